This is an optimization exercise on Yosys and OpenROAD, whose aim is small area, not a production implementation. Function was checked by simulation only, so behaviour that the tests miss may differ from the original. The runs stand in the order in which they began. Some may have run side by side, so a run need not build on the results above it, and the first need not be the original design. Some runs may be left out. An edit can pass the tests and still lose a function that they never use. The clock cells of runs 9 to 21 come from the design's own scripts or RTL, not from TritonCTS. No driver is modelled on the clock port, so clock power and skew are understated where the tree is cut down; a real chip needs a root buffer or a tree. Power and IR drop assume default switching activity.

`flow/run.sh`:
```
#!/bin/bash
# synth_recipe.tcl (not shown) runs the flow's synth.tcl, then flattens the netlist and writes it again
# the make line also repeats each setting of config.mk as NAME=value (left out here)
make -C /OpenROAD-flow-scripts/flow DESIGN_CONFIG=/design/flow/config.mk WORK_HOME=/design/flow/orfs CLKGATE_MAP_FILE= SYNTH_SCRIPT=/design/flow/synth_recipe.tcl finish
```
`flow/design.v`:
```
`timescale 1ns/1ps
`default_nettype none
module top #(
  parameter integer CLK_FREQ_HZ            = 20_000,
  parameter         BUTTONS_ACTIVE_LOW      = 1,
  parameter         TESTMODE_ACTIVE_LOW     = 0,
  parameter         LED_ENABLE_ACTIVE_LOW    = 0,
  parameter integer DEBOUNCE_TIME_MS               = 5,
  parameter integer RUN_TIME_NORMAL_S         = 30,
  parameter integer RUN_TIME_TEST_S           = 3,
  parameter integer DIV_TIMER_TOGGLE       = CLK_FREQ_HZ/2,
  parameter integer DIV_LED_TOGGLE      = CLK_FREQ_HZ/2,
  parameter integer DIV_HEARTBEAT_TOGGLE       = CLK_FREQ_HZ/4
)(
  input  wire clk,
  input  wire rst,    
  input  wire I1, I2, I3, I4, I5,
  output reg  led,
  output reg  O1, O2, O3, O4, O5
);
  reg start_s0, start_s1_n, stop_s0, stop_s1_n, rst_s0, rst_s1_n;
  reg test_s0_n, test_s1, leden_s0_n, leden_s1;
  always @(posedge clk) begin
    start_s0   <= ~rst & ~I1;
    stop_s0    <= ~rst & ~I2;
    rst_s0     <= ~rst & ~I3;
    start_s1_n <= rst | ~start_s0;
    stop_s1_n  <= rst | ~stop_s0;
    rst_s1_n   <= rst | ~rst_s0;
    test_s0_n  <= rst | ~I4;
    leden_s0_n <= rst | ~I5;
    test_s1    <= ~rst & ~test_s0_n;
    leden_s1   <= ~rst & ~leden_s0_n;
  end
  reg [6:0] db_st, db_sp, db_rs;
  reg st_state, sp_state, rs_state;
  reg st_state_d, sp_state_d, rs_state_d;
  wire st_lvl = ~start_s1_n, sp_lvl = ~stop_s1_n, rs_lvl = ~rst_s1_n;
  wire st_term = (~db_st[0] & db_st[1] & ~db_st[2] & db_st[3] & db_st[5]);
  wire sp_term = (~db_sp[0] & db_sp[1] & ~db_sp[2] & db_sp[3] & db_sp[5]);
  wire rs_term = (~db_rs[0] & db_rs[1] & ~db_rs[2] & db_rs[3] & db_rs[5]);
  always @(posedge clk) begin
    db_st <= (rst | (st_lvl == st_state) | st_term) ? 7'h0 : {~db_st[5:0], db_st[6] ^ db_st[0]};
    db_sp <= (rst | (sp_lvl == sp_state) | sp_term) ? 7'h0 : {~db_sp[5:0], db_sp[6] ^ db_sp[0]};
    db_rs <= (rst | (rs_lvl == rs_state) | rs_term) ? 7'h0 : {~db_rs[5:0], db_rs[6] ^ db_rs[0]};
    st_state <= ~rst & (st_term ? st_lvl : st_state);
    sp_state <= ~rst & (sp_term ? sp_lvl : sp_state);
    rs_state <= ~rst & (rs_term ? rs_lvl : rs_state);
    st_state_d <= ~rst & st_state;
    sp_state_d <= ~rst & sp_state;
    rs_state_d <= ~rst & rs_state;
  end
  wire start_rise = st_state & ~st_state_d;
  wire stop_rise  = sp_state & ~sp_state_d;
  wire rst_rise   = rs_state & ~rs_state_d;
  reg m1, m2;
  reg timeup, past;    
  reg [19:0] tcnt;
  wire on = m1 | m2;
  wire kill = rst | rst_rise | (on & stop_rise);
  wire wrap = (~tcnt[1] & tcnt[2] & tcnt[3] & ~tcnt[4] & ~tcnt[5] & ~tcnt[6] & ~tcnt[7] & ~tcnt[9] & tcnt[10] & ~tcnt[11] & ~tcnt[13] & tcnt[14] & ~tcnt[15] & ~tcnt[16] & ~tcnt[17] & tcnt[18] & ~tcnt[19]) | (test_s1 & past);
  wire tclr = rst | ~on | wrap;
  always @(posedge clk) begin
    m1 <= ~kill & ((~on & start_rise) | (m1 & ~timeup) | (m2 & timeup));
    m2 <= ~kill & ((m2 & ~timeup) | (m1 & timeup));
    tcnt <= tclr ? 20'hb65da : {~tcnt[18:0], tcnt[19] ^ tcnt[16]};
    timeup <= ~rst & on & wrap;
    past <= ~tclr & (past | (tcnt[0] & ~tcnt[1] & ~tcnt[4] & tcnt[6] & tcnt[7] & ~tcnt[8] & tcnt[9] & tcnt[10] & ~tcnt[13] & ~tcnt[16] & tcnt[17] & tcnt[18]));
  end
  always @* begin
    O1 = m1;
    O2 = m2;
    O4 = on;
  end
  reg [13:0] div_o3, div_led;
  reg [12:0] div_o5;
  wire o3_term  = (div_o3[0] & div_o3[2] & div_o3[4] & div_o3[6] & div_o3[8] & ~div_o3[9] & div_o3[10] & ~div_o3[11] & div_o3[12] & ~div_o3[13]);
  wire led_term = (div_led[0] & div_led[2] & div_led[4] & div_led[6] & div_led[8] & ~div_led[9] & div_led[10] & ~div_led[11] & div_led[12] & ~div_led[13]);
  wire o5_term  = (div_o5[0] & ~div_o5[1] & div_o5[4] & ~div_o5[5] & div_o5[6] & div_o5[7] & div_o5[8] & ~div_o5[9] & div_o5[10]);
  always @(posedge clk) begin
    div_o3  <= (rst | ~on | o3_term) ? 14'hf50 : {~div_o3[12:0], div_o3[13] ^ div_o3[12]};
    O3      <= ~rst & on & (O3 ^ o3_term);
    div_led <= (rst | ~leden_s1 | led_term) ? 14'hf50 : {~div_led[12:0], div_led[13] ^ div_led[12]};
    led     <= ~rst & leden_s1 & (led ^ led_term);
    div_o5  <= (rst | o5_term) ? 13'h1848 : {~div_o5[11:0], div_o5[12] ^ div_o5[3]};
    O5      <= ~rst & (O5 ^ o5_term);
  end
endmodule
`default_nettype wire
```
`flow/constraint.sdc`:
```
create_clock -name core_clock -period 10.0 [get_ports {clk}]
set_input_delay 2.0000 -clock core_clock [delete_from_list [all_inputs] [get_ports {clk}]]
set_output_delay 2.0000 -clock core_clock [all_outputs]
set_load 0.01 [all_outputs]
```
`flow/config.mk`:
```
export PLATFORM = sky130hd
export DESIGN_NAME = top
export DESIGN_NICKNAME = top
export VERILOG_FILES = /design/flow/design.v
export SDC_FILE = /design/flow/constraint.sdc
export NUM_CORES = 4
export LEC_CHECK = 0
export CAP_MARGIN = 20
export CORE_MARGIN = 2
export CORE_UTILIZATION = 40
export SLEW_MARGIN = 20
```
==> results of run 1 <==
placed cells by master (no fill, tap or decap), types with 3 or more instances in the layout:
master | netlist | final
nor2_1 | 61 | 61
clkdlybuf4s50_1 | 0 | 12
xnor2_1 | 9 | 9
nor4bb_1 | 3 | 3
a311oi_1 | 3 | 3
nor2b_1 | 11 | 11
clkbuf_8 | 0 | 9
dfxtp_1 | 105 | 105
nand2_1 | 28 | 28
a21oi_1 | 5 | 5
xor2_1 | 4 | 4
a211o_1 | 3 | 3
nand2b_1 | 9 | 9
report_power, final:
part           total [mW]  internal, mW  switching, mW  leakage (nW)
logic              0.0119       0.00628        0.00559         0.346
registers           0.429         0.426        0.00359         0.855
clock network       0.270         0.140          0.130         0.107
total               0.711         0.572          0.139          1.31
worst paths after layout:
check                                      endpoint  cells past startpoint
worst max register to register  tcnt[12]$_SDFF_PP0_                      4
worst max-delay path            tcnt[11]$_SDFF_PP0_                      6
worst min-delay path            tcnt[13]$_SDFF_PP1_                      1
worst min register to register  tcnt[13]$_SDFF_PP1_                      1
metrics by stage:
step | std cells | util, %
floorplan | 277 | -
detailed placement | 383 | 44.7
global route | 398 | 47.6
finish | 398 | 47.6
CTS | 398 | 47.6
global placement | 383 | 44.7
cell usage after synthesis, drive strengths merged (3+ instances only):
master | n | share of area, %
a311oi | 3 | 0.86
nor2 | 61 | 7.5
nand2b | 9 | 1.8
nand2 | 28 | 3.4
clkbuf | 4 | 0.49
nor2b | 11 | 2.2
a211o | 3 | 0.86
nor4bb | 3 | 0.98
dfxtp | 105 | 69
a21oi | 6 | 1.1
xnor2 | 9 | 2.6
xor2 | 4 | 1.1
cell families (layout without fill, tap and decap cells):
kind of cell	Yosys count	after routing	share of synthesized area [%]
AOI/OAI and AO/OA	17	17	4.01
xor gates and xnor gates	13	13	3.72
buffers and inverters	8	30	1.27
DFF	105	105	68.7
muxes	2	2	0.654
and+or+nand+nor	132	132	21.6
layer usage:
layer | vias up | track usage [%]
met3 | 8 | 4.32
met5 | - | 0
li1 | 933 | -
met2 | 22 | 18.8
met4 | 0 | 6.06
met1 | 819 | 13.1
flip-flops by register name (all words and copies together), names as in the netlist, 7 cells and up:
register / cells
tcnt: 20
div_led: 14
div_o3: 14
div_o5: 13
db_rs: 7
db_sp: 7
db_st: 7
area by class of cell:
type	instances	area, um^2	area share [%]
inverter	2	7.51	0.215
clock inverter	5	78.8	2.26
sequential	105	2100	60.3
clock buffer	10	128	3.66
multi-input combinational	164	918	26.3
timing repair buffer	13	128	3.66
tap	99	124	3.55
==> flow_summary.rst, run 1 <==
.. list-table::
   :header-rows: 1

   * - Metric
     - Value
   * - Reg-to-reg startpoint
     - tcnt[18]$_SDFF_PP0_
   * - WP data arrival
     - between 3 and 4 ns
   * - Number of top-level pins
     - 13
   * - Cell with the largest stage delay on the worst path
     - a21oi_2
   * - Count of instances resized after the clock tree is built
     - 0
   * - Initial cell density of the core
     - roughly two fifths
   * - Dominant delay contributor by cell family on the critical path
     - compound AO/OA/AOI/OAI gates
   * - Placed Instance Area
     - 0.00328 mm^2
   * - Slowest cell delay on critical path
     - between 0.5 and 0.6 ns
   * - Detailed Route WL
     - around 4300 um
   * - Most used flip-flop cell after synthesis
     - dfxtp_1
   * - Layout cells sized above 1
     - 6.69%
   * - Maximum clock path buffer count
     - 2
   * - Status
     - no timing/DRC/antenna violations
   * - Net Count, Synth
     - between 200 and 300
   * - Overall routing resource usage
     - 11.5%
   * - Startpoint type of the worst setup path
     - input pin
   * - Layout Skew
     - between 0.009 and 0.01 ns
   * - Setup repair bufs after CTS
     - 0
   * - CP startpoint
     - rst
   * - Antenna violations before repair
     - 0
   * - Buffers & Inverters on Critical Path
     - 2
   * - Yosys Warn Count
     - 1
   * - Crit end category
     - flip-flop
   * - Die Footprint
     - 0.00836 mm^2
   * - Synthesized instance count
     - between 200 and 300
   * - Final critical-path required period
     - between 3 and 4 ns
   * - Met2 wire len
     - 1870 um
   * - FF+latch count, synth
     - approximately 110
   * - Violation count after the first detailed-route iteration
     - just under 80
   * - Vias per cell
     - 4.48
   * - Endpoints failing setup
     - 0
   * - Pin count of the biggest net entering global routing
     - 32
   * - Cell row count
     - 31
   * - Worst skew pair latency
     - 0.35 ns
   * - Cell area after synthesis
     - ~0.0031 mm^2
   * - # clock sinks
     - 105
   * - Clock tree from TritonCTS
     - yes
   * - Global placement routability congestion
     - ~0.74
   * - Final antenna diode count
     - 0
   * - CTS H-tree lvls
     - 3
   * - Number of buffers inserted by port buffering
     - 12
   * - Register-to-register setup slack
     - 8.21 ns
   * - Post-Synthesis Mean Instance Area
     - 11.0 um^2
   * - Width of the chip
     - 91.5 um
   * - Number of hold-slack violations in the final timing report
     - 0
   * - Worst-case vdd ir drop
     - around 140 uV
   * - Detailed route wirelength on metal3
     - approximately 150 um
   * - WL/cell
     - 10.7 um
   * - Number of buffers inserted for hold repair after clock tree synthesis
     - 0
   * - Hold slack
     - approximately 0.36 ns
   * - Clock buffers created by TritonCTS
     - 9
   * - Total number of nets in the final design
     - 302
   * - Leakage component of the power
     - 1.31 nW
   * - Number of remaining DRC errors
     - 0
   * - Via count of the routed design
     - ~1800
   * - Height of the die
     - 91.5 um
   * - Number of maximum-capacitance constraint violations
     - 0
   * - Post-synthesis to final-layout area growth
     - 13.9%
   * - Maximum fanout encountered on the critical timing path
     - 31
   * - Netlist cell types
     - 36
   * - Final Cycle Share
     - approximately 36%
   * - Antenna Violating Nets Remaining
     - 0
   * - Max Fclk
     - 0.276 GHz
   * - Worst setup timing slack at the placement stage
     - about 6.0 ns
   * - Worst-path cell chain
     - clkdlybuf4s50_1 -> buf_4 -> o21bai_1 -> a21o_1 -> a21oi_2 -> nor2b_1
   * - Hpwl dp
     - 2870 um
   * - Design Area, Final
     - 0.00349 mm^2
   * - Required time of the critical path
     - between 10 and 15 ns
   * - Sequential fraction of the synthesis area
     - between 60 and 70%
   * - CTS clock-pin slew for the worst setup and hold paths
     - approximately 0.08 ns
   * - Proportion of register bits with asynchronous set or reset after synthesis
     - 0%
   * - EDFF count, synth
     - 0
   * - Count of fill cells added during filler insertion
     - ~690
   * - RSZ-0062 raised after global routing
     - false
   * - Worst Hold Class
     - flip-flop to flip-flop
   * - Max-Slew Margin vs Limit
     - about half
   * - Core area
     - roughly 0.0073 mm^2
   * - Wire length of the first global-routing pass
     - 7590 um
   * - Setup TNS
     - 0 ns
   * - Worst-margin pin slew
     - approximately 0.74 ns
   * - Routed length on met1
     - 2170 um
   * - Via count of the first global-routing pass
     - ~1800
   * - Hold path startpoint
     - tcnt[12]$_SDFF_PP0_
   * - Highest metal layer used by the detailed router
     - met4
   * - Overall power after layout
     - 711 uW
   * - Areal power density over the cells
     - a little over 200 mW/mm^2
   * - Crit path setup slack, layout
     - roughly 6.4 ns
   * - Max Transition Viols Final
     - 0
   * - Worst Path Class, Setup
     - input pin to flip-flop
   * - Remaining global-route overflow
     - 0
   * - Number of detailed-route iterations in the first pass
     - 4
   * - Clock root buffer master
     - clkbuf_8
==> inputs of run 2 (changes only) <==
--- a/flow/config.mk
+++ b/flow/config.mk
@@ -10,2 +10,4 @@
 export CORE_UTILIZATION = 40
+export CTS_BUF_LIST = sky130_fd_sc_hd__clkbuf_8
+export CTS_CLUSTER_SIZE = 40
 export SLEW_MARGIN = 20
==> run 2 against run 1 <==
Compared with the run above: non-clock buffer count is the same; critical path depth unchanged; via count barely moved; clock power hardly changed; first-iteration DRC count is 2.6% lower; final area unchanged; register-to-register slack hardly changed; power down 0.15%; clock-buffer cell count decreased by 1; sequential power about the same; setup slack lost 0.0013 ns; die area is the same; highest routed layer unchanged.
==> flow_summary.rst, run 2 <==
.. list-table::
   :header-rows: 1

   * - Metric
     - Value
   * - Yosys Warn Count
     - 1
   * - Number of non-filler instances in the completed layout
     - 398
   * - Combinational family with the most area after synthesis
     - simple AND/OR/NAND/NOR gates
   * - Sequential fraction of the synthesis area
     - approximately 69%
   * - Clock buffers created by TritonCTS
     - 9
   * - Flip-flop count of the largest register after layout
     - 20
   * - Max-Slew Margin vs Limit
     - about half
   * - Share of the synthesized area in compound gates (AO/OA/AOI/OAI)
     - under 10%
   * - Worst setup timing slack at the placement stage
     - between 5 and 6 ns
   * - Number of buffers inserted for hold repair after clock tree synthesis
     - 0
   * - Post-synthesis adder-cell area fraction
     - 0%
   * - Areal power density over the cells
     - 204 mW/mm^2
   * - # placed instances
     - about 380
   * - Clock root buffer master
     - clkbuf_8
   * - Buffers & Inverters on Critical Path
     - 2
   * - Top library cells by usage in the layout, fill and taps aside
     - dfxtp_1, nor2_1, nand2_1
   * - FF+latch count, synth
     - approximately 110
   * - Wire length of the first global-routing pass
     - between 7000 and 8000 um
   * - Final Cycle Share
     - 36.2%
   * - Height of the die
     - between 90 and 100 um
   * - CTS clock-pin slew for the worst setup and hold paths
     - 0.08 ns
   * - Multi-input combinational cell area
     - roughly 920 um^2
   * - Register-to-register setup slack
     - roughly 8.2 ns
   * - Core area
     - about 0.0073 mm^2
   * - Number of maximum-capacitance constraint violations
     - 0
   * - Proportion of register bits with asynchronous set or reset after synthesis
     - 0%
   * - # clock sinks
     - around 110
   * - Top reg by flops
     - tcnt
   * - Layout Skew
     - 0.00956 ns
   * - Dominant delay contributor by cell family on the critical path
     - compound AO/OA/AOI/OAI gates
   * - Overall routing resource usage
     - a little under an eighth
   * - Setup repair bufs after CTS
     - 0
   * - Post-synthesis to final-layout area growth
     - 13.9%
   * - Hpwl dp
     - 2870 um
   * - Global placement routability congestion
     - 0.745
   * - Count of instances resized after the clock tree is built
     - 0
   * - Cell area after synthesis
     - between 0.003 and 0.004 mm^2
   * - Capture point of the worst reg-to-reg path
     - tcnt[12]$_SDFF_PP0_
   * - Worst-case vdd ir drop
     - roughly 140 uV
   * - Library cell with the highest instance count after synthesis
     - dfxtp_1
   * - Most used flip-flop cell after synthesis
     - dfxtp_1
   * - Synthesized instance count
     - approximately 280
   * - Biggest regs
     - tcnt x20, div_led x14, div_o3 x14
   * - Number of detailed-route iterations in the first pass
     - 4
   * - Worst Path Class, Setup
     - input pin to flip-flop
   * - Last element of the critical path
     - tcnt[11]$_SDFF_PP0_
   * - Final critical-path required period
     - 3.62 ns
   * - Required time of the critical path
     - 10.29 ns
   * - Xor and xnor area share after synthesis
     - roughly 3.7%
   * - Initial cell density of the core
     - 41.7%
   * - Maximum fanout encountered on the critical timing path
     - 31
   * - Width of the chip
     - between 90 and 100 um
   * - Leakage component of the power
     - ~1.3 nW
   * - Number of buffers inserted by port buffering
     - 12
   * - Post-Synthesis Mean Instance Area
     - about 11 um^2
   * - Netlist cell types
     - 36
   * - Worst Hold Class
     - flip-flop to flip-flop
   * - Antenna Violating Nets Remaining
     - 0
   * - Vias per cell
     - 4.48
   * - RSZ-0062 raised after global routing
     - false
   * - WL/cell
     - about 11 um
   * - Via count of the first global-routing pass
     - 1776
   * - Share of synthesized cell area in and, or, nand and nor gates
     - a little over a fifth
   * - Logic depth of the worst register-to-register path
     - 4
   * - Max Transition Viols Final
     - 0
   * - Number of cells on the critical path
     - 6
   * - Max Fclk
     - between 0.2 and 0.3 GHz
   * - Worst skew pair latency
     - 0.35 ns
   * - Crit path setup slack, layout
     - 6.38 ns
   * - Pin count of the biggest net entering global routing
     - 32
   * - Library cell with the largest summed area after synthesis
     - dfxtp_1
   * - Net Count, Synth
     - about 280
   * - Worst-margin pin slew
     - approximately 0.74 ns
   * - Final Core Density
     - between 40% and 50%
   * - Status
     - no timing/DRC/antenna violations
   * - Reg-to-reg startpoint
     - tcnt[18]$_SDFF_PP0_
   * - Final antenna diode count
     - 0
   * - Antenna violations before repair
     - 0
   * - Endpoints failing setup
     - 0
   * - Clock tree from TritonCTS
     - yes
   * - Count of fill cells added during filler insertion
     - 691
   * - CTS H-tree lvls
     - 3
   * - Via count of the routed design
     - around 1800
   * - Cell with the largest stage delay on the worst path
     - a21oi_2
   * - Startpoint type of the worst setup path
     - input pin
   * - Die Footprint
     - about 0.0084 mm^2
   * - Violation count after the first detailed-route iteration
     - 75
   * - Cell row count
     - 31
   * - Leading cell types by count after synthesis
     - dfxtp_1, nor2_1, nand2_1
   * - Remaining global-route overflow
     - 0
   * - Maximum clock path buffer count
     - 2
   * - Detailed Route WL
     - 4270 um
   * - Number of hold-slack violations in the final timing report
     - 0
   * - EDFF count, synth
     - 0
   * - Share of cell area taken by muxes after synthesis
     - less than 1%
   * - Layout cells sized above 1
     - between 6 and 7%
   * - Slowest cell delay on critical path
     - roughly 0.55 ns
   * - Cell types occupying the most area after synthesis
     - dfxtp_1, nor2_1, nand2_1, xnor2_1, nor2b_1
   * - Reg area
     - roughly 0.0021 mm^2
   * - Number of remaining DRC errors
     - 0
   * - Area share of the leading cell type in the synthesized netlist
     - between 60 and 70%
   * - CP startpoint
     - rst
   * - Setup TNS
     - 0 ns
   * - Crit end category
     - flip-flop
   * - WP data arrival
     - around 3.9 ns
   * - Total number of nets in the final design
     - between 300 and 400
   * - Number of top-level pins
     - 13
   * - Commonest non-fill, non-tap cell in the layout
     - dfxtp_1
   * - Hold slack
     - roughly 0.36 ns
   * - Worst-path cell chain
     - clkdlybuf4s50_1 -> buf_4 -> o21bai_1 -> a21o_1 -> a21oi_2 -> nor2b_1
run 2: report_power, final:
group,total [mW],switching (mW),internal [mW]
Combinational,0.0119,0.00559,0.00628
Clock,0.268,0.130,0.139
Sequential,0.429,0.00358,0.426
run 2: worst min-delay path by stage:
| stage | startpoint | to | slack, ns | depth (start not counted) |
|---|---|---|---|---|
| after floorplan | div_led[3]$_SDFF_PP0_ | div_led[4]$_SDFF_PP1_ | 0.34 | 1 |
| after global placement | div_led[7]$_SDFF_PP0_ | div_led[8]$_SDFF_PP1_ | 0.34 | 1 |
| after detailed placement | div_o5[2]$_SDFF_PP0_ | div_o5[3]$_SDFF_PP1_ | 0.35 | 1 |
| after CTS | tcnt[12]$_SDFF_PP0_ | tcnt[13]$_SDFF_PP1_ | 0.37 | 1 |
| after global routing | div_led[3]$_SDFF_PP0_ | div_led[4]$_SDFF_PP1_ | 0.38 | 1 |
| final | tcnt[12]$_SDFF_PP0_ | tcnt[13]$_SDFF_PP1_ | 0.36 | 1 |
run 2: metrics by stage:
step | power (mW) | instance area [um^2]
2_1_floorplan | 0.446 | 3060
3_3_place_gp | 0.451 | 3280
3_5_place_dp | 0.451 | 3280
4_1_cts | 0.722 | 3490
5_1_grt | 0.738 | 3490
6_report | 0.710 | 3490
run 2: cells by family (layout without fill, tap and decap cells):
kind of cell,count (synthesis),after routing
xor+xnor,13,13
compound gates,17,17
simple gates,132,132
mux,2,2
flops,105,105
buf+inv,8,30
run 2: cell type report:
cell class,instances,share of cell area [%]
well taps,99,3.55
multi-input cells,164,26.3
clock inverters,6,2.37
flip-flops and latches,105,60.3
inverters,2,0.215
clock buffers,9,3.55
repair buffers,13,3.66
run 2: routing by layer:
layer / global-route usage [%] / vias up / part of all wire, %
met5: 0 / - / 0
met4: 6.06 / 0 / 2.0
met3: 4.32 / 8 / 3.4
met2: 18.8 / 20 / 44
met1: 13.1 / 822 / 51
li1: - / 933 / -
==> inputs of run 3 (changes only) <==
==> flow/flow/run.sh (new file) <==
#!/bin/bash
# Standard layout, with small port buffers and a clock tree without dummy loads.
set -euo pipefail
bash standard.sh "BUFFER_PORTS_ARGS=-buffer_cell sky130_fd_sc_hd__buf_1" "CTS_ARGS=-sink_clustering_enable -repair_clock_nets -dont_use_dummy_load" finish > flow_make.log 2>&1
==> flow/standard.sh (new file) <==
#!/bin/bash
# synth_recipe.tcl (not shown) runs the flow's synth.tcl, then flattens the netlist and writes it again
# the make line also repeats each setting of config.mk as NAME=value (left out here)
make -C /OpenROAD-flow-scripts/flow DESIGN_CONFIG=/design/flow/config.mk WORK_HOME=/design/flow/orfs CLKGATE_MAP_FILE= SYNTH_SCRIPT=/design/flow/synth_recipe.tcl "${@:-finish}"
--- a/flow/config.mk
+++ b/flow/config.mk
@@ -10,4 +10,2 @@
 export CORE_UTILIZATION = 40
-export CTS_BUF_LIST = sky130_fd_sc_hd__clkbuf_8
-export CTS_CLUSTER_SIZE = 40
 export SLEW_MARGIN = 20
removed: flow/run.sh
==> run 3 against run 2 <==
Compared with the run above: still clean; sequential power about the same; register-to-register slack about the same; clock power down 27%; cell count down 1.5%; global-route usage down 0.052 points; setup slack better by 0.31 ns; power down 10%; via count down 1.0%; core utilization down 2.2 points; first-iteration DRC count down 23%; area after synthesis unchanged; clock-buffer cell count unchanged; critical endpoint is now tcnt[12]$_SDFF_PP0_; largest cell class unchanged.
==> flow_summary.rst, run 3 <==
.. list-table::
   :header-rows: 1

   * - Metric
     - Value
   * - Worst setup timing slack at the placement stage
     - ~6.3 ns
   * - Setup TNS
     - 0 ns
   * - Capture point of the worst reg-to-reg path
     - tcnt[12]$_SDFF_PP0_
   * - CTS H-tree lvls
     - 3
   * - Count of instances resized after the clock tree is built
     - 0
   * - Most used flip-flop cell after synthesis
     - dfxtp_1
   * - Synthesized instance count
     - 277
   * - Design Area, Final
     - around 0.0033 mm^2
   * - Max-Slew Margin vs Limit
     - a little over half
   * - Combinational family with the most area after synthesis
     - simple AND/OR/NAND/NOR gates
   * - Top reg by flops
     - tcnt
   * - Clock buffers created by TritonCTS
     - 9
   * - Dominant delay contributor by cell family on the critical path
     - compound AO/OA/AOI/OAI gates
   * - Clock tree from TritonCTS
     - yes
   * - Core area
     - 0.00733 mm^2
   * - Number of maximum-capacitance constraint violations
     - 0
   * - Setup repair bufs after CTS
     - 0
   * - Worst-path cell chain
     - buf_1 -> buf_4 -> o21bai_1 -> a21o_1 -> a21oi_2 -> nor2b_1
   * - Worst Hold Class
     - flip-flop to flip-flop
   * - Xor and xnor area share after synthesis
     - about 3.7%
   * - Library cell with the highest instance count after synthesis
     - dfxtp_1
   * - Violation count after the first detailed-route iteration
     - 58
   * - Post-synthesis to final-layout area growth
     - 8.79%
   * - # clock sinks
     - 105
   * - Count of fill cells added during filler insertion
     - approximately 720
   * - Net Count, Synth
     - 284
   * - Remaining global-route overflow
     - 0
   * - Post-Synthesis Mean Instance Area
     - 11.0 um^2
   * - Number of buffers inserted for hold repair after clock tree synthesis
     - 0
   * - Crit path setup slack, layout
     - roughly 6.7 ns
   * - Hpwl dp
     - around 2900 um
   * - Layout Skew
     - between 0.03 and 0.04 ns
   * - RSZ-0062 raised after global routing
     - false
   * - Cell area after synthesis
     - approximately 0.0031 mm^2
   * - Number of top-level pins
     - 13
   * - Placed Instance Area
     - approximately 0.0032 mm^2
   * - Post-synthesis adder-cell area fraction
     - 0%
   * - Leakage component of the power
     - around 1.2 nW
   * - Antenna Violating Nets Remaining
     - 0
   * - Cell count of the worst hold path
     - 1
   * - Slowest cell delay on critical path
     - between 0.5 and 0.6 ns
   * - Via count of the first global-routing pass
     - between 1500 and 2000
   * - Layout cells sized above 1
     - 5.12%
   * - Maximum clock path buffer count
     - 2
   * - Via count of the routed design
     - around 1800
   * - Maximum fanout encountered on the critical timing path
     - 31
   * - Hold path startpoint
     - tcnt[12]$_SDFF_PP0_
   * - Library cell with the largest summed area after synthesis
     - dfxtp_1
   * - Number of hold-slack violations in the final timing report
     - 0
   * - Share of synthesized cell area in and, or, nand and nor gates
     - a little over a fifth
   * - Crit end category
     - flip-flop
   * - Global placement routability congestion
     - 0.724
   * - Area share of the leading cell type in the synthesized netlist
     - slightly below 70%
   * - Worst skew pair latency
     - roughly 0.35 ns
   * - Netlist cell types
     - 36
   * - Flip-flop count of the largest register after layout
     - 20
   * - Worst-case vdd ir drop
     - 86.7 uV
   * - Yosys Warn Count
     - 1
   * - Endpoints failing setup
     - 0
   * - Number of detailed-route iterations in the first pass
     - 4
   * - Total number of nets in the final design
     - slightly above 300
   * - Die Footprint
     - between 0.008 and 0.009 mm^2
   * - FF+latch count, synth
     - 105
   * - CTS clock-pin slew for the worst setup and hold paths
     - about 0.070 ns
   * - Register-to-register setup slack
     - approximately 8.2 ns
   * - Vias per cell
     - 4.50
   * - Buffers & Inverters on Critical Path
     - 2
   * - Detailed Route WL
     - 4260 um
   * - Startpoint type of the worst setup path
     - input pin
   * - Final critical-path required period
     - roughly 3.3 ns
   * - Initial cell density of the core
     - a little over two fifths
   * - Worst Path Class, Setup
     - input pin to flip-flop
   * - Cell with the largest stage delay on the worst path
     - a21oi_2
   * - Number of cells on the critical path
     - 6
   * - EDFF count, synth
     - 0
   * - Status
     - no timing/DRC/antenna violations
   * - Reg-to-reg startpoint
     - tcnt[18]$_SDFF_PP0_
   * - Leading cell types by count after synthesis
     - dfxtp_1, nor2_1, nand2_1
   * - Top library cells by usage in the layout, fill and taps aside
     - dfxtp_1, nor2_1, nand2_1
   * - Overall routing resource usage
     - 11.5%
   * - Number of buffers inserted by port buffering
     - 12
   * - Share of the synthesized area in compound gates (AO/OA/AOI/OAI)
     - approximately 4%
   * - Required time of the critical path
     - between 10 and 15 ns
   * - Logic depth of the worst register-to-register path
     - 4
   * - Final Cycle Share
     - about a third
   * - Wire length of the first global-routing pass
     - between 7000 and 8000 um
   * - Width of the chip
     - 91.5 um
   * - WL/cell
     - approximately 11 um
   * - Worst-margin pin slew
     - between 0.7 and 0.8 ns
   * - Pin count of the biggest net entering global routing
     - 32
   * - Hold Path Sink
     - tcnt[13]$_SDFF_PP1_
   * - Proportion of register bits with asynchronous set or reset after synthesis
     - 0%
   * - WP data arrival
     - between 3 and 4 ns
   * - Antenna violations before repair
     - 0
   * - Final antenna diode count
     - 0
   * - Cell types occupying the most area after synthesis
     - dfxtp_1, nor2_1, nand2_1, xnor2_1, nor2b_1
   * - Max Transition Viols Final
     - 0
   * - Cell row count
     - 31
   * - Biggest regs
     - tcnt x20, div_led x14, div_o3 x14
   * - Max Fclk
     - between 0.3 and 0.4 GHz
   * - Share of cell area taken by muxes after synthesis
     - less than 1%
   * - Sequential fraction of the synthesis area
     - roughly 70%
   * - Areal power density over the cells
     - approximately 190 mW/mm^2
   * - Commonest non-fill, non-tap cell in the layout
     - dfxtp_1
   * - Number of remaining DRC errors
     - 0
   * - Clock root buffer master
     - clkbuf_8
   * - Height of the die
     - roughly 91 um
## run 3: cell counts after synthesis
No cell type changed its count.
## run 3: per-stage QoR
stage,cells,util (%),hold WS [ns],power [mW]
3_3_place_gp,383,43.7,0.345,0.450
3_5_place_dp,383,43.7,0.349,0.450
5_1_grt,392,45.4,0.367,0.665
2_1_floorplan,277,-,0.343,0.446
6_report,392,45.4,0.353,0.636
4_1_cts,392,45.4,0.361,0.647
## run 3: layout make-up
type	instances	area, um^2	share of cell area (%)
Sequential cell	105	2100	63.2
Multi-Input combinational cell	164	918	27.6
Clock buffer	9	124	3.72
Tap cell	99	124	3.72
Timing Repair Buffer	13	52.6	1.58
Inverter	2	7.51	0.226
## run 3: worst register-to-register path, stage by stage (launching register included)
cell and delay, ns:
dfxtp_1 0.34, or4bb_1 0.49, nor3_1 0.32, a21oi_2 0.28, nor2b_1 0.21
## run 3: worst max path at each step
stage / start / endpoint / slack [ns]
floorplan: rst / tcnt[17]$_SDFF_PP1_ / 7.08
global placement: rst / tcnt[0]$_SDFF_PP0_ / 6.35
detailed placement: rst / tcnt[2]$_SDFF_PP0_ / 6.32
CTS: rst / tcnt[12]$_SDFF_PP0_ / 6.68
global route: rst / tcnt[12]$_SDFF_PP0_ / 6.50
finish: rst / tcnt[12]$_SDFF_PP0_ / 6.69
## run 3: kinds of logic after synthesis
| logic type | count (synthesis) |
|---|---|
| AO/OA/AOI/OAI | 17 |
| XOR/XNOR | 13 |
| buffers and inverters | 8 |
| flip-flops | 105 |
| multiplexers | 2 |
| AND/OR/NAND/NOR | 132 |
## run 3: routing by layer
layer	share of wire [%]	vias up	global-route usage, %
met5	0	-	0
li1	-	930	-
met3	3.7	6	4.56
met1	52	813	14.8
met4	1.6	0	5.30
met2	42	16	16.8
## run 3: where the power goes
group	internal, mW	total (mW)	switching, mW
Combinational	0.00478	0.0105	0.00571
Sequential	0.426	0.430	0.00355
Clock	0.0810	0.196	0.115
Total	0.512	0.636	0.124
==> inputs of run 4 (changes only) <==
==> flow/flow/run.sh (replaced) <==
#!/bin/bash
# Standard layout, with small port buffers and a clock tree without dummy loads.
set -euo pipefail
bash standard.sh "BUFFER_PORTS_ARGS=-buffer_cell sky130_fd_sc_hd__buf_1" "CTS_ARGS=-sink_clustering_enable -repair_clock_nets -dont_use_dummy_load -sink_clustering_size 35 -sink_clustering_max_diameter 60 -buf_list sky130_fd_sc_hd__clkbuf_8" finish > flow_make.log 2>&1
==> run 4 against run 3 <==
Compared with the run above: sequential share of layout area unchanged; cell count unchanged; sequential power about the same; setup slack unchanged; fmax unchanged; clock skew unchanged; highest routed layer unchanged.
==> flow_summary.rst, run 4 <==
.. list-table::
   :header-rows: 1

   * - Metric
     - Value
   * - Status
     - no timing/DRC/antenna violations
   * - WP data arrival
     - 3.57 ns
   * - Endpoints failing setup
     - 0
   * - Leakage component of the power
     - between 1 and 1.5 nW
   * - Maximum clock path buffer count
     - 2
   * - Worst-path cell chain
     - buf_1 -> buf_4 -> o21bai_1 -> a21o_1 -> a21oi_2 -> nor2b_1
   * - Cell types occupying the most area after synthesis
     - dfxtp_1, nor2_1, nand2_1, xnor2_1, nor2b_1
   * - Required time of the critical path
     - 10.26 ns
   * - Via count of the first global-routing pass
     - between 1500 and 2000
   * - Post-synthesis to final-layout area growth
     - 8.79%
   * - Total net switching power
     - approximately 120 uW
   * - Layout Skew
     - ~0.034 ns
   * - Hpwl dp
     - 2850 um
   * - Number of buffers inserted for hold repair after clock tree synthesis
     - 0
   * - Setup TNS
     - 0 ns
   * - Area share of the leading cell type in the synthesized netlist
     - around 69%
   * - Buffers & Inverters on Critical Path
     - 2
   * - Cell row count
     - 31
   * - EDFF count, synth
     - 0
   * - Register-to-register setup slack
     - 8.21 ns
   * - Reg-to-reg startpoint
     - tcnt[18]$_SDFF_PP0_
   * - Cell area after synthesis
     - between 0.003 and 0.004 mm^2
   * - Cell with the largest stage delay on the worst path
     - a21oi_2
   * - Power share of the clock group
     - a little over 30%
   * - Remaining global-route overflow
     - 0
   * - # clock sinks
     - ~110
   * - Worst-margin pin slew
     - around 0.7 ns
   * - Top reg by flops
     - tcnt
   * - Leading cell types by count after synthesis
     - dfxtp_1, nor2_1, nand2_1
   * - Number of buffers inserted by port buffering
     - 12
   * - Initial cell density of the core
     - about two fifths
   * - Commonest non-fill, non-tap cell in the layout
     - dfxtp_1
   * - Top library cells by usage in the layout, fill and taps aside
     - dfxtp_1, nor2_1, nand2_1
   * - Slowest cell delay on critical path
     - about 0.53 ns
   * - Core area
     - around 0.0073 mm^2
   * - Dominant delay contributor by cell family on the critical path
     - compound AO/OA/AOI/OAI gates
   * - Sequential fraction of the synthesis area
     - slightly below 70%
   * - Antenna violations before repair
     - 0
   * - Pin count of the biggest net entering global routing
     - 32
   * - Height of the die
     - 91.5 um
   * - Fraction of power spent switching nets
     - between 10% and 20%
   * - Max Transition Viols Final
     - 0
   * - RSZ-0062 raised after global routing
     - false
   * - Number of top-level pins
     - 13
   * - Worst Path Class, Setup
     - input pin to flip-flop
   * - Clock tree from TritonCTS
     - yes
   * - Crit end category
     - flip-flop
   * - Netlist cell types
     - 36
   * - Overall routing resource usage
     - between 10% and 20%
   * - CP startpoint
     - rst
   * - Count of instances resized after the clock tree is built
     - 0
   * - Library cell with the largest summed area after synthesis
     - dfxtp_1
   * - Library cell with the highest instance count after synthesis
     - dfxtp_1
   * - Most used flip-flop cell after synthesis
     - dfxtp_1
   * - Setup repair bufs after CTS
     - 0
   * - Number of cells on the critical path
     - 6
   * - Vias per cell
     - 4.50
   * - Final Cycle Share
     - about a third
   * - Cell internal pwr
     - a little over 500 uW
   * - Startpoint type of the worst setup path
     - input pin
   * - Net Count, Synth
     - 284
   * - Clock root buffer master
     - clkbuf_8
   * - Final critical-path required period
     - 3.31 ns
   * - Proportion of power drawn by flip-flops and latches
     - roughly 68%
   * - Worst-case vdd ir drop
     - just under 90 uV
   * - Width of the chip
     - 91.5 um
   * - Total number of nets in the final design
     - between 300 and 400
   * - Capture point of the worst reg-to-reg path
     - tcnt[12]$_SDFF_PP0_
   * - FF+latch count, synth
     - roughly 110
   * - Violation count after the first detailed-route iteration
     - 58
   * - Number of detailed-route iterations in the first pass
     - 4
   * - Detailed Route WL
     - ~4300 um
   * - Biggest regs
     - tcnt x20, div_led x14, div_o3 x14
   * - Number of remaining DRC errors
     - 0
   * - Max Fclk
     - slightly above 0.3 GHz
   * - Combinational share of power
     - ~1.6%
   * - Number of maximum-capacitance constraint violations
     - 0
   * - Overall power after layout
     - about 640 uW
   * - WL/cell
     - ~11 um
   * - Maximum fanout encountered on the critical timing path
     - 31
   * - Number of hold-slack violations in the final timing report
     - 0
   * - Post-Synthesis Mean Instance Area
     - between 10 and 15 um^2
   * - Areal power density over the cells
     - ~190 mW/mm^2
   * - Max-Slew Margin vs Limit
     - 52.0%
   * - Worst Hold Class
     - flip-flop to flip-flop
   * - Synthesized instance count
     - 277
   * - Wire length of the first global-routing pass
     - 7650 um
   * - Flip-flop count of the largest register after layout
     - 20
   * - Clock buffers created by TritonCTS
     - 9
   * - Global placement routability congestion
     - about 0.72
   * - Worst skew pair latency
     - ~0.35 ns
   * - CTS H-tree lvls
     - 3
   * - Proportion of register bits with asynchronous set or reset after synthesis
     - 0%
   * - CTS clock-pin slew for the worst setup and hold paths
     - 0.07 ns
   * - Via count of the routed design
     - ~1800
   * - Die Footprint
     - about 0.0084 mm^2
   * - Yosys Warn Count
     - 1
   * - Last element of the critical path
     - tcnt[12]$_SDFF_PP0_
   * - Antenna Violating Nets Remaining
     - 0
   * - Final antenna diode count
     - 0
   * - Logic depth of the worst register-to-register path
     - 4
   * - Layout cells sized above 1
     - under 10%
run 4: cell counts after synthesis:
Identical to the previous run, type by type.
run 4: logic make-up after synthesis:
| logic type | synth area share, % |
|---|---|
| AND/OR/NAND/NOR | 21.6 |
| multiplexers | 0.654 |
| AO/OA/AOI/OAI | 4.01 |
| flip-flops | 68.7 |
| XOR/XNOR | 3.72 |
| buffers and inverters | 1.27 |
run 4: metrics by stage:
step	std cells	area (um^2)	util, %	setup slack, ns	hold WS [ns]
5_1_grt	392	3330	45.4	6.50	0.367
6_report	392	3330	45.4	6.69	0.353
4_1_cts	392	3330	45.4	6.68	0.361
2_1_floorplan	277	3060	-	7.08	0.343
3_5_place_dp	383	3200	43.7	6.32	0.349
3_3_place_gp	383	3200	43.7	6.35	0.345
run 4: power by group through the flow:
stage	sequential, mW	combinational [mW]	clock [mW]
after floorplan	0.438	0.00807	0
after global placement	0.439	0.0106	0
after detailed placement	0.439	0.0109	0
after CTS	0.429	0.0108	0.207
after global routing	0.430	0.0123	0.222
final	0.430	0.0105	0.196
run 4: worst min-delay path by stage:
stage / startpoint / endpoint / slack [ns] / cells past startpoint
after floorplan: div_led[3]$_SDFF_PP0_ / div_led[4]$_SDFF_PP1_ / 0.34 / 1
after global placement: div_o3[3]$_SDFF_PP0_ / div_o3[4]$_SDFF_PP1_ / 0.35 / 1
after detailed placement: div_o3[5]$_SDFF_PP0_ / div_o3[6]$_SDFF_PP1_ / 0.35 / 1
after CTS: tcnt[12]$_SDFF_PP0_ / tcnt[13]$_SDFF_PP1_ / 0.36 / 1
after global routing: tcnt[12]$_SDFF_PP0_ / tcnt[13]$_SDFF_PP1_ / 0.37 / 1
final: tcnt[12]$_SDFF_PP0_ / tcnt[13]$_SDFF_PP1_ / 0.35 / 1
run 4: worst reg2reg max path: stages, from the launching register on:
cell and delay [ns]:
dfxtp_1 0.34, or4bb_1 0.49, nor3_1 0.32, a21oi_2 0.28
nor2b_1 0.21
run 4: metal layers:
layer,vias up,track usage [%],part of all wire [%]
li1,930,-,-
met1,813,14.8,52
met2,16,16.8,42
met3,6,4.56,3.7
met4,0,5.30,1.6
met5,-,0,0
run 4: final cells by class:
type                            instances  area [um^2]
Fill cell                             719         4000
Multi-Input combinational cell        164          918
Tap cell                               99          124
Timing Repair Buffer                   13         52.6
Inverter                                2         7.51
Clock buffer                            9          124
Sequential cell                       105         2100
==> inputs of run 5 (changes only) <==
==> flow/flow/run.sh (replaced) <==
#!/bin/bash
# Standard layout, with small port buffers and a clock tree without dummy loads.
set -euo pipefail
bash standard.sh "BUFFER_PORTS_ARGS=-buffer_cell sky130_fd_sc_hd__buf_1" "CTS_ARGS=-sink_clustering_enable -repair_clock_nets -dont_use_dummy_load" finish > flow_make.log 2>&1
--- a/flow/config.mk
+++ b/flow/config.mk
@@ -9,3 +9,3 @@
 export CORE_MARGIN = 2
-export CORE_UTILIZATION = 40
+export CORE_UTILIZATION = 60
 export SLEW_MARGIN = 20
==> run 5 against run 4 <==
Compared with the run above: still clean; critical path depth stayed put; flip-flop and latch count stayed put; area after synthesis stayed put; routed wire length is 1.3% lower; synthesized cell count stayed put; setup slack better by 0.0088 ns; combinational power hardly changed; cell count is 8.2% lower; critical path type unchanged; critical endpoint is now tcnt[15]$_SDFF_PP0_; largest power group unchanged; highest routed layer unchanged.
==> flow_summary.rst, run 5 <==
.. list-table::
   :header-rows: 1

   * - Metric
     - Value
   * - Status
     - no timing/DRC/antenna violations
   * - Top library cells by usage in the layout, fill and taps aside
     - dfxtp_1, nor2_1, nand2_1
   * - Initial cell density of the core
     - ~64%
   * - Number of detailed-route iterations in the first pass
     - 4
   * - Worst-margin pin slew
     - approximately 0.73 ns
   * - Cell count of the worst hold path
     - 1
   * - Via count of the first global-routing pass
     - around 1500
   * - Maximum fanout encountered on the critical timing path
     - 31
   * - CTS H-tree lvls
     - 3
   * - Most used flip-flop cell after synthesis
     - dfxtp_1
   * - Hold slack
     - about 0.35 ns
   * - Final Cycle Share
     - between 30% and 40%
   * - Yosys Warn Count
     - 1
   * - Library cell with the highest instance count after synthesis
     - dfxtp_1
   * - Max Transition Viols Final
     - 0
   * - Logic depth of the worst register-to-register path
     - 4
   * - Reg-to-reg startpoint
     - tcnt[4]$_SDFF_PP1_
   * - Worst setup timing slack at the placement stage
     - 6.30 ns
   * - Commonest non-fill, non-tap cell in the layout
     - dfxtp_1
   * - Clock buffers created by TritonCTS
     - 9
   * - Number of remaining DRC errors
     - 0
   * - Number of hold-slack violations in the final timing report
     - 0
   * - Vias per cell
     - 4.86
   * - Flip-flop count of the largest register after layout
     - 20
   * - Antenna violations before repair
     - 0
   * - Area share of the leading cell type in the synthesized netlist
     - ~69%
   * - Count of instances resized after the clock tree is built
     - 0
   * - Endpoints failing setup
     - 0
   * - Pin count of the biggest net entering global routing
     - 32
   * - Wire length of the first global-routing pass
     - roughly 6800 um
   * - Worst skew pair latency
     - 0.35 ns
   * - Post-synthesis to final-layout area growth
     - 7.48%
   * - Layout cells sized above 1
     - under 10%
   * - Max Fclk
     - approximately 0.30 GHz
   * - Clock tree from TritonCTS
     - yes
   * - Top reg by flops
     - tcnt
   * - Cell types occupying the most area after synthesis
     - dfxtp_1, nor2_1, nand2_1, xnor2_1, nor2b_1
   * - Synthesized instance count
     - ~280
   * - Layout Skew
     - 0.0161 ns
   * - Netlist cell types
     - 36
   * - Overall routing resource usage
     - between 15 and 20%
   * - Library cell with the largest summed area after synthesis
     - dfxtp_1
   * - Setup repair bufs after CTS
     - 0
   * - Proportion of register bits with asynchronous set or reset after synthesis
     - 0%
   * - Maximum clock path buffer count
     - 2
   * - Total number of nets in the final design
     - 302
   * - Count of fill cells added during filler insertion
     - 405
   * - Hpwl dp
     - between 2000 and 3000 um
   * - Die Footprint
     - between 0.005 and 0.006 mm^2
   * - Combinational family with the most area after synthesis
     - simple AND/OR/NAND/NOR gates
   * - Final critical-path required period
     - between 3 and 4 ns
   * - Crit end category
     - flip-flop
   * - Areal power density over the cells
     - 194 mW/mm^2
   * - CTS clock-pin slew for the worst setup and hold paths
     - around 0.08 ns
   * - CP startpoint
     - rst
   * - Required time of the critical path
     - ~10 ns
   * - Height of the die
     - 75.4 um
   * - Share of the synthesized area in compound gates (AO/OA/AOI/OAI)
     - about 4.0%
   * - # clock sinks
     - ~110
   * - Worst Path Class, Setup
     - input pin to flip-flop
   * - WP data arrival
     - around 3.6 ns
   * - Clock root buffer master
     - clkbuf_8
   * - Setup TNS
     - 0 ns
   * - Width of the chip
     - ~75 um
   * - Remaining global-route overflow
     - 0
   * - Leakage component of the power
     - 1.24 nW
   * - EDFF count, synth
     - 0
   * - Worst Hold Class
     - flip-flop to flip-flop
   * - Final Core Density
     - ~68%
   * - Cell row count
     - 25
   * - Violation count after the first detailed-route iteration
     - 54
   * - WL/cell
     - ~12 um
   * - Worst-case vdd ir drop
     - 118 uV
   * - Number of buffers inserted by port buffering
     - 12
   * - Share of synthesized cell area in and, or, nand and nor gates
     - between 20% and 30%
   * - RSZ-0062 raised after global routing
     - false
   * - Post-Synthesis Mean Instance Area
     - between 10 and 15 um^2
   * - Global placement routability congestion
     - between 0.7 and 0.8
   * - Share of cell area taken by muxes after synthesis
     - less than 1%
   * - Max-Slew Margin vs Limit
     - 51.3%
   * - FF+latch count, synth
     - roughly 110
   * - Crit path setup slack, layout
     - around 6.7 ns
   * - Hold path startpoint
     - div_led[3]$_SDFF_PP0_
   * - Biggest regs
     - tcnt x20, div_led x14, div_o3 x14
   * - Antenna Violating Nets Remaining
     - 0
   * - Via count of the routed design
     - approximately 1700
   * - Number of maximum-capacitance constraint violations
     - 0
   * - Leading cell types by count after synthesis
     - dfxtp_1, nor2_1, nand2_1
   * - Sequential fraction of the synthesis area
     - roughly 69%
   * - Detailed Route WL
     - 4200 um
   * - Number of buffers inserted for hold repair after clock tree synthesis
     - 0
   * - Core area
     - 0.00482 mm^2
   * - Post-synthesis adder-cell area fraction
     - 0%
   * - Number of top-level pins
     - 13
   * - Cell area after synthesis
     - around 0.0031 mm^2
   * - Final antenna diode count
     - 0
   * - Net Count, Synth
     - 284
   * - Startpoint type of the worst setup path
     - input pin
   * - Xor and xnor area share after synthesis
     - 3.72%
run 5: worst max-delay path, cell delays in order:
cell and delay, ns:
buf_1 0.08, buf_4 0.22, o21bai_1 0.30, a21o_1 0.22, a21oi_2 0.54, nor2b_1 0.23
run 5: area by class of cell:
| type | instances | area (um^2) | share of cell area, % |
|---|---|---|---|
| multi-input cells | 164 | 918 | 27.9 |
| repair buffers | 13 | 52.6 | 1.60 |
| flip-flops and latches | 105 | 2100 | 63.9 |
| well taps | 67 | 83.8 | 2.55 |
| inverters | 2 | 7.51 | 0.228 |
| clock buffers | 9 | 124 | 3.77 |
run 5: report_power, final:
group          switching, mW  total [mW]  leakage, nW  internal [mW]
Clock                  0.116       0.197       0.0647         0.0809
Sequential           0.00368       0.430        0.855          0.426
Combinational        0.00580      0.0106        0.316        0.00478
run 5: cell families (layout without fill, tap and decap cells):
group,after synthesis,in the layout
and+or+nand+nor,132,132
muxes,2,2
xor gates and xnor gates,13,13
AOI/OAI and AO/OA,17,17
DFF,105,105
buffers and inverters,8,24
run 5: routing by layer:
metal  track usage, %  vias to the layer above  wire (um)
li1                 -                      929          -
met1             21.7                      794       2180
met5                0                        -          0
met3             8.99                        6        164
met2             23.1                       20       1800
met4             6.43                        0         60
run 5: per-stage QoR:
step	total power, mW	area (um^2)	cells
final	0.637	3290	360
after global routing	0.663	3290	360
after CTS	0.646	3290	360
after detailed placement	0.450	3160	351
after global placement	0.450	3160	351
after floorplan	0.446	3060	277
run 5: path summary, 6_finish.rpt:
path	slack (ns)	endpoint
worst max-delay path	6.69	tcnt[15]$_SDFF_PP0_
worst min-delay path	0.35	div_led[4]$_SDFF_PP1_
worst max register to register	8.23	tcnt[18]$_SDFF_PP0_
worst min register to register	0.35	div_led[4]$_SDFF_PP1_
==> inputs of run 6 (changes only) <==
--- a/flow/config.mk
+++ b/flow/config.mk
@@ -9,3 +9,4 @@
 export CORE_MARGIN = 2
-export CORE_UTILIZATION = 60
+export CORE_UTILIZATION = 75
+export PLACE_DENSITY = 0.85
 export SLEW_MARGIN = 20
==> run 6 against run 5 <==
Compared with the run above: register-to-register slack got worse by 0.06 ns; synthesized cell count unchanged; critical path depth unchanged; setup slack better by 0.020 ns; critical path type unchanged.
==> flow_summary.rst, run 6 <==
.. list-table::
   :header-rows: 1

   * - Metric
     - Value
   * - Die Footprint
     - 0.00461 mm^2
   * - Overall routing resource usage
     - between 20% and 30%
   * - Clock root buffer master
     - clkbuf_8
   * - Worst-margin pin slew
     - ~0.7 ns
   * - Netlist cell types
     - 36
   * - Number of remaining DRC errors
     - 0
   * - Status
     - no timing/DRC/antenna violations
   * - Top library cells by usage in the layout, fill and taps aside
     - dfxtp_1, nor2_1, nand2_1
   * - Setup TNS
     - 0 ns
   * - Worst skew pair latency
     - between 0.3 and 0.4 ns
   * - Flip-flop count of the largest register after layout
     - 20
   * - Biggest regs
     - tcnt x20, div_led x14, div_o3 x14
   * - Top reg by flops
     - tcnt
   * - Layout Skew
     - about 0.025 ns
   * - Net Count, Synth
     - between 200 and 300
   * - WL/cell
     - around 13 um
   * - Worst Path Class, Setup
     - input pin to flip-flop
   * - Wire length of the first global-routing pass
     - about 7100 um
   * - Hold path startpoint
     - div_led[7]$_SDFF_PP0_
   * - Number of buffers inserted for hold repair after clock tree synthesis
     - 0
   * - Capture point of the worst reg-to-reg path
     - past$_DFF_P_
   * - Yosys Warn Count
     - 1
   * - Via count of the routed design
     - approximately 1800
   * - Height of the die
     - just under 70 um
   * - Clock buffers created by TritonCTS
     - 9
   * - Startpoint type of the worst setup path
     - input pin
   * - Core area
     - 0.00397 mm^2
   * - WP data arrival
     - between 3 and 4 ns
   * - Cell row count
     - 23
   * - Post-synthesis to final-layout area growth
     - 6.79%
   * - Number of buffers inserted by port buffering
     - 12
   * - Initial cell density of the core
     - approximately 77%
   * - Register-to-register setup slack
     - approximately 8 ns
   * - Width of the chip
     - 67.9 um
   * - Total number of nets in the final design
     - ~300
   * - Library cell with the largest summed area after synthesis
     - dfxtp_1
   * - Setup repair bufs after CTS
     - 0
   * - Max-Slew Margin vs Limit
     - a little over half
   * - Layout cells sized above 1
     - around 5.1%
   * - Area share of the leading cell type in the synthesized netlist
     - between 60 and 70%
   * - Hold Path Sink
     - div_led[8]$_SDFF_PP1_
   * - Leakage component of the power
     - approximately 1.2 nW
   * - Number of top-level pins
     - 13
   * - Leading cell types by count after synthesis
     - dfxtp_1, nor2_1, nand2_1
   * - Antenna violations before repair
     - 0
   * - Most used flip-flop cell after synthesis
     - dfxtp_1
   * - RSZ-0062 raised after global routing
     - false
   * - Detailed Route WL
     - around 4300 um
   * - Via count of the first global-routing pass
     - about 1700
   * - Count of instances resized after the clock tree is built
     - 0
   * - Final Cycle Share
     - between 30% and 40%
   * - Dominant delay contributor by cell family on the critical path
     - compound AO/OA/AOI/OAI gates
   * - Pin count of the biggest net entering global routing
     - 32
   * - Buffers & Inverters on Critical Path
     - 2
   * - Vias per cell
     - 5.16
   * - Logic depth of the worst register-to-register path
     - 4
   * - Number of maximum-capacitance constraint violations
     - 0
   * - Synthesized instance count
     - between 200 and 300
   * - Max Transition Viols Final
     - 0
   * - Crit end category
     - flip-flop
   * - CTS H-tree lvls
     - 3
   * - Remaining global-route overflow
     - 0
   * - # clock sinks
     - roughly 110
   * - Slowest cell delay on critical path
     - around 0.53 ns
   * - Areal power density over the cells
     - roughly 200 mW/mm^2
   * - Sequential fraction of the synthesis area
     - 68.7%
   * - Reg-to-reg startpoint
     - tcnt[4]$_SDFF_PP1_
   * - Global placement routability congestion
     - ~0.77
   * - Cell area after synthesis
     - between 0.003 and 0.004 mm^2
   * - EDFF count, synth
     - 0
   * - FF+latch count, synth
     - between 100 and 150
   * - Commonest non-fill, non-tap cell in the layout
     - dfxtp_1
   * - Cell with the largest stage delay on the worst path
     - a21oi_2
   * - Clock tree from TritonCTS
     - yes
   * - Cell count of the worst hold path
     - 1
   * - Violation count after the first detailed-route iteration
     - 53
   * - Hold slack
     - 0.365 ns
   * - Hpwl dp
     - between 2000 and 3000 um
   * - Required time of the critical path
     - a little over 10 ns
   * - Number of detailed-route iterations in the first pass
     - 4
   * - Proportion of register bits with asynchronous set or reset after synthesis
     - 0%
   * - Cell types occupying the most area after synthesis
     - dfxtp_1, nor2_1, nand2_1, xnor2_1, nor2b_1
   * - Maximum fanout encountered on the critical timing path
     - 31
   * - Endpoints failing setup
     - 0
   * - Worst-path cell chain
     - buf_1 -> buf_4 -> o21bai_1 -> a21o_1 -> a21oi_2 -> nor2b_1
   * - Maximum clock path buffer count
     - 2
   * - Final antenna diode count
     - 0
   * - Worst-case vdd ir drop
     - between 150 and 200 uV
   * - Max Fclk
     - 0.304 GHz
   * - Library cell with the highest instance count after synthesis
     - dfxtp_1
   * - CTS clock-pin slew for the worst setup and hold paths
     - about 0.060 ns
   * - Post-Synthesis Mean Instance Area
     - 11.0 um^2
   * - Antenna Violating Nets Remaining
     - 0
   * - Number of hold-slack violations in the final timing report
     - 0
   * - Worst Hold Class
     - flip-flop to flip-flop
   * - Final critical-path required period
     - 3.29 ns
run 6: logic make-up after synthesis:
| group | share of synthesized area [%] |
|---|---|
| AOI/OAI and AO/OA | 4.01 |
| xor gates and xnor gates | 3.72 |
| buffers and inverters | 1.27 |
| DFF | 68.7 |
| muxes | 0.654 |
| and+or+nand+nor | 21.6 |
run 6: layer usage:
layer | part of all wire, % | wire length [um] | vias to the layer above | track usage [%]
met1 | 51 | 2190 | 804 | 27.4
met3 | 4.0 | 174 | 5 | 10.0
li1 | - | - | 937 | -
met5 | 0 | 0 | - | 0
met4 | 1.1 | 46 | 0 | 7.50
met2 | 44 | 1890 | 23 | 32.7
run 6: layout make-up:
| class | instances | area (um^2) |
|---|---|---|
| flip-flops and latches | 105 | 2100 |
| multi-input cells | 164 | 918 |
| fillers | 256 | 704 |
| clock buffers | 9 | 124 |
| well taps | 50 | 62.6 |
| repair buffers | 13 | 52.6 |
| inverters | 2 | 7.51 |
run 6: power by group:
group / total [mW] / switching, mW / internal (mW)
sequential: 0.430 / 0.00406 / 0.426
combinational: 0.0106 / 0.00585 / 0.00478
clock: 0.195 / 0.114 / 0.0808
total: 0.635 / 0.124 / 0.512
run 6: worst max path at each step:
stage | start | to | slack, ns | cells after the start
after CTS | rst | past$_DFF_P_ | 6.69 | 6
after global routing | rst | past$_DFF_P_ | 6.56 | 6
after floorplan | rst | tcnt[17]$_SDFF_PP1_ | 7.08 | 5
after global placement | rst | tcnt[0]$_SDFF_PP0_ | 6.39 | 6
after detailed placement | rst | past$_DFF_P_ | 6.33 | 6
final | rst | past$_DFF_P_ | 6.71 | 6
run 6: worst reg2reg max path, stage by stage (launching register included):
cell	delay [ns]
dfxtp_1	0.32
or4bb_1	0.49
nor3_1	0.37
a21oi_2	0.30
nor2b_1	0.22
run 6: per-stage QoR:
step | setup slack, ns | utilization, % | instance area, um^2 | instances | power, mW
finish | 6.71 | 82.3 | 3270 | 343 | 0.635
global route | 6.56 | 82.3 | 3270 | 343 | 0.658
CTS | 6.69 | 82.3 | 3270 | 343 | 0.641
detailed placement | 6.33 | 79.1 | 3140 | 334 | 0.450
global placement | 6.39 | 79.1 | 3140 | 334 | 0.449
floorplan | 7.08 | - | 3060 | 277 | 0.446
==> inputs of run 7 (changes only) <==
--- a/flow/design.v
+++ b/flow/design.v
@@ -20,4 +20,4 @@
 );
-  reg start_s0, start_s1_n, stop_s0, stop_s1_n, rst_s0, rst_s1_n;
-  reg test_s0_n, test_s1, leden_s0_n, leden_s1;
+  reg start_s0, start_s1, stop_s0, stop_s1, rst_s0, rst_s1;
+  reg test_s0_n, test_s1_n, leden_s0_n, leden_s1_n;
   always @(posedge clk) begin
@@ -26,10 +26,11 @@
     rst_s0     <= ~rst & ~I3;
-    start_s1_n <= rst | ~start_s0;
-    stop_s1_n  <= rst | ~stop_s0;
-    rst_s1_n   <= rst | ~rst_s0;
     test_s0_n  <= rst | ~I4;
     leden_s0_n <= rst | ~I5;
-    test_s1    <= ~rst & ~test_s0_n;
-    leden_s1   <= ~rst & ~leden_s0_n;
+    start_s1   <= start_s0;
+    stop_s1    <= stop_s0;
+    rst_s1     <= rst_s0;
+    test_s1_n  <= test_s0_n;
+    leden_s1_n <= leden_s0_n;
   end
+  wire test_lvl = ~test_s1_n, leden_lvl = ~leden_s1_n;
   reg [6:0] db_st, db_sp, db_rs;
@@ -37,3 +38,3 @@
   reg st_state_d, sp_state_d, rs_state_d;
-  wire st_lvl = ~start_s1_n, sp_lvl = ~stop_s1_n, rs_lvl = ~rst_s1_n;
+  wire st_lvl = start_s1, sp_lvl = stop_s1, rs_lvl = rst_s1;
   wire st_term = (~db_st[0] & db_st[1] & ~db_st[2] & db_st[3] & db_st[5]);
@@ -48,5 +49,5 @@
     rs_state <= ~rst & (rs_term ? rs_lvl : rs_state);
-    st_state_d <= ~rst & st_state;
-    sp_state_d <= ~rst & sp_state;
-    rs_state_d <= ~rst & rs_state;
+    st_state_d <= st_state;
+    sp_state_d <= sp_state;
+    rs_state_d <= rs_state;
   end
@@ -60,4 +61,4 @@
   wire kill = rst | rst_rise | (on & stop_rise);
-  wire wrap = (~tcnt[1] & tcnt[2] & tcnt[3] & ~tcnt[4] & ~tcnt[5] & ~tcnt[6] & ~tcnt[7] & ~tcnt[9] & tcnt[10] & ~tcnt[11] & ~tcnt[13] & tcnt[14] & ~tcnt[15] & ~tcnt[16] & ~tcnt[17] & tcnt[18] & ~tcnt[19]) | (test_s1 & past);
-  wire tclr = rst | ~on | wrap;
+  wire wrap = (~tcnt[1] & tcnt[2] & tcnt[3] & ~tcnt[4] & ~tcnt[5] & ~tcnt[6] & ~tcnt[7] & ~tcnt[9] & tcnt[10] & ~tcnt[11] & ~tcnt[13] & tcnt[14] & ~tcnt[15] & ~tcnt[16] & ~tcnt[17] & tcnt[18] & ~tcnt[19]) | (test_lvl & past);
+  wire tclr = ~on | wrap;    
   always @(posedge clk) begin
@@ -66,3 +67,3 @@
     tcnt <= tclr ? 20'hb65da : {~tcnt[18:0], tcnt[19] ^ tcnt[16]};
-    timeup <= ~rst & on & wrap;
+    timeup <= on & wrap;
     past <= ~tclr & (past | (tcnt[0] & ~tcnt[1] & ~tcnt[4] & tcnt[6] & tcnt[7] & ~tcnt[8] & tcnt[9] & tcnt[10] & ~tcnt[13] & ~tcnt[16] & tcnt[17] & tcnt[18]));
@@ -80,6 +81,6 @@
   always @(posedge clk) begin
-    div_o3  <= (rst | ~on | o3_term) ? 14'hf50 : {~div_o3[12:0], div_o3[13] ^ div_o3[12]};
+    div_o3  <= (~on | o3_term) ? 14'hf50 : {~div_o3[12:0], div_o3[13] ^ div_o3[12]};
     O3      <= ~rst & on & (O3 ^ o3_term);
-    div_led <= (rst | ~leden_s1 | led_term) ? 14'hf50 : {~div_led[12:0], div_led[13] ^ div_led[12]};
-    led     <= ~rst & leden_s1 & (led ^ led_term);
+    div_led <= (rst | ~leden_lvl | led_term) ? 14'hf50 : {~div_led[12:0], div_led[13] ^ div_led[12]};
+    led     <= ~rst & leden_lvl & (led ^ led_term);
     div_o5  <= (rst | o5_term) ? 13'h1848 : {~div_o5[11:0], div_o5[12] ^ div_o5[3]};
==> flow/flow/run.sh (replaced) <==
#!/bin/bash
# The standard layout (standard.sh) with three changes:
#  - ABC's final mapping pass skips its delay-driven buffering and upsizing
#    (synthesis is otherwise the standard one, so the registers are the same);
#  - the port buffers are buf_1 cells;
#  - clock tree synthesis inserts no dummy loads.
# Each tool's output is in ORFS's logs under orfs/logs; make's output is in flow_make.log.
set -euo pipefail
here=$(pwd)
extra=()
if [[ "${ABC_NOUP:-0}" == 1 ]]; then
  cp -r "$FLOW_HOME/scripts" "$here/scripts"
  python3 - "$here/scripts/abc_speed.script" <<'P'
import sys
p = sys.argv[1]
s = open(p).read()
tail = "buffer -c\ntopo\nstime -c\nupsize -c\ndnsize -c\n"
assert s.endswith(tail), "unexpected abc script"
open(p, "w").write(s[: -len(tail)] + "topo\nstime -c\n")
P
  extra+=("SCRIPTS_DIR=$here/scripts")
fi
bash standard.sh "${extra[@]}" \
  "BUFFER_PORTS_ARGS=-buffer_cell sky130_fd_sc_hd__buf_1" \
  "CTS_ARGS=-sink_clustering_enable -repair_clock_nets -dont_use_dummy_load" \
  finish > flow_make.log 2>&1
--- a/flow/config.mk
+++ b/flow/config.mk
@@ -9,4 +9,3 @@
 export CORE_MARGIN = 2
-export CORE_UTILIZATION = 75
-export PLACE_DENSITY = 0.85
+export CORE_UTILIZATION = 60
 export SLEW_MARGIN = 20
==> run 7 against run 6 <==
Compared with the run above: still clean on timing, DRC and antenna; synthesized cell count fell by 0.36%; core utilization fell by 15 points; register-to-register slack improved by 0.09 ns; critical path depth down 3; die area is 21% higher; cell count rose by 4.7%; sequential share of layout area is 0.67 points higher; final area is 1.0% lower; sequential power about the same; global-route usage down 5.2 points; fmax decreased by 7.7%; critical path type is now flip-flop to output pin; highest routed layer unchanged.
==> flow_summary.rst, run 7 <==
.. list-table::
   :header-rows: 1

   * - Metric
     - Value
   * - Via count of the first global-routing pass
     - 1525
   * - WP data arrival
     - around 1.6 ns
   * - Number of detailed-route iterations in the first pass
     - 4
   * - Final antenna diode count
     - 0
   * - Maximum clock path buffer count
     - 2
   * - Area share of the leading cell type in the synthesized netlist
     - 70.1%
   * - CTS H-tree lvls
     - 3
   * - Final critical-path required period
     - roughly 3.6 ns
   * - Register-to-register setup slack
     - 8.26 ns
   * - Flip-flop count of the largest register after layout
     - 20
   * - Post-Synthesis Mean Instance Area
     - around 11 um^2
   * - Clock root buffer master
     - clkbuf_8
   * - Clock tree from TritonCTS
     - yes
   * - Detailed Route WL
     - about 4000 um
   * - Worst-margin pin slew
     - 0.940 ns
   * - Worst Path Class, Setup
     - flip-flop to output pin
   * - Hpwl dp
     - between 2000 and 3000 um
   * - Initial cell density of the core
     - around 63%
   * - Final Cycle Share
     - a little over a third
   * - Final Core Density
     - 67.6%
   * - Setup TNS
     - 0 ns
   * - Via count of the routed design
     - about 1700
   * - Global placement routability congestion
     - around 0.75
   * - Maximum fanout encountered on the critical timing path
     - 12
   * - Wire length of the first global-routing pass
     - roughly 6700 um
   * - Commonest non-fill, non-tap cell in the layout
     - dfxtp_1
   * - FF+latch count, synth
     - between 100 and 150
   * - Cell types occupying the most area after synthesis
     - dfxtp_1, nor2_1, nand2_1, xnor2_1, nor2b_1
   * - Layout Skew
     - 0.0184 ns
   * - Core area
     - 0.00479 mm^2
   * - Placed Instance Area
     - about 0.0031 mm^2
   * - Leakage component of the power
     - 1.20 nW
   * - Max Transition Viols Final
     - 0
   * - Remaining global-route overflow
     - 0
   * - Violation count after the first detailed-route iteration
     - between 60 and 70
   * - Proportion of register bits with asynchronous set or reset after synthesis
     - 0%
   * - WL/cell
     - 11.1 um
   * - Clock buffers created by TritonCTS
     - 9
   * - Worst skew pair latency
     - 0.35 ns
   * - Layout cells sized above 1
     - under 10%
   * - Library cell with the largest summed area after synthesis
     - dfxtp_1
   * - Startpoint type of the worst setup path
     - flip-flop
   * - Width of the chip
     - around 75 um
   * - Pin count of the biggest net entering global routing
     - 25
   * - Cell row count
     - 25
   * - Yosys Warn Count
     - 1
   * - Total number of nets in the final design
     - 301
   * - Max Fclk
     - 0.281 GHz
   * - Top library cells by usage in the layout, fill and taps aside
     - dfxtp_1, nor2_1, nand2_1
   * - Crit path setup slack, layout
     - roughly 6.4 ns
   * - Synthesized instance count
     - about 280
   * - Worst-case vdd ir drop
     - around 130 uV
   * - Design Area, Final
     - around 0.0032 mm^2
   * - # clock sinks
     - roughly 110
   * - Number of hold-slack violations in the final timing report
     - 0
   * - Number of buffers inserted for hold repair after clock tree synthesis
     - 0
   * - Endpoints failing setup
     - 0
   * - CTS clock-pin slew for the worst setup and hold paths
     - 0.08 ns
   * - Post-synthesis to final-layout area growth
     - 7.85%
   * - Overall routing resource usage
     - 16.4%
   * - Number of remaining DRC errors
     - 0
   * - Hold slack
     - about 0.32 ns
   * - Setup repair bufs after CTS
     - 0
   * - Status
     - no timing/DRC/antenna violations
   * - Max-Slew Margin vs Limit
     - 37.3%
   * - Number of top-level pins
     - 13
   * - Sequential fraction of the synthesis area
     - about 70%
   * - Crit end category
     - output pin
   * - Count of instances resized after the clock tree is built
     - 0
   * - Count of fill cells added during filler insertion
     - between 300 and 400
   * - Height of the die
     - roughly 75 um
   * - Biggest regs
     - tcnt x20, div_led x14, div_o3 x14
   * - Worst setup timing slack at the placement stage
     - about 6.7 ns
   * - Areal power density over the cells
     - between 150 and 200 mW/mm^2
   * - Leading cell types by count after synthesis
     - dfxtp_1, nor2_1, nand2_1
   * - Number of maximum-capacitance constraint violations
     - 0
   * - Cell area after synthesis
     - roughly 0.0030 mm^2
   * - Vias per cell
     - between 4 and 5
   * - Required time of the critical path
     - approximately 8 ns
   * - Net Count, Synth
     - 283
   * - Die Footprint
     - about 0.0056 mm^2
   * - Antenna Violating Nets Remaining
     - 0
   * - Most used flip-flop cell after synthesis
     - dfxtp_1
   * - Antenna violations before repair
     - 0
   * - RSZ-0062 raised after global routing
     - false
   * - Library cell with the highest instance count after synthesis
     - dfxtp_1
   * - Number of buffers inserted by port buffering
     - 12
   * - Netlist cell types
     - 32
   * - Top reg by flops
     - tcnt
   * - EDFF count, synth
     - 0
   * - Worst Hold Class
     - flip-flop to flip-flop
[run 7: layer usage]
layer  share of wire [%]  GRT usage (%)  up-vias
li1                    -              -      912
met1                  52           21.4      778
met2                  43           23.6       25
met3                 4.4           7.63        5
met4                 1.2           7.14        0
met5                   0              0        -
[run 7: logic make-up after synthesis]
group,after synthesis,synth area share [%]
and+or+nand+nor,139,22.6
DFF,105,70.1
xor gates and xnor gates,13,3.80
AOI/OAI and AO/OA,9,1.71
buffers and inverters,8,1.09
muxes,2,0.668
[run 7: stage by stage]
step	instances	power, mW
final	359	0.638
after global routing	359	0.665
after CTS	359	0.648
after detailed placement	350	0.454
after global placement	350	0.453
after floorplan	276	0.450
[run 7: path summary, 6_finish.rpt]
kind                                           from                  to  cells past startpoint
worst max-delay path                     m2$_DFF_P_                  O4                      3
worst min-delay path                 rst_s0$_DFF_P_      rst_s1$_DFF_P_                      0
worst min register to register       rst_s0$_DFF_P_      rst_s1$_DFF_P_                      0
worst max register to register  tcnt[18]$_SDFF_PP0_  tcnt[0]$_SDFF_PP0_                      5
[run 7: cell type report]
class                      instances  area [um^2]  share of cell area [%]
timing repair buffer              13         52.6                    1.63
multi-input combinational        163          863                    26.7
sequential                       105         2100                    65.0
clock buffer                       9          124                    3.83
tap                               67         83.8                    2.59
inverter                           2         7.51                   0.232
[run 7: worst max-delay path, stage by stage (launching register included)]
cell,delay [ns]
dfxtp_1,0.33
nor2_1,0.60
inv_1,0.13
buf_1,0.16
[run 7: power breakdown]
part | internal, mW | switching (mW)
clock network | 0.0809 | 0.113
registers | 0.428 | 0.00454
logic | 0.00494 | 0.00627
==> inputs of run 8 (changes only) <==
--- a/flow/flow/run.sh
+++ b/flow/flow/run.sh
@@ -10,3 +10,3 @@
 extra=()
-if [[ "${ABC_NOUP:-0}" == 1 ]]; then
+if [[ "${ABC_NOUP:-1}" == 1 ]]; then
   cp -r "$FLOW_HOME/scripts" "$here/scripts"
==> run 8 against run 7 <==
Compared with the run above: worst hold slack better by 0.010 ns; power increased by 0.15%; clock skew increased by 0.0068 ns; global-route usage grew 0.59 points; clock-buffer cell count did not move; flip-flop and latch count is the same; sequential power hardly changed; critical endpoint unchanged; highest routed layer unchanged.
==> flow_summary.rst, run 8 <==
.. list-table::
   :header-rows: 1

   * - Metric
     - Value
   * - Status
     - no timing/DRC/antenna violations
   * - Areal power density over the cells
     - 199 mW/mm^2
   * - Max-Slew Margin vs Limit
     - between 30% and 40%
   * - Initial cell density of the core
     - 62.5%
   * - Worst Hold Class
     - flip-flop to flip-flop
   * - Worst Path Class, Setup
     - flip-flop to output pin
   * - Number of maximum-capacitance constraint violations
     - 0
   * - Sequential fraction of the synthesis area
     - 71.2%
   * - Flip-flop count of the largest register after layout
     - 20
   * - Proportion of power drawn by flip-flops and latches
     - between 60% and 70%
   * - Number of top-level pins
     - 13
   * - CTS H-tree lvls
     - 3
   * - Clock tree from TritonCTS
     - yes
   * - Last element of the critical path
     - O4
   * - WL/cell
     - 11.2 um
   * - Post-synthesis to final-layout area growth
     - 8.81%
   * - Reg-to-reg startpoint
     - tcnt[15]$_SDFF_PP0_
   * - Global placement routability congestion
     - approximately 0.73
   * - Max Transition Viols Final
     - 0
   * - Die Footprint
     - roughly 0.0055 mm^2
   * - Leading cell types by count after synthesis
     - dfxtp_1, nor2_1, nand2_1
   * - Number of cells on the critical path
     - 3
   * - Dominant delay contributor by cell family on the critical path
     - simple AND/OR/NAND/NOR gates
   * - Count of instances resized after the clock tree is built
     - 0
   * - Number of non-filler instances in the completed layout
     - approximately 360
   * - Net Count, Synth
     - ~280
   * - Number of detailed-route iterations in the first pass
     - 4
   * - Final Cycle Share
     - ~36%
   * - Detailed Route WL
     - 4020 um
   * - Fraction of power spent switching nets
     - 19.6%
   * - Layout Skew
     - approximately 0.025 ns
   * - Biggest regs
     - tcnt x20, div_led x14, div_o3 x14
   * - Total number of nets in the final design
     - between 300 and 400
   * - Maximum fanout encountered on the critical timing path
     - 12
   * - Cell types occupying the most area after synthesis
     - dfxtp_1, nor2_1, nand2_1, xnor2_1, nor2b_1
   * - Antenna violations before repair
     - 0
   * - Overall power after layout
     - 639 uW
   * - Area share of the leading cell type in the synthesized netlist
     - 71.2%
   * - Remaining global-route overflow
     - 0
   * - Proportion of register bits with asynchronous set or reset after synthesis
     - 0%
   * - FF+latch count, synth
     - 105
   * - Yosys Warn Count
     - 1
   * - Final antenna diode count
     - 0
   * - Setup repair bufs after CTS
     - 0
   * - Via count of the routed design
     - 1729
   * - Crit end category
     - output pin
   * - Worst skew pair latency
     - between 0.3 and 0.4 ns
   * - Width of the chip
     - 74.2 um
   * - Vias per cell
     - a little under 5
   * - Worst-path cell chain
     - nor2_1 -> clkinv_1 -> buf_1
   * - Startpoint type of the worst setup path
     - flip-flop
   * - Number of remaining DRC errors
     - 0
   * - Number of hold-slack violations in the final timing report
     - 0
   * - Capture point of the worst reg-to-reg path
     - tcnt[0]$_SDFF_PP0_
   * - Antenna Violating Nets Remaining
     - 0
   * - Logic depth of the worst register-to-register path
     - 5
   * - Clock root buffer master
     - clkbuf_8
   * - Cell area after synthesis
     - ~0.0030 mm^2
   * - # placed instances
     - 350
   * - Height of the die
     - 74.2 um
   * - Top reg by flops
     - tcnt
   * - Pin count of the biggest net entering global routing
     - 25
   * - Required time of the critical path
     - 8.00 ns
   * - CP startpoint
     - m2$_DFF_P_
   * - Total net switching power
     - 125 uW
   * - Number of buffers inserted by port buffering
     - 12
   * - Top library cells by usage in the layout, fill and taps aside
     - dfxtp_1, nor2_1, nand2_1
   * - Hpwl dp
     - around 2800 um
   * - Layout cells sized above 1
     - approximately 3.4%
   * - Register-to-register setup slack
     - 8.17 ns
   * - Clock buffers created by TritonCTS
     - 9
   * - Library cell with the highest instance count after synthesis
     - dfxtp_1
   * - Core area
     - between 0.004 and 0.005 mm^2
   * - Cell with the largest stage delay on the worst path
     - nor2_1
   * - Violation count after the first detailed-route iteration
     - a little under 70
   * - Combinational share of power
     - approximately 1.7%
   * - Cell internal pwr
     - roughly 500 uW
   * - EDFF count, synth
     - 0
   * - Maximum clock path buffer count
     - 2
   * - Buffers & Inverters on Critical Path
     - 2
   * - # clock sinks
     - 105
   * - Number of buffers inserted for hold repair after clock tree synthesis
     - 0
   * - Leakage component of the power
     - 1.17 nW
   * - Library cell with the largest summed area after synthesis
     - dfxtp_1
   * - WP data arrival
     - approximately 1.6 ns
   * - Power share of the clock group
     - 30.6%
   * - Final critical-path required period
     - between 3 and 4 ns
   * - RSZ-0062 raised after global routing
     - false
   * - Worst-margin pin slew
     - roughly 0.94 ns
   * - CTS clock-pin slew for the worst setup and hold paths
     - around 0.08 ns
   * - Post-Synthesis Mean Instance Area
     - around 11 um^2
   * - Endpoints failing setup
     - 0
   * - Netlist cell types
     - 28
   * - Overall routing resource usage
     - 17.0%
   * - Worst-case vdd ir drop
     - between 100 and 150 uV
   * - Via count of the first global-routing pass
     - between 1500 and 2000
   * - Commonest non-fill, non-tap cell in the layout
     - dfxtp_1
   * - Wire length of the first global-routing pass
     - approximately 6900 um
   * - Most used flip-flop cell after synthesis
     - dfxtp_1
   * - Max Fclk
     - roughly 0.28 GHz
   * - Synthesized instance count
     - 270
   * - Slowest cell delay on critical path
     - 0.55 ns
   * - Cell row count
     - 25
   * - Setup TNS
     - 0 ns
run 8: worst min path at each step:
stage                       startpoint  depth (start not counted)                 end
floorplan           leden_s0_n$_DFF_P_                          0  leden_s1_n$_DFF_P_
global placement     test_s0_n$_DFF_P_                          0   test_s1_n$_DFF_P_
detailed placement     stop_s0$_DFF_P_                          0     stop_s1$_DFF_P_
CTS                  test_s0_n$_DFF_P_                          0   test_s1_n$_DFF_P_
global route         test_s0_n$_DFF_P_                          0   test_s1_n$_DFF_P_
finish               test_s0_n$_DFF_P_                          0   test_s1_n$_DFF_P_
run 8: routing by layer:
layer  track usage [%]  share of wire (%)  vias to the layer above
met5                 0                  0                        -
met4              7.68                1.1                        0
li1                  -                  -                      916
met2              26.7                 46                       25
met3              8.13                5.0                        7
met1              19.9                 48                      781
run 8: final cells by class:
cell class,instances,area (um^2)
clock buffer,9,124
sequential,105,2100
timing repair buffer,13,52.6
multi-input combinational,163,845
tap,67,83.8
inverter,2,7.51
fill,378,1510
run 8: kinds of logic (layout without fill, tap and decap cells):
logic type	Yosys count	count (layout)	share of synthesized area [%]
xor gates and xnor gates	13	13	3.85
AOI/OAI and AO/OA	9	9	1.74
muxes	2	2	0.678
DFF	105	105	71.2
and+or+nand+nor	139	139	22.3
buffers and inverters	2	24	0.254
run 8: power by group through the flow:
stage / clock network, mW / logic [mW] / registers, mW
finish: 0.195 / 0.0110 / 0.432
CTS: 0.203 / 0.0113 / 0.433
global placement: 0 / 0.0109 / 0.442
floorplan: 0 / 0.00772 / 0.441
detailed placement: 0 / 0.0114 / 0.442
global route: 0.218 / 0.0131 / 0.434
run 8: stage by stage:
| step | instance area [um^2] | hold slack, ns | util [%] | setup WS (ns) |
|---|---|---|---|---|
| after detailed placement | 3090 | 0.312 | 65.4 | 6.69 |
| final | 3210 | 0.327 | 68.1 | 6.42 |
| after global placement | 3090 | 0.310 | 65.4 | 6.73 |
| after CTS | 3210 | 0.328 | 68.1 | 6.37 |
| after floorplan | 2950 | 0.310 | - | 7.00 |
| after global routing | 3210 | 0.334 | 68.1 | 6.24 |
==> inputs of run 9 (changes only) <==
--- a/flow/flow/run.sh
+++ b/flow/flow/run.sh
@@ -5,3 +5,4 @@
 #  - the port buffers are buf_1 cells;
-#  - clock tree synthesis inserts no dummy loads.
+#  - the clock tree is built by flow/pre_cts.tcl: the clock port drives 4
+#    clkbuf_16 cells, each driving one cluster of registers.
 # Each tool's output is in ORFS's logs under orfs/logs; make's output is in flow_make.log.
@@ -22,5 +23,5 @@
 fi
+export PRE_CTS_TCL="$here/flow/pre_cts.tcl" CTS_M_K=4 CTS_M_CELL=sky130_fd_sc_hd__clkbuf_16 CTS_M_ROOT=
 bash standard.sh "${extra[@]}" \
   "BUFFER_PORTS_ARGS=-buffer_cell sky130_fd_sc_hd__buf_1" \
-  "CTS_ARGS=-sink_clustering_enable -repair_clock_nets -dont_use_dummy_load" \
   finish > flow_make.log 2>&1
==> flow/flow/manual_cts.tcl (new file) <==
# Manual one-level clock tree: the clock port drives K clock buffers, each drives
# the clock pins of one cluster of registers (k-means on register locations).
proc my_manual_cts {K master_name {root_name ""}} {
  set db [ord::get_db]
  set block [ord::get_db_block]
  set master [$db findMaster $master_name]
  set clknet [$block findNet clk]
  set sinks {}
  foreach it [$clknet getITerms] {
    set inst [$it getInst]
    lassign [$inst getLocation] x y
    set w [[$inst getMaster] getWidth]; set h [[$inst getMaster] getHeight]
    lappend sinks [list $it [expr {$x + $w/2.0}] [expr {$y + $h/2.0}]]
  }
  set n [llength $sinks]
  # k-means init: spread by sorted x then y
  set srt [lsort -real -index 1 $sinks]
  set cents {}
  for {set k 0} {$k < $K} {incr k} {
    set s [lindex $srt [expr {int(($k + 0.5) * $n / $K)}]]
    lappend cents [list [lindex $s 1] [lindex $s 2]]
  }
  for {set iter 0} {$iter < 50} {incr iter} {
    set assign {}
    foreach s $sinks {
      set best 0; set bd 1e30
      for {set k 0} {$k < $K} {incr k} {
        lassign [lindex $cents $k] cx cy
        set d [expr {abs([lindex $s 1]-$cx) + abs([lindex $s 2]-$cy)}]
        if {$d < $bd} {set bd $d; set best $k}
      }
      lappend assign $best
    }
    set nc {}
    for {set k 0} {$k < $K} {incr k} {
      set sx 0; set sy 0; set c 0
      foreach s $sinks a $assign { if {$a == $k} { set sx [expr {$sx + [lindex $s 1]}]; set sy [expr {$sy + [lindex $s 2]}]; incr c } }
      if {$c > 0} { lappend nc [list [expr {$sx/$c}] [expr {$sy/$c}]] } else { lappend nc [lindex $cents $k] }
    }
    set cents $nc
  }
  set drvnet $clknet
  if {$root_name != ""} {
    set rmaster [$db findMaster $root_name]
    set rinst [odb::dbInst_create $block $rmaster "clkbuf_m_root"]
    set rnet [odb::dbNet_create $block "clk_m_root"]
    $rnet setSigType CLOCK
    set sx 0; set sy 0
    foreach c $cents { set sx [expr {$sx + [lindex $c 0]}]; set sy [expr {$sy + [lindex $c 1]}] }
    $rinst setLocation [expr {int($sx/$K)}] [expr {int($sy/$K)}]
    $rinst setPlacementStatus PLACED
    foreach mt [$rinst getITerms] {
      set nm [[$mt getMTerm] getName]
      if {$nm == "A"} { $mt connect $clknet } elseif {$nm == "X"} { $mt connect $rnet }
    }
    set drvnet $rnet
  }
  for {set k 0} {$k < $K} {incr k} {
    set inst [odb::dbInst_create $block $master "clkbuf_m_$k"]
    set net [odb::dbNet_create $block "clk_m_$k"]
    $net setSigType CLOCK
    lassign [lindex $cents $k] cx cy
    $inst setLocation [expr {int($cx) - [$master getWidth]/2}] [expr {int($cy)}]
    $inst setPlacementStatus PLACED
    foreach mt [$inst getITerms] {
      set nm [[$mt getMTerm] getName]
      if {$nm == "A"} { $mt connect $drvnet } elseif {$nm == "X"} { $mt connect $net }
    }
    set cnt 0
    foreach s $sinks a $assign { if {$a == $k} { set it [lindex $s 0]; $it disconnect; $it connect $net; incr cnt } }
    puts "manual cts: buffer $k at [lindex $cents $k] drives $cnt sinks"
  }
}
==> flow/flow/pre_cts.tcl (new file) <==
# Sourced by ORFS's cts.tcl just before clock_tree_synthesis (PRE_CTS_TCL).
# Builds a one-level clock tree by hand (the clock port drives CTS_M_K clock
# buffers, each driving one cluster of registers) and turns the following
# clock_tree_synthesis call into setting the clock as propagated.
source [file join [file dirname [info script]] manual_cts.tcl]
my_manual_cts $::env(CTS_M_K) $::env(CTS_M_CELL) $::env(CTS_M_ROOT)
rename clock_tree_synthesis my_orig_clock_tree_synthesis
proc clock_tree_synthesis {args} {
  puts "clock_tree_synthesis replaced by the manual clock tree"
  set_propagated_clock [all_clocks]
}
==> run 9 against run 8 <==
Compared with the run above: still clean; via count decreased by 2.0%; combinational power about the same; final area decreased by 0.74%; clock power fell by 14%; area after synthesis unchanged; worst hold slack lost 0.0034 ns; sequential power hardly changed; critical path type unchanged.
==> flow_summary.rst, run 9 <==
.. list-table::
   :header-rows: 1

   * - Metric
     - Value
   * - Max Fclk
     - slightly below 0.3 GHz
   * - Number of hold-slack violations in the final timing report
     - 0
   * - Endpoints failing setup
     - 0
   * - Buffers & Inverters on Critical Path
     - 2
   * - Cell area after synthesis
     - around 0.0030 mm^2
   * - Max Transition Viols Final
     - 0
   * - Cell with the largest stage delay on the worst path
     - nor2_1
   * - Commonest non-fill, non-tap cell in the layout
     - dfxtp_1
   * - Layout cells sized above 1
     - 1.74%
   * - Setup TNS
     - 0 ns
   * - Antenna Violating Nets Remaining
     - 0
   * - Max-Slew Margin vs Limit
     - 38.3%
   * - Layout Skew
     - approximately 0.012 ns
   * - Top reg by flops
     - tcnt
   * - Library cell with the largest summed area after synthesis
     - dfxtp_1
   * - Final critical-path required period
     - between 3 and 4 ns
   * - Reg area
     - between 0.002 and 0.0025 mm^2
   * - Vias per cell
     - around 4.8
   * - Worst-path cell chain
     - nor2_1 -> clkinv_1 -> buf_1
   * - Post-Synthesis Mean Instance Area
     - between 10 and 15 um^2
   * - Number of detailed-route iterations in the first pass
     - 4
   * - Total number of nets in the final design
     - just under 300
   * - WP data arrival
     - 1.39 ns
   * - Cell internal pwr
     - about 500 uW
   * - Worst-case vdd ir drop
     - around 180 uV
   * - WL/cell
     - 11.2 um
   * - Multi-input combinational cell area
     - 845 um^2
   * - Pin count of the biggest net entering global routing
     - 30
   * - Most used flip-flop cell after synthesis
     - dfxtp_1
   * - Maximum fanout encountered on the critical timing path
     - 12
   * - Sequential fraction of the synthesis area
     - between 70% and 80%
   * - Post-synthesis to final-layout area growth
     - 8.01%
   * - Cell types occupying the most area after synthesis
     - dfxtp_1, nor2_1, nand2_1, xnor2_1, nor2b_1
   * - Worst-margin pin slew
     - between 0.9 and 1 ns
   * - CTS clock-pin slew for the worst setup and hold paths
     - 0.09 ns
   * - Global placement routability congestion
     - between 0.7 and 0.8
   * - Slowest cell delay on critical path
     - roughly 0.54 ns
   * - Count of instances resized after the clock tree is built
     - 0
   * - Total net switching power
     - 105 uW
   * - Hpwl dp
     - between 2000 and 3000 um
   * - Worst Hold Class
     - flip-flop to flip-flop
   * - Proportion of register bits with asynchronous set or reset after synthesis
     - 0%
   * - Worst skew pair latency
     - approximately 0.16 ns
   * - Cell row count
     - 25
   * - Status
     - no timing/DRC/antenna violations
   * - Net Count, Synth
     - 277
   * - Leakage component of the power
     - 1.16 nW
   * - Hold path startpoint
     - leden_s0_n$_DFF_P_
   * - Width of the chip
     - roughly 74 um
   * - Leading cell types by count after synthesis
     - dfxtp_1, nor2_1, nand2_1
   * - Crit end category
     - output pin
   * - Core area
     - about 0.0047 mm^2
   * - Count of fill cells added during filler insertion
     - ~380
   * - CP startpoint
     - m1$_DFF_P_
   * - Height of the die
     - roughly 74 um
   * - Fraction of power spent switching nets
     - between 10% and 20%
   * - Yosys Warn Count
     - 1
   * - Areal power density over the cells
     - ~190 mW/mm^2
   * - Top library cells by usage in the layout, fill and taps aside
     - dfxtp_1, nor2_1, nand2_1
   * - EDFF count, synth
     - 0
   * - RSZ-0062 raised after global routing
     - false
   * - Required time of the critical path
     - ~8.0 ns
   * - Number of remaining DRC errors
     - 0
   * - Netlist cell types
     - 28
   * - Number of buffers inserted for hold repair after clock tree synthesis
     - 0
   * - Detailed Route WL
     - 3950 um
   * - Startpoint type of the worst setup path
     - flip-flop
   * - Combinational share of power
     - 1.8%
   * - Wire length of the first global-routing pass
     - between 6000 and 7000 um
   * - Biggest regs
     - tcnt x20, div_led x14, div_o3 x14
   * - Final Cycle Share
     - 33.9%
   * - Reg-to-reg startpoint
     - tcnt[15]$_SDFF_PP0_
   * - Antenna violations before repair
     - 0
   * - Worst Path Class, Setup
     - flip-flop to output pin
   * - Via count of the first global-routing pass
     - approximately 1600
   * - Number of maximum-capacitance constraint violations
     - 0
   * - Setup repair bufs after CTS
     - 0
   * - Remaining global-route overflow
     - 0
   * - Library cell with the highest instance count after synthesis
     - dfxtp_1
   * - Flip-flop count of the largest register after layout
     - 20
   * - Via count of the routed design
     - 1694
   * - Hold slack
     - between 0.3 and 0.4 ns
   * - Power share of the clock group
     - around 27%
   * - Synthesized instance count
     - 270
   * - Violation count after the first detailed-route iteration
     - 66
   * - Final antenna diode count
     - 0
   * - Initial cell density of the core
     - a little over three fifths
   * - FF+latch count, synth
     - between 100 and 150
   * - Dominant delay contributor by cell family on the critical path
     - simple AND/OR/NAND/NOR gates
   * - Area share of the leading cell type in the synthesized netlist
     - between 70% and 80%
   * - Number of buffers inserted by port buffering
     - 12
   * - Overall routing resource usage
     - roughly 15%
   * - Proportion of power drawn by flip-flops and latches
     - a little over two thirds
   * - Number of top-level pins
     - 13
   * - Die Footprint
     - 0.00550 mm^2
## run 9: changes by cell type in the layout (fill, tap and decap cells not counted)
cell / delta
clkbuf_16: +4
clkbuf_8: -9
## run 9: cell families (layout without fill, tap and decap cells)
group | Yosys count | in the layout | share of synthesized area, %
muxes | 2 | 2 | 0.678
buffers and inverters | 2 | 19 | 0.254
and+or+nand+nor | 139 | 139 | 22.3
xor gates and xnor gates | 13 | 13 | 3.85
AOI/OAI and AO/OA | 9 | 9 | 1.74
DFF | 105 | 105 | 71.2
## run 9: stage by stage
step	util, %	std cells	total power [mW]	setup slack (ns)	instance area (um^2)
global route	67.5	354	0.634	6.42	3190
CTS	67.5	354	0.617	6.57	3190
detailed placement	65.4	350	0.454	6.69	3090
global placement	65.4	350	0.453	6.73	3090
finish	67.5	354	0.611	6.61	3190
floorplan	-	270	0.449	7.00	2950
## run 9: path summary, 6_finish.rpt
kind | slack (ns) | cells after the start | to
worst max register to register | 8.18 | 5 | tcnt[11]$_SDFF_PP0_
worst min-delay path | 0.32 | 0 | leden_s1_n$_DFF_P_
worst max-delay path | 6.61 | 3 | O4
worst min register to register | 0.32 | 0 | leden_s1_n$_DFF_P_
## run 9: cell type report
type                       instances  share of cell area [%]
sequential                       105                    65.9
multi-input combinational        163                    26.5
buffer                             4                    3.14
tap                               67                    2.63
timing repair buffer              13                    1.65
inverter                           2                   0.235
## run 9: power by group through the flow
stage | combinational, mW | sequential, mW | clock, mW
finish | 0.0111 | 0.432 | 0.168
global route | 0.0132 | 0.434 | 0.187
CTS | 0.0114 | 0.433 | 0.173
detailed placement | 0.0114 | 0.442 | 0
global placement | 0.0109 | 0.442 | 0
floorplan | 0.00772 | 0.441 | 0
## run 9: per-layer routing
metal	up-vias	share of wire (%)	global-route usage, %
li1	906	-	-
met1	769	49	20.5
met2	14	46	26.9
met3	5	3.4	1.63
met4	0	1.3	1.82
met5	-	0	0
==> inputs of run 10 (changes only) <==
--- a/flow/flow/run.sh
+++ b/flow/flow/run.sh
@@ -5,3 +5,3 @@
 #  - the port buffers are buf_1 cells;
-#  - the clock tree is built by flow/pre_cts.tcl: the clock port drives 4
+#  - the clock tree is built by flow/pre_cts.tcl: the clock port drives 3
 #    clkbuf_16 cells, each driving one cluster of registers.
@@ -23,3 +23,3 @@
 fi
-export PRE_CTS_TCL="$here/flow/pre_cts.tcl" CTS_M_K=4 CTS_M_CELL=sky130_fd_sc_hd__clkbuf_16 CTS_M_ROOT=
+export PRE_CTS_TCL="$here/flow/pre_cts.tcl" CTS_M_K=3 CTS_M_CELL=sky130_fd_sc_hd__clkbuf_16 CTS_M_ROOT=
 bash standard.sh "${extra[@]}" \
==> run 10 against run 9 <==
Compared with the run above: die area is the same; largest cell class unchanged; clock power shrank about 10%; highest routed layer unchanged; clock skew shrank 0.0032 ns; sequential share of layout area grew 0.52 points.
==> flow_summary.rst, run 10 <==
.. list-table::
   :header-rows: 1

   * - Metric
     - Value
   * - Setup repair bufs after CTS
     - 0
   * - Hold slack
     - 0.338 ns
   * - Number of detailed-route iterations in the first pass
     - 4
   * - Reg area
     - between 0.002 and 0.0025 mm^2
   * - Leading cell types by count after synthesis
     - dfxtp_1, nor2_1, nand2_1
   * - Areal power density over the cells
     - between 150 and 200 mW/mm^2
   * - Hpwl dp
     - 2760 um
   * - Number of maximum-capacitance constraint violations
     - 0
   * - Netlist cell types
     - 28
   * - Vias per cell
     - about 4.8
   * - Cell row count
     - 25
   * - FF+latch count, synth
     - between 100 and 150
   * - Maximum fanout encountered on the critical timing path
     - 12
   * - Post-Synthesis Mean Instance Area
     - about 11 um^2
   * - Total number of nets in the final design
     - around 300
   * - Detailed Route WL
     - 3880 um
   * - Crit end category
     - output pin
   * - Worst Hold Class
     - flip-flop to flip-flop
   * - Post-synthesis to final-layout area growth
     - 7.16%
   * - Synthesized instance count
     - 270
   * - Pin count of the biggest net entering global routing
     - 38
   * - Die Footprint
     - between 0.005 and 0.006 mm^2
   * - Endpoints failing setup
     - 0
   * - Final Cycle Share
     - roughly 34%
   * - Overall power after layout
     - 595 uW
   * - Global placement routability congestion
     - 0.731
   * - Max Transition Viols Final
     - 0
   * - Placed Instance Area
     - 0.00309 mm^2
   * - Most used flip-flop cell after synthesis
     - dfxtp_1
   * - Yosys Warn Count
     - 1
   * - Count of instances resized after the clock tree is built
     - 0
   * - Wire length of the first global-routing pass
     - between 6000 and 7000 um
   * - Max-Slew Margin vs Limit
     - 38.3%
   * - Height of the die
     - roughly 74 um
   * - Flip-flop count of the largest register after layout
     - 20
   * - Design Area, Final
     - roughly 0.0032 mm^2
   * - Status
     - no timing/DRC/antenna violations
   * - Library cell with the highest instance count after synthesis
     - dfxtp_1
   * - Worst-case vdd ir drop
     - 235 uV
   * - Remaining global-route overflow
     - 0
   * - Count of fill cells added during filler insertion
     - roughly 380
   * - Number of buffers inserted for hold repair after clock tree synthesis
     - 0
   * - Top reg by flops
     - tcnt
   * - Worst Path Class, Setup
     - flip-flop to output pin
   * - Cell area after synthesis
     - a little under 0.003 mm^2
   * - Area share of the leading cell type in the synthesized netlist
     - 71.2%
   * - Required time of the critical path
     - around 8.0 ns
   * - Proportion of register bits with asynchronous set or reset after synthesis
     - 0%
   * - Number of remaining DRC errors
     - 0
   * - Violation count after the first detailed-route iteration
     - 61
   * - Leakage component of the power
     - about 1.1 nW
   * - Via count of the first global-routing pass
     - 1550
   * - Core area
     - between 0.004 and 0.005 mm^2
   * - WP data arrival
     - approximately 1.4 ns
   * - Antenna violations before repair
     - 0
   * - Cell types occupying the most area after synthesis
     - dfxtp_1, nor2_1, nand2_1, xnor2_1, nor2b_1
   * - Overall routing resource usage
     - between 10% and 20%
   * - Worst-margin pin slew
     - slightly above 0.9 ns
   * - Via count of the routed design
     - 1686
   * - EDFF count, synth
     - 0
   * - Commonest non-fill, non-tap cell in the layout
     - dfxtp_1
   * - Number of top-level pins
     - 13
   * - Library cell with the largest summed area after synthesis
     - dfxtp_1
   * - Top library cells by usage in the layout, fill and taps aside
     - dfxtp_1, nor2_1, nand2_1
   * - Multi-input combinational cell area
     - about 840 um^2
   * - Antenna Violating Nets Remaining
     - 0
   * - Number of hold-slack violations in the final timing report
     - 0
   * - Net Count, Synth
     - 277
   * - Initial cell density of the core
     - 62.5%
   * - Startpoint type of the worst setup path
     - flip-flop
   * - Number of buffers inserted by port buffering
     - 12
   * - Final critical-path required period
     - between 3 and 4 ns
   * - Layout cells sized above 1
     - under 10%
   * - Layout Skew
     - roughly 0.0084 ns
   * - Setup TNS
     - 0 ns
   * - Worst skew pair latency
     - about 0.18 ns
   * - Sequential fraction of the synthesis area
     - slightly above 70%
   * - WL/cell
     - between 10 and 15 um
   * - Width of the chip
     - between 70 and 80 um
   * - RSZ-0062 raised after global routing
     - false
   * - Biggest regs
     - tcnt x20, div_led x14, div_o3 x14
   * - Max Fclk
     - ~0.29 GHz
   * - CTS clock-pin slew for the worst setup and hold paths
     - ~0.12 ns
   * - Final antenna diode count
     - 0
## run 10: cell types whose count changed in the layout (fill, tap and decap cells not counted), sizes merged
cell / delta
clkbuf: -1
## run 10: through the flow
step / utilization, % / cells / worst slack [ns]
global placement: 65.4 / 350 / 6.73
finish: 67.0 / 353 / 6.57
global route: 67.0 / 353 / 6.40
CTS: 67.0 / 353 / 6.54
detailed placement: 65.4 / 350 / 6.69
floorplan: - / 270 / 7.00
## run 10: power breakdown
part | total [mW] | internal [mW] | switching (mW)
Sequential | 0.433 | 0.428 | 0.00461
Clock | 0.151 | 0.0561 | 0.0949
Combinational | 0.0111 | 0.00487 | 0.00619
## run 10: final cells by class
type                            instances  share of cell area, %
Sequential cell                       105                   66.4
Inverter                                2                  0.237
Multi-Input combinational cell        163                   26.7
Buffer                                  3                   2.37
Timing Repair Buffer                   13                   1.66
Tap cell                               67                   2.65
## run 10: cells by family after synthesis
group	synth area share [%]
AO/OA/AOI/OAI	1.74
XOR/XNOR	3.85
buffers and inverters	0.254
flip-flops	71.2
multiplexers	0.678
AND/OR/NAND/NOR	22.3
## run 10: routing by layer
metal	wire length, um	vias to the layer above	part of all wire, %	track usage [%]
met2	1840	15	48	26.5
met5	0	-	0	0
met3	95	2	2.5	0.949
met1	1910	765	49	20.2
li1	-	904	-	-
met4	26	0	0.67	1.01
## run 10: final timing paths
path                             from  slack [ns]  cells after the start             endpoint
hold reg to reg       stop_s0$_DFF_P_        0.34                      0      stop_s1$_DFF_P_
setup / recovery           m2$_DFF_P_        6.57                      3                   O4
setup reg to reg  tcnt[15]$_SDFF_PP0_        8.17                      5  tcnt[11]$_SDFF_PP0_
hold / removal        stop_s0$_DFF_P_        0.34                      0      stop_s1$_DFF_P_
## run 10: worst max-delay path, cell delays in order, from the launching register on
cell	delay (ns)
dfxtp_1	0.35
nor2_1	0.55
clkinv_1	0.19
buf_1	0.17
==> inputs of run 11 (changes only) <==
--- a/flow/flow/run.sh
+++ b/flow/flow/run.sh
@@ -6,3 +6,3 @@
 #  - the clock tree is built by flow/pre_cts.tcl: the clock port drives 3
-#    clkbuf_16 cells, each driving one cluster of registers.
+#    buf_12 cells, each driving one cluster of registers.
 # Each tool's output is in ORFS's logs under orfs/logs; make's output is in flow_make.log.
@@ -23,3 +23,3 @@
 fi
-export PRE_CTS_TCL="$here/flow/pre_cts.tcl" CTS_M_K=3 CTS_M_CELL=sky130_fd_sc_hd__clkbuf_16 CTS_M_ROOT=
+export PRE_CTS_TCL="$here/flow/pre_cts.tcl" CTS_M_K=3 CTS_M_CELL=sky130_fd_sc_hd__buf_12 CTS_M_ROOT=
 bash standard.sh "${extra[@]}" \
--- a/flow/config.mk
+++ b/flow/config.mk
@@ -9,3 +9,4 @@
 export CORE_MARGIN = 2
-export CORE_UTILIZATION = 60
+export CORE_UTILIZATION = 80
+export PLACE_DENSITY = 0.9
 export SLEW_MARGIN = 20
==> run 11 against run 10 <==
Compared with the run above: critical path depth did not move; sequential share of layout area grew 0.82 points; clock skew about the same; cell count down 5.4%; via count grew 6.0%; clock power down 7%; die area fell by 24%; fmax fell by 2.9%; setup slack got worse by 0.10 ns; combinational power increased by 6%; core utilization up 20 points.
==> flow_summary.rst, run 11 <==
.. list-table::
   :header-rows: 1

   * - Metric
     - Value
   * - Width of the chip
     - 64.8 um
   * - Max Fclk
     - 0.283 GHz
   * - Wire length of the first global-routing pass
     - roughly 8000 um
   * - Number of buffers inserted for hold repair after clock tree synthesis
     - 0
   * - Worst-case vdd ir drop
     - 217 uV
   * - Post-synthesis to final-layout area growth
     - 5.85%
   * - Worst-margin pin slew
     - about 1 ns
   * - Hold path startpoint
     - start_s0$_DFF_P_
   * - Detailed Route WL
     - ~4500 um
   * - Library cell with the highest instance count after synthesis
     - dfxtp_1
   * - Final Cycle Share
     - about 35%
   * - Leakage component of the power
     - about 1.1 nW
   * - Via count of the first global-routing pass
     - about 1800
   * - Count of instances resized after the clock tree is built
     - 0
   * - Final antenna diode count
     - 0
   * - Cell area after synthesis
     - 0.00295 mm^2
   * - Xor and xnor area share after synthesis
     - approximately 3.9%
   * - Layout Skew
     - between 0.008 and 0.009 ns
   * - Required time of the critical path
     - around 8.0 ns
   * - Die Footprint
     - roughly 0.0042 mm^2
   * - RSZ-0062 raised after global routing
     - false
   * - Core area
     - around 0.0036 mm^2
   * - Net Count, Synth
     - roughly 280
   * - Antenna violations before repair
     - 0
   * - WL/cell
     - roughly 14 um
   * - FF+latch count, synth
     - roughly 110
   * - Worst-path cell chain
     - nor2_1 -> clkinv_1 -> buf_1
   * - Top reg by flops
     - tcnt
   * - Area share of the leading cell type in the synthesized netlist
     - between 70 and 80%
   * - Flip-flop count of the largest register after layout
     - 20
   * - Netlist cell types
     - 28
   * - Count of fill cells added during filler insertion
     - about 190
   * - Worst Path Class, Setup
     - flip-flop to output pin
   * - Final critical-path required period
     - between 3 and 4 ns
   * - Antenna Violating Nets Remaining
     - 0
   * - Share of the synthesized area in compound gates (AO/OA/AOI/OAI)
     - under 10%
   * - Max-Slew Margin vs Limit
     - approximately 34%
   * - Proportion of register bits with asynchronous set or reset after synthesis
     - 0%
   * - Number of non-filler instances in the completed layout
     - 334
   * - Design Area, Final
     - ~0.0031 mm^2
   * - Sequential fraction of the synthesis area
     - ~71%
   * - Startpoint type of the worst setup path
     - flip-flop
   * - Yosys Warn Count
     - 1
   * - CTS clock-pin slew for the worst setup and hold paths
     - about 0.12 ns
   * - Number of buffers inserted by port buffering
     - 12
   * - Number of top-level pins
     - 13
   * - Initial cell density of the core
     - 81.9%
   * - WP data arrival
     - approximately 1.5 ns
   * - Placed Instance Area
     - roughly 0.003 mm^2
   * - Violation count after the first detailed-route iteration
     - 94
   * - Crit path setup slack, layout
     - between 6 and 7 ns
   * - Combinational family with the most area after synthesis
     - simple AND/OR/NAND/NOR gates
   * - Cell with the largest stage delay on the worst path
     - nor2_1
   * - EDFF count, synth
     - 0
   * - Library cell with the largest summed area after synthesis
     - dfxtp_1
   * - Height of the die
     - 64.8 um
   * - Vias per cell
     - 5.35
   * - Setup repair bufs after CTS
     - 0
   * - CP startpoint
     - m1$_DFF_P_
   * - Overall routing resource usage
     - ~23%
   * - Crit end category
     - output pin
   * - Worst Hold Class
     - flip-flop to flip-flop
   * - Worst skew pair latency
     - roughly 0.15 ns
   * - # placed instances
     - about 330
   * - Hpwl dp
     - just over 3000 um
   * - Setup TNS
     - 0 ns
   * - Number of remaining DRC errors
     - 0
   * - Cell types occupying the most area after synthesis
     - dfxtp_1, nor2_1, nand2_1, xnor2_1, nor2b_1
   * - Global placement routability congestion
     - between 0.7 and 0.8
   * - Top library cells by usage in the layout, fill and taps aside
     - dfxtp_1, nor2_1, nand2_1
   * - Post-Synthesis Mean Instance Area
     - between 10 and 15 um^2
   * - Via count of the routed design
     - about 1800
   * - Total number of nets in the final design
     - slightly below 300
   * - Endpoints failing setup
     - 0
   * - Worst setup timing slack at the placement stage
     - ~6.7 ns
   * - Cell row count
     - 22
   * - Share of synthesized cell area in and, or, nand and nor gates
     - between 20 and 25%
   * - Status
     - no timing/DRC/antenna violations
   * - Biggest regs
     - tcnt x20, div_led x14, div_o3 x14
   * - Reg-to-reg startpoint
     - tcnt[15]$_SDFF_PP0_
   * - Layout cells sized above 1
     - between 1 and 1.5%
   * - Pin count of the biggest net entering global routing
     - 37
   * - Max Transition Viols Final
     - 0
   * - Number of detailed-route iterations in the first pass
     - 4
   * - Most used flip-flop cell after synthesis
     - dfxtp_1
   * - Synthesized instance count
     - between 200 and 300
   * - Share of cell area taken by muxes after synthesis
     - less than 1%
   * - Remaining global-route overflow
     - 0
   * - Overall power after layout
     - approximately 600 uW
   * - Number of hold-slack violations in the final timing report
     - 0
   * - Maximum fanout encountered on the critical timing path
     - 12
   * - Number of maximum-capacitance constraint violations
     - 0
   * - Commonest non-fill, non-tap cell in the layout
     - dfxtp_1
   * - Areal power density over the cells
     - 188 mW/mm^2
   * - Post-synthesis adder-cell area fraction
     - 0%
   * - Slowest cell delay on critical path
     - about 0.62 ns
   * - Leading cell types by count after synthesis
     - dfxtp_1, nor2_1, nand2_1
run 11: layer usage:
metal  vias to the layer above  track usage, %  part of all wire (%)
met2                        19            43.3                    53
met3                         5            1.56                   2.3
li1                        913               -                     -
met1                       850            30.0                    44
met4                         0            3.46                   1.1
met5                         -               0                     0
run 11: final cells by class:
cell class,count,area [um^2],share of cell area (%)
inverters,2,7.51,0.240
flip-flops and latches,105,2100,67.2
well taps,48,60.1,1.92
multi-input cells,163,845,27.0
repair buffers,13,52.6,1.68
plain buffers,3,60.1,1.92
run 11: worst max-delay path: cells and delay by family, from the launching register on:
| family | cells | cell delay [ns] |
|---|---|---|
| buffers and inverters | 2 | 0.41 |
| flip-flops | 1 | 0.36 |
| AND/OR/NAND/NOR | 1 | 0.62 |
run 11: worst paths after layout:
path                    endpoint  slack, ns  cells past startpoint
min             start_s1$_DFF_P_       0.34                      0
max reg2reg  tcnt[18]$_SDFF_PP0_       8.15                      5
min reg2reg     start_s1$_DFF_P_       0.34                      0
max                           O4       6.46                      3
run 11: cell families (layout without fill, tap and decap cells):
group                     Yosys count  count (layout)
buffers and inverters               2              18
and+or+nand+nor                   139             139
xor gates and xnor gates           13              13
AOI/OAI and AO/OA                   9               9
DFF                               105             105
muxes                               2               2
run 11: metrics by stage:
| stage | hold slack [ns] | util, % |
|---|---|---|
| detailed placement | 0.312 | 85.0 |
| finish | 0.338 | 86.7 |
| global route | 0.346 | 86.7 |
| global placement | 0.310 | 85.0 |
| floorplan | 0.310 | - |
| CTS | 0.341 | 86.7 |
run 11: power breakdown:
group | switching (mW) | leakage, nW | internal [mW]
registers | 0.00509 | 0.857 | 0.428
clock network | 0.0924 | 0.0282 | 0.0491
logic | 0.00695 | 0.252 | 0.00488
total | 0.104 | 1.14 | 0.482
==> inputs of run 12 (changes only) <==
--- a/flow/flow/run.sh
+++ b/flow/flow/run.sh
@@ -5,3 +5,3 @@
 #  - the port buffers are buf_1 cells;
-#  - the clock tree is built by flow/pre_cts.tcl: the clock port drives 3
+#  - the clock tree is built by flow/pre_cts.tcl: the clock port drives 4
 #    buf_12 cells, each driving one cluster of registers.
@@ -23,3 +23,3 @@
 fi
-export PRE_CTS_TCL="$here/flow/pre_cts.tcl" CTS_M_K=3 CTS_M_CELL=sky130_fd_sc_hd__buf_12 CTS_M_ROOT=
+export PRE_CTS_TCL="$here/flow/pre_cts.tcl" CTS_M_K=4 CTS_M_CELL=sky130_fd_sc_hd__buf_12 CTS_M_ROOT=
 bash standard.sh "${extra[@]}" \
--- a/flow/config.mk
+++ b/flow/config.mk
@@ -9,4 +9,3 @@
 export CORE_MARGIN = 2
-export CORE_UTILIZATION = 80
-export PLACE_DENSITY = 0.9
+export CORE_UTILIZATION = 60
 export SLEW_MARGIN = 20
==> run 12 against run 11 <==
Compared with the run above: fmax rose by 4.9%; combinational power decreased by 6%; sequential share of layout area shrank 0.93 points.
==> flow_summary.rst, run 12 <==
.. list-table::
   :header-rows: 1

   * - Metric
     - Value
   * - CTS clock-pin slew for the worst setup and hold paths
     - 0.10 ns
   * - Leading cell types by count after synthesis
     - dfxtp_1, nor2_1, nand2_1
   * - Endpoints failing setup
     - 0
   * - Setup repair bufs after CTS
     - 0
   * - Worst-case vdd ir drop
     - 147 uV
   * - Via count of the routed design
     - about 1700
   * - Post-Synthesis Mean Instance Area
     - 10.9 um^2
   * - Antenna violations before repair
     - 0
   * - Final Core Density
     - between 60% and 70%
   * - Design Area, Final
     - between 0.003 and 0.004 mm^2
   * - Most used flip-flop cell after synthesis
     - dfxtp_1
   * - Worst Hold Class
     - flip-flop to flip-flop
   * - Cell with the largest stage delay on the worst path
     - nor2_1
   * - Overall routing resource usage
     - around 15%
   * - Hold slack
     - roughly 0.32 ns
   * - Top library cells by usage in the layout, fill and taps aside
     - dfxtp_1, nor2_1, nand2_1
   * - Yosys Warn Count
     - 1
   * - Fraction of power spent switching nets
     - between 10% and 20%
   * - Max Fclk
     - between 0.2 and 0.3 GHz
   * - Setup TNS
     - 0 ns
   * - Total number of nets in the final design
     - approximately 300
   * - Library cell with the highest instance count after synthesis
     - dfxtp_1
   * - Biggest regs
     - tcnt x20, div_led x14, div_o3 x14
   * - Hpwl dp
     - roughly 2800 um
   * - Via count of the first global-routing pass
     - 1610
   * - Post-synthesis to final-layout area growth
     - 7.33%
   * - Max-Slew Margin vs Limit
     - between 30% and 40%
   * - Number of detailed-route iterations in the first pass
     - 4
   * - Cell row count
     - 25
   * - Worst setup timing slack at the placement stage
     - roughly 6.7 ns
   * - Flip-flop count of the largest register after layout
     - 20
   * - Layout cells sized above 1
     - around 1.7%
   * - Count of fill cells added during filler insertion
     - about 380
   * - Cell types occupying the most area after synthesis
     - dfxtp_1, nor2_1, nand2_1, xnor2_1, nor2b_1
   * - Worst-path cell chain
     - nor2_1 -> clkinv_1 -> buf_1
   * - Total net switching power
     - about 110 uW
   * - WL/cell
     - roughly 11 um
   * - FF+latch count, synth
     - between 100 and 150
   * - Final Cycle Share
     - between 30% and 40%
   * - Number of remaining DRC errors
     - 0
   * - Count of instances resized after the clock tree is built
     - 0
   * - Antenna Violating Nets Remaining
     - 0
   * - Library cell with the largest summed area after synthesis
     - dfxtp_1
   * - Number of buffers inserted for hold repair after clock tree synthesis
     - 0
   * - Number of hold-slack violations in the final timing report
     - 0
   * - Required time of the critical path
     - ~8 ns
   * - Number of maximum-capacitance constraint violations
     - 0
   * - Worst skew pair latency
     - around 0.13 ns
   * - Net Count, Synth
     - 277
   * - EDFF count, synth
     - 0
   * - Commonest non-fill, non-tap cell in the layout
     - dfxtp_1
   * - Pin count of the biggest net entering global routing
     - 30
   * - Violation count after the first detailed-route iteration
     - between 60 and 70
   * - Crit path setup slack, layout
     - roughly 6.6 ns
   * - Status
     - no timing/DRC/antenna violations
   * - Power share of the clock group
     - roughly a quarter
   * - Slowest cell delay on critical path
     - roughly 0.55 ns
   * - Proportion of register bits with asynchronous set or reset after synthesis
     - 0%
   * - Combinational share of power
     - under 10%
   * - Leakage component of the power
     - about 1.1 nW
   * - # placed instances
     - 350
   * - Netlist cell types
     - 28
   * - Sequential fraction of the synthesis area
     - 71.2%
   * - RSZ-0062 raised after global routing
     - false
   * - Areal power density over the cells
     - roughly 190 mW/mm^2
   * - Global placement routability congestion
     - 0.731
   * - Number of top-level pins
     - 13
   * - WP data arrival
     - approximately 1.4 ns
   * - Final critical-path required period
     - roughly 3.4 ns
   * - Proportion of power drawn by flip-flops and latches
     - approximately 70%
   * - Core area
     - 0.00472 mm^2
   * - Width of the chip
     - between 70 and 80 um
   * - Placed Instance Area
     - slightly above 0.003 mm^2
   * - Die Footprint
     - between 0.005 and 0.006 mm^2
   * - Height of the die
     - roughly 74 um
   * - Detailed Route WL
     - between 3000 and 4000 um
   * - Max Transition Viols Final
     - 0
   * - Worst Path Class, Setup
     - flip-flop to output pin
   * - Crit end category
     - output pin
   * - Initial cell density of the core
     - a little over three fifths
   * - Maximum fanout encountered on the critical timing path
     - 12
   * - Vias per cell
     - approximately 4.8
   * - Wire length of the first global-routing pass
     - 6820 um
   * - Synthesized instance count
     - 270
   * - Worst-margin pin slew
     - around 0.93 ns
   * - Top reg by flops
     - tcnt
   * - Number of buffers inserted by port buffering
     - 12
   * - Number of non-filler instances in the completed layout
     - between 300 and 400
   * - Overall power after layout
     - 603 uW
   * - Area share of the leading cell type in the synthesized netlist
     - a little over 70%
   * - Layout Skew
     - between 0.01 and 0.015 ns
   * - Startpoint type of the worst setup path
     - flip-flop
   * - Cell area after synthesis
     - 0.00295 mm^2
   * - Remaining global-route overflow
     - 0
   * - Final antenna diode count
     - 0
   * - Cell internal pwr
     - about 500 uW
==> run 12: cells by family after synthesis <==
group / Yosys count / synth area share [%]
DFF: 105 / 71.2
and+or+nand+nor: 139 / 22.3
xor gates and xnor gates: 13 / 3.85
AOI/OAI and AO/OA: 9 / 1.74
muxes: 2 / 0.678
buffers and inverters: 2 / 0.254
==> run 12: path summary, 6_finish.rpt <==
check | startpoint | to | slack (ns) | cells after the start
worst max-delay path | m2$_DFF_P_ | O4 | 6.63 | 3
worst min-delay path | leden_s0_n$_DFF_P_ | leden_s1_n$_DFF_P_ | 0.32 | 0
worst max register to register | tcnt[15]$_SDFF_PP0_ | tcnt[11]$_SDFF_PP0_ | 8.18 | 5
worst min register to register | leden_s0_n$_DFF_P_ | leden_s1_n$_DFF_P_ | 0.32 | 0
==> run 12: cell type report <==
class,count,area (um^2),share of cell area [%]
buffer,4,80.1,2.53
inverter,2,7.51,0.237
multi-input combinational,163,845,26.6
sequential,105,2100,66.3
tap,67,83.8,2.64
timing repair buffer,13,52.6,1.66
==> run 12: per-layer routing <==
layer	GRT usage (%)	up-vias	part of all wire, %
met5	0	-	0
met1	20.3	776	49
met4	2.83	0	2.2
met3	0.949	6	2.4
li1	-	905	-
met2	27.1	16	47
==> run 12: power groups by stage <==
stage | clock network, mW | registers (mW) | logic, mW
finish | 0.160 | 0.433 | 0.0111
global route | 0.178 | 0.434 | 0.0132
CTS | 0.165 | 0.433 | 0.0114
detailed placement | 0 | 0.442 | 0.0114
global placement | 0 | 0.442 | 0.0109
floorplan | 0 | 0.441 | 0.00772
==> run 12: critical path, delay by kind of cell, from the launching register on <==
| kind | cells | cell delay (ns) |
|---|---|---|
| buf+inv | 2 | 0.36 |
| flops | 1 | 0.34 |
| simple gates | 1 | 0.55 |
==> inputs of run 13 (changes only) <==
--- a/flow/design.v
+++ b/flow/design.v
@@ -37,3 +37,2 @@
   reg st_state, sp_state, rs_state;
-  reg st_state_d, sp_state_d, rs_state_d;
   wire st_lvl = start_s1, sp_lvl = stop_s1, rs_lvl = rst_s1;
@@ -49,14 +48,10 @@
     rs_state <= ~rst & (rs_term ? rs_lvl : rs_state);
-    st_state_d <= st_state;
-    sp_state_d <= sp_state;
-    rs_state_d <= rs_state;
   end
-  wire start_rise = st_state & ~st_state_d;
-  wire stop_rise  = sp_state & ~sp_state_d;
-  wire rst_rise   = rs_state & ~rs_state_d;
-  reg m1, m2;
+  wire st_press = st_term & st_lvl & ~st_state;
+  wire sp_press = sp_term & sp_lvl & ~sp_state;
+  wire rs_press = rs_term & rs_lvl & ~rs_state;
+  reg on, go, sel;
   reg timeup, past;    
   reg [19:0] tcnt;
-  wire on = m1 | m2;
-  wire kill = rst | rst_rise | (on & stop_rise);
+  wire on_nxt = ~rst & go;
   wire wrap = (~tcnt[1] & tcnt[2] & tcnt[3] & ~tcnt[4] & ~tcnt[5] & ~tcnt[6] & ~tcnt[7] & ~tcnt[9] & tcnt[10] & ~tcnt[11] & ~tcnt[13] & tcnt[14] & ~tcnt[15] & ~tcnt[16] & ~tcnt[17] & tcnt[18] & ~tcnt[19]) | (test_lvl & past);
@@ -64,4 +59,5 @@
   always @(posedge clk) begin
-    m1 <= ~kill & ((~on & start_rise) | (m1 & ~timeup) | (m2 & timeup));
-    m2 <= ~kill & ((m2 & ~timeup) | (m1 & timeup));
+    on  <= on_nxt;
+    go  <= ~rst & ~rs_press & ~(sp_press & on_nxt) & (on_nxt | st_press);
+    sel <= on & (sel ^ timeup);    
     tcnt <= tclr ? 20'hb65da : {~tcnt[18:0], tcnt[19] ^ tcnt[16]};
@@ -71,4 +67,4 @@
   always @* begin
-    O1 = m1;
-    O2 = m2;
+    O1 = on & ~sel;
+    O2 = on & sel;
     O4 = on;
==> run 13 against run 12 <==
Compared with the run above: final area down 0.87%; worst hold slack better by 0.0073 ns; combinational power is essentially flat; sequential power shrank 2%; flip-flop and latch count down 2; area after synthesis shrank 0.68%; first-iteration DRC count grew 19%; power down 1.6%; synthesized cell count grew 0.37%.
==> flow_summary.rst, run 13 <==
.. list-table::
   :header-rows: 1

   * - Metric
     - Value
   * - Status
     - no timing/DRC/antenna violations
   * - Cell with the largest stage delay on the worst path
     - buf_1
   * - WL/cell
     - between 10 and 15 um
   * - Setup repair bufs after CTS
     - 0
   * - Hold Path Sink
     - rst_s1$_DFF_P_
   * - Share of synthesized cell area in and, or, nand and nor gates
     - between 20% and 30%
   * - Design Area, Final
     - 0.00314 mm^2
   * - Core area
     - 0.00472 mm^2
   * - Power share of the clock group
     - approximately a quarter
   * - Final Cycle Share
     - about a third
   * - Vias per cell
     - 4.77
   * - Total number of nets in the final design
     - around 300
   * - # placed instances
     - 350
   * - Yosys Warn Count
     - 1
   * - Cell area after synthesis
     - slightly below 0.003 mm^2
   * - Leading cell types by count after synthesis
     - dfxtp_1, nor2_1, nand2_1
   * - Crit path setup slack, layout
     - between 6 and 7 ns
   * - WP data arrival
     - approximately 3.2 ns
   * - Most used flip-flop cell after synthesis
     - dfxtp_1
   * - Flip-flop count of the largest register after layout
     - 20
   * - Reg area
     - roughly 0.0021 mm^2
   * - Final antenna diode count
     - 0
   * - Cell types occupying the most area after synthesis
     - dfxtp_1, nor2_1, nand2_1, xnor2_1, nor2b_1
   * - Number of top-level pins
     - 13
   * - Post-synthesis to final-layout area growth
     - 7.12%
   * - Netlist cell types
     - 28
   * - Wire length of the first global-routing pass
     - 6710 um
   * - Worst-path cell chain
     - buf_1 -> nor2_1 -> nand2b_1 -> nor2_1
   * - Hpwl dp
     - 2740 um
   * - Antenna violations before repair
     - 0
   * - EDFF count, synth
     - 0
   * - Detailed Route WL
     - 3780 um
   * - Required time of the critical path
     - 10.02 ns
   * - Violation count after the first detailed-route iteration
     - between 70 and 80
   * - Top library cells by usage in the layout, fill and taps aside
     - dfxtp_1, nor2_1, nand2_1
   * - Worst setup timing slack at the placement stage
     - ~6.7 ns
   * - Commonest non-fill, non-tap cell in the layout
     - dfxtp_1
   * - Worst skew pair latency
     - roughly 0.14 ns
   * - Post-synthesis adder-cell area fraction
     - 0%
   * - Remaining global-route overflow
     - 0
   * - Synthesized instance count
     - between 200 and 300
   * - Combinational family with the most area after synthesis
     - simple AND/OR/NAND/NOR gates
   * - Slowest cell delay on critical path
     - slightly below 0.7 ns
   * - Areal power density over the cells
     - around 190 mW/mm^2
   * - Worst-case vdd ir drop
     - about 150 uV
   * - Hold slack
     - around 0.33 ns
   * - Overall routing resource usage
     - between 10 and 15%
   * - Multi-input combinational cell area
     - ~870 um^2
   * - Cell count of the worst hold path
     - 0
   * - RSZ-0062 raised after global routing
     - false
   * - Cell internal pwr
     - 490 uW
   * - FF+latch count, synth
     - 103
   * - Maximum fanout encountered on the critical timing path
     - 25
   * - Hold path startpoint
     - rst_s0$_DFF_P_
   * - Total net switching power
     - 103 uW
   * - Combinational share of power
     - roughly 1.9%
   * - Setup TNS
     - 0 ns
   * - Share of cell area taken by muxes after synthesis
     - less than 1%
   * - Antenna Violating Nets Remaining
     - 0
   * - Worst Path Class, Setup
     - input pin to flip-flop
   * - Worst-margin pin slew
     - 0.944 ns
   * - Xor and xnor area share after synthesis
     - approximately 4.2%
   * - Via count of the first global-routing pass
     - 1591
   * - Count of instances resized after the clock tree is built
     - 0
   * - CTS clock-pin slew for the worst setup and hold paths
     - around 0.090 ns
   * - Logic depth of the worst register-to-register path
     - 4
   * - Share of the synthesized area in compound gates (AO/OA/AOI/OAI)
     - under 10%
   * - Height of the die
     - 73.9 um
   * - Biggest regs
     - tcnt x20, div_led x14, div_o3 x14
   * - Cell type with the highest occurrence count on the critical path
     - nor2_1
   * - Reg-to-reg startpoint
     - tcnt[17]$_SDFF_PP1_
   * - Number of remaining DRC errors
     - 0
   * - Global placement routability congestion
     - between 0.7 and 0.8
   * - Die Footprint
     - between 0.005 and 0.006 mm^2
   * - Final critical-path required period
     - about 3.1 ns
   * - Overall power after layout
     - 594 uW
   * - Capture point of the worst reg-to-reg path
     - tcnt[0]$_SDFF_PP0_
   * - Via count of the routed design
     - approximately 1700
   * - Cell row count
     - 25
   * - Number of hold-slack violations in the final timing report
     - 0
   * - Area share of the leading cell type in the synthesized netlist
     - a little over two thirds
   * - Proportion of power drawn by flip-flops and latches
     - 71.6%
   * - Count of fill cells added during filler insertion
     - around 380
   * - Number of buffers inserted for hold repair after clock tree synthesis
     - 0
   * - Register-to-register setup slack
     - around 8.4 ns
   * - Initial cell density of the core
     - between 60 and 70%
   * - Crit end category
     - flip-flop
   * - Fraction of power spent switching nets
     - around 17%
   * - Number of maximum-capacitance constraint violations
     - 0
   * - Final Core Density
     - between 60% and 70%
   * - Max-Slew Margin vs Limit
     - a little under two fifths
   * - Leakage component of the power
     - between 1 and 1.5 nW
   * - Startpoint type of the worst setup path
     - input pin
   * - Max Transition Viols Final
     - 0
   * - Library cell with the largest summed area after synthesis
     - dfxtp_1
   * - Layout Skew
     - 0.0262 ns
   * - Library cell with the highest instance count after synthesis
     - dfxtp_1
   * - Post-Synthesis Mean Instance Area
     - approximately 11 um^2
   * - Pin count of the biggest net entering global routing
     - 31
   * - Sequential fraction of the synthesis area
     - 70.3%
   * - Placed Instance Area
     - 0.00306 mm^2
   * - Width of the chip
     - around 74 um
   * - Worst Hold Class
     - flip-flop to flip-flop
   * - Proportion of register bits with asynchronous set or reset after synthesis
     - 0%
   * - Number of non-filler instances in the completed layout
     - about 350
   * - Top reg by flops
     - tcnt
   * - Net Count, Synth
     - ~280
   * - Number of buffers inserted by port buffering
     - 12
   * - Max Fclk
     - 0.318 GHz
   * - Endpoints failing setup
     - 0
   * - Number of detailed-route iterations in the first pass
     - 6
   * - Layout cells sized above 1
     - 1.39%
run 13: cell types whose count changed in the layout (fill, tap and decap cells not counted), sizes merged, moves of 2 or more:
cell | before | now
a21oi | 6 | 2
and2 | 1 | 3
dfxtp | 105 | 103
nand2 | 38 | 36
nor2 | 58 | 61
nor3b | 0 | 2
nor4 | 1 | 3
run 13: layout make-up:
type | count | share of cell area [%]
Timing Repair Buffer | 12 | 1.43
Multi-Input combinational cell | 167 | 27.6
Sequential cell | 103 | 65.6
Tap cell | 67 | 2.67
Inverter | 1 | 0.119
Buffer | 4 | 2.55
run 13: cells by family after synthesis:
group,Yosys count
AOI/OAI and AO/OA,7
muxes,1
and+or+nand+nor,145
DFF,103
xor gates and xnor gates,14
buffers and inverters,1
run 13: worst max-delay path by stage:
stage / start / end / slack [ns] / depth (start not counted)
global route: rst / div_led[0]$_SDFF_PP0_ / 6.65 / 4
finish: rst / div_led[0]$_SDFF_PP0_ / 6.85 / 4
global placement: rst / div_led[0]$_SDFF_PP0_ / 6.71 / 4
CTS: rst / div_led[0]$_SDFF_PP0_ / 6.81 / 4
floorplan: on$_DFF_P_ / O1 / 7.25 / 1
detailed placement: rst / div_led[0]$_SDFF_PP0_ / 6.67 / 4
run 13: worst max-delay path: cells and delay by family:
kind                   cells  cell delay [ns]
buffers and inverters      1             0.69
and+or+nand+nor            3             0.48
run 13: power groups by stage:
| stage | clock network (mW) | registers [mW] | logic (mW) |
|---|---|---|---|
| 3_5_place_dp | 0 | 0.434 | 0.0115 |
| 3_3_place_gp | 0 | 0.434 | 0.0110 |
| 4_1_cts | 0.163 | 0.425 | 0.0115 |
| 5_1_grt | 0.176 | 0.426 | 0.0132 |
| 6_report | 0.158 | 0.425 | 0.0111 |
| 2_1_floorplan | 0 | 0.433 | 0.00792 |
run 13: routing by layer:
metal  global-route usage [%]  vias to the layer above  share of wire (%)
met2                     24.8                       14                 42
met1                     21.8                      762                 53
met5                        0                        -                  0
li1                         -                      905                  -
met3                    0.949                        7                3.1
met4                     1.62                        0                1.5
==> inputs of run 14 (changes only) <==
--- a/flow/design.v
+++ b/flow/design.v
@@ -21,3 +21,3 @@
   reg start_s0, start_s1, stop_s0, stop_s1, rst_s0, rst_s1;
-  reg test_s0_n, test_s1_n, leden_s0_n, leden_s1_n;
+  reg test_s0, test_s1, leden_s0_n, leden_s1_n;
   always @(posedge clk) begin
@@ -26,3 +26,3 @@
     rst_s0     <= ~rst & ~I3;
-    test_s0_n  <= rst | ~I4;
+    test_s0    <= I4;
     leden_s0_n <= rst | ~I5;
@@ -31,6 +31,6 @@
     rst_s1     <= rst_s0;
-    test_s1_n  <= test_s0_n;
+    test_s1    <= test_s0;
     leden_s1_n <= leden_s0_n;
   end
-  wire test_lvl = ~test_s1_n, leden_lvl = ~leden_s1_n;
+  wire test_lvl = test_s1, leden_lvl = ~leden_s1_n;
   reg [6:0] db_st, db_sp, db_rs;
==> run 14 against run 13 <==
Compared with the run above: still clean on timing, DRC and antenna; routed wire length down 0.24%; fmax up 4.5%; global-route usage shrank 0.75 points; cell count decreased by 0.28%; largest cell class unchanged; largest power group unchanged.
==> flow_summary.rst, run 14 <==
.. list-table::
   :header-rows: 1

   * - Metric
     - Value
   * - Status
     - no timing/DRC/antenna violations
   * - Share of synthesized cell area in and, or, nand and nor gates
     - 23.3%
   * - Proportion of register bits with asynchronous set or reset after synthesis
     - 0%
   * - Leading cell types by count after synthesis
     - dfxtp_1, nor2_1, nand2_1
   * - WP data arrival
     - about 1.0 ns
   * - Initial cell density of the core
     - slightly above 60%
   * - Combinational family with the most area after synthesis
     - simple AND/OR/NAND/NOR gates
   * - Width of the chip
     - between 70 and 80 um
   * - Layout cells sized above 1
     - 1.75%
   * - Setup TNS
     - 0 ns
   * - Height of the die
     - approximately 74 um
   * - FF+latch count, synth
     - roughly 100
   * - Startpoint type of the worst setup path
     - flip-flop
   * - Number of top-level pins
     - 13
   * - Share of cell area taken by muxes after synthesis
     - less than 1%
   * - Wire length of the first global-routing pass
     - 6290 um
   * - Top reg by flops
     - tcnt
   * - Cell with the largest stage delay on the worst path
     - dfxtp_1
   * - Overall routing resource usage
     - 13.9%
   * - Worst-case vdd ir drop
     - between 150 and 200 uV
   * - Most used flip-flop cell after synthesis
     - dfxtp_1
   * - Number of buffers inserted for hold repair after clock tree synthesis
     - 0
   * - Cell types occupying the most area after synthesis
     - dfxtp_1, nor2_1, nand2_1, xnor2_1, nor2b_1
   * - RSZ-0062 raised after global routing
     - false
   * - Worst-margin pin slew
     - between 0.6 and 0.7 ns
   * - Layout Skew
     - around 0.024 ns
   * - Biggest regs
     - tcnt x20, div_led x14, div_o3 x14
   * - Max-Slew Margin vs Limit
     - a little under three fifths
   * - Net Count, Synth
     - about 280
   * - Worst skew pair latency
     - 0.14 ns
   * - Final antenna diode count
     - 0
   * - Yosys Warn Count
     - 1
   * - Remaining global-route overflow
     - 0
   * - Post-Synthesis Mean Instance Area
     - ~11 um^2
   * - Count of instances resized after the clock tree is built
     - 0
   * - Netlist cell types
     - 27
   * - Number of buffers inserted by port buffering
     - 12
   * - Sequential fraction of the synthesis area
     - between 70% and 80%
   * - Crit path setup slack, layout
     - roughly 7 ns
   * - Required time of the critical path
     - around 8.0 ns
   * - Max Fclk
     - 0.332 GHz
   * - Commonest non-fill, non-tap cell in the layout
     - dfxtp_1
   * - Max Transition Viols Final
     - 0
   * - Endpoints failing setup
     - 0
   * - Antenna violations before repair
     - 0
   * - Slowest cell delay on critical path
     - 0.55 ns
   * - Cell row count
     - 25
   * - Number of remaining DRC errors
     - 0
   * - Hpwl dp
     - roughly 2700 um
   * - Via count of the first global-routing pass
     - 1556
   * - Worst Hold Class
     - flip-flop to flip-flop
   * - Global placement routability congestion
     - slightly above 0.7
   * - Areal power density over the cells
     - 189 mW/mm^2
   * - Worst Path Class, Setup
     - flip-flop to output pin
   * - Xor and xnor area share after synthesis
     - between 4 and 5%
   * - Number of maximum-capacitance constraint violations
     - 0
   * - Die Footprint
     - around 0.0054 mm^2
   * - Leakage component of the power
     - between 1 and 1.5 nW
   * - Number of detailed-route iterations in the first pass
     - 4
   * - Detailed Route WL
     - between 3000 and 4000 um
   * - Post-synthesis adder-cell area fraction
     - 0%
   * - Cell area after synthesis
     - 0.00292 mm^2
   * - Core area
     - approximately 0.0047 mm^2
   * - Number of hold-slack violations in the final timing report
     - 0
   * - EDFF count, synth
     - 0
   * - Area share of the leading cell type in the synthesized netlist
     - 70.5%
   * - Final Cycle Share
     - a little under a third
   * - Final critical-path required period
     - 3.01 ns
   * - Setup repair bufs after CTS
     - 0
   * - Synthesized instance count
     - 269
   * - Post-synthesis to final-layout area growth
     - 7.40%
   * - CTS clock-pin slew for the worst setup and hold paths
     - ~0.10 ns
   * - Pin count of the biggest net entering global routing
     - 31
   * - Maximum fanout encountered on the critical timing path
     - 14
   * - Total number of nets in the final design
     - 295
   * - Vias per cell
     - around 4.9
   * - Top library cells by usage in the layout, fill and taps aside
     - dfxtp_1, nor2_1, nand2_1
   * - Share of the synthesized area in compound gates (AO/OA/AOI/OAI)
     - between 1.5 and 2%
   * - WL/cell
     - between 10 and 15 um
   * - Crit end category
     - output pin
   * - Via count of the routed design
     - 1713
   * - Library cell with the largest summed area after synthesis
     - dfxtp_1
   * - Violation count after the first detailed-route iteration
     - 56
   * - Library cell with the highest instance count after synthesis
     - dfxtp_1
   * - Flip-flop count of the largest register after layout
     - 20
   * - Worst setup timing slack at the placement stage
     - around 7.0 ns
   * - Worst-path cell chain
     - nor2b_1 -> buf_1
   * - Hold slack
     - around 0.33 ns
   * - Antenna Violating Nets Remaining
     - 0
[run 14: final timing paths]
kind	startpoint	cells past startpoint	slack, ns	endpoint
min reg2reg	start_s0$_DFF_P_	0	0.33	start_s1$_DFF_P_
max	on$_DFF_P_	2	6.99	O1
max reg2reg	tcnt[16]$_SDFF_PP1_	4	8.35	tcnt[0]$_SDFF_PP0_
min	start_s0$_DFF_P_	0	0.33	start_s1$_DFF_P_
[run 14: through the flow]
stage	cells	utilization (%)	area (um^2)	power, mW
6_report	353	66.5	3140	0.593
3_3_place_gp	349	64.8	3060	0.445
2_1_floorplan	269	-	2920	0.441
3_5_place_dp	349	64.8	3060	0.446
5_1_grt	353	66.5	3140	0.615
4_1_cts	353	66.5	3140	0.598
[run 14: kinds of logic (layout without fill, tap and decap cells)]
logic type	after synthesis	in the layout
compound gates	7	7
buf+inv	0	17
xor+xnor	14	14
flops	103	103
simple gates	144	144
mux	1	1
[run 14: layout make-up]
class | count | area (um^2)
Tap cell | 67 | 83.8
Fill cell | 386 | 1580
Buffer | 4 | 80.1
Timing Repair Buffer | 13 | 52.6
Sequential cell | 103 | 2060
Multi-Input combinational cell | 166 | 862
[run 14: metal layers]
metal  routed length (um)  global-route usage [%]
met4                    8                    2.02
met1                 1970                    19.3
met3                  112                    1.65
met5                    0                       0
met2                 1680                    24.1
[run 14: worst max-delay path: cells and delay by family (launching register included)]
| family | cells | cell delay (ns) |
|---|---|---|
| DFF | 1 | 0.55 |
| and+or+nand+nor | 1 | 0.17 |
| buffers and inverters | 1 | 0.15 |
[run 14: power breakdown]
group          internal [mW]  switching, mW  total (mW)
Sequential             0.420        0.00474       0.425
Combinational        0.00513        0.00613      0.0113
Clock                 0.0651         0.0919       0.157
==> inputs of run 15 (changes only) <==
==> flow/flow/run.sh (replaced) <==
#!/bin/bash
# The standard layout (standard.sh) with three changes:
#  - ABC's final mapping pass uses flow/abc.script, an area-oriented script
#    (synthesis is otherwise the standard one, so the registers are the same);
#  - the port buffers are buf_1 cells;
#  - the clock tree is built by flow/pre_cts.tcl: the clock port drives 4
#    buf_12 cells, each driving one cluster of registers.
# Each tool's output is in ORFS's logs under orfs/logs; make's output is in flow_make.log.
set -euo pipefail
here=$(pwd)
extra=()
cp -r "$FLOW_HOME/scripts" "$here/scripts"
cp "$here/flow/abc.script" "$here/scripts/abc_speed.script"
extra+=("SCRIPTS_DIR=$here/scripts")
export PRE_CTS_TCL="$here/flow/pre_cts.tcl" CTS_M_K=4 CTS_M_CELL=sky130_fd_sc_hd__buf_12 CTS_M_ROOT=
bash standard.sh "${extra[@]}" \
  "BUFFER_PORTS_ARGS=-buffer_cell sky130_fd_sc_hd__buf_1" \
  finish > flow_make.log 2>&1
==> flow/flow/abc.script (new file) <==
strash
&get -n
&st
&syn2
&dch -f
&nf -a
&st
&dch -f
&nf -a
&put
topo
stime -c
==> run 15 against run 14 <==
Compared with the run above: clock skew shrank 0.0032 ns; die area shrank 1.1%; sequential power is essentially flat; highest routed layer unchanged; combinational power is 9% lower; still clean; register-to-register slack got worse by 0.02 ns; fmax is 2.1% lower.
==> flow_summary.rst, run 15 <==
.. list-table::
   :header-rows: 1

   * - Metric
     - Value
   * - Remaining global-route overflow
     - 0
   * - Post-synthesis to final-layout area growth
     - 6.67%
   * - Antenna Violating Nets Remaining
     - 0
   * - Layout Skew
     - between 0.02 and 0.025 ns
   * - Number of buffers inserted for hold repair after clock tree synthesis
     - 0
   * - Post-Synthesis Mean Instance Area
     - approximately 11 um^2
   * - Share of cell area taken by muxes after synthesis
     - 1.43%
   * - Width of the chip
     - around 73 um
   * - Synthesized instance count
     - approximately 260
   * - Count of instances resized after the clock tree is built
     - 0
   * - Reg-to-reg startpoint
     - tcnt[17]$_SDFF_PP1_
   * - Biggest regs
     - tcnt x20, div_led x14, div_o3 x14
   * - Vias per cell
     - roughly 5
   * - Share of the synthesized area in compound gates (AO/OA/AOI/OAI)
     - 2.38%
   * - Layout cells sized above 1
     - roughly 1.4%
   * - Violation count after the first detailed-route iteration
     - 57
   * - Status
     - no timing/DRC/antenna violations
   * - RSZ-0062 raised after global routing
     - false
   * - Sequential fraction of the synthesis area
     - 71.3%
   * - Netlist cell types
     - 28
   * - Library cell with the highest instance count after synthesis
     - dfxtp_1
   * - Final antenna diode count
     - 0
   * - Cell type with the highest occurrence count on the critical path
     - nor2_1
   * - Proportion of register bits with asynchronous set or reset after synthesis
     - 0%
   * - Initial cell density of the core
     - between 60% and 70%
   * - Wire length of the first global-routing pass
     - between 6000 and 7000 um
   * - Buffers & Inverters on Critical Path
     - 1
   * - Endpoints failing setup
     - 0
   * - Number of cells on the critical path
     - 4
   * - Maximum fanout encountered on the critical timing path
     - 21
   * - Most used flip-flop cell after synthesis
     - dfxtp_1
   * - WL/cell
     - 11.4 um
   * - Cell row count
     - 25
   * - Yosys Warn Count
     - 1
   * - Net Count, Synth
     - about 270
   * - Number of detailed-route iterations in the first pass
     - 4
   * - Setup TNS
     - 0 ns
   * - Worst Hold Class
     - flip-flop to flip-flop
   * - Overall routing resource usage
     - ~14%
   * - Count of fill cells added during filler insertion
     - around 380
   * - Number of top-level pins
     - 13
   * - Xor and xnor area share after synthesis
     - between 3 and 4%
   * - FF+latch count, synth
     - just over 100
   * - Area share of the leading cell type in the synthesized netlist
     - between 70 and 80%
   * - Combinational family with the most area after synthesis
     - simple AND/OR/NAND/NOR gates
   * - Max Transition Viols Final
     - 0
   * - Library cell with the largest summed area after synthesis
     - dfxtp_1
   * - Cell area after synthesis
     - 0.00289 mm^2
   * - Reg area
     - 0.00206 mm^2
   * - Hold path startpoint
     - rst_s0$_DFF_P_
   * - Worst-path cell chain
     - buf_1 -> nor2_1 -> nand2b_1 -> nor2_1
   * - Top library cells by usage in the layout, fill and taps aside
     - dfxtp_1, nor2_1, nand2_1
   * - Logic depth of the worst register-to-register path
     - 4
   * - Dominant delay contributor by cell family on the critical path
     - buffers and inverters
   * - Via count of the first global-routing pass
     - roughly 1500
   * - Core area
     - approximately 0.0047 mm^2
   * - Number of hold-slack violations in the final timing report
     - 0
   * - Final Cycle Share
     - between 30% and 40%
   * - Final critical-path required period
     - about 3.1 ns
   * - Via count of the routed design
     - approximately 1700
   * - EDFF count, synth
     - 0
   * - Startpoint type of the worst setup path
     - input pin
   * - Post-synthesis adder-cell area fraction
     - 0%
   * - Share of synthesized cell area in and, or, nand and nor gates
     - 21.7%
   * - Cell types occupying the most area after synthesis
     - dfxtp_1, nor2_1, nand2_1, xnor2_1, nor4b_1
   * - Setup repair bufs after CTS
     - 0
   * - Die Footprint
     - between 0.005 and 0.006 mm^2
   * - Flip-flop count of the largest register after layout
     - 20
   * - Leakage component of the power
     - about 1.2 nW
   * - Pin count of the biggest net entering global routing
     - 33
   * - Total number of nets in the final design
     - approximately 290
   * - Slowest cell delay on critical path
     - a little under 0.6 ns
   * - Multi-input combinational cell area
     - 825 um^2
   * - Top reg by flops
     - tcnt
   * - Hold Path Sink
     - rst_s1$_DFF_P_
   * - Worst-case vdd ir drop
     - 145 uV
   * - Number of maximum-capacitance constraint violations
     - 0
   * - Areal power density over the cells
     - between 150 and 200 mW/mm^2
   * - Max-Slew Margin vs Limit
     - roughly 47%
   * - Number of remaining DRC errors
     - 0
   * - Worst skew pair latency
     - approximately 0.14 ns
   * - Cell with the largest stage delay on the worst path
     - buf_1
   * - Antenna violations before repair
     - 0
   * - Cell count of the worst hold path
     - 0
   * - Number of buffers inserted by port buffering
     - 12
   * - CTS clock-pin slew for the worst setup and hold paths
     - around 0.08 ns
   * - Capture point of the worst reg-to-reg path
     - tcnt[0]$_SDFF_PP0_
   * - WP data arrival
     - between 3 and 4 ns
   * - Hpwl dp
     - ~2700 um
   * - Height of the die
     - approximately 73 um
   * - Register-to-register setup slack
     - 8.33 ns
   * - Crit end category
     - flip-flop
   * - Worst Path Class, Setup
     - input pin to flip-flop
   * - Overall power after layout
     - about 600 uW
   * - Worst-margin pin slew
     - around 0.79 ns
   * - Max Fclk
     - between 0.3 and 0.4 GHz
   * - Leading cell types by count after synthesis
     - dfxtp_1, nor2_1, nand2_1
   * - Required time of the critical path
     - 10.01 ns
   * - Detailed Route WL
     - ~3800 um
   * - Commonest non-fill, non-tap cell in the layout
     - dfxtp_1
   * - Global placement routability congestion
     - between 0.7 and 0.8
[run 15: cell count changes in the layout (fill, tap and decap cells not counted), sizes merged, moves of 2 or more]
| cell | change |
|---|---|
| nor3b | -2 |
| nor4b | +2 |
| nand3 | -2 |
| mux2i | +2 |
| nor3 | -3 |
| or3 | +2 |
| xnor2 | -3 |
| nor2 | +3 |
| o21ai | +2 |
| nand2 | -4 |
| nand3b | -2 |
| nor2b | -5 |
[run 15: how the worst max path moves through the flow]
| stage | start | end | slack (ns) |
|---|---|---|---|
| after floorplan | on$_DFF_P_ | O1 | 7.27 |
| after global placement | rst | div_led[0]$_SDFF_PP0_ | 6.77 |
| after detailed placement | rst | div_led[0]$_SDFF_PP0_ | 6.75 |
| after CTS | rst | div_led[0]$_SDFF_PP0_ | 6.89 |
| after global routing | rst | div_led[0]$_SDFF_PP0_ | 6.71 |
| final | rst | div_led[0]$_SDFF_PP0_ | 6.92 |
[run 15: layout make-up]
cell class / count / area share (%)
Inverter: 1 / 0.122
Buffer: 4 / 2.60
Tap cell: 54 / 2.19
Multi-Input combinational cell: 158 / 26.7
Sequential cell: 103 / 66.9
Timing Repair Buffer: 12 / 1.46
[run 15: per-layer routing]
metal,global-route usage (%),vias up,part of all wire (%)
met4,2.02,0,1.6
met2,25.5,18,45
met1,19.1,750,50
met5,0,-,0
met3,0.960,5,2.8
li1,-,893,-
[run 15: cell families (layout without fill, tap and decap cells)]
group	count (synthesis)	in the layout
simple gates	133	133
flops	103	103
compound gates	11	11
xor+xnor	10	10
mux	4	4
buf+inv	1	17
[run 15: report_power, final]
part | leakage (nW) | total [mW] | internal (mW) | switching (mW)
logic | 0.273 | 0.0103 | 0.00467 | 0.00562
registers | 0.841 | 0.425 | 0.420 | 0.00456
clock network | 0.0376 | 0.158 | 0.0652 | 0.0930
total | 1.15 | 0.593 | 0.490 | 0.103
[run 15: through the flow]
stage               hold WS [ns]  cell area [um^2]  instances  util (%)  worst slack [ns]
floorplan                  0.310              2890        262         -              7.27
global placement           0.310              3000        328      64.0              6.77
detailed placement         0.313              3000        328      64.0              6.75
CTS                        0.333              3080        332      65.7              6.89
global route               0.339              3080        332      65.7              6.71
finish                     0.330              3080        332      65.7              6.92
==> inputs of run 16 (changes only) <==
==> flow/flow/abc.script (replaced) <==
strash
&get -n
&st
&syn2
&dch
&nf -a
&st
&dch
&nf -a
&put
topo
stime -c
==> run 16 against run 15 <==
Compared with the run above: still clean on timing, DRC and antenna; fmax down 3.4%; routed wire length increased by 1.0%; sequential power barely moved; final area down 0.16%; core utilization is 0.11 points lower; synthesized cell count is 0.76% higher; worst hold slack improved by 0.0025 ns; area after synthesis shrank 0.17%; largest cell class unchanged; largest power group unchanged.
==> flow_summary.rst, run 16 <==
.. list-table::
   :header-rows: 1

   * - Metric
     - Value
   * - Core area
     - roughly 0.0047 mm^2
   * - Most used flip-flop cell after synthesis
     - dfxtp_1
   * - Reg-to-reg startpoint
     - tcnt[17]$_SDFF_PP1_
   * - Share of cell area taken by muxes after synthesis
     - less than 1%
   * - Layout cells sized above 1
     - 1.43%
   * - Area share of the leading cell type in the synthesized netlist
     - between 70% and 80%
   * - Post-synthesis adder-cell area fraction
     - 0%
   * - Count of fill cells added during filler insertion
     - 388
   * - Library cell with the highest instance count after synthesis
     - dfxtp_1
   * - Antenna violations before repair
     - 0
   * - Detailed Route WL
     - between 3000 and 4000 um
   * - Setup TNS
     - 0 ns
   * - Count of instances resized after the clock tree is built
     - 0
   * - Worst-case vdd ir drop
     - 173 uV
   * - Multi-input combinational cell area
     - between 800 and 900 um^2
   * - Register-to-register setup slack
     - 8.39 ns
   * - Areal power density over the cells
     - 192 mW/mm^2
   * - Worst Hold Class
     - flip-flop to flip-flop
   * - Required time of the critical path
     - 8.00 ns
   * - Sequential fraction of the synthesis area
     - about 71%
   * - Leading cell types by count after synthesis
     - dfxtp_1, nor2_1, nand2_1
   * - Global placement routability congestion
     - 0.763
   * - Yosys Warn Count
     - 1
   * - Number of top-level pins
     - 13
   * - Hold path startpoint
     - stop_s0$_DFF_P_
   * - Die Footprint
     - 0.00538 mm^2
   * - Wire length of the first global-routing pass
     - about 6700 um
   * - Commonest non-fill, non-tap cell in the layout
     - dfxtp_1
   * - Cell types occupying the most area after synthesis
     - dfxtp_1, nor2_1, nand2_1, xnor2_1, nor4b_1
   * - Pin count of the biggest net entering global routing
     - 29
   * - Placed Instance Area
     - about 0.0030 mm^2
   * - EDFF count, synth
     - 0
   * - Setup repair bufs after CTS
     - 0
   * - Layout Skew
     - about 0.014 ns
   * - Proportion of register bits with asynchronous set or reset after synthesis
     - 0%
   * - Overall routing resource usage
     - around 15%
   * - Number of detailed-route iterations in the first pass
     - 4
   * - RSZ-0062 raised after global routing
     - false
   * - Hpwl dp
     - about 2700 um
   * - Combinational family with the most area after synthesis
     - simple AND/OR/NAND/NOR gates
   * - Antenna Violating Nets Remaining
     - 0
   * - WL/cell
     - roughly 11 um
   * - Synthesized instance count
     - roughly 260
   * - Maximum fanout encountered on the critical timing path
     - 8
   * - Via count of the first global-routing pass
     - approximately 1600
   * - Worst-margin pin slew
     - 0.842 ns
   * - Worst skew pair latency
     - between 0.1 and 0.15 ns
   * - Initial cell density of the core
     - between 60% and 70%
   * - Total number of nets in the final design
     - between 200 and 300
   * - Logic depth of the worst register-to-register path
     - 4
   * - Max Fclk
     - about 0.31 GHz
   * - Netlist cell types
     - 29
   * - Xor and xnor area share after synthesis
     - 3.04%
   * - Vias per cell
     - between 5 and 6
   * - Cell area after synthesis
     - just under 0.003 mm^2
   * - Top reg by flops
     - tcnt
   * - Post-Synthesis Mean Instance Area
     - roughly 11 um^2
   * - Post-synthesis to final-layout area growth
     - 6.68%
   * - FF+latch count, synth
     - approximately 100
   * - Status
     - no timing/DRC/antenna violations
   * - Final antenna diode count
     - 0
   * - Number of maximum-capacitance constraint violations
     - 0
   * - Startpoint type of the worst setup path
     - flip-flop
   * - Capture point of the worst reg-to-reg path
     - tcnt[12]$_SDFF_PP0_
   * - Net Count, Synth
     - 271
   * - WP data arrival
     - ~1.2 ns
   * - Library cell with the largest summed area after synthesis
     - dfxtp_1
   * - Top library cells by usage in the layout, fill and taps aside
     - dfxtp_1, nor2_1, nand2_1
   * - Via count of the routed design
     - roughly 1700
   * - Share of the synthesized area in compound gates (AO/OA/AOI/OAI)
     - between 2 and 3%
   * - Overall power after layout
     - 592 uW
   * - Leakage component of the power
     - 1.15 nW
   * - Worst Path Class, Setup
     - flip-flop to output pin
   * - Final critical-path required period
     - 3.18 ns
   * - Number of hold-slack violations in the final timing report
     - 0
   * - Crit end category
     - output pin
   * - Hold Path Sink
     - stop_s1$_DFF_P_
   * - Share of synthesized cell area in and, or, nand and nor gates
     - 22.3%
   * - Height of the die
     - 73.3 um
   * - Remaining global-route overflow
     - 0
   * - Cell count of the worst hold path
     - 0
   * - Cell row count
     - 25
   * - Violation count after the first detailed-route iteration
     - 57
   * - Max-Slew Margin vs Limit
     - between 40% and 50%
   * - Max Transition Viols Final
     - 0
   * - Width of the chip
     - ~73 um
   * - Number of buffers inserted by port buffering
     - 12
   * - Reg area
     - 0.00206 mm^2
   * - Biggest regs
     - tcnt x20, div_led x14, div_o3 x14
   * - CTS clock-pin slew for the worst setup and hold paths
     - around 0.090 ns
   * - Number of buffers inserted for hold repair after clock tree synthesis
     - 0
   * - Final Cycle Share
     - between 30% and 40%
   * - Endpoints failing setup
     - 0
   * - Flip-flop count of the largest register after layout
     - 20
   * - Design Area, Final
     - just over 0.003 mm^2
   * - Number of remaining DRC errors
     - 0
[run 16: metrics by stage]
stage,worst slack (ns),std cells,utilization [%],hold slack [ns]
floorplan,7.15,264,-,0.310
global placement,6.77,330,63.9,0.310
finish,6.82,334,65.6,0.333
detailed placement,6.75,330,63.9,0.312
global route,6.71,334,65.6,0.338
CTS,6.77,334,65.6,0.335
[run 16: where the power goes]
part | total [mW] | switching, mW | internal, mW | leakage (nW)
clock | 0.157 | 0.0919 | 0.0651 | 0.0376
combinational | 0.0101 | 0.00557 | 0.00456 | 0.273
sequential | 0.425 | 0.00465 | 0.420 | 0.841
total | 0.592 | 0.102 | 0.490 | 1.15
[run 16: kinds of logic after synthesis]
| group | Yosys count |
|---|---|
| simple gates | 138 |
| flops | 103 |
| buf+inv | 2 |
| mux | 1 |
| compound gates | 10 |
| xor+xnor | 10 |
[run 16: worst max-delay path by stage]
stage	slack (ns)	startpoint	cells after the start	end
after floorplan	7.15	on$_DFF_P_	2	O1
final	6.82	on$_DFF_P_	3	O1
after global routing	6.71	on$_DFF_P_	3	O1
after global placement	6.77	rst	3	div_o5[0]$_SDFF_PP0_
after CTS	6.77	on$_DFF_P_	3	O1
after detailed placement	6.75	rst	3	div_led[6]$_SDFF_PP1_
[run 16: layout make-up]
type / count / share of cell area [%]
buffer: 4 / 2.60
inverter: 2 / 0.244
multi-input combinational: 159 / 26.5
sequential: 103 / 67.0
tap: 54 / 2.20
timing repair buffer: 12 / 1.46
[run 16: metal layers]
layer	GRT usage [%]	vias up	part of all wire, %
li1	-	897	-
met1	20.8	783	52
met2	26.0	20	43
met3	1.10	6	2.8
met4	2.22	0	1.9
met5	0	-	0
[run 16: worst max-delay path: stages, from the launching register on]
cell and delay, ns:
dfxtp_1 0.48, clkinv_1 0.24, nor2_1 0.16, buf_1 0.17
==> inputs of run 17 (changes only) <==
==> flow/flow/abc.script (replaced) <==
strash
&get -n
&st
&syn2
&dch
&nf -a -R 1000
&st
&dch
&nf -a -R 1000
&put
topo
stime -c
==> run 17 against run 16 <==
Compared with the run above: register-to-register slack got worse by 0.34 ns; fmax barely moved; cell count did not move; die area fell by 0.45%; worst hold slack got worse by 0.0035 ns; combinational power barely moved; via count fell by 0.94%; setup slack barely moved; final area fell by 0.45%; synthesized cell count did not move; global-route usage fell by 0.61 points; still clean; critical endpoint unchanged; sequential power barely moved.
==> flow_summary.rst, run 17 <==
.. list-table::
   :header-rows: 1

   * - Metric
     - Value
   * - Number of remaining DRC errors
     - 0
   * - Proportion of register bits with asynchronous set or reset after synthesis
     - 0%
   * - Via count of the first global-routing pass
     - ~1500
   * - Overall routing resource usage
     - 14.3%
   * - Setup TNS
     - 0 ns
   * - Antenna Violating Nets Remaining
     - 0
   * - Remaining global-route overflow
     - 0
   * - Cell types occupying the most area after synthesis
     - dfxtp_1, nor2_1, nand2_1, xnor2_1, nor4b_1
   * - Area share of the leading cell type in the synthesized netlist
     - between 70% and 80%
   * - Hpwl dp
     - ~2600 um
   * - Layout cells sized above 1
     - under 10%
   * - Number of buffers inserted by port buffering
     - 12
   * - Leading cell types by count after synthesis
     - dfxtp_1, nor2_1, nand2_1
   * - Status
     - no timing/DRC/antenna violations
   * - EDFF count, synth
     - 0
   * - Leakage component of the power
     - around 1.1 nW
   * - Power share of the clock group
     - between 20% and 30%
   * - Height of the die
     - between 70 and 80 um
   * - Total number of nets in the final design
     - approximately 290
   * - Wire length of the first global-routing pass
     - roughly 6400 um
   * - Worst-case vdd ir drop
     - between 100 and 150 uV
   * - Register-to-register setup slack
     - roughly 8 ns
   * - Setup repair bufs after CTS
     - 0
   * - Initial cell density of the core
     - about three fifths
   * - Number of detailed-route iterations in the first pass
     - 6
   * - Library cell with the largest summed area after synthesis
     - dfxtp_1
   * - Layout Skew
     - roughly 0.018 ns
   * - Violation count after the first detailed-route iteration
     - between 60 and 70
   * - Global placement routability congestion
     - 0.740
   * - Startpoint type of the worst setup path
     - flip-flop
   * - Number of top-level pins
     - 13
   * - Flip-flop count of the largest register after layout
     - 20
   * - Top reg by flops
     - tcnt
   * - Final Cycle Share
     - a little under a third
   * - Number of buffers inserted for hold repair after clock tree synthesis
     - 0
   * - Max-Slew Margin vs Limit
     - 43.8%
   * - Cell area after synthesis
     - about 0.0029 mm^2
   * - Netlist cell types
     - 28
   * - Worst skew pair latency
     - between 0.1 and 0.15 ns
   * - Worst Path Class, Setup
     - flip-flop to output pin
   * - Hold Path Sink
     - rst_s1$_DFF_P_
   * - Detailed Route WL
     - about 3800 um
   * - Core area
     - between 0.004 and 0.005 mm^2
   * - Required time of the critical path
     - about 8.0 ns
   * - FF+latch count, synth
     - between 100 and 150
   * - Commonest non-fill, non-tap cell in the layout
     - dfxtp_1
   * - Max Transition Viols Final
     - 0
   * - Number of maximum-capacitance constraint violations
     - 0
   * - WP data arrival
     - 1.19 ns
   * - CTS clock-pin slew for the worst setup and hold paths
     - ~0.09 ns
   * - Final critical-path required period
     - 3.19 ns
   * - Worst Hold Class
     - flip-flop to flip-flop
   * - Total net switching power
     - approximately 100 uW
   * - Width of the chip
     - 73.2 um
   * - Cell count of the worst hold path
     - 0
   * - Reg-to-reg startpoint
     - tcnt[17]$_SDFF_PP1_
   * - Overall power after layout
     - 593 uW
   * - Pin count of the biggest net entering global routing
     - 32
   * - Count of instances resized after the clock tree is built
     - 0
   * - Via count of the routed design
     - roughly 1700
   * - Library cell with the highest instance count after synthesis
     - dfxtp_1
   * - Hold path startpoint
     - rst_s0$_DFF_P_
   * - Antenna violations before repair
     - 0
   * - Final antenna diode count
     - 0
   * - Cell internal pwr
     - about 490 uW
   * - Worst-margin pin slew
     - ~0.84 ns
   * - Sequential fraction of the synthesis area
     - 71.8%
   * - Number of hold-slack violations in the final timing report
     - 0
   * - Crit end category
     - output pin
   * - Die Footprint
     - 0.00536 mm^2
   * - Yosys Warn Count
     - 1
   * - Endpoints failing setup
     - 0
   * - RSZ-0062 raised after global routing
     - false
   * - Most used flip-flop cell after synthesis
     - dfxtp_1
   * - Post-Synthesis Mean Instance Area
     - ~11 um^2
   * - WL/cell
     - roughly 11 um
   * - Biggest regs
     - tcnt x20, div_led x14, div_o3 x14
   * - Combinational share of power
     - 1.7%
   * - Logic depth of the worst register-to-register path
     - 5
   * - Cell row count
     - 25
   * - Fraction of power spent switching nets
     - 17.4%
   * - Proportion of power drawn by flip-flops and latches
     - between 70% and 80%
   * - Vias per cell
     - 5.06
   * - Areal power density over the cells
     - just under 200 mW/mm^2
   * - Synthesized instance count
     - between 200 and 300
   * - Net Count, Synth
     - about 270
   * - Capture point of the worst reg-to-reg path
     - tcnt[9]$_SDFF_PP0_
   * - Max Fclk
     - between 0.3 and 0.4 GHz
   * - Post-synthesis to final-layout area growth
     - 6.71%
   * - Top library cells by usage in the layout, fill and taps aside
     - dfxtp_1, nor2_1, nand2_1
   * - Final Core Density
     - between 60% and 70%
   * - Maximum fanout encountered on the critical timing path
     - 8
run 17: cell families after synthesis:
group	synth area share, %
simple gates	22.2
flops	71.8
xor+xnor	2.75
compound gates	2.61
mux	0.392
buf+inv	0.262
run 17: metrics by stage:
stage	hold slack [ns]	setup WS [ns]	instance area (um^2)	std cells
after floorplan	0.310	7.17	2870	264
after global placement	0.310	6.72	2980	330
after detailed placement	0.312	6.69	2980	330
after CTS	0.332	6.79	3060	334
after global routing	0.339	6.66	3060	334
final	0.329	6.81	3060	334
run 17: final cells by class:
class	count	area [um^2]
fill	386	1600
sequential	103	2060
buffer	4	80.1
inverter	2	7.51
timing repair buffer	12	45.0
tap	54	67.6
multi-input combinational	159	802
run 17: critical path, stage by stage, from the launching register on:
cell and delay (ns):
dfxtp_1 0.45, clkinv_1 0.26, nor2_1 0.18, buf_1 0.16
run 17: per-layer routing:
layer	vias to the layer above	global-route usage [%]	share of wire (%)
li1	893	-	-
met1	773	21.6	54
met2	19	22.7	41
met3	5	1.66	3.4
met4	0	1.65	1.4
met5	-	0	0
run 17: worst max path at each step:
stage                    start                      to  slack [ns]  cells past startpoint
floorplan           on$_DFF_P_                      O1        7.17                      2
finish              on$_DFF_P_                      O1        6.81                      3
global placement           rst     db_rs[0]$_SDFF_PP0_        6.72                      4
global route        on$_DFF_P_                      O1        6.66                      3
detailed placement         rst  div_led[11]$_SDFF_PP1_        6.69                      3
CTS                 on$_DFF_P_                      O1        6.79                      3
run 17: power groups by stage:
stage / registers (mW) / clock network (mW) / logic (mW)
5_1_grt: 0.426 / 0.178 / 0.0117
6_report: 0.425 / 0.158 / 0.0101
3_3_place_gp: 0.434 / 0 / 0.00999
4_1_cts: 0.425 / 0.162 / 0.0103
3_5_place_dp: 0.434 / 0 / 0.0104
2_1_floorplan: 0.433 / 0 / 0.00711
==> inputs of run 18 (changes only) <==
==> flow/flow/abc.script (replaced) <==
strash
&get -n
&st
&dch
&nf -a -R 1000
&put
topo
stime -c
==> run 18 against run 17 <==
Compared with the run above: still clean; register-to-register slack worse by 0.61 ns; worst hold slack worse by 0.014 ns; clock power barely moved; sequential power barely moved; global-route usage up 0.25 points; die area rose by 0.33%; flip-flop and latch count did not move; final area grew 0.33%; fmax increased by 2.9%; routed wire length about the same; largest power group unchanged.
==> flow_summary.rst, run 18 <==
.. list-table::
   :header-rows: 1

   * - Metric
     - Value
   * - Commonest non-fill, non-tap cell in the layout
     - dfxtp_1
   * - Post-synthesis to final-layout area growth
     - 6.69%
   * - Crit end category
     - flip-flop
   * - Total net switching power
     - roughly 100 uW
   * - Max Fclk
     - around 0.32 GHz
   * - Netlist cell types
     - 28
   * - Cell types occupying the most area after synthesis
     - dfxtp_1, nor2_1, nand2_1, xnor2_1, nor3_1
   * - Width of the chip
     - between 70 and 80 um
   * - Leading cell types by count after synthesis
     - dfxtp_1, nor2_1, nand2_1
   * - Top library cells by usage in the layout, fill and taps aside
     - dfxtp_1, nor2_1, nand2_1
   * - Detailed Route WL
     - 3810 um
   * - Violation count after the first detailed-route iteration
     - between 80 and 90
   * - Remaining global-route overflow
     - 0
   * - Worst-margin pin slew
     - 0.863 ns
   * - Count of instances resized after the clock tree is built
     - 0
   * - Max-Slew Margin vs Limit
     - 42.5%
   * - Buffers & Inverters on Critical Path
     - 1
   * - Synthesized instance count
     - ~270
   * - CTS clock-pin slew for the worst setup and hold paths
     - approximately 0.10 ns
   * - Hpwl dp
     - around 2700 um
   * - Worst-path cell chain
     - buf_1 -> nor3_1 -> nand2_1
   * - Overall routing resource usage
     - between 10 and 15%
   * - Sequential fraction of the synthesis area
     - a little under three quarters
   * - Post-Synthesis Mean Instance Area
     - between 10 and 15 um^2
   * - Combinational share of power
     - between 1.5 and 2%
   * - Total number of nets in the final design
     - slightly below 300
   * - Number of hold-slack violations in the final timing report
     - 0
   * - Number of detailed-route iterations in the first pass
     - 4
   * - Areal power density over the cells
     - between 150 and 200 mW/mm^2
   * - Maximum fanout encountered on the critical timing path
     - 22
   * - Worst skew pair latency
     - between 0.1 and 0.15 ns
   * - Global placement routability congestion
     - around 0.73
   * - Antenna violations before repair
     - 0
   * - Number of top-level pins
     - 13
   * - Initial cell density of the core
     - about three fifths
   * - Final Cycle Share
     - between 30% and 40%
   * - Via count of the routed design
     - about 1700
   * - EDFF count, synth
     - 0
   * - FF+latch count, synth
     - 103
   * - Number of buffers inserted for hold repair after clock tree synthesis
     - 0
   * - Cell area after synthesis
     - between 0.002 and 0.003 mm^2
   * - Required time of the critical path
     - 10.00 ns
   * - Register-to-register setup slack
     - 7.44 ns
   * - Flip-flop count of the largest register after layout
     - 20
   * - Library cell with the highest instance count after synthesis
     - dfxtp_1
   * - Layout Skew
     - around 0.016 ns
   * - Final antenna diode count
     - 0
   * - Antenna Violating Nets Remaining
     - 0
   * - Max Transition Viols Final
     - 0
   * - Fraction of power spent switching nets
     - between 10% and 20%
   * - Dominant delay contributor by cell family on the critical path
     - simple AND/OR/NAND/NOR gates
   * - WL/cell
     - between 10 and 15 um
   * - WP data arrival
     - between 3 and 4 ns
   * - Net Count, Synth
     - 279
   * - Startpoint type of the worst setup path
     - input pin
   * - Layout cells sized above 1
     - approximately 1.4%
   * - Number of maximum-capacitance constraint violations
     - 0
   * - Count of fill cells added during filler insertion
     - approximately 380
   * - Proportion of register bits with asynchronous set or reset after synthesis
     - 0%
   * - Leakage component of the power
     - between 1 and 1.5 nW
   * - Yosys Warn Count
     - 1
   * - Worst Path Class, Setup
     - input pin to flip-flop
   * - Endpoints failing setup
     - 0
   * - Number of buffers inserted by port buffering
     - 12
   * - Via count of the first global-routing pass
     - around 1600
   * - Wire length of the first global-routing pass
     - around 6500 um
   * - Power share of the clock group
     - 26.8%
   * - Worst-case vdd ir drop
     - approximately 140 uV
   * - Placed Instance Area
     - 0.00299 mm^2
   * - Cell internal pwr
     - about 490 uW
   * - Final critical-path required period
     - between 3 and 4 ns
   * - Proportion of power drawn by flip-flops and latches
     - between 70% and 80%
   * - Height of the die
     - 73.3 um
   * - Area share of the leading cell type in the synthesized netlist
     - a little under three quarters
   * - Core area
     - 0.00469 mm^2
   * - Setup TNS
     - 0 ns
   * - Pin count of the biggest net entering global routing
     - 29
   * - Vias per cell
     - between 5 and 6
   * - Number of remaining DRC errors
     - 0
   * - Final Core Density
     - between 60% and 70%
   * - Library cell with the largest summed area after synthesis
     - dfxtp_1
   * - Worst Hold Class
     - flip-flop to flip-flop
   * - Status
     - no timing/DRC/antenna violations
   * - Most used flip-flop cell after synthesis
     - dfxtp_1
   * - Die Footprint
     - approximately 0.0054 mm^2
   * - Design Area, Final
     - a little over 0.003 mm^2
   * - Slowest cell delay on critical path
     - 0.63 ns
   * - Cell row count
     - 25
   * - Cell with the largest stage delay on the worst path
     - nor3_1
   * - Biggest regs
     - tcnt x20, div_led x14, div_o3 x14
   * - Top reg by flops
     - tcnt
   * - Setup repair bufs after CTS
     - 0
   * - RSZ-0062 raised after global routing
     - false
-- run 18: cell count changes in the layout (fill, tap and decap cells not counted), sizes merged, moves of 2 or more --
cell,change
o21ai,+2
nand2,+10
nor2,-4
and4b,-2
nor2b,-5
a2111oi,-2
a21oi,+4
-- run 18: metrics by stage --
step / std cells / worst slack, ns / hold slack, ns / total power [mW]
2_1_floorplan: 272 / 7.23 / 0.310 / 0.440
3_3_place_gp: 338 / 6.77 / 0.310 / 0.444
3_5_place_dp: 338 / 6.72 / 0.315 / 0.444
4_1_cts: 342 / 6.88 / 0.321 / 0.599
5_1_grt: 342 / 6.76 / 0.323 / 0.617
6_report: 342 / 6.91 / 0.315 / 0.594
-- run 18: path summary, 6_finish.rpt --
path	endpoint	start	depth (start not counted)
hold reg to reg	start_s1$_DFF_P_	start_s0$_DFF_P_	0
setup reg to reg	tcnt[0]$_SDFF_PP0_	tcnt[1]$_SDFF_PP1_	11
hold / removal	start_s1$_DFF_P_	start_s0$_DFF_P_	0
setup / recovery	div_led[10]$_SDFF_PP1_	rst	3
-- run 18: logic make-up after synthesis --
kind of cell	Yosys count	synth area share (%)
compound gates	11	2.17
xor+xnor	11	3.34
buf+inv	3	0.391
flops	103	71.6
mux	1	0.391
simple gates	143	22.1
-- run 18: cell type report --
cell class | instances | area [um^2] | share of cell area [%]
Inverter | 3 | 11.3 | 0.366
Tap cell | 54 | 67.6 | 2.20
Timing Repair Buffer | 12 | 45.0 | 1.47
Sequential cell | 103 | 2060 | 67.1
Buffer | 4 | 80.1 | 2.60
Multi-Input combinational cell | 166 | 808 | 26.3
-- run 18: metal layers --
layer | GRT usage, % | share of wire, % | wire (um)
met5 | 0 | 0 | 0
met4 | 2.02 | 1.9 | 73
met3 | 0.960 | 2.0 | 77
met2 | 25.4 | 43 | 1660
met1 | 20.4 | 53 | 2000
-- run 18: power groups by stage --
stage	combinational [mW]	clock, mW	sequential (mW)
6_report	0.00996	0.159	0.425
3_3_place_gp	0.00988	0	0.434
5_1_grt	0.0117	0.180	0.426
3_5_place_dp	0.0103	0	0.434
4_1_cts	0.0103	0.165	0.425
2_1_floorplan	0.00700	0	0.433
==> inputs of run 19 (changes only) <==
--- a/flow/flow/run.sh
+++ b/flow/flow/run.sh
@@ -2,3 +2,3 @@
 # The standard layout (standard.sh) with three changes:
-#  - ABC's final mapping pass uses flow/abc.script, an area-oriented script
+#  - ABC's final mapping pass uses flow/abc.script, an area-oriented script with the delay target relaxed
 #    (synthesis is otherwise the standard one, so the registers are the same);
==> flow/flow/abc.script (replaced) <==
strash
&get -n
&st
&syn2
&dch
&nf -a -R 1000
&st
&dch
&nf -a -R 1000
&put
topo
stime -c
==> run 19 against run 18 <==
Compared with the run above: via count decreased by 1.5%; flip-flop and latch count unchanged; largest cell class unchanged; sequential share of layout area increased by 0.22 points.
==> flow_summary.rst, run 19 <==
.. list-table::
   :header-rows: 1

   * - Metric
     - Value
   * - Max Fclk
     - approximately 0.31 GHz
   * - Core area
     - ~0.0047 mm^2
   * - Leading cell types by count after synthesis
     - dfxtp_1, nor2_1, nand2_1
   * - Cell types occupying the most area after synthesis
     - dfxtp_1, nor2_1, nand2_1, xnor2_1, nor4b_1
   * - Number of remaining DRC errors
     - 0
   * - Number of hold-slack violations in the final timing report
     - 0
   * - Antenna violations before repair
     - 0
   * - Top reg by flops
     - tcnt
   * - Vias per cell
     - 5.06
   * - Number of top-level pins
     - 13
   * - Synthesized instance count
     - 264
   * - Crit end category
     - output pin
   * - Number of buffers inserted by port buffering
     - 12
   * - WP data arrival
     - 1.19 ns
   * - Worst Hold Class
     - flip-flop to flip-flop
   * - Height of the die
     - 73.2 um
   * - RSZ-0062 raised after global routing
     - false
   * - Biggest regs
     - tcnt x20, div_led x14, div_o3 x14
   * - Post-Synthesis Mean Instance Area
     - ~11 um^2
   * - Worst skew pair latency
     - ~0.14 ns
   * - Width of the chip
     - around 73 um
   * - Multi-input combinational cell area
     - about 800 um^2
   * - Final critical-path required period
     - 3.19 ns
   * - Number of buffers inserted for hold repair after clock tree synthesis
     - 0
   * - Yosys Warn Count
     - 1
   * - Areal power density over the cells
     - between 150 and 200 mW/mm^2
   * - Count of instances resized after the clock tree is built
     - 0
   * - Startpoint type of the worst setup path
     - flip-flop
   * - Placed Instance Area
     - around 0.0030 mm^2
   * - Antenna Violating Nets Remaining
     - 0
   * - Worst Path Class, Setup
     - flip-flop to output pin
   * - Top library cells by usage in the layout, fill and taps aside
     - dfxtp_1, nor2_1, nand2_1
   * - Cell with the largest stage delay on the worst path
     - dfxtp_1
   * - Worst-path cell chain
     - clkinv_1 -> nor2_1 -> buf_1
   * - Overall routing resource usage
     - 14.3%
   * - Flip-flop count of the largest register after layout
     - 20
   * - FF+latch count, synth
     - between 100 and 150
   * - Setup repair bufs after CTS
     - 0
   * - Final antenna diode count
     - 0
   * - Detailed Route WL
     - between 3000 and 4000 um
   * - Die Footprint
     - approximately 0.0054 mm^2
   * - Post-synthesis to final-layout area growth
     - 6.71%
   * - Most used flip-flop cell after synthesis
     - dfxtp_1
   * - Count of fill cells added during filler insertion
     - just under 400
   * - Wire length of the first global-routing pass
     - around 6400 um
   * - Sequential fraction of the synthesis area
     - a little over 70%
   * - Global placement routability congestion
     - approximately 0.74
   * - Layout cells sized above 1
     - under 10%
   * - Setup TNS
     - 0 ns
   * - Library cell with the highest instance count after synthesis
     - dfxtp_1
   * - WL/cell
     - around 11 um
   * - Remaining global-route overflow
     - 0
   * - Number of maximum-capacitance constraint violations
     - 0
   * - Max Transition Viols Final
     - 0
   * - Number of detailed-route iterations in the first pass
     - 6
   * - Reg area
     - 0.00206 mm^2
   * - Netlist cell types
     - 28
   * - EDFF count, synth
     - 0
   * - Area share of the leading cell type in the synthesized netlist
     - 71.8%
   * - Net Count, Synth
     - ~270
   * - CTS clock-pin slew for the worst setup and hold paths
     - ~0.090 ns
   * - Via count of the routed design
     - between 1500 and 2000
   * - Pin count of the biggest net entering global routing
     - 32
   * - Final Cycle Share
     - a little under a third
   * - Worst-case vdd ir drop
     - ~150 uV
   * - Slowest cell delay on critical path
     - between 0.4 and 0.5 ns
   * - Worst-margin pin slew
     - 0.844 ns
   * - Design Area, Final
     - roughly 0.003 mm^2
   * - Layout Skew
     - roughly 0.018 ns
   * - Status
     - no timing/DRC/antenna violations
   * - Initial cell density of the core
     - between 60% and 70%
   * - Proportion of register bits with asynchronous set or reset after synthesis
     - 0%
   * - Hpwl dp
     - between 2000 and 3000 um
   * - Violation count after the first detailed-route iteration
     - 65
   * - Cell row count
     - 25
   * - Endpoints failing setup
     - 0
   * - Max-Slew Margin vs Limit
     - a little over two fifths
   * - Total number of nets in the final design
     - 289
   * - Overall power after layout
     - about 590 uW
   * - Via count of the first global-routing pass
     - between 1000 and 1500
   * - Maximum fanout encountered on the critical timing path
     - 8
   * - Cell area after synthesis
     - between 0.002 and 0.003 mm^2
   * - Commonest non-fill, non-tap cell in the layout
     - dfxtp_1
   * - Leakage component of the power
     - 1.14 nW
   * - Library cell with the largest summed area after synthesis
     - dfxtp_1
   * - Required time of the critical path
     - 8.00 ns
==> run 19: cell types whose count changed in the layout (fill, tap and decap cells not counted), moves of 2 or more <==
cell,change
nand2_1,-10
nor2b_1,+5
a21oi_1,-4
nor2_1,+4
a2111oi_0,+2
and4b_1,+2
o21ai_0,-2
==> run 19: path summary, 6_finish.rpt <==
path | startpoint | to | slack (ns) | cells past startpoint
worst max-delay path | on$_DFF_P_ | O1 | 6.81 | 3
worst min-delay path | rst_s0$_DFF_P_ | rst_s1$_DFF_P_ | 0.33 | 0
worst max register to register | tcnt[17]$_SDFF_PP1_ | tcnt[9]$_SDFF_PP0_ | 8.05 | 5
worst min register to register | rst_s0$_DFF_P_ | rst_s1$_DFF_P_ | 0.33 | 0
==> run 19: worst max-delay path: cells and delay by family, from the launching register on <==
family	cells	cell delay, ns
DFF	1	0.45
and+or+nand+nor	1	0.18
buffers and inverters	2	0.42
==> run 19: metrics by stage <==
| stage | hold slack [ns] | setup slack, ns | util [%] | instances |
|---|---|---|---|---|
| final | 0.329 | 6.81 | 65.7 | 334 |
| after global routing | 0.339 | 6.66 | 65.7 | 334 |
| after CTS | 0.332 | 6.79 | 65.7 | 334 |
| after detailed placement | 0.312 | 6.69 | 64.0 | 330 |
| after global placement | 0.310 | 6.72 | 64.0 | 330 |
| after floorplan | 0.310 | 7.17 | - | 264 |
==> run 19: per-layer routing <==
metal  wire length [um]  track usage [%]  up-vias
met3                128             1.66        5
li1                   -                -      893
met5                  0                0        -
met1               2070             21.6      773
met2               1550             22.7       19
met4                 54             1.65        0
==> run 19: final cells by class <==
cell class	count	area share, %
inverters	2	0.245
plain buffers	4	2.61
repair buffers	12	1.47
well taps	54	2.20
flip-flops and latches	103	67.3
multi-input cells	159	26.2
==> run 19: kinds of logic (layout without fill, tap and decap cells) <==
kind of cell	count (synthesis)	count (layout)	share of synthesized area (%)
and+or+nand+nor	139	139	22.2
DFF	103	103	71.8
AOI/OAI and AO/OA	10	10	2.61
xor gates and xnor gates	9	9	2.75
buffers and inverters	2	18	0.262
muxes	1	1	0.392
==> run 19: power breakdown <==
part           leakage (nW)  internal (mW)  total (mW)  switching [mW]
Combinational         0.266        0.00448      0.0101         0.00566
Sequential            0.841          0.420       0.425         0.00472
Clock                0.0376         0.0652       0.158          0.0931
Total                  1.14          0.490       0.593           0.103
==> inputs of run 20 (changes only) <==
--- a/flow/design.v
+++ b/flow/design.v
@@ -61,3 +61,3 @@
     go  <= ~rst & ~rs_press & ~(sp_press & on_nxt) & (on_nxt | st_press);
-    sel <= on & (sel ^ timeup);    
+    sel <= on_nxt & on & (sel ^ timeup);    
     tcnt <= tclr ? 20'hb65da : {~tcnt[18:0], tcnt[19] ^ tcnt[16]};
@@ -68,3 +68,3 @@
     O1 = on & ~sel;
-    O2 = on & sel;
+    O2 = sel;
     O4 = on;
==> run 20 against run 19 <==
Compared with the run above: synthesized cell count rose by 0.38%; highest routed layer unchanged; still clean; critical path depth is 1 higher; sequential power about the same; worst hold slack gained 0.0017 ns; critical endpoint is now db_rs[0]$_SDFF_PP0_.
==> flow_summary.rst, run 20 <==
.. list-table::
   :header-rows: 1

   * - Metric
     - Value
   * - Status
     - no timing/DRC/antenna violations
   * - Top reg by flops
     - tcnt
   * - Post-Synthesis Mean Instance Area
     - ~11 um^2
   * - Proportion of power drawn by flip-flops and latches
     - approximately 72%
   * - Layout cells sized above 1
     - 1.42%
   * - Cell with the largest stage delay on the worst path
     - buf_1
   * - Worst-case vdd ir drop
     - between 100 and 150 uV
   * - Pin count of the biggest net entering global routing
     - 31
   * - Endpoints failing setup
     - 0
   * - Cell type with the highest occurrence count on the critical path
     - nor2_1
   * - Buffers & Inverters on Critical Path
     - 1
   * - Dominant delay contributor by cell family on the critical path
     - buffers and inverters
   * - Flip-flop count of the largest register after layout
     - 20
   * - Number of hold-slack violations in the final timing report
     - 0
   * - Number of buffers inserted for hold repair after clock tree synthesis
     - 0
   * - Cell internal pwr
     - 490 uW
   * - Wire length of the first global-routing pass
     - approximately 6600 um
   * - Crit end category
     - flip-flop
   * - Die Footprint
     - roughly 0.0054 mm^2
   * - Post-synthesis to final-layout area growth
     - 6.71%
   * - Max-Slew Margin vs Limit
     - a little over two fifths
   * - Top library cells by usage in the layout, fill and taps aside
     - dfxtp_1, nor2_1, nand2_1
   * - Design Area, Final
     - 0.00306 mm^2
   * - Library cell with the highest instance count after synthesis
     - dfxtp_1
   * - Netlist cell types
     - 29
   * - Final Core Density
     - ~66%
   * - CTS clock-pin slew for the worst setup and hold paths
     - about 0.090 ns
   * - Worst Hold Class
     - flip-flop to flip-flop
   * - Max Transition Viols Final
     - 0
   * - Leakage component of the power
     - between 1 and 1.5 nW
   * - Final critical-path required period
     - around 3.1 ns
   * - Remaining global-route overflow
     - 0
   * - Cell row count
     - 25
   * - Number of maximum-capacitance constraint violations
     - 0
   * - Yosys Warn Count
     - 1
   * - Library cell with the largest summed area after synthesis
     - dfxtp_1
   * - FF+latch count, synth
     - 103
   * - Power share of the clock group
     - between 20% and 30%
   * - Number of top-level pins
     - 13
   * - Share of synthesized cell area in and, or, nand and nor gates
     - 22.2%
   * - Area share of the leading cell type in the synthesized netlist
     - between 70% and 80%
   * - Leading cell types by count after synthesis
     - dfxtp_1, nor2_1, nand2_1
   * - Hold path startpoint
     - rst_s0$_DFF_P_
   * - Overall routing resource usage
     - between 10% and 20%
   * - Antenna violations before repair
     - 0
   * - Commonest non-fill, non-tap cell in the layout
     - dfxtp_1
   * - Number of detailed-route iterations in the first pass
     - 4
   * - Via count of the first global-routing pass
     - approximately 1600
   * - RSZ-0062 raised after global routing
     - false
   * - Maximum fanout encountered on the critical timing path
     - 22
   * - Vias per cell
     - roughly 5.0
   * - WP data arrival
     - 3.14 ns
   * - Number of buffers inserted by port buffering
     - 12
   * - Post-synthesis adder-cell area fraction
     - 0%
   * - Slowest cell delay on critical path
     - ~0.63 ns
   * - Synthesized instance count
     - around 270
   * - Layout Skew
     - around 0.013 ns
   * - Reg-to-reg startpoint
     - tcnt[17]$_SDFF_PP1_
   * - Violation count after the first detailed-route iteration
     - 61
   * - Number of remaining DRC errors
     - 0
   * - Required time of the critical path
     - 10.00 ns
   * - Global placement routability congestion
     - 0.769
   * - Number of non-filler instances in the completed layout
     - about 340
   * - Setup repair bufs after CTS
     - 0
   * - Share of the synthesized area in compound gates (AO/OA/AOI/OAI)
     - around 2.7%
   * - Count of instances resized after the clock tree is built
     - 0
   * - Proportion of register bits with asynchronous set or reset after synthesis
     - 0%
   * - Count of fill cells added during filler insertion
     - roughly 380
   * - Via count of the routed design
     - around 1700
   * - Sequential fraction of the synthesis area
     - a little under three quarters
   * - Initial cell density of the core
     - roughly 62%
   * - Final antenna diode count
     - 0
   * - Areal power density over the cells
     - ~190 mW/mm^2
   * - Height of the die
     - between 70 and 80 um
   * - Width of the chip
     - 73.2 um
   * - Combinational share of power
     - 1.7%
   * - Setup TNS
     - 0 ns
   * - Total number of nets in the final design
     - 290
   * - Placed Instance Area
     - just under 0.003 mm^2
   * - Fraction of power spent switching nets
     - about 17%
   * - EDFF count, synth
     - 0
   * - CP startpoint
     - rst
   * - Worst-path cell chain
     - buf_1 -> nor2_1 -> o21ai_0 -> nor2_1
   * - # placed instances
     - about 330
   * - Startpoint type of the worst setup path
     - input pin
   * - Total net switching power
     - around 100 uW
   * - Most used flip-flop cell after synthesis
     - dfxtp_1
   * - WL/cell
     - 11.4 um
   * - Cell area after synthesis
     - between 0.002 and 0.003 mm^2
   * - Share of cell area taken by muxes after synthesis
     - 0%
   * - Xor and xnor area share after synthesis
     - under 10%
   * - Combinational family with the most area after synthesis
     - simple AND/OR/NAND/NOR gates
   * - Hpwl dp
     - 2640 um
   * - Worst-margin pin slew
     - ~0.86 ns
   * - Worst skew pair latency
     - approximately 0.13 ns
   * - Core area
     - approximately 0.0047 mm^2
   * - Cell types occupying the most area after synthesis
     - dfxtp_1, nor2_1, nand2_1, xnor2_1, nor4b_1
   * - Net Count, Synth
     - 272
   * - Worst Path Class, Setup
     - input pin to flip-flop
   * - Max Fclk
     - 0.318 GHz
   * - Antenna Violating Nets Remaining
     - 0
   * - Biggest regs
     - tcnt x20, div_led x14, div_o3 x14
   * - Final Cycle Share
     - 31.4%
   * - Detailed Route WL
     - 3820 um
==> run 20: changes by cell type after synthesis, sizes merged <==
cell     previous run  this run
o21ai               1         2
mux2                1         0
and2                2         1
and3                0         1
xor2                0         1
a21oi               1         2
a2111oi             2         1
==> run 20: cell families after synthesis <==
logic type | after synthesis
AND/OR/NAND/NOR | 139
AO/OA/AOI/OAI | 11
buffers and inverters | 2
flip-flops | 103
XOR/XNOR | 10
==> run 20: power groups by stage <==
stage / registers, mW / logic (mW) / clock network [mW]
2_1_floorplan: 0.433 / 0.00711 / 0
3_3_place_gp: 0.434 / 0.0101 / 0
3_5_place_dp: 0.434 / 0.0104 / 0
4_1_cts: 0.425 / 0.0105 / 0.162
5_1_grt: 0.426 / 0.0121 / 0.176
6_report: 0.425 / 0.0102 / 0.157
==> run 20: path summary, 6_finish.rpt <==
path | to | slack [ns] | cells after the start
worst max-delay path | db_rs[0]$_SDFF_PP0_ | 6.86 | 4
worst min-delay path | rst_s1$_DFF_P_ | 0.33 | 0
worst max register to register | past$_DFF_P_ | 8.04 | 5
worst min register to register | rst_s1$_DFF_P_ | 0.33 | 0
==> run 20: area by class of cell <==
class | instances | area, um^2 | area share, %
buffer | 4 | 80.1 | 2.61
inverter | 2 | 7.51 | 0.245
multi-input combinational | 160 | 801 | 26.1
sequential | 103 | 2060 | 67.3
tap | 54 | 67.6 | 2.21
timing repair buffer | 12 | 45.0 | 1.47
==> run 20: per-layer routing <==
layer	wire length [um]	global-route usage, %
met1	2040	21.4
met2	1610	23.9
met3	119	1.66
met4	53	3.29
met5	0	0
==> run 20: stage by stage <==
stage / total power [mW] / worst slack (ns) / hold WS (ns)
finish: 0.592 / 6.86 / 0.331
global route: 0.614 / 6.61 / 0.341
CTS: 0.597 / 6.82 / 0.334
detailed placement: 0.444 / 6.70 / 0.313
global placement: 0.444 / 6.73 / 0.310
floorplan: 0.440 / 7.18 / 0.310
==> inputs of run 21 (changes only) <==
--- a/flow/design.v
+++ b/flow/design.v
@@ -56,3 +56,3 @@
   wire on_nxt = ~rst & go;
-  wire wrap = (~tcnt[1] & tcnt[2] & tcnt[3] & ~tcnt[4] & ~tcnt[5] & ~tcnt[6] & ~tcnt[7] & ~tcnt[9] & tcnt[10] & ~tcnt[11] & ~tcnt[13] & tcnt[14] & ~tcnt[15] & ~tcnt[16] & ~tcnt[17] & tcnt[18] & ~tcnt[19]) | (test_lvl & past);
+  wire wrap = (~tcnt[0] & tcnt[1] & ~tcnt[3] & tcnt[4] & tcnt[5] & tcnt[6] & tcnt[7] & ~tcnt[8] & tcnt[9] & ~tcnt[10] & ~tcnt[12] & ~tcnt[13] & tcnt[14] & ~tcnt[15] & ~tcnt[16] & ~tcnt[17] & ~tcnt[18] & ~tcnt[19]) | (test_lvl & past);
   wire tclr = ~on | wrap;    
@@ -62,5 +62,5 @@
     sel <= on_nxt & on & (sel ^ timeup);    
-    tcnt <= tclr ? 20'hb65da : {~tcnt[18:0], tcnt[19] ^ tcnt[16]};
+    tcnt <= tclr ? 20'h0 : {~tcnt[18:0], tcnt[19] ^ tcnt[16]};
     timeup <= on & wrap;
-    past <= ~tclr & (past | (tcnt[0] & ~tcnt[1] & ~tcnt[4] & tcnt[6] & tcnt[7] & ~tcnt[8] & tcnt[9] & tcnt[10] & ~tcnt[13] & ~tcnt[16] & tcnt[17] & tcnt[18]));
+    past <= ~tclr & (past | (~tcnt[0] & tcnt[2] & ~tcnt[4] & ~tcnt[6] & tcnt[9] & ~tcnt[12] & tcnt[13] & ~tcnt[14] & ~tcnt[15] & ~tcnt[16] & tcnt[17] & ~tcnt[18] & ~tcnt[19]));
   end
@@ -73,11 +73,11 @@
   reg [12:0] div_o5;
-  wire o3_term  = (div_o3[0] & div_o3[2] & div_o3[4] & div_o3[6] & div_o3[8] & ~div_o3[9] & div_o3[10] & ~div_o3[11] & div_o3[12] & ~div_o3[13]);
-  wire led_term = (div_led[0] & div_led[2] & div_led[4] & div_led[6] & div_led[8] & ~div_led[9] & div_led[10] & ~div_led[11] & div_led[12] & ~div_led[13]);
-  wire o5_term  = (div_o5[0] & ~div_o5[1] & div_o5[4] & ~div_o5[5] & div_o5[6] & div_o5[7] & div_o5[8] & ~div_o5[9] & div_o5[10]);
+  wire o3_term  = (div_o3[1] & div_o3[2] & ~div_o3[3] & ~div_o3[4] & ~div_o3[5] & div_o3[7] & div_o3[8] & div_o3[9] & div_o3[10] & ~div_o3[11] & div_o3[12] & div_o3[13]);
+  wire led_term = (div_led[1] & div_led[2] & ~div_led[3] & ~div_led[4] & ~div_led[5] & div_led[7] & div_led[8] & div_led[9] & div_led[10] & ~div_led[11] & div_led[12] & div_led[13]);
+  wire o5_term  = (div_o5[1] & div_o5[2] & div_o5[3] & div_o5[4] & div_o5[5] & div_o5[7] & ~div_o5[8] & div_o5[9] & div_o5[10] & ~div_o5[11]);
   always @(posedge clk) begin
-    div_o3  <= (~on | o3_term) ? 14'hf50 : {~div_o3[12:0], div_o3[13] ^ div_o3[12]};
+    div_o3  <= (~on | o3_term) ? 14'h0 : {~div_o3[12:0], div_o3[13] ^ div_o3[12]};
     O3      <= ~rst & on & (O3 ^ o3_term);
-    div_led <= (rst | ~leden_lvl | led_term) ? 14'hf50 : {~div_led[12:0], div_led[13] ^ div_led[12]};
+    div_led <= (rst | ~leden_lvl | led_term) ? 14'h0 : {~div_led[12:0], div_led[13] ^ div_led[12]};
     led     <= ~rst & leden_lvl & (led ^ led_term);
-    div_o5  <= (rst | o5_term) ? 13'h1848 : {~div_o5[11:0], div_o5[12] ^ div_o5[3]};
+    div_o5  <= (rst | o5_term) ? 13'h0 : {~div_o5[11:0], div_o5[12] ^ div_o5[2]};
     O5      <= ~rst & (O5 ^ o5_term);
==> run 21 against run 20 <==
Compared with the run above: clock power about the same; global-route usage about the same; fmax decreased by 3.6%; flip-flop and latch count unchanged; register-to-register slack got worse by 0.23 ns; routed wire length decreased by 2.2%; via count decreased by 2.9%; sequential share of layout area increased by 0.083 points; first-iteration DRC count decreased by 36%; core utilization decreased by 0.081 points; largest power group unchanged; highest routed layer unchanged.
==> flow_summary.rst, run 21 <==
.. list-table::
   :header-rows: 1

   * - Metric
     - Value
   * - Total number of nets in the final design
     - roughly 290
   * - Synthesized instance count
     - 264
   * - Final Cycle Share
     - about a third
   * - Flip-flop count of the largest register after layout
     - 20
   * - Areal power density over the cells
     - 195 mW/mm^2
   * - WL/cell
     - 11.2 um
   * - Yosys Warn Count
     - 1
   * - Pin count of the biggest net entering global routing
     - 28
   * - Via count of the routed design
     - 1633
   * - Remaining global-route overflow
     - 0
   * - Post-Synthesis Mean Instance Area
     - 10.9 um^2
   * - Sequential fraction of the synthesis area
     - between 70% and 80%
   * - Endpoints failing setup
     - 0
   * - Number of non-filler instances in the completed layout
     - between 300 and 400
   * - Status
     - no timing/DRC/antenna violations
   * - Count of fill cells added during filler insertion
     - 372
   * - Number of detailed-route iterations in the first pass
     - 4
   * - Worst-margin pin slew
     - ~0.85 ns
   * - Top reg by flops
     - tcnt
   * - Cell types occupying the most area after synthesis
     - dfxtp_1, nor2_1, xnor2_1, nor2b_1, nand2_1
   * - Vias per cell
     - about 4.9
   * - Initial cell density of the core
     - between 60% and 70%
   * - Library cell with the highest instance count after synthesis
     - dfxtp_1
   * - Commonest non-fill, non-tap cell in the layout
     - dfxtp_1
   * - Crit end category
     - flip-flop
   * - Required time of the critical path
     - 10.01 ns
   * - Top library cells by usage in the layout, fill and taps aside
     - dfxtp_1, nor2_1, buf_1
   * - Leading cell types by count after synthesis
     - dfxtp_1, nor2_1, nand2_1
   * - Maximum fanout encountered on the critical timing path
     - 22
   * - Max Transition Viols Final
     - 0
   * - FF+latch count, synth
     - 103
   * - Number of hold-slack violations in the final timing report
     - 0
   * - Biggest regs
     - tcnt x20, div_led x14, div_o3 x14
   * - Height of the die
     - roughly 73 um
   * - Worst-case vdd ir drop
     - about 170 uV
   * - Layout Skew
     - about 0.0095 ns
   * - Antenna Violating Nets Remaining
     - 0
   * - Most used flip-flop cell after synthesis
     - dfxtp_1
   * - Max-Slew Margin vs Limit
     - a little over two fifths
   * - Library cell with the largest summed area after synthesis
     - dfxtp_1
   * - Worst Hold Class
     - flip-flop to flip-flop
   * - Number of top-level pins
     - 13
   * - Number of buffers inserted by port buffering
     - 12
   * - WP data arrival
     - between 3 and 4 ns
   * - CTS clock-pin slew for the worst setup and hold paths
     - approximately 0.10 ns
   * - Setup repair bufs after CTS
     - 0
   * - Violation count after the first detailed-route iteration
     - 39
   * - Final antenna diode count
     - 0
   * - Cell area after synthesis
     - about 0.0029 mm^2
   * - Core area
     - about 0.0047 mm^2
   * - Die Footprint
     - between 0.005 and 0.006 mm^2
   * - Net Count, Synth
     - between 200 and 300
   * - Detailed Route WL
     - approximately 3700 um
   * - Area share of the leading cell type in the synthesized netlist
     - 71.9%
   * - Max Fclk
     - between 0.3 and 0.4 GHz
   * - Number of buffers inserted for hold repair after clock tree synthesis
     - 0
   * - Netlist cell types
     - 25
   * - Width of the chip
     - 73.1 um
   * - Number of remaining DRC errors
     - 0
   * - Proportion of register bits with asynchronous set or reset after synthesis
     - 0%
   * - Global placement routability congestion
     - between 0.7 and 0.8
   * - Cell row count
     - 25
   * - Post-synthesis to final-layout area growth
     - 6.72%
   * - Via count of the first global-routing pass
     - about 1500
   * - Leakage component of the power
     - approximately 1.3 nW
   * - Hpwl dp
     - 2550 um
   * - RSZ-0062 raised after global routing
     - false
   * - EDFF count, synth
     - 0
   * - Worst Path Class, Setup
     - input pin to flip-flop
   * - Antenna violations before repair
     - 0
   * - # placed instances
     - between 300 and 400
   * - Startpoint type of the worst setup path
     - input pin
   * - Number of maximum-capacitance constraint violations
     - 0
   * - Layout cells sized above 1
     - 1.43%
   * - Setup TNS
     - 0 ns
   * - Worst skew pair latency
     - ~0.13 ns
   * - Overall routing resource usage
     - between 10% and 20%
   * - Wire length of the first global-routing pass
     - approximately 6600 um
   * - Count of instances resized after the clock tree is built
     - 0
   * - Final critical-path required period
     - 3.26 ns
## run 21: worst paths after layout
check / start / to / slack [ns] / depth (start not counted)
setup reg to reg: tcnt[16]$_SDFF_PP0_ / tcnt[11]$_SDFF_PP0_ / 7.81 / 5
hold reg to reg: leden_s0_n$_DFF_P_ / leden_s1_n$_DFF_P_ / 0.32 / 0
hold / removal: leden_s0_n$_DFF_P_ / leden_s1_n$_DFF_P_ / 0.32 / 0
setup / recovery: rst / div_led[0]$_SDFF_PP0_ / 6.74 / 4
## run 21: power by group
part / internal, mW / switching [mW] / leakage [nW]
clock network: 0.0652 / 0.0928 / 0.0376
logic: 0.00461 / 0.00600 / 0.407
registers: 0.422 / 0.00551 / 0.841
## run 21: logic make-up after synthesis
logic type	Yosys count	synth area share, %
flops	103	71.9
buf+inv	2	0.262
compound gates	7	1.62
simple gates	140	22.5
xor+xnor	12	3.67
## run 21: per-stage QoR
step	total power [mW]	util, %	setup WS [ns]	hold WS (ns)	area [um^2]
2_1_floorplan	0.443	-	7.35	0.310	2870
3_3_place_gp	0.447	63.9	6.60	0.311	2980
3_5_place_dp	0.447	63.9	6.53	0.313	2980
4_1_cts	0.602	65.6	6.69	0.330	3060
5_1_grt	0.617	65.6	6.57	0.325	3060
6_report	0.596	65.6	6.74	0.321	3060
## run 21: cell type report
cell class | count | area [um^2] | share of cell area (%)
flip-flops and latches | 103 | 2060 | 67.4
plain buffers | 4 | 80.1 | 2.62
multi-input cells | 159 | 797 | 26.1
inverters | 2 | 7.51 | 0.245
repair buffers | 12 | 45.0 | 1.47
well taps | 54 | 67.6 | 2.21
## run 21: layer usage
metal | vias up | track usage, % | part of all wire, %
li1 | 885 | - | -
met1 | 728 | 22.5 | 56
met2 | 14 | 23.2 | 39
met3 | 6 | 1.24 | 2.9
met4 | 0 | 2.67 | 1.9
met5 | - | 0 | 0
## run 21: worst max-delay path, cell delays in order
cell and delay, ns:
buf_1 0.62, nor2_1 0.15, nand2b_1 0.39, nor2_1 0.10

[what the ideal ports hide]
Ports are ideal in the flow. The routed layouts listed here were re-timed in OpenROAD. Step 1: set_driving_cell puts a clkbuf_16 on clk and a buf_2 on each other input, an assumption about the parent block. Step 2 also shifts input and output timing later by t, the mid clock arrival at the registers, as if the neighbouring blocks saw the same clock. Three values: ideal ports, drivers, drivers and shift; two values: the first two.
run | t (ns) | slack for setup (ns) | worst setup path after step 2 | cell pins on the clock port's net
run 1 | 0.377 | 6.378 / 6.385 / 6.008 | input to register | 1
run 2 | 0.376 | 6.377 / 6.383 / 6.007 | input to register | 1
run 3 | 0.368 | 6.685 / 6.695 / 6.326 | input to register | 1
run 4 | 0.368 | 6.685 / 6.695 / 6.326 | input to register | 1
run 5 | 0.368 | 6.694 / 6.702 / 6.334 | input to register | 1
run 6 | 0.371 | 6.713 / 6.718 / 6.347 | input to register | 1
run 7 | 0.367 | 6.440 / 6.411 / 6.709 | input to register | 1
run 8 | 0.373 | 6.419 / 6.391 / 6.702 | input to register | 1
run 9 | 0.226 | 6.608 / 6.533 / 6.709 | input to register | 4
run 10 | 0.226 | 6.568 / 6.513 / 6.712 | input to register | 3
run 11 | 0.206 | 6.465 / 6.404 / 6.609 | register to output | 3
run 12 | 0.208 | 6.631 / 6.550 / 6.703 | input to register | 4
run 13 | 0.200 | 6.851 / 6.888 / 6.700 | input to register | 4
run 14 | 0.206 | 6.986 / 6.909 / 7.054 | input to register | 4
run 15 | 0.204 | 6.922 / 6.921 / 6.769 | input to register | 4
run 16 | 0.204 | 6.815 / 6.739 / 6.780 | input to register | 4
run 17 | 0.209 | 6.815 / 6.735 / 6.715 | input to register | 4
run 18 | 0.204 | 6.906 / 6.885 / 6.761 | input to register | 4
run 19 | 0.209 | 6.815 / 6.735 / 6.715 | input to register | 4
run 20 | 0.205 | 6.857 / 6.789 / 6.705 | input to register | 4
run 21 | 0.203 | 6.740 / 6.791 / 6.588 | input to register | 4
After both steps every run listed still meets setup and hold.
